Context: an optimization exercise on an open-source flow, tuned for small area. The choices shown serve that exercise and are no tape-out recipe.
Only simulation tests tie the RTL to the original design; equivalence was not proved.
Order is by start time. A run may have started before the one above it ended, and the first run may already hold edits.
Some runs may be left out. An edit can pass the tests and still lose a function that they never use.
Power and IR drop assume default switching activity.

==> flow/design.v <==
`timescale 1ns / 1ps
module sah(
  input  CLK, BTN_R, BTN_RST, BTN_L, BTN_SR, ROT_BT, reset, SW3,
  output VGA_H, VGA_V, VGA_R, VGA_G, VGA_B
);
  reg [9:0] h_counter, v_counter;
  reg [9:0] vcount_next, hcount_next;
  reg hsync_next, vsync_next, hsync, vsync;
  reg clk25;
  reg zelena, plava, crvena;
  wire ce25 = ~clk25;
  localparam h_display    = 640;
  localparam h_frontporch = 16;
  localparam h_syncwidth  = 96;
  localparam h_backporch  = 48;
  localparam h_total      = 800;
  localparam v_display    = 480;
  localparam v_frontporch = 10;
  localparam v_syncwidth  = 2;
  localparam v_backporch  = 33;
  localparam v_total      = 525;
  reg btnL_q, btnR_q, btnU_q, btnD_q;  
  reg [2:0] pokazivac_x, pokazivac_y;  
  reg [5:0] tmp_id;  
  reg turn_white;  
  reg holding;
  reg [5:0]  sel_id;    
  reg [6:0] pos  [0:31];
  localparam [6:0] NONE = 7'h7F;
  reg [3:0] kind [0:31];
  localparam integer SLOW_TICKS = 500;
  reg [8:0] slow_cnt;
  wire tick = (slow_cnt == SLOW_TICKS-1);
  localparam integer LINE_LEFT_X1  = 60;    
  localparam integer LINE_LEFT_X2  = 100;
  localparam integer LINE_RIGHT_X1 = 540;   
  localparam integer LINE_RIGHT_X2 = 580;
  localparam integer BOOST_PIXELS = 67;
  reg [8:0]  line_y_white;   
  reg [8:0]  line_y_black;
  reg        run_white_line;
  reg        run_black_line;
  reg        first_line_started;   
  reg        turn_white_q;         
reg game_over;
  localparam integer LINE_TICKS = 375;
  reg [8:0] line_div;
  wire line_tick = (line_div == LINE_TICKS-1);
  wire [5:0] cur_idx = pokazivac_y * 6'd8 + pokazivac_x;  
  localparam ACTIVE_LOW_CLICK = 1'b1;           
  wire click_raw = (ACTIVE_LOW_CLICK) ? ~BTN_RST : BTN_RST;  
  localparam X0 = 120, Y0 = 40;
  wire inside_board = (h_counter >= X0 && h_counter < X0 + 10'd400 &&
                       v_counter >= Y0 && v_counter < Y0 + 10'd400);
  wire [9:0] lx = h_counter - X0;    
  wire [9:0] ly = v_counter - Y0;    
localparam integer DEB_TICKS  = 50;
localparam integer RATE_TICKS = 600;
reg        click_m, click_s;         
reg        click_state, click_prev_db;
reg [5:0]  dbC_cnt;                      
reg [9:0]  click_cooldown;               
reg  take_pulse;    
wire TAKE_p     = take_pulse;  
  function [2:0] seg50(input [9:0] val);
    begin
      if      (val < 10'd50)   seg50 = 3'd0;
      else if (val < 10'd100)  seg50 = 3'd1;
      else if (val < 10'd150)  seg50 = 3'd2;
      else if (val < 10'd200)  seg50 = 3'd3;
      else if (val < 10'd250)  seg50 = 3'd4;
      else if (val < 10'd300)  seg50 = 3'd5;
      else if (val < 10'd350)  seg50 = 3'd6;
      else                     seg50 = 3'd7;
    end
  endfunction
  wire [2:0] tile_x   = seg50(lx);
  wire [2:0] tile_y   = seg50(ly);
  wire [5:0] tile_idx = {tile_y,3'b000} + tile_x;    
  wire [9:0] mul50x = {tile_x,5'b0} + {tile_x,4'b0} + {tile_x,1'b0};  
  wire [9:0] mul50y = {tile_y,5'b0} + {tile_y,4'b0} + {tile_y,1'b0};
  wire [9:0] local_x = lx - mul50x;  
  wire [9:0] local_y = ly - mul50y;  
  reg sw3_m, sw3_s, sw3_prev;
always @(posedge CLK) begin
  if (reset) begin
    sw3_m <= 1'b0; sw3_s <= 1'b0; sw3_prev <= 1'b0;
  end else if (ce25) begin
    sw3_m   <= SW3;
    sw3_s   <= sw3_m;
    sw3_prev<= sw3_s;
  end
end
wire sw3_pulse = sw3_s & ~sw3_prev;   
  function pawn_pixel;   input [9:0] x,y; begin
    pawn_pixel = 1'b0;
    if (y>=10 && y<=12 && x>=20 && x<=30) pawn_pixel = 1'b1;
    else if (y>=13 && y<=18 && x>=22 && x<=28) pawn_pixel = 1'b1;
    else if (y>=19 && y<=20 && x>=23 && x<=27) pawn_pixel = 1'b1;
    else if (y>=21 && y<=24 && x>=20 && x<=30) pawn_pixel = 1'b1;
    else if (y>=25 && y<=28 && x>=18 && x<=32) pawn_pixel = 1'b1;
    else if (y>=29 && y<=32 && x>=17 && x<=33) pawn_pixel = 1'b1;
    else if (y>=33 && y<=36 && x>=16 && x<=34) pawn_pixel = 1'b1;
    else if (y>=37 && y<=40 && x>=14 && x<=36) pawn_pixel = 1'b1;
    else if (y>=41 && y<=43 && x>=12 && x<=38) pawn_pixel = 1'b1;
    else if (y>=44 && y<=45 && x>=10 && x<=40) pawn_pixel = 1'b1;
  end endfunction
  function rook_pixel;    input [9:0] x,y; begin
    rook_pixel = 1'b0;
    if (y>=10 && y<=12 && ((x>=12 && x<=16)||(x>=20 && x<=30)||(x>=34 && x<=38))) rook_pixel = 1'b1;
    else if (y>=13 && y<=32 && x>=14 && x<=36) rook_pixel = 1'b1;
    else if (y>=18 && y<=20 && x>=22 && x<=28) rook_pixel = 1'b0;
    else if (y>=33 && y<=36 && x>=12 && x<=38) rook_pixel = 1'b1;
    else if (y>=37 && y<=45 && x>=10 && x<=40) rook_pixel = 1'b1;
  end endfunction
  function bishop_pixel;  input [9:0] x,y; begin
    bishop_pixel = 1'b0;
    if (y>=10 && y<=12 && x>=22 && x<=28) bishop_pixel = 1'b1;
    else if (y>=13 && y<=16 && x>=20 && x<=30) bishop_pixel = 1'b1;
    else if (y>=17 && y<=20 && x>=18 && x<=32) bishop_pixel = 1'b1;
    else if ((x>=y && x<=y+2) && y>=18 && y<=28) bishop_pixel = 1'b1;
    else if (y>=21 && y<=30 && x>=16 && x<=34) bishop_pixel = 1'b1;
    else if (y>=31 && y<=34 && x>=14 && x<=36) bishop_pixel = 1'b1;
    else if (y>=35 && y<=45 && x>=10 && x<=40) bishop_pixel = 1'b1;
  end endfunction
  function knight_pixel;  input [9:0] x,y; begin
    knight_pixel = 1'b0;
    if (y>=12 && y<=16 && x>=24 && x<=32) knight_pixel = 1'b1;
    else if (y>=16 && y<=20 && x>=20 && x<=30) knight_pixel = 1'b1;
    else if (y>=20 && y<=24 && x>=18 && x<=28) knight_pixel = 1'b1;
    else if (y>=24 && y<=28 && x>=16 && x<=26) knight_pixel = 1'b1;
    else if (y>=28 && y<=34 && x>=14 && x<=30) knight_pixel = 1'b1;
    else if (y>=35 && y<=45 && x>=10 && x<=40) knight_pixel = 1'b1;
    if (y>=17 && y<=18 && x>=27 && x<=28) knight_pixel = 1'b0;
  end endfunction
  function queen_pixel;   input [9:0] x,y; begin
    queen_pixel = 1'b0;
    if (y>=10 && y<=12 && ((x>=12 && x<=14)||(x>=20 && x<=22)||(x>=28 && x<=30)||(x>=36 && x<=38))) queen_pixel = 1'b1;
    else if (y>=13 && y<=15 && x>=14 && x<=36) queen_pixel = 1'b1;
    else if (y>=16 && y<=24 && x>=16 && x<=34) queen_pixel = 1'b1;
    else if (y>=25 && y<=28 && x>=18 && x<=32) queen_pixel = 1'b1;
    else if (y>=29 && y<=32 && x>=16 && x<=34) queen_pixel = 1'b1;
    else if (y>=33 && y<=36 && x>=14 && x<=36) queen_pixel = 1'b1;
    else if (y>=37 && y<=45 && x>=10 && x<=40) queen_pixel = 1'b1;
  end endfunction
 function king_pixel;  input [9:0] x,y; begin
  king_pixel = 1'b0;
  if (y >= 4  && y <= 12 && x >= 24 && x <= 26) king_pixel = 1'b1;
  if (y >= 7  && y <= 9  && x >= 20 && x <= 30) king_pixel = 1'b1;
  if (y>=10 && y<=12 && x>=24 && x<=26) king_pixel = 1'b1;
  if (y>=12 && y<=14 && x>=22 && x<=28) king_pixel = 1'b1;
  if (y>=15 && y<=18 && x>=20 && x<=30) king_pixel = 1'b1;
  if (y>=19 && y<=30 && x>=18 && x<=32) king_pixel = 1'b1;
  if (y>=31 && y<=34 && x>=16 && x<=34) king_pixel = 1'b1;
  if (y>=35 && y<=45 && x>=10 && x<=40) king_pixel = 1'b1;
end endfunction
  function piece_on; input [3:0] code; input [9:0] x,y; begin
    case (code)
      4'd1, 4'd7:  piece_on = king_pixel(x,y);
      4'd2, 4'd8:  piece_on = queen_pixel(x,y);
      4'd3, 4'd9:  piece_on = rook_pixel(x,y);
      4'd4, 4'd10: piece_on = bishop_pixel(x,y);
      4'd5, 4'd11: piece_on = knight_pixel(x,y);
      4'd6, 4'd12: piece_on = pawn_pixel(x,y);
      default:     piece_on = 1'b0;
    endcase
  end endfunction
 task reset_board_ids;
  integer p;
  begin
    pos[0]  <= 56; kind[0]  <= 4'd3;    
    pos[1]  <= 57; kind[1]  <= 4'd5;    
    pos[2]  <= 58; kind[2]  <= 4'd4;    
    pos[3]  <= 59; kind[3]  <= 4'd2;    
    pos[4]  <= 60; kind[4]  <= 4'd1;    
    pos[5]  <= 61; kind[5]  <= 4'd4;    
    pos[6]  <= 62; kind[6]  <= 4'd5;    
    pos[7]  <= 63; kind[7]  <= 4'd3;    
    for (p=0; p<8; p=p+1) begin
      pos[8+p]  <= 6'd48 + p[5:0];
      kind[8+p] <= 4'd6;
    end
    for (p=0; p<8; p=p+1) begin
      pos[16+p]  <= 6'd8 + p[5:0];
      kind[16+p] <= 4'd12;
    end
    pos[24] <=  0; kind[24] <= 4'd9;    
    pos[25] <=  1; kind[25] <= 4'd11;   
    pos[26] <=  2; kind[26] <= 4'd10;   
    pos[27] <=  3; kind[27] <= 4'd8;    
    pos[28] <=  4; kind[28] <= 4'd7;    
    pos[29] <=  5; kind[29] <= 4'd10;   
    pos[30] <=  6; kind[30] <= 4'd11;   
    pos[31] <=  7; kind[31] <= 4'd9;    
  end
endtask
  function [5:0] find_piece_at_idx;
  input [5:0] idx;
  integer i;
  begin
    find_piece_at_idx = 6'h3F;
    for (i=0; i<32; i=i+1)
      if (pos[i] != NONE && pos[i][6:0] == idx) begin
        find_piece_at_idx = i[5:0];
      end
  end
endfunction
always @(posedge CLK) begin
 if (reset) begin
  click_m        <= 1'b0;
  click_s        <= 1'b0;
  click_state    <= 1'b0;
  dbC_cnt        <= 0;
  take_pulse     <= 1'b0;
  click_cooldown <= 0;
  click_prev_db  <= 0;
 end else if (ce25) begin
  click_m <= click_raw;
  click_s <= click_m;
  if (click_s == click_state) begin
    dbC_cnt <= 0;          
  end else begin
    if (dbC_cnt == DEB_TICKS-1) begin
      click_state <= click_s;   
      dbC_cnt     <= 0;
    end else begin
      dbC_cnt <= dbC_cnt + 1;
    end
  end
  take_pulse <= 1'b0;
    if (click_cooldown != 0) click_cooldown <= click_cooldown - 1;
    if ( (click_state & ~click_prev_db) && (click_cooldown == 0) ) begin
      take_pulse     <= 1'b1;            
      click_cooldown <= RATE_TICKS;      
    end
    click_prev_db <= click_state;
 end
end
always @(posedge CLK) begin
  if (reset) line_div <= 0;
  else if (ce25) line_div <= line_tick ? 0 : line_div + 1;
end
always @(posedge CLK) begin
  if (reset) begin
    line_y_white       <= 0;
    line_y_black       <= 0;
    run_white_line     <= 1'b0;
    run_black_line     <= 1'b0;
    first_line_started <= 1'b0;
    turn_white_q       <= 1'b1;
    game_over          <= 1'b0;
  end else if (ce25) begin
  if (sw3_pulse) begin
  line_y_white <= 9'd0;
  line_y_black <= 9'd0;
  run_white_line <=1'b0;
  run_black_line <=1'b0;
  first_line_started <= 1'b0;
  turn_white_q <= 1'b1;  
  game_over     <= 1'b0;
  end
  if (!game_over) begin
if (turn_white != turn_white_q) begin
  if (turn_white_q) begin
    if (line_y_white > BOOST_PIXELS) line_y_white <= line_y_white - BOOST_PIXELS;
    else                             line_y_white <= 9'd0;
    run_white_line <= 1'b0;    
    run_black_line <= 1'b1;    
  end else begin
    if (line_y_black > BOOST_PIXELS) line_y_black <= line_y_black - BOOST_PIXELS;
    else                             line_y_black <= 9'd0;
    run_black_line <= 1'b0;    
    run_white_line <= 1'b1;    
  end
  turn_white_q <= turn_white;
end
end
    if (!first_line_started && TAKE_p && turn_white && !holding) begin
      run_white_line     <= 1'b1;
      first_line_started <= 1'b1;  
    end
    if (line_tick) begin
      if (run_white_line && line_y_white < 9'd399) line_y_white <= line_y_white + 1;
      if (run_black_line && line_y_black < 9'd399) line_y_black <= line_y_black + 1;
    end
     if ( (run_white_line && (line_y_white >= 9'd399)) ||
            (run_black_line && (line_y_black >= 9'd399)) ) begin
            run_white_line <= 1'b0;
            run_black_line <= 1'b0;
            game_over       <= 1'b1;
  end
end
end
    always @(posedge CLK) begin
    if (reset) begin
      slow_cnt <= 0;
      pokazivac_x <= 0; pokazivac_y <= 0;
      btnL_q <= 0; btnR_q <= 0; btnU_q <= 0; btnD_q <= 0;
      holding <= 1'b0; sel_id <= 6'h3F;
      reset_board_ids();
        turn_white <= 1'b1;
    end else if (ce25) begin
    if (slow_cnt == SLOW_TICKS-1) slow_cnt <= 0;
    else                          slow_cnt <= slow_cnt + 1;
      if (!game_over && tick) begin
        if (BTN_L && (!btnL_q || BTN_L) && pokazivac_x > 0) pokazivac_x <= pokazivac_x - 1;
        else if (BTN_R && (!btnR_q || BTN_R) && pokazivac_x < 7) pokazivac_x <= pokazivac_x + 1;
        else if (BTN_SR && (!btnD_q || BTN_SR) && pokazivac_y < 7) pokazivac_y <= pokazivac_y + 1;  
        else if (ROT_BT && (!btnU_q || ROT_BT) && pokazivac_y > 0) pokazivac_y <= pokazivac_y - 1;  
        btnL_q <= BTN_L; btnR_q <= BTN_R; btnU_q <= ROT_BT; btnD_q <= BTN_SR;
      end
if (SW3) begin
  reset_board_ids();
  holding   <= 1'b0;
  sel_id    <= 6'h3F;
  turn_white <= 1'b1;
end
if (!game_over && TAKE_p) begin
  if (!holding) begin
    tmp_id = find_piece_at_idx(cur_idx);
    if (tmp_id != 6'h3F) begin
      if ( (turn_white && (kind[tmp_id] <= 4'd6)) ||
           (!turn_white && (kind[tmp_id] >= 4'd7)) ) begin
        sel_id  <= tmp_id;
        holding <= 1'b1;
        pos[tmp_id] <= NONE;            
      end
    end
  end else begin
    tmp_id = find_piece_at_idx(cur_idx);   
    if (tmp_id == 6'h3F) begin
      pos[sel_id] <= {1'b0, cur_idx};
      holding     <= 1'b0;
      sel_id      <= 6'h3F;
      turn_white  <= ~turn_white;         
    end else begin
      if ( (kind[sel_id] <= 4'd6) != (kind[tmp_id] <= 4'd6) ) begin
        pos[tmp_id]   <= NONE;
        pos[sel_id]   <= {1'b0, cur_idx};
        holding       <= 1'b0;
        sel_id        <= 6'h3F;
        turn_white    <= ~turn_white;     
      end
    end
  end
end
end
end
  always @(posedge CLK) begin
    if (reset) clk25 <= 1'b0;
    else       clk25 <= ~clk25;
  end
  always @(posedge CLK) begin
    if (reset) begin
      vsync <= 1'b0; hsync <= 1'b0;
      v_counter <= 0; h_counter <= 0;
    end else begin
      vsync <= vsync_next; hsync <= hsync_next;
      v_counter <= vcount_next; h_counter <= hcount_next;
    end
  end
  always @(posedge CLK) begin
    if (reset)                        hcount_next <= 0;
    else if (ce25) begin
      if (h_counter == h_total - 1) hcount_next <= 0;
      else                          hcount_next <= h_counter + 1;
    end
  end
  always @(posedge CLK) begin
    if (reset)                        vcount_next <= 0;
    else if (ce25) begin
      if (h_counter == h_total - 1) begin
        if (v_counter == v_total - 1) vcount_next <= 0;
        else                          vcount_next <= v_counter + 1;
      end
    end
  end
  always @(posedge CLK) begin
   if (reset) begin
    crvena <= 0; zelena <= 0; plava <= 0;
   end else begin
    if (((h_counter >= 110 && h_counter <= 120) && (v_counter >= 40 && v_counter <= 440)) ||
        ((h_counter >= 520 && h_counter <= 530) && (v_counter >= 40 && v_counter <= 440)) ||
        ((v_counter >= 30 && v_counter <= 40)  && (h_counter >= 110 && h_counter <= 530)) ||
        ((v_counter >= 440 && v_counter <= 450) && (h_counter >= 110 && h_counter <= 530))) begin
      zelena <= 1; plava <= 1; crvena <= 1;
    end
    else if (((h_counter >= 169 && h_counter <= 170) && (v_counter >= 40 && v_counter <= 440)) ||
             ((h_counter >= 219 && h_counter <= 220) && (v_counter >= 40 && v_counter <= 440)) ||
             ((h_counter >= 269 && h_counter <= 270) && (v_counter >= 40 && v_counter <= 440)) ||
             ((h_counter >= 319 && h_counter <= 320) && (v_counter >= 40 && v_counter <= 440)) ||
             ((h_counter >= 369 && h_counter <= 370) && (v_counter >= 40 && v_counter <= 440)) ||
             ((h_counter >= 419 && h_counter <= 420) && (v_counter >= 40 && v_counter <= 440)) ||
             ((h_counter >= 469 && h_counter <= 470) && (v_counter >= 40 && v_counter <= 440))) begin
      zelena <= 1; plava <= 1; crvena <= 1;
    end
    else if (((h_counter >= 120 && h_counter <= 520) && (v_counter >= 89  && v_counter <= 90 )) ||
             ((h_counter >= 120 && h_counter <= 520) && (v_counter >= 139 && v_counter <= 140)) ||
             ((h_counter >= 120 && h_counter <= 520) && (v_counter >= 189 && v_counter <= 190)) ||
             ((h_counter >= 120 && h_counter <= 520) && (v_counter >= 239 && v_counter <= 240)) ||
             ((h_counter >= 120 && h_counter <= 520) && (v_counter >= 289 && v_counter <= 290)) ||
             ((h_counter >= 120 && h_counter <= 520) && (v_counter >= 339 && v_counter <= 340)) ||
             ((h_counter >= 120 && h_counter <= 520) && (v_counter >= 389 && v_counter <= 390))) begin
      zelena <= 1; plava <= 1; crvena <= 1;
    end
    else begin
      crvena <= 0; zelena <= 0; plava <= 0;
    end
    begin : DRAW_PIECE
      integer i;
      reg hit; reg [3:0] ht_kind;
      hit = 1'b0; ht_kind = 4'd0;
      if (inside_board) begin
        for (i=0; i<32; i=i+1)
          if (!hit && pos[i] != NONE && pos[i][6:0] == tile_idx) begin
  hit = 1'b1; ht_kind = kind[i];
end
        if (hit && piece_on(ht_kind, local_x, local_y)) begin
          if (ht_kind <= 4'd6) begin
            crvena<=1; zelena<=1; plava<=1;       
          end else begin
            crvena<=0; zelena<=0; plava<=1;       
          end
        end
      end
    end
if ( (v_counter == (Y0 + line_y_white)) &&
     (h_counter >= LINE_LEFT_X1 && h_counter <= LINE_LEFT_X2) ) begin
  crvena <= 1; zelena <= 1; plava <= 0;    
end
if ( (v_counter == (Y0 + line_y_black)) &&
     (h_counter >= LINE_RIGHT_X1 && h_counter <= LINE_RIGHT_X2) ) begin
  crvena <= 1; zelena <= 0; plava <= 0;    
end
if (inside_board && (tile_idx == cur_idx)) begin
  if (local_x < 2 || local_x > 47 || local_y < 2 || local_y > 47) begin
    if (turn_white) begin
      crvena <= 1; zelena <= 1; plava <= 0;
    end else begin
      crvena <= 1; zelena <= 0; plava <= 0;
    end
  end
end
   end
end
  always @(posedge CLK) begin
    if (reset) begin
      hsync_next <= 1'b0; vsync_next <= 1'b0;
    end else if (ce25) begin
    hsync_next <= (h_counter >= (h_display + h_frontporch) &&
                   h_counter <= (h_display + h_frontporch + h_syncwidth - 1));
    vsync_next <= (v_counter >= (v_display + v_frontporch) &&
                   v_counter <= (v_display + v_frontporch + v_syncwidth - 1));
    end
  end
  assign VGA_H = ~hsync;
  assign VGA_V = ~vsync;
  assign VGA_G = zelena;
  assign VGA_B = plava;
  assign VGA_R = crvena;
endmodule
==> flow/run.sh <==
#!/bin/bash
# synth_recipe.tcl (not shown) runs the flow's synth.tcl, then flattens the netlist and writes it again
# the make line also repeats each setting of config.mk as NAME=value (left out here)
make -C /OpenROAD-flow-scripts/flow DESIGN_CONFIG=/design/flow/config.mk WORK_HOME=/design/flow/orfs CLKGATE_MAP_FILE= SYNTH_SCRIPT=/design/flow/synth_recipe.tcl finish
==> flow/config.mk <==
export PLATFORM = sky130hd
export DESIGN_NAME = sah
export DESIGN_NICKNAME = sah
export VERILOG_FILES = /design/flow/design.v
export SDC_FILE = /design/flow/constraint.sdc
export NUM_CORES = 4
export LEC_CHECK = 0
export CAP_MARGIN = 20
export CORE_MARGIN = 2
export CORE_UTILIZATION = 40
export SLEW_MARGIN = 20
==> flow/constraint.sdc <==
create_clock -name core_clock -period 10.0 [get_ports {CLK}]
set_input_delay 2.0000 -clock core_clock [delete_from_list [all_inputs] [get_ports {CLK}]]
set_output_delay 2.0000 -clock core_clock [all_outputs]
set_load 0.01 [all_outputs]
==> flow_summary.yaml, run 1 <==
routing:
  wire_per_inst_um: 22.1
  firstDrtPassIters: 6
  drcViolationCount: 0
  wl_um: 88000
  vias_per_cell: 6.10
  drtIter0Drc: 2956
  antenna_left: 0
  vias: 24265
finish:
  antenna_cells: 0
  syn_to_final_growth_pct: 8.17
  fill_cells: 6531
  drive_above_1_share_pct: 6.65
  nets: 3175
clocking:
  cts-resized-gates: 0
  cts_tree: "done"
  clock_latency_ps: 570
  cts_root_buffer: "clkbuf_16"
  htree_levels: 2
  clk_pin_slew_ps: 60
  postCtsHoldBufs: 0
  cts_buffers: 41
  cts_buffer_depth: 3
  clock_sinks: 350
  cts_setup_buffers: 0
timing:
  finClkSkew_ps: 28.0
  post-route-period-util_pct: 88.2
  relSlewSlack_pct: 23.8
  min_period_ps: 8820
  setup_viol: 0
  tns_ps: 0
  hold_viol_final: 0
  slew_violations: 0
  worstMarginPinSlew_ps: 1130
  max_freq_mhz: 113
  rsz0062_at_grt: "false"
worst_setup_path:
  startpoint_type: "flip-flop"
  cp_slowest_stage_delay_ps: 860
  critPathKind: "flip-flop to flip-flop"
  cp_slowest_cell: "dfxtp_1"
  critPathRequiredTime_ps: 10420
  path_max_fanout: 26
  reg2reg_setup_slack_ps: 1180
  worstSetupEndpointType: "flip-flop"
  r2r_end: "zelena$_SDFF_PP0_"
  r2r-start: "h_counter[3]$_SDFF_PP0_"
  reg2regPathDepth: 28
  worst_ep_arrival_time_ps: 9240
logic_synthesis:
  synth_cells: 3164
  synth_mux_area_share_pct: 0.457
  synth_edf_count: 192
  avgSynthCellArea_um2: 8.39
  synthSimpleGateAreaFrac_pct: 23.1
  synth_seq_cells: 350
  synth_top_area_share_pct: 21.7
  synth_area_leader_cell: "edfxtp_1"
  synth_adder_area_share_pct: 4.12
  synthDistinctLibCells: 109
  ys.warnings.count: 2
  synthXorXnorAreaFrac_pct: 13.7
  synth_top_family_by_area: "simple AND/OR/NAND/NOR gates"
  async_flop_share_pct: 0
  synth_nets: 3257
  synthTopCellsByArea: "edfxtp_1 (22%), dfxtp_1 (12%), xnor2_1 (8.5%), xor2_1 (5.1%), nand2_1 (4.3%)"
  ys_seq_area_share_pct: 33.6
  ys.flop_type: "edfxtp_1"
  netlist_area_um2: 26500
  synth_compound_area_share_pct: 20.1
min_path:
  hp-class: "flip-flop to flip-flop"
  min_path_cells: 2
  min_from: "vcount_next[8]$_SDFFE_PP0P_"
  hold_path_end: "v_counter[8]$_SDFF_PP0_"
place:
  io_buffer_count: 12
  gp_congestion: 0.959
  dp_hpwl_um: 60600
grt:
  antenna_found_initial: 0
  grt_overflow: 0
  grt_pass1_wl_um: 135000
  grtUsageTotal_pct: 25.4
  grt_pass1_vias: 22354
  grt_max_degree: 66
floorplan:
  core_area_um2: 65700
  initial_core_util_pct: 40.4
  dieWidth_um: 262
  rows: 94
  ioPinCount: 13
  die_area_um2: 68400
  die_h_um: 262
pwr:
  p_total_mw: 3.39
  ir_drop_uv: 198
  power.density_nw_per_um2: 118
  p_leak_nw: 10.5
status:
  outcome: "finished clean"
job:
  maxCapViolations: 0
[how the worst max path moves through the flow]
stage | slack [ps] | depth (start not counted) | from | endpoint
after floorplan | 3180 | 31 | h_counter[3]$_SDFF_PP0_ | zelena$_SDFF_PP0_
after global placement | 1630 | 28 | h_counter[3]$_SDFF_PP0_ | crvena$_SDFF_PP0_
after detailed placement | 1460 | 28 | h_counter[3]$_SDFF_PP0_ | zelena$_SDFF_PP0_
after CTS | 1400 | 28 | h_counter[3]$_SDFF_PP0_ | zelena$_SDFF_PP0_
after global routing | 580 | 28 | h_counter[3]$_SDFF_PP0_ | crvena$_SDFF_PP0_
final | 1180 | 28 | h_counter[3]$_SDFF_PP0_ | zelena$_SDFF_PP0_
[cell type report]
class / count / area, um2 / area share, %
clock buffers: 57 / 1190 / 4.14
clock inverters: 17 / 173 / 0.601
inverters: 122 / 459 / 1.60
multi-input cells: 2499 / 16300 / 56.9
flip-flops and latches: 350 / 8940 / 31.1
well taps: 864 / 1080 / 3.76
repair buffers: 68 / 538 / 1.87
[stage by stage]
stage,instances,instance area [um2],utilization (%),hold slack (ps),setup slack [ps]
after global placement,3903,27400,41.6,424,1630
final,3977,28700,43.7,435,1180
after floorplan,3164,26500,-,416,3180
after CTS,3977,28700,43.7,434,1400
after global routing,3977,28700,43.7,461,580
after detailed placement,3903,27400,41.6,429,1460
[cell families after synthesis]
group                    count (synthesis)
AO/OA/AOI/OAI                          775
XOR/XNOR                               414
adder cells (fa/ha/maj)                 85
buffers and inverters                  315
flip-flops                             350
multiplexers                            12
AND/OR/NAND/NOR                       1213
[power breakdown]
group          switching, mW  leakage, nW  internal, mW
Clock                  0.620        0.677         0.907
Combinational          0.160         6.85         0.102
Sequential            0.0435         3.01          1.56
[metal layers]
| layer | GRT usage, % | share of wire, % | up-vias |
|---|---|---|---|
| li1 | - | - | 11352 |
| met1 | 36.4 | 44 | 11595 |
| met2 | 39.4 | 44 | 1129 |
| met3 | 3.66 | 8.8 | 189 |
| met4 | 8.11 | 3.2 | 0 |
| met5 | 0 | 0 | - |
[critical path, delay by kind of cell, from the launching register on]
| family | cells | cell delay [ps] |
|---|---|---|
| muxes | 1 | 300 |
| and+or+nand+nor | 7 | 1840 |
| adders and majority gates | 4 | 1760 |
| buffers and inverters | 4 | 710 |
| DFF | 1 | 860 |
| xor gates and xnor gates | 1 | 570 |
| AOI/OAI and AO/OA | 11 | 2620 |
[cells in the final DEF, fill, tap and decap left out, types with 12 or more instances in the layout]
| cell | instances |
|---|---|
| a21o_1 | 83 |
| a22o_1 | 15 |
| or3_1 | 38 |
| clkbuf_16 | 42 |
| o32ai_1 | 16 |
| nor2b_1 | 43 |
| o22ai_1 | 21 |
| dfxtp_1 | 151 |
| o211ai_1 | 21 |
| nand3_1 | 130 |
| nand4_1 | 76 |
| o21ai_0 | 169 |
| nor3_1 | 88 |
| a211oi_1 | 23 |
| a21oi_1 | 146 |
| ha_1 | 81 |
| a211o_1 | 13 |
| a22oi_1 | 19 |
| or4_1 | 12 |
| and3_1 | 36 |
| o2111ai_1 | 21 |
| inv_1 | 107 |
| buf_4 | 57 |
| or2_2 | 21 |
| nor2_1 | 264 |
| xnor2_1 | 257 |
| o21a_1 | 28 |
| o31ai_1 | 19 |
| a31oi_1 | 33 |
| nor4_1 | 75 |
| and2_1 | 16 |
| edfxtp_1 | 192 |
| a2111oi_0 | 15 |
| a21boi_0 | 19 |
| xor2_1 | 155 |
| nand2_1 | 301 |
| nand2b_1 | 39 |
[synth_stat cells (12+ instances only)]
cell	instances
o32ai_1	16
or3_1	38
buf_2	16
or2_2	21
a22o_1	15
nand2b_1	40
a2111oi_0	15
nand3_1	130
o21a_1	28
nor2b_1	43
o31ai_1	19
nor3_1	89
o2111ai_1	21
a21oi_1	147
o22ai_1	21
and2_1	16
ha_1	81
or4_1	12
o211ai_1	21
inv_1	107
edfxtp_1	192
nand4_1	76
and3_1	36
xnor2_1	257
nor4_1	75
nand2_1	301
a211oi_1	23
buf_1	20
nor2_1	264
dfxtp_1	158
a21boi_0	19
clkbuf_1	137
a31oi_1	33
xor2_1	155
a211o_1	13
a22oi_1	19
o21ai_0	169
a21o_1	83
[registers in the layout, indices dropped and copies added, names as in the netlist, 3 cells and up]
| register | cells |
|---|---|
| pokazivac_x | 3 |
| v_counter | 10 |
| pos | 224 |
| hcount_next | 10 |
| pokazivac_y | 3 |
| sel_id | 5 |
| dbC_cnt | 6 |
| click_cooldown | 10 |
| vcount_next | 10 |
| line_y_black | 9 |
| h_counter | 10 |
| slow_cnt | 9 |
| line_div | 9 |
| line_y_white | 9 |
==> run 2, diff against run 1 <==
==> flow/design.v (replaced) <==
`timescale 1ns / 1ps
module sah(
  input  CLK, BTN_R, BTN_RST, BTN_L, BTN_SR, ROT_BT, reset, SW3,
  output VGA_H, VGA_V, VGA_R, VGA_G, VGA_B
);
  reg ph;
  wire ce = ~ph;
  always @(posedge CLK) begin
    if (reset) ph <= 1'b0;
    else       ph <= ~ph;
  end
  reg [3:0] hc; reg [5:0] hf;
  reg [3:0] vr; reg [5:0] vg;
  wire hf_last = (hf == 6'd49);
  wire hwrap   = (hc == 4'd13) && (hf == 6'd29);    
  wire vwrap   = (vr == 4'd10) && (vg == 6'd24);    
  always @(posedge CLK) begin
    if (reset) begin
      hc <= 4'd13; hf <= 6'd30;    
      vr <= 4'd9;  vg <= 6'd35;    
    end else if (ph) begin
      if (hf_last) begin hf <= 6'd0; hc <= hc + 4'd1; end
      else hf <= hf + 6'd1;
      if (hwrap) begin
        if (vwrap) begin vr <= 4'd0; vg <= 6'd0; end
        else if (vg == 6'd49) begin vg <= 6'd0; vr <= vr + 4'd1; end
        else vg <= vg + 6'd1;
      end
    end
  end
  wire p25 = (hf == 6'd4) || (hf == 6'd29);         
  reg [3:0] m15;                                    
  always @(posedge CLK) begin
    if (reset) m15 <= 4'd0;
    else if (ph && p25) m15 <= (m15 == 4'd14) ? 4'd0 : m15 + 4'd1;
  end
  wire [1:0] q_s  = (hf < 6'd5) ? 2'd0 : (hf < 6'd30) ? 2'd1 : 2'd2;
  wire [1:0] q4   = {hc[0], 1'b0} + q_s;            
  wire m5is4      = (m15 == 4'd4) || (m15 == 4'd9) || (m15 == 4'd14);
  wire tick       = p25 && (q4 == 2'd3) && m5is4;   
  wire line_tick  = p25 && (m15 == 4'd14);          
  reg click_m, click_s, click_state, click_prev_db, take_pulse;
  reg [5:0] dbC_cnt;
  reg [9:0] click_cooldown;
  always @(posedge CLK) begin
    if (reset) begin
      click_m <= 1'b0; click_s <= 1'b0; click_state <= 1'b0; click_prev_db <= 1'b0;
      take_pulse <= 1'b0; dbC_cnt <= 6'd0; click_cooldown <= 10'd0;
    end else if (ce) begin
      click_m <= ~BTN_RST;
      click_s <= click_m;
      if (click_s == click_state) dbC_cnt <= 6'd0;
      else if (dbC_cnt == 6'd49) begin click_state <= click_s; dbC_cnt <= 6'd0; end
      else dbC_cnt <= dbC_cnt + 6'd1;
      take_pulse <= 1'b0;
      if (click_cooldown != 10'd0) click_cooldown <= click_cooldown - 10'd1;
      if (click_state && !click_prev_db && click_cooldown == 10'd0) begin
        take_pulse <= 1'b1;
        click_cooldown <= 10'd600;
      end
      click_prev_db <= click_state;
    end
  end
  reg sw3_m, sw3_s, sw3_prev;
  always @(posedge CLK) begin
    if (reset) begin
      sw3_m <= 1'b0; sw3_s <= 1'b0; sw3_prev <= 1'b0;
    end else if (ce) begin
      sw3_m <= SW3; sw3_s <= sw3_m; sw3_prev <= sw3_s;
    end
  end
  wire sw3_pulse = sw3_s & ~sw3_prev;
  reg [2:0] cx, cy;
  reg turn_white, holding;
  reg [4:0] sel;
  reg game_over;
  wire [5:0] cur = {cy, cx};
  reg [5:0] pos [0:31];
  reg [31:0] off;
  reg pend;      
  wire [2:0] txn  = hf_last ? hc[2:0] + 3'd1 : hc[2:0];
  wire [5:0] bidx = ph ? {vr[2:0], txn} : cur;
  reg  [31:0] match;
  reg  [4:0]  mn, mx;
  reg         any;
  integer i;
  always @* begin
    for (i = 0; i < 32; i = i + 1) match[i] = ~off[i] && (pos[i] == bidx);
    any = |match;
    mn = 5'd0; mx = 5'd0;
    for (i = 31; i >= 0; i = i - 1) if (match[i]) mn = i[4:0];
    for (i = 0; i < 32; i = i + 1)  if (match[i]) mx = i[4:0];
  end
  wire act     = ce && !game_over && take_pulse;
  wire pick    = act && !holding && any && (mx[4] != turn_white);
  wire place   = act && holding && !any;
  wire capture = act && holding && any && (sel[4] != mx[4]);
  wire pickcap  = pick | capture;
  wire placecap = place | capture;
  wire sw3b    = ce && SW3;
  wire rst_pos = reset | sw3b;
  wire wr_sel  = ~reset & ((placecap & ~SW3) | (ph & pend));
  integer p;
  always @(posedge CLK) begin
    for (p = 0; p < 32; p = p + 1) begin
      if (rst_pos) pos[p] <= {~p[4], ~p[4], ~p[3], p[2:0]};
      else if (wr_sel && sel == p[4:0]) pos[p] <= cur;
    end
  end
  always @(posedge CLK) begin
    for (p = 0; p < 32; p = p + 1) begin
      if (reset) off[p] <= 1'b0;
      else if (ce) begin
        if (pickcap && mx == p[4:0]) off[p] <= 1'b1;
        else if (SW3) off[p] <= 1'b0;
        else if (placecap && sel == p[4:0]) off[p] <= 1'b0;
      end
    end
  end
  always @(posedge CLK) begin
    if (reset) begin
      holding <= 1'b0; turn_white <= 1'b1; pend <= 1'b0;
    end else if (ce) begin
      if (SW3) begin holding <= 1'b0; turn_white <= 1'b1; end
      if (pick) begin holding <= 1'b1; sel <= mx; end
      if (placecap) begin holding <= 1'b0; turn_white <= ~turn_white; end
      pend <= SW3 & placecap;
    end else begin
      pend <= 1'b0;
    end
  end
  always @(posedge CLK) begin
    if (reset) begin
      cx <= 3'd0; cy <= 3'd0;
    end else if (ce && !game_over && tick) begin
      if (BTN_L && cx != 3'd0) cx <= cx - 3'd1;
      else if (BTN_R && cx != 3'd7) cx <= cx + 3'd1;
      else if (BTN_SR && cy != 3'd7) cy <= cy + 3'd1;
      else if (ROT_BT && cy != 3'd0) cy <= cy - 3'd1;
    end
  end
  reg [2:0] ywr, ybr; reg [5:0] ywg, ybg;
  reg run_w, run_b, first_started, turn_q;
  wire yw_gt67 = (ywr > 3'd1) || (ywr == 3'd1 && ywg > 6'd17);
  wire yb_gt67 = (ybr > 3'd1) || (ybr == 3'd1 && ybg > 6'd17);
  wire yw_max  = (ywr == 3'd7) && (ywg == 6'd49);
  wire yb_max  = (ybr == 3'd7) && (ybg == 6'd49);
  always @(posedge CLK) begin
    if (reset) begin
      ywr <= 3'd0; ywg <= 6'd0; ybr <= 3'd0; ybg <= 6'd0;
      run_w <= 1'b0; run_b <= 1'b0; first_started <= 1'b0; turn_q <= 1'b1; game_over <= 1'b0;
    end else if (ce) begin
      if (sw3_pulse) begin
        ywr <= 3'd0; ywg <= 6'd0; ybr <= 3'd0; ybg <= 6'd0;
        run_w <= 1'b0; run_b <= 1'b0; first_started <= 1'b0; turn_q <= 1'b1; game_over <= 1'b0;
      end
      if (!game_over && turn_white != turn_q) begin
        if (turn_q) begin
          if (yw_gt67) begin
            if (ywg >= 6'd17) begin ywr <= ywr - 3'd1; ywg <= ywg - 6'd17; end
            else begin ywr <= ywr - 3'd2; ywg <= ywg + 6'd33; end
          end else begin ywr <= 3'd0; ywg <= 6'd0; end
          run_w <= 1'b0; run_b <= 1'b1;
        end else begin
          if (yb_gt67) begin
            if (ybg >= 6'd17) begin ybr <= ybr - 3'd1; ybg <= ybg - 6'd17; end
            else begin ybr <= ybr - 3'd2; ybg <= ybg + 6'd33; end
          end else begin ybr <= 3'd0; ybg <= 6'd0; end
          run_b <= 1'b0; run_w <= 1'b1;
        end
        turn_q <= turn_white;
      end
      if (!first_started && take_pulse && turn_white && !holding) begin
        run_w <= 1'b1; first_started <= 1'b1;
      end
      if (line_tick) begin
        if (run_w && !yw_max) begin
          if (ywg == 6'd49) begin ywg <= 6'd0; ywr <= ywr + 3'd1; end else ywg <= ywg + 6'd1;
        end
        if (run_b && !yb_max) begin
          if (ybg == 6'd49) begin ybg <= 6'd0; ybr <= ybr + 3'd1; end else ybg <= ybg + 6'd1;
        end
      end
      if ((run_w && yw_max) || (run_b && yb_max)) begin
        run_w <= 1'b0; run_b <= 1'b0; game_over <= 1'b1;
      end
    end
  end
  reg Lv, Lt; reg [4:0] Lm;
  wire [5:0] tile = {vr[2:0], hc[2:0]};
  wire       u_v = (tile[5] == tile[4]);
  wire [4:0] u   = {~tile[5], ~tile[3], tile[2:0]};
  wire       sel_lt_m = (sel < Lm);
  always @(posedge CLK) begin
    if (reset) begin
      Lv <= 1'b0; Lt <= 1'b0; Lm <= 5'd0;
    end else if (ph) begin
      if (pend) begin
        begin : PEND
          reg av, bv;
          av = any && (mn != sel);
          bv = (cur == {vr[2:0], txn});
          Lv <= av | bv;
          Lt <= av & bv;
          Lm <= (av && (!bv || mn < sel)) ? mn : sel;
        end
      end else begin
        Lv <= any;
        Lm <= mn;
        Lt <= any && (mn != mx);
      end
    end else if (SW3) begin
      begin : SW3L
        reg av, bv;
        av = u_v && !(pickcap && u == mx) && !(placecap && u == sel);
        bv = placecap && (cur == tile);
        Lv <= av | bv;
        Lt <= av & bv;
        Lm <= (av && (!bv || u < sel)) ? u : sel;
      end
    end else if (tile == cur) begin
      if (pick) begin
        Lv <= Lt; Lt <= 1'b0;
      end else if (place) begin
        Lv <= 1'b1; Lt <= 1'b0; Lm <= sel;
      end else if (capture) begin
        Lv <= 1'b1;
        if (Lt) begin Lm <= sel_lt_m ? sel : Lm; end
        else Lm <= sel;
      end
    end
  end
  function pawn_pixel;   input [5:0] x,y; begin
    pawn_pixel = 1'b0;
    if (y>=10 && y<=12 && x>=20 && x<=30) pawn_pixel = 1'b1;
    else if (y>=13 && y<=18 && x>=22 && x<=28) pawn_pixel = 1'b1;
    else if (y>=19 && y<=20 && x>=23 && x<=27) pawn_pixel = 1'b1;
    else if (y>=21 && y<=24 && x>=20 && x<=30) pawn_pixel = 1'b1;
    else if (y>=25 && y<=28 && x>=18 && x<=32) pawn_pixel = 1'b1;
    else if (y>=29 && y<=32 && x>=17 && x<=33) pawn_pixel = 1'b1;
    else if (y>=33 && y<=36 && x>=16 && x<=34) pawn_pixel = 1'b1;
    else if (y>=37 && y<=40 && x>=14 && x<=36) pawn_pixel = 1'b1;
    else if (y>=41 && y<=43 && x>=12 && x<=38) pawn_pixel = 1'b1;
    else if (y>=44 && y<=45 && x>=10 && x<=40) pawn_pixel = 1'b1;
  end endfunction
  function rook_pixel;    input [5:0] x,y; begin
    rook_pixel = 1'b0;
    if (y>=10 && y<=12 && ((x>=12 && x<=16)||(x>=20 && x<=30)||(x>=34 && x<=38))) rook_pixel = 1'b1;
    else if (y>=13 && y<=32 && x>=14 && x<=36) rook_pixel = 1'b1;
    else if (y>=33 && y<=36 && x>=12 && x<=38) rook_pixel = 1'b1;
    else if (y>=37 && y<=45 && x>=10 && x<=40) rook_pixel = 1'b1;
  end endfunction
  function bishop_pixel;  input [5:0] x,y; begin
    bishop_pixel = 1'b0;
    if (y>=10 && y<=12 && x>=22 && x<=28) bishop_pixel = 1'b1;
    else if (y>=13 && y<=16 && x>=20 && x<=30) bishop_pixel = 1'b1;
    else if (y>=17 && y<=20 && x>=18 && x<=32) bishop_pixel = 1'b1;
    else if (y>=21 && y<=30 && x>=16 && x<=34) bishop_pixel = 1'b1;
    else if (y>=31 && y<=34 && x>=14 && x<=36) bishop_pixel = 1'b1;
    else if (y>=35 && y<=45 && x>=10 && x<=40) bishop_pixel = 1'b1;
  end endfunction
  function knight_pixel;  input [5:0] x,y; begin
    knight_pixel = 1'b0;
    if (y>=12 && y<=16 && x>=24 && x<=32) knight_pixel = 1'b1;
    else if (y>=16 && y<=20 && x>=20 && x<=30) knight_pixel = 1'b1;
    else if (y>=20 && y<=24 && x>=18 && x<=28) knight_pixel = 1'b1;
    else if (y>=24 && y<=28 && x>=16 && x<=26) knight_pixel = 1'b1;
    else if (y>=28 && y<=34 && x>=14 && x<=30) knight_pixel = 1'b1;
    else if (y>=35 && y<=45 && x>=10 && x<=40) knight_pixel = 1'b1;
    if (y>=17 && y<=18 && x>=27 && x<=28) knight_pixel = 1'b0;
  end endfunction
  function queen_pixel;   input [5:0] x,y; begin
    queen_pixel = 1'b0;
    if (y>=10 && y<=12 && ((x>=12 && x<=14)||(x>=20 && x<=22)||(x>=28 && x<=30)||(x>=36 && x<=38))) queen_pixel = 1'b1;
    else if (y>=13 && y<=15 && x>=14 && x<=36) queen_pixel = 1'b1;
    else if (y>=16 && y<=24 && x>=16 && x<=34) queen_pixel = 1'b1;
    else if (y>=25 && y<=28 && x>=18 && x<=32) queen_pixel = 1'b1;
    else if (y>=29 && y<=32 && x>=16 && x<=34) queen_pixel = 1'b1;
    else if (y>=33 && y<=36 && x>=14 && x<=36) queen_pixel = 1'b1;
    else if (y>=37 && y<=45 && x>=10 && x<=40) queen_pixel = 1'b1;
  end endfunction
  function king_pixel;  input [5:0] x,y; begin
    king_pixel = 1'b0;
    if (y >= 4  && y <= 12 && x >= 24 && x <= 26) king_pixel = 1'b1;
    if (y >= 7  && y <= 9  && x >= 20 && x <= 30) king_pixel = 1'b1;
    if (y>=12 && y<=14 && x>=22 && x<=28) king_pixel = 1'b1;
    if (y>=15 && y<=18 && x>=20 && x<=30) king_pixel = 1'b1;
    if (y>=19 && y<=30 && x>=18 && x<=32) king_pixel = 1'b1;
    if (y>=31 && y<=34 && x>=16 && x<=34) king_pixel = 1'b1;
    if (y>=35 && y<=45 && x>=10 && x<=40) king_pixel = 1'b1;
  end endfunction
  function piece_on; input [4:0] id; input [5:0] x,y; begin
    if (id[4] ^ id[3]) piece_on = pawn_pixel(x,y);
    else case (id[2:0])
      3'd0, 3'd7: piece_on = rook_pixel(x,y);
      3'd1, 3'd6: piece_on = knight_pixel(x,y);
      3'd2, 3'd5: piece_on = bishop_pixel(x,y);
      3'd3:       piece_on = queen_pixel(x,y);
      default:    piece_on = king_pixel(x,y);
    endcase
  end endfunction
  wire inb = ~hc[3] & ~vr[3];
  wire vin  = ~vr[3] || (vr == 4'd8 && vg == 6'd0);                                
  wire hin  = (hc == 4'd15 && hf >= 6'd40) || ~hc[3] || (hc == 4'd8 && hf <= 6'd10);  
  wire fr_b1 = ((hc == 4'd15 && hf >= 6'd40) || (hc == 4'd0 && hf == 6'd0)) && vin;
  wire fr_b2 = (hc == 4'd8 && hf <= 6'd10) && vin;
  wire fr_b3 = ((vr == 4'd10 && vg >= 6'd15) || (vr == 4'd0 && vg == 6'd0)) && hin;
  wire fr_b4 = (vr == 4'd8 && vg <= 6'd10) && hin;
  wire fr_vg = ((hf == 6'd49 && hc < 4'd7) || (hf == 6'd0 && hc >= 4'd1 && hc <= 4'd7)) && vin;
  wire fr_hg = ((vg == 6'd49 && vr < 4'd7) || (vg == 6'd0 && vr >= 4'd1 && vr <= 4'd7)) &&
               (~hc[3] || (hc == 4'd8 && hf == 6'd0));
  wire frame = fr_b1 | fr_b2 | fr_b3 | fr_b4 | fr_vg | fr_hg;
  wire pc_on  = inb && Lv && piece_on(Lm, hf, vg);
  wire pc_wh  = ~Lm[4];
  wire ln_y   = (vr == {1'b0, ywr}) && (vg == ywg) &&
                ((hc == 4'd14 && hf >= 6'd40) || (hc == 4'd15 && hf <= 6'd30));
  wire ln_r   = (vr == {1'b0, ybr}) && (vg == ybg) &&
                ((hc == 4'd8 && hf >= 6'd20) || (hc == 4'd9 && hf <= 6'd10));
  wire hl     = inb && (tile == cur) &&
                (hf < 6'd2 || hf > 6'd47 || vg < 6'd2 || vg > 6'd47);
  reg crvena, zelena, plava;
  always @(posedge CLK) begin
    if (reset) begin
      crvena <= 1'b0; zelena <= 1'b0; plava <= 1'b0;
    end else begin
      if (frame) begin crvena <= 1'b1; zelena <= 1'b1; plava <= 1'b1; end
      else begin crvena <= 1'b0; zelena <= 1'b0; plava <= 1'b0; end
      if (pc_on) begin
        if (pc_wh) begin crvena <= 1'b1; zelena <= 1'b1; plava <= 1'b1; end
        else       begin crvena <= 1'b0; zelena <= 1'b0; plava <= 1'b1; end
      end
      if (ln_y) begin crvena <= 1'b1; zelena <= 1'b1; plava <= 1'b0; end
      if (ln_r) begin crvena <= 1'b1; zelena <= 1'b0; plava <= 1'b0; end
      if (hl) begin crvena <= 1'b1; zelena <= turn_white; plava <= 1'b0; end
    end
  end
  wire h0    = (hc == 4'd13) && (hf == 6'd30);
  wire hsync = (hc == 4'd10 && hf >= 6'd37) || (hc == 4'd11) || (hc == 4'd12 && hf <= 6'd32);
  wire vsync = (vr == 4'd9) && ((vg == 6'd0 && !h0) || (vg == 6'd1) || (vg == 6'd2 && h0));
  assign VGA_H = ~hsync;
  assign VGA_V = ~vsync;
  assign VGA_R = crvena;
  assign VGA_G = zelena;
  assign VGA_B = plava;
endmodule
==> run 2 against run 1 <==
Design area down 24%. Clock skew up 6.8 ps. Clock power about the same. Register-to-register slack better by 1500 ps. Worst setup slack better by 1500 ps. Critical path depth down 6. Largest cell class unchanged. Sequential power down 17%. Global-route usage up 1.0 points.
==> flow_summary.yaml, run 2 <==
place:
  gp_congestion: 0.934
  post_dp_cell_area_um2: 20400
  io_buffer_count: 12
  dp_hpwl_um: 45600
finish:
  final_area_um2: 21700
  drive_above_1_share_pct: 6.06
  syn_to_final_growth_pct: 8.82
  top_regs: "pos (192), off (32), click_cooldown (10)"
  multi_input_area_um2: 12500
  layout_commonest_cell: "dfxtp_1"
  antenna_cells: 0
  largest_register_ffs: 192
  nets: 2524
  regArea_um2: 6460
  fill_cells: 4958
  largest-register: "pos"
  mostFrequentLayoutCells: "dfxtp_1 (312), nand2_1 (253), a21oi_1 (218)"
timing:
  setup_viol: 0
  relSlewSlack_pct: 26.1
  hold_viol_final: 0
  finClkSkew_ps: 34.7
  worstMarginPinSlew_ps: 1100
  slew_violations: 0
  min_period_ps: 7310
  tns_ps: 0
  post-route-period-util_pct: 73.1
  rsz0062_at_grt: "false"
  max_freq_mhz: 137
worst_setup_path:
  startpoint_type: "flip-flop"
  reg2reg_setup_slack_ps: 2690
  critPathKind: "flip-flop to flip-flop"
  worstSetupEndpoint: "Lt$_SDFFE_PP0P_"
  r2r_end: "Lt$_SDFFE_PP0P_"
  critPathRequiredTime_ps: 10450
  worstSetupEndpointType: "flip-flop"
  path_max_fanout: 32
  cp_slowest_cell: "and2_1"
  reg2regPathDepth: 22
  cp_slowest_stage_delay_ps: 800
  r2r-start: "hc[0]$_SDFFE_PP1P_"
  worst_ep_arrival_time_ps: 7760
  cp-startpoint: "hc[0]$_SDFFE_PP1P_"
  crit_chain: "ha_1 -> and3_1 -> buf_4 -> and2_1 -> buf_4 -> o21ai_0 -> a2111oi_0 -> o2111ai_1 -> a211o_1 -> or4b_2 -> o32ai_1 -> inv_1 -> ha_1 -> nand3_1 -> nor2_1 -> or2_2 -> inv_1 -> maj3_1 -> o21ai_0 -> nand2_1 -> o31ai_1 -> nand3_1"
logic_synthesis:
  synthTopCellsByArea: "dfxtp_1 (32%), xnor2_1 (7.3%), a21oi_1 (5.5%), o21ai_0 (5.0%), nand2_1 (4.8%)"
  synthXorXnorAreaFrac_pct: 11.0
  synth_area_leader_cell: "dfxtp_1"
  synthDistinctLibCells: 89
  synth_top_area_share_pct: 31.6
  synthTopCellsByCount: "dfxtp_1 (315), nand2_1 (254), a21oi_1 (218)"
  ys_seq_area_share_pct: 32.3
  synth_mux_area_share_pct: 1.18
  netlist_area_um2: 20000
  ys.warnings.count: 2
  synth_seq_cells: 320
  synth_edf_count: 5
  synth_adder_area_share_pct: 3.44
  synth_top_family_by_area: "compound AO/OA/AOI/OAI gates"
  ys.flop_type: "dfxtp_1"
  synthSimpleGateAreaFrac_pct: 22.8
  async_flop_share_pct: 0
  avgSynthCellArea_um2: 7.76
  synth_compound_area_share_pct: 23.8
  post-synth-top-count-cell: "dfxtp_1"
  synth_cells: 2576
  synth_nets: 2637
clocking:
  postCtsHoldBufs: 0
  htree_levels: 2
  clock_sinks: 320
  clk_pin_slew_ps: 60
  clock_latency_ps: 590
  cts-resized-gates: 0
  cts_root_buffer: "clkbuf_16"
  cts_buffers: 39
  cts_setup_buffers: 0
  cts_buffer_depth: 3
  cts_tree: "done"
min_path:
  hp-class: "flip-flop to flip-flop"
  min_from: "pos[12][3]$_SDFFE_PP0P_"
routing:
  firstDrtPassIters: 6
  antenna_left: 0
  wire_per_inst_um: 22.0
  vias: 19411
  wl_um: 69300
  drtIter0Drc: 1883
  vias_per_cell: 6.15
  drcViolationCount: 0
grt:
  grt_pass1_vias: 17881
  grt_max_degree: 75
  grtUsageTotal_pct: 26.4
  grt_pass1_wl_um: 106000
  grt_overflow: 0
  antenna_found_initial: 0
pwr:
  ir_drop_uv: 143
  power.density_nw_per_um2: 147
  p_total_mw: 3.20
  p_leak_nw: 7.41
floorplan:
  rows: 81
  ioPinCount: 13
  die_area_um2: 51800
  die_h_um: 228
  initial_core_util_pct: 40.7
  dieWidth_um: 228
  core_area_um2: 49200
job:
  maxCapViolations: 0
status:
  outcome: "finished clean"
run 2: cell types whose count changed in the layout (fill, tap and decap cells not counted), moves of 35 or more:
cell      before  now
inv_1        107   57
xnor2_1      257  166
a21oi_1      146  218
nand2_1      301  253
dfxtp_1      151  312
nor4_1        75   16
nor3_1        88  123
nor2_1       264  163
edfxtp_1     192    5
a21o_1        83    6
xor2_1       155   83
run 2: cells by family (layout without fill, tap and decap cells):
logic type / count (synthesis) / count (layout)
compound gates: 744 / 744
mux: 23 / 23
fa+ha+maj: 54 / 54
buf+inv: 261 / 176
xor+xnor: 250 / 250
flops: 320 / 320
simple gates: 924 / 924
run 2: worst min path at each step:
stage | slack [ps] | cells past startpoint | endpoint
detailed placement | 460 | 2 | pos[12][3]$_SDFFE_PP0P_
floorplan | 440 | 2 | pos[11][3]$_SDFFE_PP0P_
finish | 470 | 2 | pos[12][3]$_SDFFE_PP0P_
CTS | 470 | 2 | pos[12][3]$_SDFFE_PP0P_
global route | 490 | 2 | pos[14][0]$_SDFFE_PP0P_
global placement | 450 | 2 | pos[12][3]$_SDFFE_PP0P_
run 2: metal layers:
layer,part of all wire (%),vias up,track usage (%),wire [um]
met1,44,9317,34.8,30300
li1,-,9140,-,-
met4,4.1,0,10.8,2820
met2,46,797,43.3,31600
met5,0,-,0,0
met3,6.5,157,3.91,4530
run 2: worst max-delay path, delay by kind of cell (launching register included):
kind | cells | cell delay [ps]
flip-flops | 1 | 620
AND/OR/NAND/NOR | 8 | 2240
AO/OA/AOI/OAI | 7 | 2270
adder cells (fa/ha/maj) | 3 | 1020
buffers and inverters | 4 | 1000
run 2: per-stage QoR:
step | setup slack (ps) | hold WS (ps) | utilization [%] | cells
6_report | 2690 | 469 | 44.2 | 3155
5_1_grt | 2310 | 491 | 44.2 | 3155
4_1_cts | 2860 | 468 | 44.2 | 3155
3_5_place_dp | 2880 | 458 | 41.5 | 3086
3_3_place_gp | 2990 | 452 | 41.5 | 3086
2_1_floorplan | 4370 | 440 | - | 2576
run 2: area by class of cell:
class / instances / share of cell area (%)
inverters: 59 / 1.02
repair buffers: 48 / 1.78
well taps: 664 / 3.82
multi-input cells: 1995 / 57.4
flip-flops and latches: 320 / 29.7
clock inverters: 18 / 1.32
clock buffers: 51 / 4.92
run 2: report_power, final:
group | switching (mW) | total, mW | internal, mW
Combinational | 0.225 | 0.343 | 0.119
Sequential | 0.0305 | 1.33 | 1.30
Clock | 0.605 | 1.52 | 0.917
==> run 3, diff against run 2 <==
--- a/flow/config.mk
+++ b/flow/config.mk
@@ -5,6 +5,7 @@
 export SDC_FILE = /design/flow/constraint.sdc
 export NUM_CORES = 4
 export LEC_CHECK = 0
+export ABC_AREA = 1
 export CAP_MARGIN = 20
 export CORE_MARGIN = 2
 export CORE_UTILIZATION = 40
==> run 3 against run 2 <==
Still clean. Synthesized cell count is 5.9% higher. Fmax is 17% higher. Power is 2.0% lower. Worst setup slack better by 1000 ps. Sequential power hardly changed. Die area is 3.1% lower. Clock power is 6% lower. Register-to-register slack better by 1000 ps. Clock-buffer cell count is 5 higher.
==> flow_summary.yaml, run 3 <==
floorplan:
  dieWidth_um: 224
  rows: 80
  initial_core_util_pct: 40.5
  ioPinCount: 13
  die_h_um: 224
  core_area_um2: 47700
  die_area_um2: 50100
logic_synthesis:
  synth_cells: 2729
  ys_seq_area_share_pct: 33.4
  post-synth-top-count-cell: "nand2_1"
  synth_nets: 2790
  avgSynthCellArea_um2: 7.09
  ys.flop_type: "dfxtp_1"
  synthTopCellsByArea: "dfxtp_1 (33%), nand2_1 (10%), a21oi_1 (5.5%), inv_1 (5.5%), o21ai_0 (4.7%)"
  synth_seq_cells: 320
  netlist_area_um2: 19300
  synth_top_area_share_pct: 32.6
  synth_edf_count: 5
  synth_area_leader_cell: "dfxtp_1"
  async_flop_share_pct: 0
  synthDistinctLibCells: 72
  ys.warnings.count: 2
  synthTopCellsByCount: "nand2_1 (522), dfxtp_1 (315), inv_1 (282)"
clocking:
  clk_pin_slew_ps: 60
  cts_tree: "done"
  cts_buffers: 39
  cts_buffer_depth: 3
  cts-resized-gates: 0
  clock_sinks: 320
  cts_root_buffer: "clkbuf_16"
  clock_latency_ps: 570
  htree_levels: 2
  postCtsHoldBufs: 0
  cts_setup_buffers: 0
status:
  outcome: "finished clean"
finish:
  multi_input_area_um2: 11100
  utilization_pct: 44.1
  antenna_cells: 0
  drive_above_1_share_pct: 5.99
  largest-register: "pos"
  top_regs: "pos (192), off (32), click_cooldown (10)"
  layout_commonest_cell: "nand2_1"
  nets: 2739
  mostFrequentLayoutCells: "nand2_1 (522), dfxtp_1 (315), inv_1 (282)"
  largest_register_ffs: 192
  final_area_um2: 21100
  syn_to_final_growth_pct: 8.90
  fill_cells: 4885
  regArea_um2: 6460
worst_setup_path:
  r2r-start: "hf[1]$_SDFFE_PP1P_"
  cp_slowest_stage_delay_ps: 740
  startpoint_type: "flip-flop"
  reg2reg_setup_slack_ps: 3730
  critPathRequiredTime_ps: 10450
  reg2regPathDepth: 50
  worst-path-buf-inv: 2
  worst_ep_arrival_time_ps: 6730
  worstSetupEndpointType: "flip-flop"
  critPathKind: "flip-flop to flip-flop"
  r2r_end: "Lm[1]$_SDFFE_PP0P_"
  cp_slowest_cell: "nand2_1"
  path_delay_family: "simple AND/OR/NAND/NOR gates"
  worst_path_most_repeated_cell: "nand2_1"
  path_max_fanout: 15
grt:
  grt_max_degree: 94
  antenna_found_initial: 1
  grt_pass1_vias: 18169
  grt_overflow: 0
  grtUsageTotal_pct: 25.5
  grt_pass1_wl_um: 102000
job:
  maxCapViolations: 0
place:
  post_dp_cell_area_um2: 19800
  io_buffer_count: 12
  dp_hpwl_um: 44300
  gp_congestion: 0.990
timing:
  hold_viol_final: 0
  setup_viol: 0
  worstMarginPinSlew_ps: 1030
  finClkSkew_ps: 17.6
  tns_ps: 0
  relSlewSlack_pct: 31.2
  rsz0062_at_grt: "false"
  post-route-period-util_pct: 62.7
  slew_violations: 0
  min_period_ps: 6270
  max_freq_mhz: 159
routing:
  wire_per_inst_um: 19.5
  wl_um: 64600
  wl_met2_um: 30400
  drtIter0Drc: 1631
  wl_met3_um: 3360
  wirelength_met1_um: 28600
  top_layer: "met5"
  drcViolationCount: 0
  vias: 18819
  antenna_left: 0
  firstDrtPassIters: 5
  vias_per_cell: 5.67
min_path:
  hold_path_end: "pos[13][3]$_SDFFE_PP0P_"
  min_from: "pos[13][3]$_SDFFE_PP0P_"
  hp-class: "flip-flop to flip-flop"
  min_path_cells: 2
pwr:
  power.density_nw_per_um2: 149
  p_leak_nw: 9.14
  ir_drop_uv: 130
==> run 3: changes by cell type in the layout (fill, tap and decap cells not counted), sizes merged, moves of 43 or more <==
cell	previous run	this run
nor2	169	244
nor3	130	53
inv	60	309
xnor2	167	51
o211ai	41	120
nand2	254	547
nand3	159	116
==> run 3: how the worst max path moves through the flow <==
stage / from / endpoint / slack, ps / cells past startpoint
after floorplan: hf[1]$_SDFFE_PP1P_ / Lm[1]$_SDFFE_PP0P_ / 5470 / 50
after global placement: hf[1]$_SDFFE_PP1P_ / Lm[1]$_SDFFE_PP0P_ / 3720 / 48
after detailed placement: ph$_SDFF_PP0_ / pos[30][4]$_SDFFE_PP0P_ / 3800 / 22
after CTS: ph$_SDFF_PP0_ / pos[30][4]$_SDFFE_PP0P_ / 3770 / 22
after global routing: ph$_SDFF_PP0_ / pos[9][3]$_SDFFE_PP0P_ / 3120 / 23
final: hf[1]$_SDFFE_PP1P_ / Lm[1]$_SDFFE_PP0P_ / 3730 / 50
==> run 3: routing by layer <==
metal,track usage [%],vias up
li1,-,9205
met1,33.3,8933
met2,43.2,539
met3,2.92,140
met4,9.91,2
met5,0,-
==> run 3: cell families (layout without fill, tap and decap cells) <==
family	Yosys count	in the layout	synth area share [%]
xor gates and xnor gates	152	152	6.92
adders and majority gates	53	53	3.51
AOI/OAI and AO/OA	744	744	23.9
and+or+nand+nor	1023	1023	23.0
muxes	1	1	0.0517
buffers and inverters	436	411	9.27
DFF	320	320	33.4
==> run 3: final cells by class <==
| class | instances | share of cell area (%) |
|---|---|---|
| Inverter | 310 | 5.55 |
| Multi-Input combinational cell | 1973 | 52.8 |
| Clock buffer | 56 | 5.22 |
| Timing Repair Buffer | 34 | 1.41 |
| Sequential cell | 320 | 30.6 |
| Tap cell | 615 | 3.65 |
| Clock inverter | 11 | 0.760 |
==> run 3: worst register-to-register path: cells and delay by family (launching register included) <==
| family | cells | cell delay (ps) |
|---|---|---|
| AO/OA/AOI/OAI | 5 | 840 |
| adder cells (fa/ha/maj) | 2 | 660 |
| buffers and inverters | 2 | 410 |
| flip-flops | 1 | 580 |
| AND/OR/NAND/NOR | 41 | 3670 |
==> run 3: through the flow <==
stage / power, mW / cells / setup slack, ps / hold slack [ps]
6_report: 3.13 / 3319 / 3730 / 466
5_1_grt: 3.27 / 3319 / 3120 / 485
4_1_cts: 3.15 / 3319 / 3770 / 464
3_5_place_dp: 1.73 / 3252 / 3800 / 455
3_3_place_gp: 1.72 / 3250 / 3720 / 443
2_1_floorplan: 1.63 / 2729 / 5470 / 422
==> run 3: where the power goes <==
part / switching (mW) / leakage, nW / internal (mW) / total [mW]
Sequential: 0.0236 / 2.59 / 1.30 / 1.33
Combinational: 0.267 / 5.94 / 0.114 / 0.380
Clock: 0.582 / 0.606 / 0.846 / 1.43
==> run 4, diff against run 3 <==
--- a/flow/config.mk
+++ b/flow/config.mk
@@ -9,4 +9,7 @@
 export CAP_MARGIN = 20
 export CORE_MARGIN = 2
 export CORE_UTILIZATION = 40
+export CTS_BUF_LIST = sky130_fd_sc_hd__clkbuf_4
+export CTS_CLUSTER_DIAMETER = 40
+export CTS_CLUSTER_SIZE = 10
 export SLEW_MARGIN = 20
==> run 4 against run 3 <==
Global-route usage decreased by 0.093 points. Combinational power hardly changed. Register-to-register slack hardly changed. Via count rose by 0.45%. Flip-flop and latch count unchanged. Core utilization down 0.83 points. Critical endpoint unchanged. Highest routed layer unchanged. Largest cell class unchanged. Clock-buffer cell count is 2 higher. Synthesized cell count unchanged. Critical path type unchanged.
==> flow_summary.yaml, run 4 <==
timing:
  finClkSkew_ps: 66.4
  tns_ps: 0
  fin_ws_ps: 3730
  min_period_ps: 6270
  rsz0062_at_grt: "false"
  setup_viol: 0
  max_freq_mhz: 159
  slew_violations: 0
  relSlewSlack_pct: 26.5
  worstMarginPinSlew_ps: 1090
  holdWs_ps: 471
  hold_viol_final: 0
  post-route-period-util_pct: 62.7
place:
  place_inst: 3252
  io_buffer_count: 12
  dp_hpwl_um: 44300
  post_dp_cell_area_um2: 19800
  gp_congestion: 0.990
  post-place-ws_ps: 3800
clocking:
  clk_pin_slew_ps: 100
  cts_root_buffer: "clkbuf_4"
  cts_buffer_depth: 3
  cts_setup_buffers: 0
  htree_levels: 2
  cts-resized-gates: 0
  cts_buffers: 53
  clock_latency_ps: 830
  clock_sinks: 320
  postCtsHoldBufs: 0
  cts_tree: "done"
finish:
  top_regs: "pos (192), off (32), click_cooldown (10)"
  largest-register: "pos"
  utilization_pct: 43.3
  nets: 2753
  largest_register_ffs: 192
  instances_no_fill: 3350
  final_area_um2: 20700
  drive_above_1_share_pct: 7.02
  layout_commonest_cell: "nand2_1"
  mostFrequentLayoutCells: "nand2_1 (522), dfxtp_1 (315), inv_1 (282)"
  syn_to_final_growth_pct: 6.85
min_path:
  min_path_cells: 2
  min_from: "pos[13][3]$_SDFFE_PP0P_"
  hp-class: "flip-flop to flip-flop"
  hold_path_end: "pos[13][3]$_SDFFE_PP0P_"
logic_synthesis:
  synthDistinctLibCells: 72
  ys.flop_type: "dfxtp_1"
  avgSynthCellArea_um2: 7.09
  synth_area_leader_cell: "dfxtp_1"
  netlist_area_um2: 19300
  synthSimpleGateAreaFrac_pct: 23.0
  ys_seq_area_share_pct: 33.4
  synth_compound_area_share_pct: 23.9
  synth_cells: 2729
  synthTopCellsByCount: "nand2_1 (522), dfxtp_1 (315), inv_1 (282)"
  post-synth-top-count-cell: "nand2_1"
  synth_top_area_share_pct: 32.6
  synth_seq_cells: 320
  async_flop_share_pct: 0
  synthXorXnorAreaFrac_pct: 6.92
  synth_nets: 2790
  synth_mux_area_share_pct: 0.0517
  synthTopCellsByArea: "dfxtp_1 (33%), nand2_1 (10%), a21oi_1 (5.5%), inv_1 (5.5%), o21ai_0 (4.7%)"
  synth_adder_area_share_pct: 3.51
  synth_edf_count: 5
  synth_top_family_by_area: "compound AO/OA/AOI/OAI gates"
  ys.warnings.count: 2
grt:
  antenna_found_initial: 2
  grt_pass1_wl_um: 102000
  grtUsageTotal_pct: 25.5
  grt_overflow: 0
  grt_max_degree: 94
  grt_pass1_vias: 18244
worst_setup_path:
  r2r-start: "hf[1]$_SDFFE_PP1P_"
  worst_ep_arrival_time_ps: 6950
  cp_slowest_cell: "nand2_1"
  worstSetupEndpointType: "flip-flop"
  startpoint_type: "flip-flop"
  worst_path_most_repeated_cell: "nand2_1"
  r2r_end: "Lm[1]$_SDFFE_PP0P_"
  critPathRequiredTime_ps: 10680
  cp_slowest_stage_delay_ps: 730
  path_max_fanout: 15
  reg2reg_setup_slack_ps: 3730
  reg2regPathDepth: 50
  critPathKind: "flip-flop to flip-flop"
pwr:
  internal_power_mw: 1.92
  p_total_mw: 2.76
  switching_share_pct: 30.4
  ir_drop_uv: 61.5
  p_leak_nw: 8.97
  switching_power_mw: 0.840
  pwr-share-comb_pct: 13.7
  clkPwrFrac_pct: 38.3
  power.density_nw_per_um2: 134
  p_seq_share_pct: 48.0
floorplan:
  die_area_um2: 50100
  initial_core_util_pct: 40.5
  ioPinCount: 13
  core_area_um2: 47700
  rows: 80
  dieWidth_um: 224
  die_h_um: 224
routing:
  drcViolationCount: 0
  drtIter0Drc: 1593
  vias: 18903
  antenna_left: 0
  firstDrtPassIters: 6
  wl_um: 64500
  vias_per_cell: 5.64
  wire_per_inst_um: 19.2
status:
  outcome: "finished clean"
job:
  maxCapViolations: 0
run 4: worst max path at each step:
stage                  startpoint                 endpoint  slack (ps)  cells past startpoint
6_report       hf[1]$_SDFFE_PP1P_       Lm[1]$_SDFFE_PP0P_        3730                     50
5_1_grt             ph$_SDFF_PP0_   pos[9][3]$_SDFFE_PP0P_        3110                     23
4_1_cts        hf[1]$_SDFFE_PP1P_       Lm[1]$_SDFFE_PP0P_        3780                     50
3_5_place_dp        ph$_SDFF_PP0_  pos[30][4]$_SDFFE_PP0P_        3800                     22
3_3_place_gp   hf[1]$_SDFFE_PP1P_       Lm[1]$_SDFFE_PP0P_        3720                     48
2_1_floorplan  hf[1]$_SDFFE_PP1P_       Lm[1]$_SDFFE_PP0P_        5470                     50
run 4: area by class of cell:
type / instances / area (um2)
multi-input cells: 1973 / 11100
repair buffers: 34 / 297
well taps: 615 / 769
clock buffers: 58 / 435
clock inverters: 39 / 425
diodes: 1 / 2.50
fillers: 4954 / 27100
flip-flops and latches: 320 / 6460
inverters: 310 / 1170
run 4: critical path: cells and delay by family (launching register included):
family / cells / cell delay (ps)
simple gates: 41 / 3670
compound gates: 5 / 840
fa+ha+maj: 2 / 670
flops: 1 / 600
buf+inv: 2 / 410
run 4: kinds of logic (layout without fill, tap and decap cells):
group | count (synthesis) | after routing
simple gates | 1023 | 1023
xor+xnor | 152 | 152
flops | 320 | 320
buf+inv | 436 | 441
mux | 1 | 1
fa+ha+maj | 53 | 53
compound gates | 744 | 744
other cells | 0 | 1
run 4: per-layer routing:
| metal | track usage [%] | wire [um] |
|---|---|---|
| met1 | 33.1 | 28300 |
| met3 | 3.15 | 3570 |
| met5 | 0 | 13 |
| met2 | 42.9 | 30300 |
| met4 | 10.0 | 2300 |
run 4: power groups by stage:
stage	registers (mW)	logic, mW	clock network (mW)
2_1_floorplan	1.34	0.285	0
3_3_place_gp	1.35	0.367	0
3_5_place_dp	1.35	0.373	0
5_1_grt	1.33	0.426	1.15
4_1_cts	1.33	0.375	1.09
6_report	1.32	0.379	1.06
==> run 5, diff against run 4 <==
--- a/flow/config.mk
+++ b/flow/config.mk
@@ -9,7 +9,7 @@
 export CAP_MARGIN = 20
 export CORE_MARGIN = 2
 export CORE_UTILIZATION = 40
-export CTS_BUF_LIST = sky130_fd_sc_hd__clkbuf_4
-export CTS_CLUSTER_DIAMETER = 40
-export CTS_CLUSTER_SIZE = 10
+export CTS_BUF_LIST = sky130_fd_sc_hd__clkbuf_8
+export CTS_CLUSTER_DIAMETER = 50
+export CTS_CLUSTER_SIZE = 15
 export SLEW_MARGIN = 20
==> run 5 against run 4 <==
Critical endpoint unchanged. Critical path type unchanged. Largest cell class unchanged. Global-route usage decreased by 0.068 points. Clock skew down 18 ps. Highest routed layer unchanged. Final cell count down 0.81%. Critical path depth did not move. Via count shrank 0.50%. Core utilization is 0.081 points higher.
==> flow_summary.yaml, run 5 <==
clocking:
  cts_tree: "done"
  clk_pin_slew_ps: 80
  cts-resized-gates: 0
  cts_root_buffer: "clkbuf_8"
  cts_buffers: 39
  clock_latency_ps: 640
  postCtsHoldBufs: 0
  cts_setup_buffers: 0
  clock_sinks: 320
  cts_buffer_depth: 3
  htree_levels: 2
logic_synthesis:
  ys.warnings.count: 2
  synthDistinctLibCells: 72
  async_flop_share_pct: 0
  ys_seq_area_share_pct: 33.4
  ys.flop_type: "dfxtp_1"
  synth_cells: 2729
  synthTopCellsByArea: "dfxtp_1 (33%), nand2_1 (10%), a21oi_1 (5.5%), inv_1 (5.5%), o21ai_0 (4.7%)"
  synth_area_leader_cell: "dfxtp_1"
  synth_top_area_share_pct: 32.6
  netlist_area_um2: 19300
  post-synth-top-count-cell: "nand2_1"
  synth_nets: 2790
  synth_seq_cells: 320
  avgSynthCellArea_um2: 7.09
  synth_edf_count: 5
  synthTopCellsByCount: "nand2_1 (522), dfxtp_1 (315), inv_1 (282)"
pwr:
  ir_drop_uv: 87.2
  p_leak_nw: 9.01
  power.density_nw_per_um2: 136
finish:
  layout_commonest_cell: "nand2_1"
  top_regs: "pos (192), off (32), click_cooldown (10)"
  nets: 2739
  syn_to_final_growth_pct: 7.05
  instances_no_fill: 3323
  drive_above_1_share_pct: 6.35
  largest-register: "pos"
  mostFrequentLayoutCells: "nand2_1 (522), dfxtp_1 (315), inv_1 (287)"
  antenna_cells: 0
  largest_register_ffs: 192
routing:
  wl_um: 64400
  drtIter0Drc: 1507
  antenna_left: 0
  firstDrtPassIters: 5
  vias: 18809
  drcViolationCount: 0
  wire_per_inst_um: 19.4
  vias_per_cell: 5.66
timing:
  min_period_ps: 6310
  max_freq_mhz: 159
  tns_ps: 0
  slew_violations: 0
  worstMarginPinSlew_ps: 1030
  finClkSkew_ps: 48.5
  holdWs_ps: 466
  fin_ws_ps: 3690
  relSlewSlack_pct: 30.9
  rsz0062_at_grt: "false"
  hold_viol_final: 0
  setup_viol: 0
  post-route-period-util_pct: 63.1
worst_setup_path:
  worst_ep_arrival_time_ps: 6820
  worst-path-buf-inv: 2
  worst_path_most_repeated_cell: "nand2_1"
  cp-startpoint: "hf[1]$_SDFFE_PP1P_"
  worstSetupEndpointType: "flip-flop"
  r2r-start: "hf[1]$_SDFFE_PP1P_"
  cp_slowest_cell: "nand2_1"
  startpoint_type: "flip-flop"
  critPathRequiredTime_ps: 10510
  critPathKind: "flip-flop to flip-flop"
  path_max_fanout: 15
  path_delay_family: "simple AND/OR/NAND/NOR gates"
  reg2reg_setup_slack_ps: 3690
  cp_slowest_stage_delay_ps: 730
floorplan:
  ioPinCount: 13
  core_area_um2: 47700
  die_h_um: 224
  dieWidth_um: 224
  die_area_um2: 50100
  initial_core_util_pct: 40.5
  rows: 80
job:
  maxCapViolations: 0
grt:
  grt_pass1_wl_um: 101000
  grt_overflow: 0
  grtUsageTotal_pct: 25.4
  grt_max_degree: 94
  grt_pass1_vias: 18065
  antenna_found_initial: 1
place:
  io_buffer_count: 12
  dp_hpwl_um: 44300
  post-place-ws_ps: 3800
  gp_congestion: 0.990
  place_inst: 3252
min_path:
  min_from: "pos[6][0]$_SDFFE_PP0P_"
  hp-class: "flip-flop to flip-flop"
status:
  outcome: "finished clean"
## run 5: cell counts after synthesis
No cell type changed its count.
## run 5: worst register-to-register path, delay by kind of cell (launching register included)
kind,cells,cell delay [ps]
AO/OA/AOI/OAI,5,830
AND/OR/NAND/NOR,41,3690
adder cells (fa/ha/maj),2,670
flip-flops,1,590
buffers and inverters,2,410
## run 5: worst paths after layout
kind / to / cells after the start
min reg2reg: pos[6][0]$_SDFFE_PP0P_ / 2
max: Lm[1]$_SDFFE_PP0P_ / 50
max reg2reg: Lm[1]$_SDFFE_PP0P_ / 50
min: pos[6][0]$_SDFFE_PP0P_ / 2
## run 5: layer usage
layer | track usage, % | up-vias | wire (um)
met1 | 33.0 | 8880 | 28300
met3 | 3.11 | 128 | 3570
met2 | 43.1 | 606 | 30300
met5 | 0 | - | 13
met4 | 9.33 | 2 | 2180
li1 | - | 9193 | -
## run 5: final cells by class
cell class | instances | area, um2
fill | 4958 | 27000
multi-input combinational | 1973 | 11100
sequential | 320 | 6460
inverter | 310 | 1170
tap | 615 | 769
clock buffer | 42 | 578
clock inverter | 29 | 324
timing repair buffer | 34 | 297
## run 5: cells by family after synthesis
group	share of synthesized area [%]
xor gates and xnor gates	6.92
adders and majority gates	3.51
AOI/OAI and AO/OA	23.9
and+or+nand+nor	23.0
buffers and inverters	9.27
muxes	0.0517
DFF	33.4
## run 5: through the flow
stage          area (um2)  power (mW)  utilization (%)
3_3_place_gp        19800        1.72             41.4
5_1_grt             20700        2.94             43.4
3_5_place_dp        19800        1.73             41.5
6_report            20700        2.81             43.4
4_1_cts             20700        2.83             43.4
2_1_floorplan       19300        1.63                -
## run 5: power by group
part / internal, mW / leakage [nW] / switching [mW]
clock network: 0.543 / 0.472 / 0.560
logic: 0.114 / 5.94 / 0.266
registers: 1.30 / 2.59 / 0.0238
total: 1.96 / 9.01 / 0.850
==> run 6, diff against run 5 <==
--- a/flow/config.mk
+++ b/flow/config.mk
@@ -6,10 +6,10 @@
 export NUM_CORES = 4
 export LEC_CHECK = 0
 export ABC_AREA = 1
-export CAP_MARGIN = 20
+export CAP_MARGIN = 0
 export CORE_MARGIN = 2
 export CORE_UTILIZATION = 40
 export CTS_BUF_LIST = sky130_fd_sc_hd__clkbuf_8
 export CTS_CLUSTER_DIAMETER = 50
 export CTS_CLUSTER_SIZE = 15
-export SLEW_MARGIN = 20
+export SLEW_MARGIN = 0
==> run 6 against run 5 <==
Worst setup slack worse by 140 ps. Routed wire length is 0.84% lower. Final cell count hardly changed. Register-to-register slack worse by 140 ps. Synthesized cell count stayed put. Clock skew is 2.2 ps higher. Die area stayed put. Design area is 0.25% lower.
==> flow_summary.yaml, run 6 <==
status:
  outcome: "finished clean"
routing:
  vias: 18784
  drcViolationCount: 0
  antenna_left: 0
  drtIter0Drc: 1642
  vias_per_cell: 5.66
  wl_um: 63800
  wire_per_inst_um: 19.2
  firstDrtPassIters: 7
pwr:
  ir_drop_uv: 80.4
  p_total_mw: 2.78
  p_leak_nw: 8.99
  power.density_nw_per_um2: 135
finish:
  nets: 2736
  antenna_cells: 0
  largest-register: "pos"
  drive_above_1_share_pct: 6.21
  syn_to_final_growth_pct: 6.78
  layout_commonest_cell: "nand2_1"
  mostFrequentLayoutCells: "nand2_1 (522), dfxtp_1 (315), inv_1 (287)"
  top_regs: "pos (192), off (32), click_cooldown (10)"
  fill_cells: 4932
  final_area_um2: 20700
  largest_register_ffs: 192
floorplan:
  core_area_um2: 47700
  rows: 80
  initial_core_util_pct: 40.5
  dieWidth_um: 224
  ioPinCount: 13
  die_h_um: 224
  die_area_um2: 50100
logic_synthesis:
  post-synth-top-count-cell: "nand2_1"
  synth_nets: 2790
  synth_compound_area_share_pct: 23.9
  synth_cells: 2729
  synthDistinctLibCells: 72
  synth_area_leader_cell: "dfxtp_1"
  synthTopCellsByCount: "nand2_1 (522), dfxtp_1 (315), inv_1 (282)"
  synth_top_area_share_pct: 32.6
  synth_top_family_by_area: "compound AO/OA/AOI/OAI gates"
  netlist_area_um2: 19300
  ys.warnings.count: 2
  synth_edf_count: 5
  synth_seq_cells: 320
  synthSimpleGateAreaFrac_pct: 23.0
  ys.flop_type: "dfxtp_1"
  async_flop_share_pct: 0
  avgSynthCellArea_um2: 7.09
  ys_seq_area_share_pct: 33.4
  synthTopCellsByArea: "dfxtp_1 (33%), nand2_1 (10%), a21oi_1 (5.5%), inv_1 (5.5%), o21ai_0 (4.7%)"
  synth_mux_area_share_pct: 0.0517
  synth_adder_area_share_pct: 3.51
  synthXorXnorAreaFrac_pct: 6.92
grt:
  antenna_found_initial: 1
  grt_max_degree: 94
  grt_pass1_vias: 18044
  grt_pass1_wl_um: 100000
  grt_overflow: 0
  grtUsageTotal_pct: 25.1
worst_setup_path:
  critPathRequiredTime_ps: 10490
  worst_ep_arrival_time_ps: 6940
  critPathKind: "flip-flop to flip-flop"
  path_delay_family: "simple AND/OR/NAND/NOR gates"
  worst_path_most_repeated_cell: "nand2_1"
  worstSetupEndpointType: "flip-flop"
  reg2regPathDepth: 48
  startpoint_type: "flip-flop"
  cp_slowest_cell: "nand2_2"
  worst-path-stages: 48
  worst-path-buf-inv: 2
  path_max_fanout: 46
  cp_slowest_stage_delay_ps: 660
timing:
  hold_viol_final: 0
  tns_ps: 0
  finClkSkew_ps: 50.7
  slew_violations: 0
  min_period_ps: 6440
  max_freq_mhz: 155
  relSlewSlack_pct: 21.1
  rsz0062_at_grt: "false"
  worstMarginPinSlew_ps: 1180
  post-route-period-util_pct: 64.4
  setup_viol: 0
place:
  gp_congestion: 0.990
  post_dp_cell_area_um2: 19800
  dp_hpwl_um: 43900
  io_buffer_count: 12
clocking:
  clock_latency_ps: 640
  cts_root_buffer: "clkbuf_8"
  clock_sinks: 320
  htree_levels: 2
  cts-resized-gates: 0
  clk_pin_slew_ps: 80
  cts_setup_buffers: 0
  postCtsHoldBufs: 0
  cts_buffer_depth: 3
  cts_buffers: 38
  cts_tree: "done"
min_path:
  min_path_cells: 2
  hp-class: "flip-flop to flip-flop"
job:
  maxCapViolations: 0
==> run 6: per-stage QoR <==
step                util, %  worst slack (ps)  cells  hold WS [ps]
finish                 43.3              3560   3320           463
global route           43.3              2850   3320           486
CTS                    43.3              3650   3320           464
detailed placement     41.4              3700   3250           453
global placement       41.4              3720   3250           443
floorplan                 -              5470   2729           422
==> run 6: cell families after synthesis <==
kind of cell    after synthesis
simple gates               1023
compound gates              744
buf+inv                     436
flops                       320
xor+xnor                    152
fa+ha+maj                    53
mux                           1
==> run 6: area by class of cell <==
| type | count | area [um2] | share of cell area [%] |
|---|---|---|---|
| Clock inverter | 28 | 309 | 1.50 |
| Multi-Input combinational cell | 1973 | 11100 | 53.8 |
| Timing Repair Buffer | 32 | 265 | 1.28 |
| Sequential cell | 320 | 6460 | 31.3 |
| Tap cell | 615 | 769 | 3.72 |
| Clock buffer | 42 | 578 | 2.80 |
| Inverter | 310 | 1170 | 5.66 |
==> run 6: worst paths after layout <==
check / startpoint / endpoint / slack (ps)
setup / recovery: hf[1]$_SDFFE_PP1P_ / Lm[1]$_SDFFE_PP0P_ / 3560
hold reg to reg: pos[6][0]$_SDFFE_PP0P_ / pos[6][0]$_SDFFE_PP0P_ / 460
setup reg to reg: hf[1]$_SDFFE_PP1P_ / Lm[1]$_SDFFE_PP0P_ / 3560
hold / removal: pos[6][0]$_SDFFE_PP0P_ / pos[6][0]$_SDFFE_PP0P_ / 460
==> run 6: tightest hold or removal path: stages, from the launching register on <==
cell and delay, ps:
dfxtp_1 320, inv_1 50, a21oi_1 50
==> run 6: routing by layer <==
layer	track usage [%]	vias up	wire, um
li1	-	9191	-
met1	32.1	8868	28200
met5	0	-	13
met4	10.3	2	2370
met2	42.7	585	30100
met3	3.03	138	3210
==> run 6: power by group <==
group	switching [mW]	total [mW]	internal, mW
registers	0.0235	1.32	1.30
clock network	0.545	1.08	0.537
logic	0.264	0.377	0.113
total	0.832	2.78	1.95
==> run 7, diff against run 6 <==
--- a/flow/design.v
+++ b/flow/design.v
@@ -186,50 +186,21 @@
       end
     end
   end
-  reg Lv, Lt; reg [4:0] Lm;
   wire [5:0] tile = {vr[2:0], hc[2:0]};
-  wire       u_v = (tile[5] == tile[4]);
-  wire [4:0] u   = {~tile[5], ~tile[3], tile[2:0]};
-  wire       sel_lt_m = (sel < Lm);
+  wire       pv_a = any && (mn != sel);
+  wire       pv_b = (cur == {vr[2:0], txn});
+  wire       Dv   = pend ? (pv_a | pv_b) : any;
+  wire [4:0] Dm   = (pend && !(pv_a && (!pv_b || mn < sel))) ? sel : mn;
+  reg Lv; reg [4:0] Lm;
   always @(posedge CLK) begin
     if (reset) begin
-      Lv <= 1'b0; Lt <= 1'b0; Lm <= 5'd0;
+      Lv <= 1'b0; Lm <= 5'd0;
     end else if (ph) begin
-      if (pend) begin
-        begin : PEND
-          reg av, bv;
-          av = any && (mn != sel);
-          bv = (cur == {vr[2:0], txn});
-          Lv <= av | bv;
-          Lt <= av & bv;
-          Lm <= (av && (!bv || mn < sel)) ? mn : sel;
-        end
-      end else begin
-        Lv <= any;
-        Lm <= mn;
-        Lt <= any && (mn != mx);
-      end
-    end else if (SW3) begin
-      begin : SW3L
-        reg av, bv;
-        av = u_v && !(pickcap && u == mx) && !(placecap && u == sel);
-        bv = placecap && (cur == tile);
-        Lv <= av | bv;
-        Lt <= av & bv;
-        Lm <= (av && (!bv || u < sel)) ? u : sel;
-      end
-    end else if (tile == cur) begin
-      if (pick) begin
-        Lv <= Lt; Lt <= 1'b0;
-      end else if (place) begin
-        Lv <= 1'b1; Lt <= 1'b0; Lm <= sel;
-      end else if (capture) begin
-        Lv <= 1'b1;
-        if (Lt) begin Lm <= sel_lt_m ? sel : Lm; end
-        else Lm <= sel;
-      end
+      Lv <= Dv; Lm <= Dm;
     end
   end
+  wire       Cv = ph ? Dv : Lv;
+  wire [4:0] Cm = ph ? Dm : Lm;
   function pawn_pixel;   input [5:0] x,y; begin
     pawn_pixel = 1'b0;
     if (y>=10 && y<=12 && x>=20 && x<=30) pawn_pixel = 1'b1;
@@ -310,8 +281,8 @@
   wire fr_hg = ((vg == 6'd49 && vr < 4'd7) || (vg == 6'd0 && vr >= 4'd1 && vr <= 4'd7)) &&
                (~hc[3] || (hc == 4'd8 && hf == 6'd0));
   wire frame = fr_b1 | fr_b2 | fr_b3 | fr_b4 | fr_vg | fr_hg;
-  wire pc_on  = inb && Lv && piece_on(Lm, hf, vg);
-  wire pc_wh  = ~Lm[4];
+  wire pc_on  = inb && Cv && piece_on(Cm, hf, vg);
+  wire pc_wh  = ~Cm[4];
   wire ln_y   = (vr == {1'b0, ywr}) && (vg == ywg) &&
                 ((hc == 4'd14 && hf >= 6'd40) || (hc == 4'd15 && hf <= 6'd30));
   wire ln_r   = (vr == {1'b0, ybr}) && (vg == ybg) &&
==> run 7 against run 6 <==
Clock-buffer cell count did not move. Register-to-register slack got worse by 570 ps. Largest power group unchanged. Synthesized cell count fell by 4.0%. Final cell count fell by 3.4%. Critical path depth fell by 26. Non-clock buffer count fell by 4.
==> flow_summary.yaml, run 7 <==
clocking:
  clock_sinks: 319
  cts_buffer_depth: 3
  cts_tree: "done"
  cts_buffers: 39
  htree_levels: 2
  postCtsHoldBufs: 0
  cts_root_buffer: "clkbuf_8"
  clock_latency_ps: 640
  cts_setup_buffers: 0
  clk_pin_slew_ps: 90
  cts-resized-gates: 0
logic_synthesis:
  synth_nets: 2669
  synthTopCellsByCount: "nand2_1 (504), dfxtp_1 (314), inv_1 (271)"
  synth_area_leader_cell: "dfxtp_1"
  synth_edf_count: 5
  netlist_area_um2: 18700
  synth_top_area_share_pct: 33.6
  ys.flop_type: "dfxtp_1"
  synthTopCellsByArea: "dfxtp_1 (34%), nand2_1 (10%), inv_1 (5.4%), o211ai_1 (5.4%), xor2_1 (5.2%)"
  ys.warnings.count: 2
  ys_seq_area_share_pct: 34.4
  synth_cells: 2619
  synthDistinctLibCells: 62
  synth_seq_cells: 319
  async_flop_share_pct: 0
  post-synth-top-count-cell: "nand2_1"
  avgSynthCellArea_um2: 7.14
min_path:
  hp-class: "flip-flop to flip-flop"
floorplan:
  die_area_um2: 48500
  dieWidth_um: 220
  core_area_um2: 46400
  initial_core_util_pct: 40.3
  ioPinCount: 13
  rows: 79
  die_h_um: 220
pwr:
  p_seq_share_pct: 47.1
  ir_drop_uv: 132
  p_leak_nw: 8.41
  switching_share_pct: 29.5
  switching_power_mw: 0.822
  pwr-share-comb_pct: 11.6
  clkPwrFrac_pct: 41.2
  power.density_nw_per_um2: 139
  internal_power_mw: 1.96
worst_setup_path:
  worstSetupEndpointType: "flip-flop"
  worst_ep_arrival_time_ps: 7560
  worstSetupEndpoint: "pos[28][5]$_SDFFE_PP0P_"
  reg2regPathDepth: 22
  cp-startpoint: "ph$_SDFF_PP0_"
  path_max_fanout: 38
  startpoint_type: "flip-flop"
  critPathKind: "flip-flop to flip-flop"
  reg2reg_setup_slack_ps: 2990
  r2r_end: "pos[28][5]$_SDFFE_PP0P_"
  critPathRequiredTime_ps: 10550
  r2r-start: "ph$_SDFF_PP0_"
routing:
  drcViolationCount: 0
  firstDrtPassIters: 7
  wl_um: 57700
  vias_per_cell: 5.54
  vias: 17770
  drtIter0Drc: 1530
  wire_per_inst_um: 18.0
  antenna_left: 0
finish:
  drive_above_1_share_pct: 7.46
  nets: 2619
  largest-register: "pos"
  layout_commonest_cell: "nand2_1"
  utilization_pct: 43.2
  top_regs: "pos (192), off (32), click_cooldown (10)"
  syn_to_final_growth_pct: 7.15
  largest_register_ffs: 192
  fill_cells: 4778
  mostFrequentLayoutCells: "nand2_1 (504), dfxtp_1 (314), inv_1 (275)"
timing:
  worstMarginPinSlew_ps: 1170
  slew_violations: 0
  post-route-period-util_pct: 70.1
  hold_viol_final: 0
  setup_viol: 0
  relSlewSlack_pct: 21.8
  finClkSkew_ps: 42.1
  max_freq_mhz: 143
  rsz0062_at_grt: "false"
  tns_ps: 0
  min_period_ps: 7010
grt:
  grtUsageTotal_pct: 23.8
  grt_pass1_vias: 17038
  grt_pass1_wl_um: 92100
  antenna_found_initial: 1
  grt_overflow: 0
  grt_max_degree: 119
job:
  maxCapViolations: 0
place:
  dp_hpwl_um: 39700
  gp_congestion: 0.981
  io_buffer_count: 12
status:
  outcome: "finished clean"
## run 7: cell count changes after synthesis, moves of 12 or more
cell / previous run / this run
nor2_2: 1 / 13
nand2_1: 522 / 504
a21oi_1: 214 / 185
o21ai_1: 49 / 67
xnor2_1: 50 / 36
nor2_1: 238 / 204
o211ai_1: 112 / 134
nor3_1: 52 / 38
nand3_1: 110 / 96
## run 7: stage by stage
stage / instances / hold slack [ps] / setup slack (ps) / cell area (um2) / total power [mW]
after floorplan: 2619 / 423 / 5270 / 18700 / 1.59
after global placement: 3135 / 439 / 3210 / 19100 / 1.66
after detailed placement: 3135 / 449 / 3050 / 19100 / 1.66
after CTS: 3206 / 461 / 3030 / 20000 / 2.81
after global routing: 3207 / 473 / 2240 / 20000 / 2.91
final: 3207 / 456 / 2990 / 20000 / 2.79
## run 7: power by group through the flow
stage                     Combinational, mW  Sequential, mW  Clock [mW]
after floorplan                       0.250            1.34           0
after global placement                0.318            1.34           0
after detailed placement              0.321            1.34           0
after CTS                             0.323            1.31        1.18
after global routing                  0.362            1.32        1.23
final                                 0.324            1.31        1.15
## run 7: worst min path at each step
| stage | startpoint | endpoint | slack [ps] | cells past startpoint |
|---|---|---|---|---|
| after floorplan | click_cooldown[0]$_SDFFE_PP0P_ | click_cooldown[0]$_SDFFE_PP0P_ | 420 | 1 |
| after global placement | click_cooldown[0]$_SDFFE_PP0P_ | click_cooldown[0]$_SDFFE_PP0P_ | 440 | 1 |
| after detailed placement | click_cooldown[0]$_SDFFE_PP0P_ | click_cooldown[0]$_SDFFE_PP0P_ | 450 | 1 |
| after CTS | click_cooldown[0]$_SDFFE_PP0P_ | click_cooldown[0]$_SDFFE_PP0P_ | 460 | 1 |
| after global routing | pos[23][4]$_SDFFE_PP0P_ | pos[23][4]$_SDFFE_PP0P_ | 470 | 2 |
| final | click_cooldown[0]$_SDFFE_PP0P_ | click_cooldown[0]$_SDFFE_PP0P_ | 460 | 1 |
## run 7: cells by family after synthesis
logic type               share of synthesized area, %
AO/OA/AOI/OAI                                    23.5
XOR/XNOR                                         6.89
buffers and inverters                            9.63
adder cells (fa/ha/maj)                          2.89
AND/OR/NAND/NOR                                  22.7
flip-flops                                       34.4
## run 7: layer usage
layer	part of all wire, %	up-vias	track usage, %
met1	45	8385	30.9
met3	4.9	106	3.30
li1	-	8779	-
met4	2.9	0	7.70
met2	47	500	40.7
met5	0	-	0
## run 7: final cells by class
class	instances	area, um2	area share [%]
well taps	607	759	3.79
inverters	316	1190	5.95
flip-flops and latches	319	6440	32.1
multi-input cells	1865	10500	52.2
repair buffers	28	240	1.20
clock buffers	42	578	2.89
clock inverters	29	364	1.82
diodes	1	2.50	0.0125
## run 7: critical path, stage by stage (launching register included)
cell	delay, ps
dfxtp_1	780
inv_2	400
nand2_1	170
nand2_2	360
inv_2	750
o21bai_1	130
a2111oi_0	440
o21ai_0	150
nor4_1	320
nor2_1	130
nand2_1	140
inv_2	60
nand2_4	80
nor2_8	50
xor2_1	210
inv_2	50
nand2_1	50
nand2_1	530
o22ai_4	650
inv_2	460
nor2_1	630
o21ai_0	160
a21oi_1	170
==> run 8, diff against run 7 <==
==> flow/flow/run.sh (new file) <==
#!/bin/bash
set -e
export CTS_ARGS="-sink_clustering_enable -repair_clock_nets -dont_use_dummy_load -buf_list sky130_fd_sc_hd__clkbuf_8 -sink_clustering_size 15 -sink_clustering_max_diameter 50"
bash standard.sh > standard.log 2>&1
==> flow/standard.sh (new file) <==
#!/bin/bash
# synth_recipe.tcl (not shown) runs the flow's synth.tcl, then flattens the netlist and writes it again
# the make line also repeats each setting of config.mk as NAME=value (left out here)
make -C /OpenROAD-flow-scripts/flow DESIGN_CONFIG=/design/flow/config.mk WORK_HOME=/design/flow/orfs CLKGATE_MAP_FILE= SYNTH_SCRIPT=/design/flow/synth_recipe.tcl "${@:-finish}"
removed: flow/run.sh
==> run 8 against run 7 <==
Still clean. Fmax increased by 1.0%. Core utilization shrank 0.87 points. Design area fell by 2.0%. Combinational power about the same. First-iteration DRC count down 5.1%. Largest cell class unchanged.
==> flow_summary.yaml, run 8 <==
routing:
  firstDrtPassIters: 6
  antenna_left: 0
  drcViolationCount: 0
  wire_per_inst_um: 18.1
  vias: 17690
  drtIter0Drc: 1452
  wl_um: 57600
  vias_per_cell: 5.57
floorplan:
  die_h_um: 220
  die_area_um2: 48500
  core_area_um2: 46400
  initial_core_util_pct: 40.3
  ioPinCount: 13
  rows: 79
  dieWidth_um: 220
logic_synthesis:
  synth_top_area_share_pct: 33.6
  ys.warnings.count: 2
  synth_edf_count: 5
  synthXorXnorAreaFrac_pct: 6.89
  synth_area_leader_cell: "dfxtp_1"
  synth_nets: 2669
  synthDistinctLibCells: 62
  synth_top_family_by_area: "compound AO/OA/AOI/OAI gates"
  synth_compound_area_share_pct: 23.5
  avgSynthCellArea_um2: 7.14
  synthTopCellsByArea: "dfxtp_1 (34%), nand2_1 (10%), inv_1 (5.4%), o211ai_1 (5.4%), xor2_1 (5.2%)"
  synthSimpleGateAreaFrac_pct: 22.7
  synth_cells: 2619
  synth_adder_area_share_pct: 2.89
  synthTopCellsByCount: "nand2_1 (504), dfxtp_1 (314), inv_1 (271)"
  async_flop_share_pct: 0
  netlist_area_um2: 18700
  post-synth-top-count-cell: "nand2_1"
  synth_seq_cells: 319
  ys.flop_type: "dfxtp_1"
  ys_seq_area_share_pct: 34.4
  synth_mux_area_share_pct: 0
worst_setup_path:
  startpoint_type: "flip-flop"
  cp_slowest_cell: "dfxtp_1"
  path_delay_family: "simple AND/OR/NAND/NOR gates"
  worst_ep_arrival_time_ps: 7440
  path_max_fanout: 38
  critPathKind: "flip-flop to flip-flop"
  worst_path_most_repeated_cell: "nand2_1"
  worstSetupEndpointType: "flip-flop"
  critPathRequiredTime_ps: 10500
  cp_slowest_stage_delay_ps: 770
  worst-path-buf-inv: 4
clocking:
  cts_buffers: 39
  cts_setup_buffers: 0
  htree_levels: 2
  cts_root_buffer: "clkbuf_8"
  clk_pin_slew_ps: 90
  cts_tree: "done"
  clock_latency_ps: 640
  postCtsHoldBufs: 0
  clock_sinks: 319
  cts-resized-gates: 0
  cts_buffer_depth: 3
timing:
  fin_ws_ps: 3060
  relSlewSlack_pct: 22.4
  tns_ps: 0
  finClkSkew_ps: 80.1
  slew_violations: 0
  max_freq_mhz: 144
  hold_viol_final: 0
  min_period_ps: 6940
  rsz0062_at_grt: "false"
  post-route-period-util_pct: 69.4
  setup_viol: 0
  worstMarginPinSlew_ps: 1160
job:
  maxCapViolations: 0
pwr:
  clkPwrFrac_pct: 33.3
  power.density_nw_per_um2: 125
  internal_power_mw: 1.74
  ir_drop_uv: 87.0
  switching_power_mw: 0.715
  p_leak_nw: 8.20
  pwr-share-comb_pct: 13.2
  p_seq_share_pct: 53.6
  p_total_mw: 2.45
  switching_share_pct: 29.2
grt:
  grt_overflow: 0
  grt_pass1_wl_um: 91900
  grt_pass1_vias: 16985
  grt_max_degree: 119
  grtUsageTotal_pct: 23.8
  antenna_found_initial: 1
place:
  post-place-ws_ps: 3050
  io_buffer_count: 12
  dp_hpwl_um: 39700
  gp_congestion: 0.981
finish:
  top_regs: "pos (192), off (32), click_cooldown (10)"
  mostFrequentLayoutCells: "nand2_1 (504), dfxtp_1 (314), inv_1 (270)"
  nets: 2619
  syn_to_final_growth_pct: 4.98
  layout_commonest_cell: "nand2_1"
  drive_above_1_share_pct: 6.51
  largest-register: "pos"
  fill_cells: 4820
  largest_register_ffs: 192
min_path:
  hp-class: "flip-flop to flip-flop"
status:
  outcome: "finished clean"
==> run 8: final cells by class <==
class / instances / area [um2] / share of cell area, %
diodes: 1 / 2.50 / 0.0128
clock buffers: 39 / 537 / 2.74
inverters: 316 / 1190 / 6.07
multi-input cells: 1865 / 10500 / 53.3
flip-flops and latches: 319 / 6440 / 32.8
well taps: 607 / 759 / 3.87
repair buffers: 28 / 240 / 1.22
==> run 8: worst paths after layout <==
check / from / endpoint / slack (ps) / cells past startpoint
worst min-delay path: click_cooldown[0]$_SDFFE_PP0P_ / click_cooldown[0]$_SDFFE_PP0P_ / 450 / 1
worst min register to register: click_cooldown[0]$_SDFFE_PP0P_ / click_cooldown[0]$_SDFFE_PP0P_ / 450 / 1
worst max register to register: ph$_SDFF_PP0_ / crvena$_SDFF_PP0_ / 3060 / 48
worst max-delay path: ph$_SDFF_PP0_ / crvena$_SDFF_PP0_ / 3060 / 48
==> run 8: kinds of logic (layout without fill, tap and decap cells) <==
| family | after synthesis | after routing |
|---|---|---|
| buffers and inverters | 435 | 383 |
| AOI/OAI and AO/OA | 718 | 718 |
| adders and majority gates | 42 | 42 |
| DFF | 319 | 319 |
| xor gates and xnor gates | 147 | 147 |
| and+or+nand+nor | 958 | 958 |
| other | 0 | 1 |
==> run 8: routing by layer <==
| layer | vias to the layer above | wire length, um | share of wire, % | GRT usage [%] |
|---|---|---|---|---|
| li1 | 8741 | - | - | - |
| met4 | 0 | 1670 | 2.9 | 7.58 |
| met2 | 505 | 27200 | 47 | 40.7 |
| met3 | 100 | 3010 | 5.2 | 3.35 |
| met1 | 8344 | 25700 | 45 | 30.9 |
| met5 | - | 0 | 0 | 0 |
==> run 8: stage by stage <==
step,instance area (um2),instances,utilization (%),hold slack [ps]
2_1_floorplan,18700,2619,-,423
3_3_place_gp,19100,3135,41.2,439
3_5_place_dp,19100,3135,41.2,449
4_1_cts,19600,3174,42.3,458
5_1_grt,19600,3175,42.3,471
6_report,19600,3175,42.3,453
==> run 8: power groups by stage <==
| stage | logic [mW] | registers, mW | clock network, mW |
|---|---|---|---|
| after global placement | 0.318 | 1.34 | 0 |
| final | 0.323 | 1.31 | 0.816 |
| after detailed placement | 0.321 | 1.34 | 0 |
| after floorplan | 0.250 | 1.34 | 0 |
| after CTS | 0.322 | 1.31 | 0.842 |
| after global routing | 0.362 | 1.32 | 0.892 |
==> run 9, diff against run 8 <==
--- a/flow/design.v
+++ b/flow/design.v
@@ -75,68 +75,176 @@
   reg [4:0] sel;
   reg game_over;
   wire [5:0] cur = {cy, cx};
-  reg [5:0] pos [0:31];
-  reg [31:0] off;
-  reg pend;      
-  wire [2:0] txn  = hf_last ? hc[2:0] + 3'd1 : hc[2:0];
-  wire [5:0] bidx = ph ? {vr[2:0], txn} : cur;
-  reg  [31:0] match;
-  reg  [4:0]  mn, mx;
-  reg         any;
-  integer i;
-  always @* begin
-    for (i = 0; i < 32; i = i + 1) match[i] = ~off[i] && (pos[i] == bidx);
-    any = |match;
-    mn = 5'd0; mx = 5'd0;
-    for (i = 31; i >= 0; i = i - 1) if (match[i]) mn = i[4:0];
-    for (i = 0; i < 32; i = i + 1)  if (match[i]) mx = i[4:0];
-  end
-  wire act     = ce && !game_over && take_pulse;
-  wire pick    = act && !holding && any && (mx[4] != turn_white);
-  wire place   = act && holding && !any;
-  wire capture = act && holding && any && (sel[4] != mx[4]);
-  wire pickcap  = pick | capture;
-  wire placecap = place | capture;
-  wire sw3b    = ce && SW3;
-  wire rst_pos = reset | sw3b;
-  wire wr_sel  = ~reset & ((placecap & ~SW3) | (ph & pend));
-  integer p;
-  always @(posedge CLK) begin
-    for (p = 0; p < 32; p = p + 1) begin
-      if (rst_pos) pos[p] <= {~p[4], ~p[4], ~p[3], p[2:0]};
-      else if (wr_sel && sel == p[4:0]) pos[p] <= cur;
-    end
-  end
+  wire mv_en = ce && !reset && !game_over && tick;
+  wire mvL = mv_en && BTN_L && cx != 3'd0;
+  wire mvR = mv_en && !mvL && BTN_R && cx != 3'd7;
+  wire mvD = mv_en && !mvL && !mvR && BTN_SR && cy != 3'd7;
+  wire mvU = mv_en && !mvL && !mvR && !mvD && ROT_BT && cy != 3'd0;
+  wire mv  = mvL | mvR | mvD | mvU;
+  wire [2:0] cx_n = mvL ? cx - 3'd1 : mvR ? cx + 3'd1 : cx;
+  wire [2:0] cy_n = mvD ? cy + 3'd1 : mvU ? cy - 3'd1 : cy;
   always @(posedge CLK) begin
-    for (p = 0; p < 32; p = p + 1) begin
-      if (reset) off[p] <= 1'b0;
-      else if (ce) begin
-        if (pickcap && mx == p[4:0]) off[p] <= 1'b1;
-        else if (SW3) off[p] <= 1'b0;
-        else if (placecap && sel == p[4:0]) off[p] <= 1'b0;
-      end
+    if (reset) begin
+      cx <= 3'd0; cy <= 3'd0;
+    end else begin
+      cx <= cx_n; cy <= cy_n;
     end
   end
+  reg [6:0] slot [0:31];
+  reg [4:0] hid;
+  reg       rl_act;  reg [4:0] rl_cnt;    
+  reg       ms_v;    reg [5:0] ms_pos;    
+  reg       mt_v;    reg [4:0] mt_idx;    
+  reg [4:0] cv, ca;
+  reg [4:0] cm [0:4];
+  reg       gs;          
+  reg       pristine;
+  wire       act      = ce && !reset && !game_over && take_pulse;
+  wire       found    = pristine ? (cur[5] == cur[4]) : ca[0];
+  wire [4:0] tmp      = pristine ? {~cur[5], ~cur[3], cur[2:0]} : cm[0];
+  wire       pick     = act && !holding && found && (tmp[4] != turn_white);
+  wire       place    = act && holding && !found;
+  wire       capture  = act && holding && found && (sel[4] != tmp[4]);
+  wire       pickcap  = pick | capture;
+  wire       placecap = place | capture;
+  wire       sw3b     = ce && !reset && SW3;
+  wire       restart  = reset | sw3b;
+  wire       bchg     = pickcap | placecap;
   always @(posedge CLK) begin
     if (reset) begin
-      holding <= 1'b0; turn_white <= 1'b1; pend <= 1'b0;
+      holding <= 1'b0; turn_white <= 1'b1;
     end else if (ce) begin
       if (SW3) begin holding <= 1'b0; turn_white <= 1'b1; end
-      if (pick) begin holding <= 1'b1; sel <= mx; end
+      if (pick) begin holding <= 1'b1; sel <= tmp; end
       if (placecap) begin holding <= 1'b0; turn_white <= ~turn_white; end
-      pend <= SW3 & placecap;
+    end
+  end
+  wire       ms_v_n   = ~reset & (placecap | (ms_v & ~sw3b));
+  wire [5:0] ms_pos_n = placecap ? cur : ms_pos;
+  wire       mt_v_n   = ~reset & (pickcap | (mt_v & ~sw3b));
+  wire [4:0] mt_idx_n = pickcap ? tmp : mt_idx;
+  wire [4:0] sel_n    = pick ? tmp : sel;
+  wire [4:0] hid_w    = reset ? 5'd31 : hid;      
+  wire       ms_hit   = ms_v_n && (sel_n == hid);
+  wire       mt_hit   = mt_v_n && (mt_idx_n == hid);
+  wire [6:0] wb = ms_hit ? {1'b0, ms_pos_n} :
+                  mt_hit ? 7'h40 :
+                  (restart | rl_act) ? {1'b0, ~hid_w[4], ~hid_w[4], ~hid_w[3], hid_w[2:0]} :
+                  slot[0];
+  integer k;
+  always @(posedge CLK) begin
+    for (k = 0; k < 31; k = k + 1) slot[k] <= slot[k + 1];
+    slot[31] <= wb;
+  end
+  always @(posedge CLK) begin
+    hid    <= reset ? 5'd0 : hid + 5'd1;
+    ms_v   <= ms_v_n & ~ms_hit;
+    mt_v   <= mt_v_n & ~mt_hit;
+    ms_pos <= ms_pos_n;
+    mt_idx <= mt_idx_n;
+    if (restart) begin
+      rl_act <= 1'b1; rl_cnt <= 5'd31;
+    end else if (rl_act) begin
+      rl_cnt <= rl_cnt - 5'd1;
+      if (rl_cnt == 5'd1) rl_act <= 1'b0;
+    end
+  end
+  wire win0 = (hid == 5'd0);
+  wire win1 = (hid == 5'd31);
+  wire [5:0] cq  [0:4];
+  assign cq[0] = cur;
+  assign cq[1] = cur - 6'd1;
+  assign cq[2] = cur + 6'd1;
+  assign cq[3] = cur + 6'd8;
+  assign cq[4] = cur - 6'd8;
+  always @(posedge CLK) begin
+    pristine <= reset | (~bchg & (sw3b | pristine));
+  end
+  integer j;
+  always @(posedge CLK) begin
+    if (reset || bchg || sw3b) begin
+      cv <= 5'd0; gs <= 1'b0;
+    end else if (mv) begin
+      cv <= {4'd0, mvL ? cv[1] : mvR ? cv[2] : mvD ? cv[3] : cv[4]};
+      ca[0] <= mvL ? ca[1] : mvR ? ca[2] : mvD ? ca[3] : ca[4];
+      cm[0] <= mvL ? cm[1] : mvR ? cm[2] : mvD ? cm[3] : cm[4];
+      gs <= 1'b0;
+    end else if (win0 || gs) begin
+      for (j = 0; j < 5; j = j + 1) begin
+        if (!cv[j]) begin
+          if (!wb[6] && wb[5:0] == cq[j]) begin ca[j] <= 1'b1; cm[j] <= hid; end
+          else if (win0) ca[j] <= 1'b0;
+        end
+      end
+      gs <= !win1;
+      if (win1) cv <= 5'b11111;
+    end
+  end
+  wire [5:0] tile  = {vr[2:0], hc[2:0]};
+  wire [5:0] ntile = {vr[2:0], hc[2:0] + 3'd1};
+  function [6:0] patch;
+    input [6:0] old;       
+    input [5:0] X;
+    input tin, sin;
+    reg v, t, uv, a2, b2, rem, add; reg [4:0] m, u;
+    begin
+      v = old[6]; t = old[5]; m = old[4:0];
+      if (sw3b) begin
+        uv = (X[5] == X[4]);
+        u  = {~X[5], ~X[3], X[2:0]};
+        a2 = uv && !(pickcap && u == tmp) && !(placecap && u == sel);
+        b2 = placecap && (cur == X);
+        v = a2 | b2;
+        t = a2 & b2;
+        m = (a2 && (!b2 || u < sel)) ? u : sel;
+      end else begin
+        rem = pickcap && (X == cur) && tin;
+        add = placecap && (X == cur) && sin;
+        if (rem) begin v = t; t = 1'b0; end
+        if (add) begin
+          t = v;
+          m = (v && m < sel) ? m : sel;
+          v = 1'b1;
+        end
+      end
+      patch = {v, t, m};
+    end
+  endfunction
+  reg Lv, Lt; reg [4:0] Lm;
+  reg Nv, Nt; reg [4:0] Nm;
+  reg nval, nscan;
+  wire bnd = ph && hf_last;        
+  wire [6:0] Lp = patch({Lv, Lt, Lm}, tile, 1'b1, 1'b1);
+  wire [6:0] Np = patch({Nv, Nt, Nm}, ntile, nval | (tmp < hid), nval | (sel < hid));
+  wire       n_m = !wb[6] && (wb[5:0] == ntile);
+  always @(posedge CLK) begin
+    if (bnd) begin
+      Lv <= Nv; Lt <= Nt; Lm <= Nm;
     end else begin
-      pend <= 1'b0;
+      Lv <= Lp[6]; Lt <= Lp[5]; Lm <= Lp[4:0];
     end
   end
   always @(posedge CLK) begin
-    if (reset) begin
-      cx <= 3'd0; cy <= 3'd0;
-    end else if (ce && !game_over && tick) begin
-      if (BTN_L && cx != 3'd0) cx <= cx - 3'd1;
-      else if (BTN_R && cx != 3'd7) cx <= cx + 3'd1;
-      else if (BTN_SR && cy != 3'd7) cy <= cy + 3'd1;
-      else if (ROT_BT && cy != 3'd0) cy <= cy - 3'd1;
+    if (reset || bnd) begin
+      nval <= 1'b0; nscan <= 1'b0;
+    end else if (sw3b) begin
+      nval <= 1'b1; nscan <= 1'b0;
+      Nv <= Np[6]; Nt <= Np[5]; Nm <= Np[4:0];
+    end else if (!nval && (nscan || win0)) begin
+      begin : NACC
+        reg v, t; reg [4:0] m;
+        if (win0) begin v = 1'b0; t = 1'b0; m = 5'd0; end
+        else begin v = Np[6]; t = Np[5]; m = Np[4:0]; end
+        if (n_m) begin
+          if (v) t = 1'b1;
+          else begin v = 1'b1; m = hid; end
+        end
+        Nv <= v; Nt <= t; Nm <= m;
+      end
+      nscan <= !win1;
+      nval  <= win1;
+    end else if (nval) begin
+      Nv <= Np[6]; Nt <= Np[5]; Nm <= Np[4:0];
     end
   end
   reg [2:0] ywr, ybr; reg [5:0] ywg, ybg;
@@ -186,21 +294,6 @@
       end
     end
   end
-  wire [5:0] tile = {vr[2:0], hc[2:0]};
-  wire       pv_a = any && (mn != sel);
-  wire       pv_b = (cur == {vr[2:0], txn});
-  wire       Dv   = pend ? (pv_a | pv_b) : any;
-  wire [4:0] Dm   = (pend && !(pv_a && (!pv_b || mn < sel))) ? sel : mn;
-  reg Lv; reg [4:0] Lm;
-  always @(posedge CLK) begin
-    if (reset) begin
-      Lv <= 1'b0; Lm <= 5'd0;
-    end else if (ph) begin
-      Lv <= Dv; Lm <= Dm;
-    end
-  end
-  wire       Cv = ph ? Dv : Lv;
-  wire [4:0] Cm = ph ? Dm : Lm;
   function pawn_pixel;   input [5:0] x,y; begin
     pawn_pixel = 1'b0;
     if (y>=10 && y<=12 && x>=20 && x<=30) pawn_pixel = 1'b1;
@@ -281,8 +374,8 @@
   wire fr_hg = ((vg == 6'd49 && vr < 4'd7) || (vg == 6'd0 && vr >= 4'd1 && vr <= 4'd7)) &&
                (~hc[3] || (hc == 4'd8 && hf == 6'd0));
   wire frame = fr_b1 | fr_b2 | fr_b3 | fr_b4 | fr_vg | fr_hg;
-  wire pc_on  = inb && Cv && piece_on(Cm, hf, vg);
-  wire pc_wh  = ~Cm[4];
+  wire pc_on  = inb && Lv && piece_on(Lm, hf, vg);
+  wire pc_wh  = ~Lm[4];
   wire ln_y   = (vr == {1'b0, ywr}) && (vg == ywg) &&
                 ((hc == 4'd14 && hf >= 6'd40) || (hc == 4'd15 && hf <= 6'd30));
   wire ln_r   = (vr == {1'b0, ybr}) && (vg == ybg) &&
==> run 9 against run 8 <==
Still clean. Final cell count down 21%. Worst hold slack worse by 180 ps. Die area down 11%. Clock-buffer cell count unchanged. Flip-flop and latch count up 67. Critical path type is now primary input to flip-flop.
==> flow_summary.yaml, run 9 <==
clocking:
  cts_buffers: 39
  cts_buffer_depth: 3
  cts-resized-gates: 0
  clock_sinks: 386
  postCtsHoldBufs: 0
  htree_levels: 2
  clock_latency_ps: 620
  cts_tree: "done"
  clk_pin_slew_ps: 80
  cts_setup_buffers: 0
  cts_root_buffer: "clkbuf_8"
finish:
  antenna_cells: 0
  largest_register_ffs: 224
  mostFrequentLayoutCells: "dfxtp_1 (338), nand2_1 (315), inv_1 (230)"
  drive_above_1_share_pct: 6.05
  syn_to_final_growth_pct: 6.83
  nets: 2070
  layout_commonest_cell: "dfxtp_1"
  top_regs: "slot (224), cm (25), click_cooldown (10)"
  largest-register: "slot"
logic_synthesis:
  post-synth-top-count-cell: "dfxtp_1"
  async_flop_share_pct: 0
  ys.flop_type: "dfxtp_1"
  synthDistinctLibCells: 63
  netlist_area_um2: 16700
  synth_area_leader_cell: "dfxtp_1"
  synth_nets: 2058
  synthTopCellsByArea: "dfxtp_1 (41%), edfxtp_1 (8.6%), nand2_1 (7.1%), ha_1 (5.6%), inv_1 (5.2%)"
  synth_cells: 1975
  synthTopCellsByCount: "dfxtp_1 (338), nand2_1 (315), inv_1 (230)"
  ys.warnings.count: 3
  ys_seq_area_share_pct: 49.2
  avgSynthCellArea_um2: 8.45
  synth_edf_count: 48
  synth_seq_cells: 386
  synth_top_area_share_pct: 40.6
worst_setup_path:
  worst_ep_arrival_time_ps: 6090
  worstSetupEndpointType: "flip-flop"
  startpoint_type: "primary input"
  path_delay_family: "simple AND/OR/NAND/NOR gates"
  critPathKind: "primary input to flip-flop"
  path_max_fanout: 29
  cp_slowest_stage_delay_ps: 520
  cp_slowest_cell: "nor3_4"
  crit_chain: "clkdlybuf4s50_1 -> buf_4 -> nor2_4 -> nand2_1 -> nor2_1 -> o21ai_0 -> nor3_4 -> nand2_2 -> nand2_1 -> inv_1 -> nand2_1 -> nor3_2 -> inv_2 -> nand2_2 -> nor2_4 -> nand2_2 -> nor3_4 -> inv_1 -> nor2_1"
  critPathRequiredTime_ps: 10220
  worst-path-buf-inv: 5
floorplan:
  dieWidth_um: 208
  core_area_um2: 41000
  ioPinCount: 13
  rows: 74
  die_area_um2: 43400
  initial_core_util_pct: 40.7
  die_h_um: 208
timing:
  rsz0062_at_grt: "false"
  max_freq_mhz: 170
  min_period_ps: 5870
  holdWs_ps: 278
  setup_viol: 0
  worstMarginPinSlew_ps: 897
  finClkSkew_ps: 71.9
  slew_violations: 0
  tns_ps: 0
  relSlewSlack_pct: 39.6
  post-route-period-util_pct: 58.7
  hold_viol_final: 0
routing:
  wire_per_inst_um: 17.1
  drtIter0Drc: 1093
  drcViolationCount: 0
  antenna_left: 0
  wl_um: 43100
  vias_per_cell: 5.31
  firstDrtPassIters: 5
  vias: 13376
grt:
  antenna_found_initial: 0
  grt_pass1_vias: 12866
  grtUsageTotal_pct: 20.2
  grt_max_degree: 34
  grt_overflow: 0
  grt_pass1_wl_um: 70300
status:
  outcome: "finished clean"
pwr:
  p_leak_nw: 7.58
  ir_drop_uv: 103
  power.density_nw_per_um2: 158
job:
  maxCapViolations: 0
place:
  dp_hpwl_um: 31500
  io_buffer_count: 12
  gp_congestion: 0.911
min_path:
  hp-class: "flip-flop to flip-flop"
-- run 9: cell families after synthesis --
family	synth area share [%]
and+or+nand+nor	21.4
AOI/OAI and AO/OA	13.5
xor gates and xnor gates	3.41
buffers and inverters	6.77
muxes	0.0600
DFF	49.2
adders and majority gates	5.67
-- run 9: area by class of cell --
cell class	instances	area, um2
fill	4038	23200
inverter	242	908
timing repair buffer	17	158
sequential	386	8210
multi-input combinational	1301	7340
clock buffer	39	537
tap	532	666
-- run 9: per-layer routing --
metal	track usage (%)	vias to the layer above	part of all wire [%]
met1	28.1	6300	47
li1	-	6598	-
met2	32.5	407	45
met4	6.50	0	2.4
met3	2.60	71	5.7
met5	0	-	0
-- run 9: final timing paths --
check                  endpoint  slack (ps)                from  cells after the start
max          cm[1][2]$_DFFE_PP_        4130               reset                     19
min          slot[2][6]$_DFF_P_         280  slot[3][6]$_DFF_P_                      0
max reg2reg  cm[1][2]$_DFFE_PP_        5190  hf[5]$_SDFFE_PP0P_                     17
min reg2reg  slot[2][6]$_DFF_P_         280  slot[3][6]$_DFF_P_                      0
-- run 9: through the flow --
step / cells / util, % / total power [mW] / cell area [um2] / setup WS (ps)
after global routing: 2517 / 43.4 / 2.97 / 17800 / 3760
after global placement: 2478 / 42.1 / 2.01 / 17300 / 3770
after CTS: 2517 / 43.4 / 2.86 / 17800 / 4230
after detailed placement: 2478 / 42.1 / 2.02 / 17300 / 3630
after floorplan: 1975 / - / 1.93 / 16700 / 5410
final: 2517 / 43.4 / 2.82 / 17800 / 4130
-- run 9: report_power, final --
part | internal (mW) | leakage [nW] | switching [mW]
Combinational | 0.0901 | 4.05 | 0.193
Clock | 0.347 | 0.280 | 0.482
Sequential | 1.66 | 3.25 | 0.0470
Total | 2.09 | 7.58 | 0.722
-- run 9: worst reg2reg max path: cells and delay by family, from the launching register on --
family,cells,cell delay (ps)
AO/OA/AOI/OAI,1,520
flip-flops,1,490
buffers and inverters,3,390
AND/OR/NAND/NOR,13,3060
==> run 10, diff against run 9 <==
==> flow/flow/run.sh (replaced) <==
#!/bin/bash
set -e
export CTS_ARGS="-sink_clustering_enable -repair_clock_nets -dont_use_dummy_load -buf_list sky130_fd_sc_hd__clkbuf_8 -sink_clustering_size 20 -sink_clustering_max_diameter 60"
bash standard.sh > standard.log 2>&1
==> run 10 against run 9 <==
Worst setup slack better by 72 ps. Power decreased by 3.3%. Fmax is 1.2% higher. First-iteration DRC count down 1.3%. Via count decreased by 0.66%. Register-to-register slack improved by 100 ps. Synthesized cell count unchanged. Non-clock buffer count stayed put. Global-route usage decreased by 0.30 points. Core utilization shrank 0.27 points. Combinational power is essentially flat. Critical path depth is the same. Largest cell class unchanged.
==> flow_summary.yaml, run 10 <==
floorplan:
  core_area_um2: 41000
  rows: 74
  dieWidth_um: 208
  ioPinCount: 13
  die_area_um2: 43400
  die_h_um: 208
  initial_core_util_pct: 40.7
pwr:
  clkPwrFrac_pct: 27.1
  p_leak_nw: 7.53
  ir_drop_uv: 138
  switching_share_pct: 25.8
  p_total_mw: 2.72
  switching_power_mw: 0.702
  power.density_nw_per_um2: 154
  pwr-share-comb_pct: 10.4
  internal_power_mw: 2.02
  p_seq_share_pct: 62.5
clocking:
  cts_buffers: 31
  cts_buffer_depth: 3
  cts_setup_buffers: 0
  clock_sinks: 386
  clk_pin_slew_ps: 110
  cts_root_buffer: "clkbuf_8"
  clock_latency_ps: 660
  cts-resized-gates: 0
  htree_levels: 1
  cts_tree: "done"
  postCtsHoldBufs: 0
finish:
  nets: 2062
  top_regs: "slot (224), cm (25), click_cooldown (10)"
  layout_commonest_cell: "dfxtp_1"
  drive_above_1_share_pct: 5.67
  syn_to_final_growth_pct: 6.17
  largest_register_ffs: 224
  regArea_um2: 8210
  mostFrequentLayoutCells: "dfxtp_1 (338), nand2_1 (315), inv_1 (230)"
  largest-register: "slot"
  antenna_cells: 0
  utilization_pct: 43.2
  multi_input_area_um2: 7340
  fill_cells: 4057
worst_setup_path:
  path_delay_family: "simple AND/OR/NAND/NOR gates"
  r2r-start: "hf[5]$_SDFFE_PP0P_"
  worstSetupEndpoint: "cm[1][2]$_DFFE_PP_"
  worst-path-buf-inv: 5
  worstSetupEndpointType: "flip-flop"
  crit_chain: "clkdlybuf4s50_1 -> buf_4 -> nor2_4 -> nand2_1 -> nor2_1 -> o21ai_0 -> nor3_4 -> nand2_2 -> nand2_1 -> inv_1 -> nand2_1 -> nor3_2 -> inv_2 -> nand2_2 -> nor2_4 -> nand2_2 -> nor3_4 -> inv_1 -> nor2_1"
  critPathRequiredTime_ps: 10320
  worst_ep_arrival_time_ps: 6120
  reg2regPathDepth: 17
  reg2reg_setup_slack_ps: 5290
  cp_slowest_cell: "nor3_4"
  critPathKind: "primary input to flip-flop"
  r2r_end: "cm[1][2]$_DFFE_PP_"
  startpoint_type: "primary input"
  worst-path-stages: 19
  cp_slowest_stage_delay_ps: 520
  cp-startpoint: "reset"
  path_max_fanout: 29
grt:
  grt_pass1_vias: 12810
  antenna_found_initial: 0
  grt_overflow: 0
  grt_max_degree: 34
  grt_pass1_wl_um: 69900
  grtUsageTotal_pct: 19.9
logic_synthesis:
  ys.flop_type: "dfxtp_1"
  synthTopCellsByArea: "dfxtp_1 (41%), edfxtp_1 (8.6%), nand2_1 (7.1%), ha_1 (5.6%), inv_1 (5.2%)"
  avgSynthCellArea_um2: 8.45
  synth_area_leader_cell: "dfxtp_1"
  synth_top_area_share_pct: 40.6
  netlist_area_um2: 16700
  synth_edf_count: 48
  synth_nets: 2058
  synth_cells: 1975
  synthDistinctLibCells: 63
  ys.warnings.count: 3
  post-synth-top-count-cell: "dfxtp_1"
  synth_seq_cells: 386
  synthTopCellsByCount: "dfxtp_1 (338), nand2_1 (315), inv_1 (230)"
  async_flop_share_pct: 0
  ys_seq_area_share_pct: 49.2
place:
  dp_hpwl_um: 31500
  gp_congestion: 0.911
  io_buffer_count: 12
timing:
  worstMarginPinSlew_ps: 874
  relSlewSlack_pct: 41.7
  slew_violations: 0
  rsz0062_at_grt: "false"
  post-route-period-util_pct: 58.0
  setup_viol: 0
  min_period_ps: 5800
  max_freq_mhz: 172
  finClkSkew_ps: 102
  tns_ps: 0
  hold_viol_final: 0
routing:
  wl_um: 42900
  antenna_left: 0
  drtIter0Drc: 1079
  vias: 13288
  firstDrtPassIters: 7
  vias_per_cell: 5.30
  wire_per_inst_um: 17.1
  drcViolationCount: 0
min_path:
  hp-class: "flip-flop to flip-flop"
status:
  outcome: "finished clean"
job:
  maxCapViolations: 0
run 10: cell counts after synthesis:
Identical to the previous run, type by type.
run 10: per-stage QoR:
| stage | worst slack (ps) | hold slack [ps] | instance area, um2 | instances |
|---|---|---|---|---|
| 2_1_floorplan | 5410 | 310 | 16700 | 1975 |
| 3_3_place_gp | 3770 | 310 | 17300 | 2478 |
| 3_5_place_dp | 3630 | 312 | 17300 | 2478 |
| 4_1_cts | 4340 | 240 | 17700 | 2509 |
| 5_1_grt | 3880 | 245 | 17700 | 2509 |
| 6_report | 4200 | 251 | 17700 | 2509 |
run 10: layer usage:
layer | routed length [um] | vias up | GRT usage, %
met4 | 912 | 0 | 4.54
met5 | 0 | - | 0
li1 | - | 6589 | -
met1 | 20400 | 6265 | 28.1
met3 | 2260 | 62 | 2.26
met2 | 19300 | 372 | 32.6
run 10: cells by family (layout without fill, tap and decap cells):
| family | count (synthesis) | after routing | synth area share (%) |
|---|---|---|---|
| simple gates | 783 | 783 | 21.4 |
| flops | 386 | 386 | 49.2 |
| compound gates | 377 | 377 | 13.5 |
| buf+inv | 288 | 290 | 6.77 |
| fa+ha+maj | 75 | 75 | 5.67 |
| xor+xnor | 65 | 65 | 3.41 |
| mux | 1 | 1 | 0.0600 |
run 10: how the worst min path moves through the flow:
stage	start	endpoint	slack [ps]	cells past startpoint
2_1_floorplan	slot[1][0]$_DFF_P_	slot[0][0]$_DFF_P_	310	0
5_1_grt	slot[1][6]$_DFF_P_	slot[0][6]$_DFF_P_	250	0
3_5_place_dp	slot[18][3]$_DFF_P_	slot[17][3]$_DFF_P_	310	0
3_3_place_gp	slot[16][0]$_DFF_P_	slot[15][0]$_DFF_P_	310	0
4_1_cts	slot[4][0]$_DFF_P_	slot[3][0]$_DFF_P_	240	0
6_report	slot[4][0]$_DFF_P_	slot[3][0]$_DFF_P_	250	0
run 10: cell type report:
class                   instances  area share, %
flip-flops and latches        386           46.3
multi-input cells            1301           41.5
inverters                     242           5.13
well taps                     532           3.76
clock buffers                  31           2.41
repair buffers                 17          0.890
run 10: power by group through the flow:
stage / registers, mW / clock network (mW) / logic, mW
2_1_floorplan: 1.72 / 0 / 0.213
3_5_place_dp: 1.74 / 0 / 0.281
6_report: 1.70 / 0.737 / 0.283
4_1_cts: 1.70 / 0.771 / 0.281
5_1_grt: 1.71 / 0.823 / 0.327
3_3_place_gp: 1.74 / 0 / 0.272
run 10: worst reg2reg max path, cell delays in order (launching register included):
cell and delay (ps):
dfxtp_1 490, nor2_2 400, nand2_1 200, o31ai_1 500, nand2_1 180, nor3_4 480
nand2_2 150, nand2_1 340, inv_1 140, nand2_1 100, nor3_2 70, inv_2 170
nand2_2 120, nor2_4 320, nand2_2 140, nor3_4 210, inv_1 90, nor2_1 370
==> run 11, diff against run 10 <==
==> flow/flow/run.sh (replaced) <==
#!/bin/bash
# The standard layout (standard.sh) with two changes:
#  1. the synthesis maps the logic with a stronger ABC area script (flow/abc_area.script:
#     deepsyn, then repeated dch / map -a). ABC runs without -dff, as in the standard
#     synthesis, so the registers are those of the standard synthesis.
#  2. clock tree synthesis without dummy load cells, with clkbuf_8 buffers.
# Each tool's output is in standard.log and orfs/logs/.
set -euo pipefail
here=$(pwd)
rm -rf "$here/scripts_mod"
cp -r "$FLOW_HOME/scripts" "$here/scripts_mod"
cp "$here/flow/abc_area.script" "$here/scripts_mod/abc_area.script"
export SCRIPTS_DIR="$here/scripts_mod"
export CTS_ARGS="-sink_clustering_enable -repair_clock_nets -dont_use_dummy_load -buf_list sky130_fd_sc_hd__clkbuf_8 -sink_clustering_size 20 -sink_clustering_max_diameter 60"
bash standard.sh > standard.log 2>&1
==> flow/flow/abc_area.script (new file) <==
strash
&get -n
&deepsyn -T 240
&put
dch -f
map -a
strash
dc2
dch -f
map -a
strash
dc2
dch -f
map -a
topo
stime -c
buffer -c
upsize -c
dnsize -c
--- a/flow/config.mk
+++ b/flow/config.mk
@@ -10,6 +10,6 @@
 export CORE_MARGIN = 2
 export CORE_UTILIZATION = 40
 export CTS_BUF_LIST = sky130_fd_sc_hd__clkbuf_8
-export CTS_CLUSTER_DIAMETER = 50
-export CTS_CLUSTER_SIZE = 15
+export CTS_CLUSTER_DIAMETER = 60
+export CTS_CLUSTER_SIZE = 20
 export SLEW_MARGIN = 0
==> run 11 against run 10 <==
Still clean on timing, DRC and antenna. Synthesized area decreased by 9.9%. First-iteration DRC count is 4.2% lower. Fmax decreased by 9.3%. Critical path type unchanged.
==> flow_summary.yaml, run 11 <==
timing:
  finClkSkew_ps: 84.9
  rsz0062_at_grt: "false"
  relSlewSlack_pct: 17.9
  max_freq_mhz: 156
  min_period_ps: 6400
  post-route-period-util_pct: 64.0
  setup_viol: 0
  hold_viol_final: 0
  worstMarginPinSlew_ps: 1230
  tns_ps: 0
  slew_violations: 0
logic_synthesis:
  synthTopCellsByArea: "dfxtp_1 (45%), edfxtp_1 (9.6%), ha_1 (6.2%), inv_1 (5.1%), nor2_1 (4.7%)"
  synth_edf_count: 48
  synthDistinctLibCells: 63
  ys.warnings.count: 3
  async_flop_share_pct: 0
  synth_area_leader_cell: "dfxtp_1"
  ys.flop_type: "dfxtp_1"
  synth_cells: 1619
  synth_seq_cells: 386
  post-synth-top-count-cell: "dfxtp_1"
  avgSynthCellArea_um2: 9.28
  synth_nets: 1702
  ys_seq_area_share_pct: 54.6
  netlist_area_um2: 15000
  synthTopCellsByCount: "dfxtp_1 (338), inv_1 (204), nor2_1 (188)"
  synth_top_area_share_pct: 45.0
worst_setup_path:
  startpoint_type: "primary input"
  critPathRequiredTime_ps: 10340
  worst_ep_arrival_time_ps: 6730
  critPathKind: "primary input to flip-flop"
  cp_slowest_stage_delay_ps: 540
  cp_slowest_cell: "clkdlybuf4s50_1"
  worstSetupEndpointType: "flip-flop"
  worst_path_most_repeated_cell: "nor2_8"
  path_max_fanout: 16
grt:
  grtUsageTotal_pct: 18.2
  met2_usage_pct: 29.3
  antenna_found_initial: 0
  grt_max_degree: 29
  grt_pass1_wl_um: 56500
  grtUsageMet1_pct: 24.7
  globalRoute.busiestLayer: "met2"
  grt_pass1_vias: 10558
  grtUsageMet3_pct: 2.78
  grt_overflow: 0
floorplan:
  core_area_um2: 37300
  die_h_um: 198
  die_area_um2: 39100
  dieWidth_um: 198
  initial_core_util_pct: 40.3
  rows: 71
  ioPinCount: 13
min_path:
  hp-class: "flip-flop to flip-flop"
pwr:
  p_leak_nw: 6.61
  power.density_nw_per_um2: 174
  ir_drop_uv: 169
  p_total_mw: 2.80
routing:
  vias_per_cell: 5.28
  drtIter0Drc: 1034
  drcViolationCount: 0
  wire_per_inst_um: 16.8
  wl_um: 35500
  vias: 11172
  antenna_left: 0
  firstDrtPassIters: 6
clocking:
  cts-resized-gates: 0
  clock_latency_ps: 660
  htree_levels: 1
  cts_tree: "done"
  clk_pin_slew_ps: 100
  cts_buffer_depth: 3
  cts_setup_buffers: 0
  cts_root_buffer: "clkbuf_8"
  cts_buffers: 31
  postCtsHoldBufs: 0
  clock_sinks: 386
finish:
  top_regs: "slot (224), cm (25), click_cooldown (10)"
  mostFrequentLayoutCells: "dfxtp_1 (338), inv_1 (204), nor2_1 (188)"
  layout_commonest_cell: "dfxtp_1"
  drive_above_1_share_pct: 4.56
  nets: 1728
  largest_register_ffs: 224
  antenna_cells: 0
  syn_to_final_growth_pct: 7.12
  largest-register: "slot"
  fill_cells: 3682
job:
  maxCapViolations: 0
place:
  io_buffer_count: 12
  dp_hpwl_um: 26300
  gp_congestion: 0.931
status:
  outcome: "finished clean"
-- run 11: power by group --
part,leakage [nW],total (mW),switching [mW],internal [mW]
Clock,0.223,0.734,0.459,0.275
Combinational,3.13,0.337,0.217,0.120
Sequential,3.26,1.73,0.0548,1.67
Total,6.61,2.80,0.731,2.07
-- run 11: cell type report --
type | instances | area [um2] | share of cell area, %
sequential | 386 | 8210 | 51.0
inverter | 221 | 837 | 5.20
clock buffer | 31 | 427 | 2.65
timing repair buffer | 16 | 150 | 0.933
tap | 474 | 593 | 3.68
multi-input combinational | 989 | 5880 | 36.6
-- run 11: per-layer routing --
metal / wire length (um) / part of all wire [%] / vias up
met4: 1220 / 3.4 / 0
met3: 2030 / 5.7 / 85
met2: 15900 / 45 / 338
met5: 0 / 0 / -
met1: 16400 / 46 / 5227
li1: - / - / 5522
-- run 11: per-stage QoR --
| step | cells | instance area (um2) | hold WS [ps] | setup slack [ps] | util [%] |
|---|---|---|---|---|---|
| floorplan | 1619 | 15000 | 310 | 4430 | - |
| global route | 2117 | 16100 | 284 | 3210 | 43.1 |
| global placement | 2086 | 15700 | 310 | 3120 | 42.0 |
| finish | 2117 | 16100 | 284 | 3600 | 43.1 |
| CTS | 2117 | 16100 | 282 | 3640 | 43.1 |
| detailed placement | 2086 | 15700 | 312 | 2930 | 42.0 |
-- run 11: kinds of logic after synthesis --
group           count (synthesis)  share of synthesized area [%]
buf+inv                       244                           6.24
compound gates                375                           15.4
fa+ha+maj                      75                           6.29
mux                             1                         0.0749
simple gates                  490                           14.5
xor+xnor                       48                           2.80
flops                         386                           54.6
-- run 11: path summary, 6_finish.rpt --
path	from	slack, ps	cells past startpoint	end
min	slot[18][3]$_DFF_P_	280	0	slot[17][3]$_DFF_P_
max	reset	3600	28	cm[1][2]$_DFFE_PP_
max reg2reg	pristine$_DFF_P_	4920	27	cm[1][2]$_DFFE_PP_
min reg2reg	slot[18][3]$_DFF_P_	280	0	slot[17][3]$_DFF_P_
-- run 11: worst max-delay path: cells and delay by family --
kind	cells	cell delay [ps]
AOI/OAI and AO/OA	7	1280
buffers and inverters	5	1060
and+or+nand+nor	14	1960
xor gates and xnor gates	2	440
==> run 12, diff against run 11 <==
==> flow/flow/run.sh (replaced) <==
#!/bin/bash
set -e
export CTS_ARGS='-sink_clustering_enable -repair_clock_nets -dont_use_dummy_load -buf_list {sky130_fd_sc_hd__clkbuf_8 sky130_fd_sc_hd__clkbuf_16} -sink_clustering_size 30 -sink_clustering_max_diameter 80'
bash standard.sh > standard.log 2>&1
--- a/flow/config.mk
+++ b/flow/config.mk
@@ -10,6 +10,6 @@
 export CORE_MARGIN = 2
 export CORE_UTILIZATION = 40
 export CTS_BUF_LIST = sky130_fd_sc_hd__clkbuf_8
-export CTS_CLUSTER_DIAMETER = 60
-export CTS_CLUSTER_SIZE = 20
+export CTS_CLUSTER_DIAMETER = 50
+export CTS_CLUSTER_SIZE = 15
 export SLEW_MARGIN = 0
removed: flow/flow/abc_area.script
==> run 12 against run 11 <==
Still clean. Sequential power hardly changed. Design area increased by 11%. Flip-flop and latch count unchanged. Critical path depth shrank 9. Synthesized cell count increased by 22%. Sequential share of layout area decreased by 5.0 points. Non-clock buffer count is 1 higher. Global-route usage increased by 1.7 points. Critical endpoint is now cm[1][4]$_DFFE_PP_. Largest cell class unchanged. Largest power group unchanged. Highest routed layer unchanged.
==> flow_summary.yaml, run 12 <==
status:
  outcome: "finished clean"
worst_setup_path:
  cp_slowest_cell: "nor3_4"
  crit_chain: "clkdlybuf4s50_1 -> buf_4 -> nor2_4 -> nand2_1 -> nor2_1 -> o21ai_0 -> nor3_4 -> nand2_2 -> nand2_1 -> inv_1 -> nand2_1 -> nor3_2 -> inv_2 -> nand2_2 -> nor2_4 -> nand2_2 -> nor3_4 -> inv_1 -> nor2_1"
  worst_ep_arrival_time_ps: 6090
  reg2reg_setup_slack_ps: 5250
  startpoint_type: "primary input"
  cp-startpoint: "reset"
  r2r_end: "cm[1][4]$_DFFE_PP_"
  critPathKind: "primary input to flip-flop"
  critPathRequiredTime_ps: 10230
  worstSetupEndpointType: "flip-flop"
  path_max_fanout: 29
  cp_slowest_stage_delay_ps: 520
  reg2regPathDepth: 17
  r2r-start: "hf[5]$_SDFFE_PP0P_"
routing:
  wire_per_inst_um: 17.1
  antenna_left: 0
  drtIter0Drc: 1101
  firstDrtPassIters: 6
  vias: 13335
  drcViolationCount: 0
  wl_um: 42800
  vias_per_cell: 5.33
grt:
  grt_max_degree: 34
  grtUsageTotal_pct: 19.9
  grt_pass1_vias: 12781
  grt_overflow: 0
  antenna_found_initial: 0
  grt_pass1_wl_um: 69900
logic_synthesis:
  synth_edf_count: 48
  netlist_area_um2: 16700
  synthTopCellsByCount: "dfxtp_1 (338), nand2_1 (315), inv_1 (230)"
  synth_area_leader_cell: "dfxtp_1"
  ys.flop_type: "dfxtp_1"
  post-synth-top-count-cell: "dfxtp_1"
  synth_cells: 1975
  async_flop_share_pct: 0
  ys_seq_area_share_pct: 49.2
  synth_seq_cells: 386
  avgSynthCellArea_um2: 8.45
  synthTopCellsByArea: "dfxtp_1 (41%), edfxtp_1 (8.6%), nand2_1 (7.1%), ha_1 (5.6%), inv_1 (5.2%)"
  synth_nets: 2058
  synth_top_area_share_pct: 40.6
  ys.warnings.count: 3
  synthDistinctLibCells: 63
timing:
  rsz0062_at_grt: "false"
  relSlewSlack_pct: 39.9
  holdWs_ps: 276
  slew_violations: 0
  setup_viol: 0
  finClkSkew_ps: 107
  post-route-period-util_pct: 58.6
  worstMarginPinSlew_ps: 892
  hold_viol_final: 0
  tns_ps: 0
  max_freq_mhz: 171
  min_period_ps: 5860
place:
  dp_hpwl_um: 31500
  gp_congestion: 0.911
  io_buffer_count: 12
floorplan:
  core_area_um2: 41000
  die_h_um: 208
  ioPinCount: 13
  die_area_um2: 43400
  initial_core_util_pct: 40.7
  rows: 74
  dieWidth_um: 208
clocking:
  clk_pin_slew_ps: 100
  cts_buffers: 22
  clock_sinks: 386
  htree_levels: 1
  clock_latency_ps: 580
  cts_setup_buffers: 0
  postCtsHoldBufs: 0
  cts-resized-gates: 0
  cts_buffer_depth: 3
  cts_tree: "done"
  cts_root_buffer: "clkbuf_16"
pwr:
  power.density_nw_per_um2: 160
  p_leak_nw: 7.57
  ir_drop_uv: 134
finish:
  nets: 2053
  mostFrequentLayoutCells: "dfxtp_1 (338), nand2_1 (315), inv_1 (230)"
  top_regs: "slot (224), cm (25), click_cooldown (10)"
  drive_above_1_share_pct: 5.23
  largest_register_ffs: 224
  antenna_cells: 0
  utilization_pct: 43.5
  largest-register: "slot"
  layout_commonest_cell: "dfxtp_1"
  syn_to_final_growth_pct: 6.92
min_path:
  min_path_cells: 0
  min_from: "slot[18][5]$_DFF_P_"
  hold_path_end: "slot[17][5]$_DFF_P_"
  hp-class: "flip-flop to flip-flop"
job:
  maxCapViolations: 0
-- run 12: cell count changes in the layout (fill, tap and decap cells not counted), sizes merged, moves of 8 or more --
cell / delta
o21ai: +37
xnor2: +10
nand2: +180
inv: +28
o22ai: -28
nor2: +18
nand4: +17
o211ai: +14
o221ai: +8
nand3: +88
a22oi: -8
clkbuf: -9
-- run 12: final cells by class --
cell class / instances / area, um2
Clock buffer: 22 / 551
Fill cell: 4027 / 23200
Inverter: 242 / 908
Multi-Input combinational cell: 1301 / 7340
Sequential cell: 386 / 8210
Tap cell: 532 / 666
Timing Repair Buffer: 17 / 158
-- run 12: cells by family after synthesis --
kind of cell               synth area share (%)
and+or+nand+nor                            21.4
AOI/OAI and AO/OA                          13.5
muxes                                    0.0600
xor gates and xnor gates                   3.41
DFF                                        49.2
buffers and inverters                      6.77
adders and majority gates                  5.67
-- run 12: worst max-delay path by stage --
stage                     depth (start not counted)                 end
after floorplan                                  20  cm[1][0]$_DFFE_PP_
after global placement                           19  cm[1][0]$_DFFE_PP_
after detailed placement                         19  cm[1][2]$_DFFE_PP_
after CTS                                        19  cm[1][1]$_DFFE_PP_
after global routing                             19  cm[1][3]$_DFFE_PP_
final                                            19  cm[1][4]$_DFFE_PP_
-- run 12: through the flow --
step	std cells	total power [mW]	cell area, um2	worst slack [ps]
after floorplan	1975	1.93	16700	5410
after global placement	2478	2.01	17300	3770
after detailed placement	2478	2.02	17300	3630
after CTS	2500	2.88	17800	4230
after global routing	2500	2.98	17800	3770
final	2500	2.85	17800	4140
-- run 12: layer usage --
layer  up-vias  global-route usage, %  part of all wire, %  wire, um
li1       6569                      -                    -         -
met1      6290                   28.1                   47     20100
met2       407                   32.6                   45     19400
met3        69                   1.92                  5.6      2390
met4         0                   5.21                  2.2       927
met5         -                      0                    0         0
-- run 12: where the power goes --
part / total (mW) / internal (mW) / switching, mW
combinational: 0.284 / 0.0902 / 0.193
clock: 0.862 / 0.391 / 0.471
sequential: 1.70 / 1.66 / 0.0471
-- run 12: critical path: cells and delay by family --
kind,cells,cell delay (ps)
AOI/OAI and AO/OA,1,150
buffers and inverters,5,1060
and+or+nand+nor,13,2860
==> run 13, diff against run 12 <==
==> flow/flow/run.sh (replaced) <==
#!/bin/bash
set -e
export CTS_ARGS="-sink_clustering_enable -repair_clock_nets -dont_use_dummy_load -buf_list sky130_fd_sc_hd__clkbuf_16 -sink_clustering_size 30 -sink_clustering_max_diameter 60"
bash standard.sh > standard.log 2>&1
==> run 13 against run 12 <==
Register-to-register slack worse by 30 ps. Die area unchanged. Clock skew shrank 24 ps. Critical endpoint is now cm[1][2]$_DFFE_PP_.
==> flow_summary.yaml, run 13 <==
routing:
  wire_per_inst_um: 17.2
  drcViolationCount: 0
  wl_um: 43000
  antenna_left: 0
  firstDrtPassIters: 5
  drtIter0Drc: 1093
  vias_per_cell: 5.32
  vias: 13336
logic_synthesis:
  synth_top_area_share_pct: 40.6
  avgSynthCellArea_um2: 8.45
  ys.warnings.count: 3
  ys_seq_area_share_pct: 49.2
  netlist_area_um2: 16700
  synth_seq_cells: 386
  synthTopCellsByCount: "dfxtp_1 (338), nand2_1 (315), inv_1 (230)"
  synth_edf_count: 48
  synthDistinctLibCells: 63
  synth_cells: 1975
  async_flop_share_pct: 0
  synthTopCellsByArea: "dfxtp_1 (41%), edfxtp_1 (8.6%), nand2_1 (7.1%), ha_1 (5.6%), inv_1 (5.2%)"
  post-synth-top-count-cell: "dfxtp_1"
  synth_area_leader_cell: "dfxtp_1"
  ys.flop_type: "dfxtp_1"
  synth_nets: 2058
pwr:
  power.density_nw_per_um2: 166
  p_total_mw: 2.99
  clkPwrFrac_pct: 33.5
  switching_power_mw: 0.739
  pwr-share-comb_pct: 9.5
  p_leak_nw: 7.66
  p_seq_share_pct: 56.9
  switching_share_pct: 24.7
  ir_drop_uv: 162
  internal_power_mw: 2.25
grt:
  grt_max_degree: 34
  grt_pass1_wl_um: 70000
  grt_pass1_vias: 12804
  grtUsageTotal_pct: 19.9
  grt_overflow: 0
  antenna_found_initial: 0
finish:
  utilization_pct: 43.9
  layout_commonest_cell: "dfxtp_1"
  final_area_um2: 18000
  top_regs: "slot (224), cm (25), click_cooldown (10)"
  mostFrequentLayoutCells: "dfxtp_1 (338), nand2_1 (315), inv_1 (230)"
  nets: 2060
  largest_register_ffs: 224
  instances_no_fill: 2507
  drive_above_1_share_pct: 5.57
  antenna_cells: 0
  largest-register: "slot"
  syn_to_final_growth_pct: 7.97
worst_setup_path:
  worst-path-buf-inv: 5
  path_max_fanout: 29
  worst_ep_arrival_time_ps: 6110
  startpoint_type: "primary input"
  critPathKind: "primary input to flip-flop"
  worstSetupEndpointType: "flip-flop"
  critPathRequiredTime_ps: 10210
  path_delay_family: "simple AND/OR/NAND/NOR gates"
  cp_slowest_stage_delay_ps: 520
  crit_chain: "clkdlybuf4s50_1 -> buf_4 -> nor2_4 -> nand2_1 -> nor2_1 -> o21ai_0 -> nor3_4 -> nand2_2 -> nand2_1 -> inv_1 -> nand2_1 -> nor3_2 -> inv_2 -> nand2_2 -> nor2_4 -> nand2_2 -> nor3_4 -> inv_1 -> nor2_1"
  cp_slowest_cell: "nor3_4"
job:
  maxCapViolations: 0
timing:
  holdWs_ps: 264
  min_period_ps: 5900
  fin_ws_ps: 4100
  post-route-period-util_pct: 59.0
  worstMarginPinSlew_ps: 886
  hold_viol_final: 0
  tns_ps: 0
  relSlewSlack_pct: 40.9
  finClkSkew_ps: 82.5
  setup_viol: 0
  slew_violations: 0
  max_freq_mhz: 169
  rsz0062_at_grt: "false"
floorplan:
  core_area_um2: 41000
  initial_core_util_pct: 40.7
  die_area_um2: 43400
  die_h_um: 208
  dieWidth_um: 208
  ioPinCount: 13
  rows: 74
clocking:
  htree_levels: 1
  clock_sinks: 386
  cts_tree: "done"
  postCtsHoldBufs: 0
  cts_buffers: 29
  cts_buffer_depth: 3
  clk_pin_slew_ps: 90
  cts-resized-gates: 0
  cts_root_buffer: "clkbuf_16"
  clock_latency_ps: 600
  cts_setup_buffers: 0
place:
  place_inst: 2478
  io_buffer_count: 12
  gp_congestion: 0.911
  dp_hpwl_um: 31500
  post-place-ws_ps: 3630
  post_dp_cell_area_um2: 17300
min_path:
  hp-class: "flip-flop to flip-flop"
status:
  outcome: "finished clean"
## run 13: cell families after synthesis
logic type | after synthesis | share of synthesized area (%)
buf+inv | 288 | 6.77
fa+ha+maj | 75 | 5.67
flops | 386 | 49.2
xor+xnor | 65 | 3.41
mux | 1 | 0.0600
compound gates | 377 | 13.5
simple gates | 783 | 21.4
## run 13: layout make-up
type,instances,area (um2)
clock buffer,29,726
fill,4015,23000
inverter,242,908
multi-input combinational,1301,7340
sequential,386,8210
tap,532,666
timing repair buffer,17,158
## run 13: path summary, 6_finish.rpt
check	cells after the start	to	start	slack [ps]
max	19	cm[1][2]$_DFFE_PP_	reset	4100
min	0	slot[3][0]$_DFF_P_	slot[4][0]$_DFF_P_	260
max reg2reg	17	cm[1][2]$_DFFE_PP_	hf[5]$_SDFFE_PP0P_	5220
min reg2reg	0	slot[3][0]$_DFF_P_	slot[4][0]$_DFF_P_	260
## run 13: per-layer routing
layer	GRT usage (%)	up-vias	part of all wire (%)	routed length (um)
li1	-	6583	-	-
met1	28.3	6276	48	20500
met2	32.5	404	45	19300
met3	2.31	73	5.0	2170
met4	4.74	0	2.5	1060
met5	0	-	0	0
## run 13: power groups by stage
stage | Clock [mW] | Combinational [mW] | Sequential [mW]
floorplan | 0 | 0.213 | 1.72
global placement | 0 | 0.272 | 1.74
detailed placement | 0 | 0.281 | 1.74
CTS | 1.04 | 0.283 | 1.71
global route | 1.09 | 0.328 | 1.72
finish | 1.00 | 0.285 | 1.70
==> run 14, diff against run 13 <==
--- a/flow/design.v
+++ b/flow/design.v
@@ -12,6 +12,8 @@
   reg [3:0] hc; reg [5:0] hf;
   reg [3:0] vr; reg [5:0] vg;
   wire hf_last = (hf == 6'd49);
+  wire [3:0] hmod = hf[3:0] + {hc[2:0], 1'b0} + 4'd8;
+  wire [4:0] hid  = {hmod, ph};
   wire hwrap   = (hc == 4'd13) && (hf == 6'd29);    
   wire vwrap   = (vr == 4'd10) && (vg == 6'd24);    
   always @(posedge CLK) begin
@@ -91,8 +93,7 @@
     end
   end
   reg [6:0] slot [0:31];
-  reg [4:0] hid;
-  reg       rl_act;  reg [4:0] rl_cnt;    
+  reg [1:0] rls;       
   reg       ms_v;    reg [5:0] ms_pos;    
   reg       mt_v;    reg [4:0] mt_idx;    
   reg [4:0] cv, ca;
@@ -127,9 +128,12 @@
   wire [4:0] hid_w    = reset ? 5'd31 : hid;      
   wire       ms_hit   = ms_v_n && (sel_n == hid);
   wire       mt_hit   = mt_v_n && (mt_idx_n == hid);
+  wire       rl_here  = restart | (rls != 2'd0);
+  wire [1:0] rls_n    = restart ? ((hid_w == 5'd31) ? 2'd1 : 2'd2) :
+                        (rls != 2'd0 && hid == 5'd31) ? rls - 2'd1 : rls;
   wire [6:0] wb = ms_hit ? {1'b0, ms_pos_n} :
                   mt_hit ? 7'h40 :
-                  (restart | rl_act) ? {1'b0, ~hid_w[4], ~hid_w[4], ~hid_w[3], hid_w[2:0]} :
+                  rl_here ? {1'b0, ~hid_w[4], ~hid_w[4], ~hid_w[3], hid_w[2:0]} :
                   slot[0];
   integer k;
   always @(posedge CLK) begin
@@ -137,17 +141,11 @@
     slot[31] <= wb;
   end
   always @(posedge CLK) begin
-    hid    <= reset ? 5'd0 : hid + 5'd1;
-    ms_v   <= ms_v_n & ~ms_hit;
-    mt_v   <= mt_v_n & ~mt_hit;
+    ms_v   <= ms_v_n & ~(ms_hit & (rls_n == 2'd0));
+    mt_v   <= mt_v_n & ~(mt_hit & (rls_n == 2'd0));
     ms_pos <= ms_pos_n;
     mt_idx <= mt_idx_n;
-    if (restart) begin
-      rl_act <= 1'b1; rl_cnt <= 5'd31;
-    end else if (rl_act) begin
-      rl_cnt <= rl_cnt - 5'd1;
-      if (rl_cnt == 5'd1) rl_act <= 1'b0;
-    end
+    rls    <= rls_n;
   end
   wire win0 = (hid == 5'd0);
   wire win1 = (hid == 5'd31);
==> flow/flow/run.sh (replaced) <==
#!/bin/bash
# The standard layout (standard.sh) with two changes:
#  1. the synthesis maps the logic with a stronger ABC area script (flow/abc_area.script:
#     deepsyn, then repeated dch / map -a). ABC runs without -dff, as in the standard
#     synthesis, so the registers are those of the standard synthesis.
#  2. clock tree synthesis without dummy load cells, with clkbuf_8 buffers.
# Each tool's output is in standard.log and orfs/logs/.
set -euo pipefail
here=$(pwd)
rm -rf "$here/scripts_mod"
cp -r "$FLOW_HOME/scripts" "$here/scripts_mod"
cp "$here/flow/abc_area.script" "$here/scripts_mod/abc_area.script"
export SCRIPTS_DIR="$here/scripts_mod"
export CTS_ARGS="-sink_clustering_enable -repair_clock_nets -dont_use_dummy_load -buf_list sky130_fd_sc_hd__clkbuf_8 -sink_clustering_size 20 -sink_clustering_max_diameter 60"
bash standard.sh > standard.log 2>&1
==> flow/flow/abc_area.script (new file) <==
strash
&get -n
&deepsyn -T 240
&put
dch -f
map -a
strash
dc2
dch -f
map -a
strash
dc2
dch -f
map -a
topo
stime -c
buffer -c
upsize -c
dnsize -c
--- a/flow/config.mk
+++ b/flow/config.mk
@@ -10,6 +10,6 @@
 export CORE_MARGIN = 2
 export CORE_UTILIZATION = 40
 export CTS_BUF_LIST = sky130_fd_sc_hd__clkbuf_8
-export CTS_CLUSTER_DIAMETER = 50
-export CTS_CLUSTER_SIZE = 15
+export CTS_CLUSTER_DIAMETER = 60
+export CTS_CLUSTER_SIZE = 20
 export SLEW_MARGIN = 0
==> run 14 against run 13 <==
Still clean. Worst setup slack got worse by 460 ps. First-iteration DRC count decreased by 9.3%. Via count fell by 15%. Routed wire length fell by 12%. Non-clock buffer count down 1. Register-to-register slack got worse by 660 ps. Core utilization shrank 0.20 points. Final cell count decreased by 15%. Combinational power up 18%. Critical path type unchanged. Largest cell class unchanged.
==> flow_summary.yaml, run 14 <==
pwr:
  p_total_mw: 2.85
  pwr-share-comb_pct: 11.8
  p_leak_nw: 6.86
  switching_share_pct: 26.0
  switching_power_mw: 0.740
  internal_power_mw: 2.11
  ir_drop_uv: 120
  power.density_nw_per_um2: 177
  clkPwrFrac_pct: 26.8
  p_seq_share_pct: 61.4
finish:
  fill_cells: 3622
  utilization_pct: 43.7
  largest-register: "slot"
  antenna_cells: 0
  drive_above_1_share_pct: 5.52
  mostFrequentLayoutCells: "dfxtp_1 (329), inv_1 (218), nand2_1 (187)"
  final_area_um2: 16100
  regArea_um2: 8030
  nets: 1752
  layout_commonest_cell: "dfxtp_1"
  instances_no_fill: 2136
  multi_input_area_um2: 5960
  syn_to_final_growth_pct: 7.22
  largest_register_ffs: 224
  top_regs: "slot (224), cm (25), click_cooldown (10)"
clocking:
  clock_sinks: 377
  cts_buffer_depth: 3
  cts_buffers: 34
  htree_levels: 2
  clk_pin_slew_ps: 110
  cts_root_buffer: "clkbuf_8"
  cts-resized-gates: 0
  postCtsHoldBufs: 0
  clock_latency_ps: 570
  cts_setup_buffers: 0
  cts_tree: "done"
place:
  post_dp_cell_area_um2: 15600
  io_buffer_count: 12
  place_inst: 2102
  dp_hpwl_um: 27900
  gp_congestion: 0.918
logic_synthesis:
  synthTopCellsByCount: "dfxtp_1 (329), inv_1 (218), nand2_1 (187)"
  synth_top_area_share_pct: 43.9
  synthTopCellsByArea: "dfxtp_1 (44%), edfxtp_1 (9.6%), ha_1 (6.1%), inv_1 (5.5%), nand2_1 (4.7%)"
  async_flop_share_pct: 0
  synth_seq_cells: 377
  synth_cells: 1646
  netlist_area_um2: 15000
  synth_area_leader_cell: "dfxtp_1"
  ys_seq_area_share_pct: 53.5
  synthDistinctLibCells: 76
  avgSynthCellArea_um2: 9.11
  synth_nets: 1728
  post-synth-top-count-cell: "dfxtp_1"
  ys.warnings.count: 3
  synth_edf_count: 48
  ys.flop_type: "dfxtp_1"
routing:
  wl_um: 37700
  antenna_left: 0
  firstDrtPassIters: 5
  vias_per_cell: 5.32
  vias: 11372
  drtIter0Drc: 991
  wire_per_inst_um: 17.7
  drcViolationCount: 0
grt:
  grt_max_degree: 33
  grtUsageTotal_pct: 19.5
  antenna_found_initial: 0
  grt_overflow: 0
  grt_pass1_wl_um: 59300
  grt_pass1_vias: 10872
worst_setup_path:
  reg2regPathDepth: 9
  critPathRequiredTime_ps: 10260
  path_max_fanout: 32
  startpoint_type: "primary input"
  critPathKind: "primary input to flip-flop"
  worstSetupEndpointType: "flip-flop"
  worst_ep_arrival_time_ps: 6630
  r2r-start: "hf[0]$_SDFFE_PP0P_"
  r2r_end: "cm[0][1]$_DFFE_PP_"
  reg2reg_setup_slack_ps: 4560
timing:
  slew_violations: 0
  relSlewSlack_pct: 37.0
  min_period_ps: 6360
  max_freq_mhz: 157
  worstMarginPinSlew_ps: 921
  tns_ps: 0
  rsz0062_at_grt: "false"
  hold_viol_final: 0
  post-route-period-util_pct: 63.6
  finClkSkew_ps: 79.2
  setup_viol: 0
status:
  outcome: "finished clean"
min_path:
  min_from: "slot[31][1]$_DFF_P_"
  hp-class: "flip-flop to flip-flop"
  hold_path_end: "slot[30][1]$_DFF_P_"
  min_path_cells: 0
floorplan:
  die_h_um: 198
  ioPinCount: 13
  dieWidth_um: 198
  core_area_um2: 36800
  die_area_um2: 39000
  rows: 70
  initial_core_util_pct: 40.8
job:
  maxCapViolations: 0
[run 14: changes by cell type after synthesis, sizes merged, moves of 11 or more]
cell,delta
o22ai,+15
nand2,-157
o21ai,-39
nor2,-21
nand3,-78
o211ai,-12
nand4,-11
buf,-12
[run 14: worst max path at each step]
stage	startpoint	to	slack, ps	depth (start not counted)
floorplan	reset	cm[1][0]$_DFFE_PP_	4600	26
finish	reset	cm[4][1]$_DFFE_PP_	3640	28
global placement	reset	cm[1][3]$_DFFE_PP_	3110	31
detailed placement	reset	cm[1][4]$_DFFE_PP_	3080	29
global route	reset	cm[4][4]$_DFFE_PP_	3280	27
CTS	reset	Nm[4]$_DFFE_PP_	3700	30
[run 14: cell type report]
cell class	instances	share of cell area, %
multi-input combinational	1006	37.1
inverter	235	5.50
sequential	377	49.9
timing repair buffer	16	0.934
tap	468	3.64
clock buffer	34	2.91
[run 14: power groups by stage]
| stage | combinational (mW) | clock, mW | sequential, mW |
|---|---|---|---|
| floorplan | 0.256 | 0 | 1.75 |
| global placement | 0.326 | 0 | 1.78 |
| detailed placement | 0.332 | 0 | 1.78 |
| CTS | 0.334 | 0.800 | 1.75 |
| global route | 0.385 | 0.858 | 1.76 |
| finish | 0.337 | 0.762 | 1.75 |
[run 14: logic make-up (layout without fill, tap and decap cells)]
group	count (synthesis)	count (layout)	synth area share (%)
xor gates and xnor gates	50	50	3.02
DFF	377	377	53.5
buffers and inverters	263	285	6.71
and+or+nand+nor	528	528	15.9
AOI/OAI and AO/OA	354	354	14.6
adders and majority gates	74	74	6.22
[run 14: worst max-delay path, cell delays in order]
cell and delay, ps:
clkdlybuf4s50_1 400, buf_4 260, nor2_8 280, inv_4 130, nor2_8 110, inv_2 50
nor3_2 100, inv_1 90, nor2_4 390, nor2_4 90, nor2_8 160, inv_2 80
or2_1 220, o21ai_2 60, inv_2 60, o22ai_1 140, a211oi_2 60, nand4_2 110
nand2_2 100, nor3_4 260, nand2_1 110, nand3_2 150, xor2_1 130, nor3_1 350
nand2_1 140, nor3_1 240, nand2_1 130, inv_1 190
[run 14: per-layer routing]
layer / track usage [%] / routed length (um) / vias to the layer above
met5: 0 / 0 / -
li1: - / - / 5551
met2: 30.0 / 16100 / 396
met3: 3.64 / 2530 / 97
met1: 27.2 / 17700 / 5328
met4: 7.66 / 1350 / 0
[run 14: stage by stage]
| stage | setup slack, ps | hold WS (ps) |
|---|---|---|
| 2_1_floorplan | 4600 | 310 |
| 3_3_place_gp | 3110 | 310 |
| 3_5_place_dp | 3080 | 312 |
| 4_1_cts | 3700 | 276 |
| 5_1_grt | 3280 | 274 |
| 6_report | 3640 | 275 |
==> run 15, diff against run 14 <==
--- a/flow/flow/run.sh
+++ b/flow/flow/run.sh
@@ -1,7 +1,8 @@
 #!/bin/bash
 # The standard layout (standard.sh) with two changes:
 #  1. the synthesis maps the logic with a stronger ABC area script (flow/abc_area.script:
-#     deepsyn, then repeated dch / map -a). ABC runs without -dff, as in the standard
+#     deepsyn, then repeated dch / map -a, no buffering or upsizing). ABC runs without
+#     -dff, as in the standard
 #     synthesis, so the registers are those of the standard synthesis.
 #  2. clock tree synthesis without dummy load cells, with clkbuf_8 buffers.
 # Each tool's output is in standard.log and orfs/logs/.
==> flow/flow/abc_area.script (replaced) <==
strash
&get -n
&deepsyn -T 300
&put
dch -f
map -a
strash
dc2
dch -f
map -a
strash
dc2
dch -f
map -a
topo
dnsize -c
==> run 15 against run 14 <==
Clock skew grew 63 ps. Core utilization shrank 0.20 points. Via count grew 0.36%. Sequential share of layout area grew 0.84 points. Synthesized area shrank 2.4%. Design area shrank 1.7%. Sequential power is essentially flat. Worst setup slack lost 1800 ps. Register-to-register slack lost 1100 ps. Flip-flop and latch count is the same. Worst hold slack lost 9.8 ps. Power shrank 2.0%. Largest power group unchanged. Highest routed layer unchanged.
==> flow_summary.yaml, run 15 <==
floorplan:
  ioPinCount: 13
  rows: 70
  die_h_um: 195
  initial_core_util_pct: 40.3
  core_area_um2: 36300
  dieWidth_um: 195
  die_area_um2: 38100
logic_synthesis:
  async_flop_share_pct: 0
  ys_seq_area_share_pct: 54.8
  avgSynthCellArea_um2: 9.04
  synthTopCellsByArea: "dfxtp_1 (45%), edfxtp_1 (9.8%), ha_1 (6.2%), clkinv_1 (6.0%), nand2_1 (5.0%)"
  synthTopCellsByCount: "dfxtp_1 (329), clkinv_1 (235), nand2_1 (194)"
  synth_nets: 1701
  netlist_area_um2: 14600
  synthDistinctLibCells: 50
  synth_cells: 1619
  ys.flop_type: "dfxtp_1"
  synth_edf_count: 48
  synth_seq_cells: 377
  ys.warnings.count: 3
  post-synth-top-count-cell: "dfxtp_1"
  synth_area_leader_cell: "dfxtp_1"
  synth_top_area_share_pct: 45.0
place:
  dp_hpwl_um: 27500
  io_buffer_count: 12
  place_inst: 2106
  gp_congestion: 0.935
  post_dp_cell_area_um2: 15400
finish:
  antenna_cells: 0
  mostFrequentLayoutCells: "dfxtp_1 (329), clkinv_1 (235), nand2_1 (194)"
  largest_register_ffs: 224
  instances_no_fill: 2136
  layout_commonest_cell: "dfxtp_1"
  fill_cells: 3525
  largest-register: "slot"
  top_regs: "slot (224), cm (25), click_cooldown (10)"
  syn_to_final_growth_pct: 8.03
  nets: 1752
  drive_above_1_share_pct: 3.00
  final_area_um2: 15800
pwr:
  pwr-share-comb_pct: 11.8
  switching_share_pct: 26.0
  power.density_nw_per_um2: 176
  p_total_mw: 2.79
  p_leak_nw: 6.07
  internal_power_mw: 2.06
  ir_drop_uv: 125
  switching_power_mw: 0.726
  clkPwrFrac_pct: 25.5
  p_seq_share_pct: 62.7
job:
  maxCapViolations: 0
worst_setup_path:
  reg2regPathDepth: 25
  critPathKind: "primary input to flip-flop"
  worst-path-buf-inv: 6
  worst_ep_arrival_time_ps: 8490
  worst_path_most_repeated_cell: "nor2_1"
  critPathRequiredTime_ps: 10370
  cp_slowest_cell: "a2111oi_0"
  path_max_fanout: 10
  startpoint_type: "primary input"
  worst-path-stages: 26
  cp_slowest_stage_delay_ps: 670
  worstSetupEndpointType: "flip-flop"
  path_delay_family: "simple AND/OR/NAND/NOR gates"
clocking:
  cts-resized-gates: 0
  cts_buffer_depth: 3
  clock_sinks: 377
  cts_buffers: 30
  cts_tree: "done"
  cts_root_buffer: "clkbuf_8"
  clock_latency_ps: 670
  clk_pin_slew_ps: 110
  htree_levels: 1
  postCtsHoldBufs: 0
  cts_setup_buffers: 0
timing:
  finClkSkew_ps: 142
  rsz0062_at_grt: "false"
  slew_violations: 0
  hold_viol_final: 0
  relSlewSlack_pct: 47.0
  min_period_ps: 8120
  setup_viol: 0
  tns_ps: 0
  worstMarginPinSlew_ps: 794
  max_freq_mhz: 123
  post-route-period-util_pct: 81.2
grt:
  antenna_found_initial: 0
  grt_pass1_vias: 10791
  grt_pass1_wl_um: 59100
  grt_overflow: 0
  grt_max_degree: 32
  grtUsageTotal_pct: 19.5
routing:
  drcViolationCount: 0
  firstDrtPassIters: 6
  antenna_left: 0
  vias: 11413
  wl_um: 37200
  drtIter0Drc: 881
  vias_per_cell: 5.34
  wire_per_inst_um: 17.4
min_path:
  min_path_cells: 0
  hp-class: "flip-flop to flip-flop"
status:
  outcome: "finished clean"
run 15: cell types whose count changed after synthesis, sizes merged:
cell / change
clkinv: +230
clkbuf: -24
buf: -3
inv: -230
run 15: area by class of cell:
cell class | instances | area [um2] | share of cell area [%]
sequential | 377 | 8030 | 50.8
multi-input combinational | 1006 | 5720 | 36.2
inverter | 235 | 882 | 5.58
tap | 468 | 586 | 3.70
clock buffer | 30 | 413 | 2.61
timing repair buffer | 20 | 180 | 1.14
run 15: worst reg2reg max path: stages (launching register included):
cell and delay [ps]:
dfxtp_1 370, nor2_1 170, clkinv_1 480, nor2_1 380, nand4_1 240, nand2_1 300
nor2_1 120, nor2_1 440, clkinv_1 250, or2_2 320, o21ai_0 80, clkinv_1 140
o22ai_1 150, a211oi_1 80, nand4_1 140, nand2_1 90, nor3_1 490, nand2_1 100
nand3_1 330, xor2_1 370, clkinv_1 140, nor2_1 160, nor2_1 60, a2111oi_0 670
nand2_1 160, clkinv_1 170
run 15: power groups by stage:
stage,Clock (mW),Combinational [mW],Sequential [mW]
after floorplan,0,0.242,1.76
after global placement,0,0.315,1.78
after detailed placement,0,0.324,1.78
after CTS,0.744,0.325,1.75
after global routing,0.794,0.374,1.77
final,0.712,0.330,1.75
run 15: logic make-up (layout without fill, tap and decap cells):
logic type                 count (synthesis)  count (layout)  synth area share (%)
xor gates and xnor gates                  50              50                  2.99
and+or+nand+nor                          528             528                  15.1
AOI/OAI and AO/OA                        354             354                  14.6
buffers and inverters                    236             285                  6.05
DFF                                      377             377                  54.8
adders and majority gates                 74              74                  6.38
run 15: metrics by stage:
stage	util, %	hold WS [ps]	setup WS [ps]
after floorplan	-	310	2380
after global placement	42.4	310	1720
after detailed placement	42.4	312	1380
after CTS	43.5	257	2090
after global routing	43.5	273	1330
final	43.5	266	1880
run 15: final timing paths:
kind | start | endpoint | slack, ps
setup / recovery | reset | cm[1][4]$_DFFE_PP_ | 1880
hold reg to reg | slot[3][4]$_DFF_P_ | slot[2][4]$_DFF_P_ | 270
hold / removal | slot[3][4]$_DFF_P_ | slot[2][4]$_DFF_P_ | 270
setup reg to reg | ph$_SDFF_PP0_ | cm[1][4]$_DFFE_PP_ | 3420
run 15: per-layer routing:
metal / global-route usage [%] / vias to the layer above / wire length, um
li1: - / 5593 / -
met1: 26.9 / 5355 / 17400
met2: 31.2 / 374 / 16500
met3: 2.95 / 91 / 2070
met4: 6.73 / 0 / 1260
met5: 0 / - / 0
==> run 16, diff against run 15 <==
--- a/flow/flow/run.sh
+++ b/flow/flow/run.sh
@@ -1,7 +1,7 @@
 #!/bin/bash
 # The standard layout (standard.sh) with two changes:
 #  1. the synthesis maps the logic with a stronger ABC area script (flow/abc_area.script:
-#     deepsyn, then repeated dch / map -a, no buffering or upsizing). ABC runs without
+#     deepsyn, then repeated dch / amap, no buffering or upsizing). ABC runs without
 #     -dff, as in the standard
 #     synthesis, so the registers are those of the standard synthesis.
 #  2. clock tree synthesis without dummy load cells, with clkbuf_8 buffers.
==> flow/flow/abc_area.script (replaced) <==
strash
&get -n
&deepsyn -T 300
&put
dch -f
amap
strash
dc2
dch -f
amap
strash
dc2
dch -f
amap
topo
dnsize -c
==> run 16 against run 15 <==
Still clean on timing, DRC and antenna. Clock-buffer cell count up 1. Clock skew down 37 ps. Fmax decreased by 5.8%. Synthesized cell count fell by 7.0%. Worst setup slack lost 500 ps. Routed wire length shrank 2.4%. Flip-flop and latch count is the same. Die area is 1.9% lower. Sequential share of layout area increased by 0.85 points. Sequential power hardly changed. Critical path depth increased by 1. Clock power is 2% higher.
==> flow_summary.yaml, run 16 <==
grt:
  grt_pass1_vias: 10465
  grt_overflow: 0
  antenna_found_initial: 0
  grt_pass1_wl_um: 57600
  grtUsageTotal_pct: 19.1
  grt_max_degree: 27
finish:
  drive_above_1_share_pct: 2.63
  mostFrequentLayoutCells: "dfxtp_1 (329), nor2_1 (225), clkinv_1 (197)"
  nets: 1640
  syn_to_final_growth_pct: 8.31
  antenna_cells: 0
  largest-register: "slot"
  utilization_pct: 43.8
  fill_cells: 3456
  layout_commonest_cell: "dfxtp_1"
  instances_no_fill: 2017
  top_regs: "slot (224), cm (25), click_cooldown (10)"
  largest_register_ffs: 224
timing:
  worstMarginPinSlew_ps: 865
  max_freq_mhz: 116
  tns_ps: 0
  rsz0062_at_grt: "false"
  slew_violations: 0
  setup_viol: 0
  min_period_ps: 8620
  post-route-period-util_pct: 86.2
  hold_viol_final: 0
  holdWs_ps: 292
  relSlewSlack_pct: 42.1
  finClkSkew_ps: 105
routing:
  drtIter0Drc: 934
  vias_per_cell: 5.55
  wl_um: 36400
  vias: 11185
  firstDrtPassIters: 6
  antenna_left: 0
  wire_per_inst_um: 18.0
  drcViolationCount: 0
floorplan:
  dieWidth_um: 193
  initial_core_util_pct: 40.5
  die_h_um: 193
  ioPinCount: 13
  die_area_um2: 37400
  core_area_um2: 35500
  rows: 69
pwr:
  p_leak_nw: 5.66
  power.density_nw_per_um2: 176
  ir_drop_uv: 142
logic_synthesis:
  synthTopCellsByArea: "dfxtp_1 (46%), edfxtp_1 (10%), ha_1 (6.4%), nor2_1 (5.9%), clkinv_1 (5.2%)"
  synth_nets: 1587
  avgSynthCellArea_um2: 9.54
  synthTopCellsByCount: "dfxtp_1 (329), nor2_1 (225), clkinv_1 (197)"
  synth_edf_count: 48
  async_flop_share_pct: 0
  synth_seq_cells: 377
  synth_area_leader_cell: "dfxtp_1"
  ys_seq_area_share_pct: 55.9
  netlist_area_um2: 14400
  post-synth-top-count-cell: "dfxtp_1"
  synth_top_area_share_pct: 45.9
  ys.flop_type: "dfxtp_1"
  synth_cells: 1505
  synthDistinctLibCells: 50
  ys.warnings.count: 3
min_path:
  min_from: "slot[30][4]$_DFF_P_"
  hold_path_end: "slot[29][4]$_DFF_P_"
  min_path_cells: 0
  hp-class: "flip-flop to flip-flop"
worst_setup_path:
  critPathKind: "primary input to flip-flop"
  r2r_end: "ca[2]$_SDFFCE_PP1P_"
  critPathRequiredTime_ps: 10380
  startpoint_type: "primary input"
  path_max_fanout: 13
  worst_ep_arrival_time_ps: 9000
  reg2regPathDepth: 26
  worstSetupEndpointType: "flip-flop"
  reg2reg_setup_slack_ps: 2550
  worst_path_most_repeated_cell: "nor2_1"
  cp_slowest_stage_delay_ps: 590
  path_delay_family: "simple AND/OR/NAND/NOR gates"
  cp_slowest_cell: "a221oi_1"
  r2r-start: "cy[2]$_SDFFE_PP0P_"
  worst-path-buf-inv: 6
clocking:
  cts_setup_buffers: 0
  postCtsHoldBufs: 0
  clk_pin_slew_ps: 110
  clock_latency_ps: 650
  cts-resized-gates: 0
  htree_levels: 1
  cts_root_buffer: "clkbuf_8"
  cts_buffer_depth: 3
  cts_tree: "done"
  cts_buffers: 31
  clock_sinks: 377
status:
  outcome: "finished clean"
place:
  gp_congestion: 0.915
  dp_hpwl_um: 26600
  place_inst: 1986
  io_buffer_count: 12
job:
  maxCapViolations: 0
==> run 16: changes by cell type in the layout (fill, tap and decap cells not counted), moves of 33 or more <==
cell,change
nand2_1,-104
xor2_1,-37
a21oi_1,-38
nor2_1,+33
o22ai_1,+42
o21ai_0,-39
clkinv_1,-38
nand3_1,-35
==> run 16: cells by family after synthesis <==
group | after synthesis | synth area share (%)
fa+ha+maj | 74 | 6.50
simple gates | 468 | 14.4
buf+inv | 198 | 5.18
compound gates | 388 | 18.0
flops | 377 | 55.9
==> run 16: worst max path at each step <==
stage / startpoint / endpoint / slack (ps) / cells after the start
after floorplan: reset / ca[2]$_SDFFCE_PP1P_ / 1610 / 22
after global placement: reset / ca[1]$_SDFFCE_PP1P_ / 1120 / 26
after detailed placement: reset / ca[2]$_SDFFCE_PP1P_ / 850 / 27
after CTS: reset / ca[2]$_SDFFCE_PP1P_ / 1520 / 27
after global routing: reset / ca[1]$_SDFFCE_PP1P_ / 760 / 26
final: reset / ca[2]$_SDFFCE_PP1P_ / 1380 / 27
==> run 16: layer usage <==
| layer | vias up | GRT usage (%) | routed length, um |
|---|---|---|---|
| met5 | - | 0 | 0 |
| met1 | 5228 | 27.4 | 17100 |
| li1 | 5468 | - | - |
| met2 | 386 | 29.0 | 15500 |
| met3 | 103 | 2.77 | 2200 |
| met4 | 0 | 7.80 | 1540 |
==> run 16: final cells by class <==
| type | instances | area (um2) | area share (%) |
|---|---|---|---|
| Sequential cell | 377 | 8030 | 51.6 |
| Multi-Input combinational cell | 930 | 5590 | 36.0 |
| Inverter | 197 | 739 | 4.75 |
| Tap cell | 461 | 577 | 3.71 |
| Clock buffer | 31 | 427 | 2.74 |
| Timing Repair Buffer | 21 | 188 | 1.21 |
==> run 16: worst register-to-register path, cell delays in order, from the launching register on <==
cell,delay (ps)
dfxtp_1,440
clkinv_1,280
o22ai_1,190
o22ai_1,240
or3_1,410
nor3_1,220
nor2_1,170
clkinv_1,160
nor2_1,110
nor2_1,460
clkinv_1,290
o22ai_1,260
clkinv_1,110
a222oi_1,320
nand4_1,210
nand2_1,130
a31oi_1,100
and3_1,260
a221oi_1,590
clkinv_1,320
o22ai_1,340
nor2b_1,290
nor2_1,80
a2111oi_0,410
o21ai_0,240
nor2_1,410
or2_0,190
==> run 16: per-stage QoR <==
stage | worst slack, ps | total power [mW] | instance area, um2
2_1_floorplan | 1610 | 1.95 | 14400
3_3_place_gp | 1120 | 2.05 | 15100
3_5_place_dp | 847 | 2.05 | 15100
4_1_cts | 1520 | 2.78 | 15600
5_1_grt | 765 | 2.88 | 15600
6_report | 1380 | 2.74 | 15600
==> run 16: report_power, final <==
| group | total [mW] | internal [mW] | leakage (nW) | switching [mW] |
|---|---|---|---|---|
| clock | 0.723 | 0.275 | 0.223 | 0.448 |
| combinational | 0.286 | 0.102 | 2.26 | 0.184 |
| sequential | 1.74 | 1.68 | 3.17 | 0.0566 |
==> run 17, diff against run 16 <==
--- a/flow/design.v
+++ b/flow/design.v
@@ -12,8 +12,6 @@
   reg [3:0] hc; reg [5:0] hf;
   reg [3:0] vr; reg [5:0] vg;
   wire hf_last = (hf == 6'd49);
-  wire [3:0] hmod = hf[3:0] + {hc[2:0], 1'b0} + 4'd8;
-  wire [4:0] hid  = {hmod, ph};
   wire hwrap   = (hc == 4'd13) && (hf == 6'd29);    
   wire vwrap   = (vr == 4'd10) && (vg == 6'd24);    
   always @(posedge CLK) begin
@@ -93,7 +91,8 @@
     end
   end
   reg [6:0] slot [0:31];
-  reg [1:0] rls;       
+  reg [4:0] hid;
+  reg       rl_act;  reg [4:0] rl_cnt;    
   reg       ms_v;    reg [5:0] ms_pos;    
   reg       mt_v;    reg [4:0] mt_idx;    
   reg [4:0] cv, ca;
@@ -128,12 +127,9 @@
   wire [4:0] hid_w    = reset ? 5'd31 : hid;      
   wire       ms_hit   = ms_v_n && (sel_n == hid);
   wire       mt_hit   = mt_v_n && (mt_idx_n == hid);
-  wire       rl_here  = restart | (rls != 2'd0);
-  wire [1:0] rls_n    = restart ? ((hid_w == 5'd31) ? 2'd1 : 2'd2) :
-                        (rls != 2'd0 && hid == 5'd31) ? rls - 2'd1 : rls;
   wire [6:0] wb = ms_hit ? {1'b0, ms_pos_n} :
                   mt_hit ? 7'h40 :
-                  rl_here ? {1'b0, ~hid_w[4], ~hid_w[4], ~hid_w[3], hid_w[2:0]} :
+                  (restart | rl_act) ? {1'b0, ~hid_w[4], ~hid_w[4], ~hid_w[3], hid_w[2:0]} :
                   slot[0];
   integer k;
   always @(posedge CLK) begin
@@ -141,11 +137,17 @@
     slot[31] <= wb;
   end
   always @(posedge CLK) begin
-    ms_v   <= ms_v_n & ~(ms_hit & (rls_n == 2'd0));
-    mt_v   <= mt_v_n & ~(mt_hit & (rls_n == 2'd0));
+    hid    <= reset ? 5'd0 : hid + 5'd1;
+    ms_v   <= ms_v_n & ~ms_hit;
+    mt_v   <= mt_v_n & ~mt_hit;
     ms_pos <= ms_pos_n;
     mt_idx <= mt_idx_n;
-    rls    <= rls_n;
+    if (restart) begin
+      rl_act <= 1'b1; rl_cnt <= 5'd31;
+    end else if (rl_act) begin
+      rl_cnt <= rl_cnt - 5'd1;
+      if (rl_cnt == 5'd1) rl_act <= 1'b0;
+    end
   end
   wire win0 = (hid == 5'd0);
   wire win1 = (hid == 5'd31);
==> flow/flow/run.sh (replaced) <==
#!/bin/bash
set -e
export CTS_ARGS='-sink_clustering_enable -repair_clock_nets -dont_use_dummy_load -buf_list {sky130_fd_sc_hd__clkbuf_4 sky130_fd_sc_hd__clkbuf_8} -sink_clustering_size 20 -sink_clustering_max_diameter 60'
bash standard.sh > standard.log 2>&1
--- a/flow/config.mk
+++ b/flow/config.mk
@@ -10,6 +10,6 @@
 export CORE_MARGIN = 2
 export CORE_UTILIZATION = 40
 export CTS_BUF_LIST = sky130_fd_sc_hd__clkbuf_8
-export CTS_CLUSTER_DIAMETER = 60
-export CTS_CLUSTER_SIZE = 20
+export CTS_CLUSTER_DIAMETER = 50
+export CTS_CLUSTER_SIZE = 15
 export SLEW_MARGIN = 0
removed: flow/flow/abc_area.script
==> run 17 against run 16 <==
Sequential power shrank 2%. Synthesized area grew 16%. Final cell count grew 24%. Global-route usage grew 0.76 points. Power shrank 0.76%. Sequential share of layout area shrank 5.3 points. Fmax grew 49%. Clock skew shrank 3.8 ps. Register-to-register slack gained 2700 ps. Routed wire length grew 18%. Critical path type unchanged.
==> flow_summary.yaml, run 17 <==
place:
  post-place-ws_ps: 3630
  dp_hpwl_um: 31500
  gp_congestion: 0.911
  io_buffer_count: 12
floorplan:
  ioPinCount: 13
  die_h_um: 208
  initial_core_util_pct: 40.7
  dieWidth_um: 208
  rows: 74
  core_area_um2: 41000
  die_area_um2: 43400
clocking:
  clock_latency_ps: 660
  cts-resized-gates: 0
  postCtsHoldBufs: 0
  cts_setup_buffers: 0
  clk_pin_slew_ps: 110
  cts_root_buffer: "clkbuf_8"
  cts_buffers: 31
  htree_levels: 1
  clock_sinks: 386
  cts_buffer_depth: 3
  cts_tree: "done"
finish:
  nets: 2062
  largest_register_ffs: 224
  largest-register: "slot"
  layout_commonest_cell: "dfxtp_1"
  drive_above_1_share_pct: 5.67
  top_regs: "slot (224), cm (25), click_cooldown (10)"
  utilization_pct: 43.2
  antenna_cells: 0
  fill_cells: 4057
  mostFrequentLayoutCells: "dfxtp_1 (338), nand2_1 (315), inv_1 (230)"
  syn_to_final_growth_pct: 6.17
status:
  outcome: "finished clean"
timing:
  fin_ws_ps: 4200
  post-route-period-util_pct: 58.0
  worstMarginPinSlew_ps: 874
  relSlewSlack_pct: 41.7
  hold_viol_final: 0
  max_freq_mhz: 172
  rsz0062_at_grt: "false"
  slew_violations: 0
  setup_viol: 0
  min_period_ps: 5800
  tns_ps: 0
  finClkSkew_ps: 102
logic_synthesis:
  ys.flop_type: "dfxtp_1"
  avgSynthCellArea_um2: 8.45
  synthTopCellsByArea: "dfxtp_1 (41%), edfxtp_1 (8.6%), nand2_1 (7.1%), ha_1 (5.6%), inv_1 (5.2%)"
  netlist_area_um2: 16700
  ys.warnings.count: 3
  ys_seq_area_share_pct: 49.2
  synthTopCellsByCount: "dfxtp_1 (338), nand2_1 (315), inv_1 (230)"
  post-synth-top-count-cell: "dfxtp_1"
  synth_edf_count: 48
  synth_top_area_share_pct: 40.6
  synth_area_leader_cell: "dfxtp_1"
  synth_nets: 2058
  synthDistinctLibCells: 63
  async_flop_share_pct: 0
  synth_cells: 1975
  synth_seq_cells: 386
pwr:
  ir_drop_uv: 138
  power.density_nw_per_um2: 154
  p_leak_nw: 7.53
routing:
  vias_per_cell: 5.30
  wire_per_inst_um: 17.1
  vias: 13288
  wl_um: 42900
  drcViolationCount: 0
  antenna_left: 0
  firstDrtPassIters: 7
  drtIter0Drc: 1079
grt:
  grt_pass1_vias: 12810
  grt_overflow: 0
  grt_pass1_wl_um: 69900
  grt_max_degree: 34
  grtUsageTotal_pct: 19.9
  antenna_found_initial: 0
job:
  maxCapViolations: 0
worst_setup_path:
  worst-path-buf-inv: 5
  critPathKind: "primary input to flip-flop"
  startpoint_type: "primary input"
  path_delay_family: "simple AND/OR/NAND/NOR gates"
  path_max_fanout: 29
  worst_ep_arrival_time_ps: 6120
  critPathRequiredTime_ps: 10320
  worstSetupEndpointType: "flip-flop"
  cp_slowest_cell: "nor3_4"
  crit_chain: "clkdlybuf4s50_1 -> buf_4 -> nor2_4 -> nand2_1 -> nor2_1 -> o21ai_0 -> nor3_4 -> nand2_2 -> nand2_1 -> inv_1 -> nand2_1 -> nor3_2 -> inv_2 -> nand2_2 -> nor2_4 -> nand2_2 -> nor3_4 -> inv_1 -> nor2_1"
  cp_slowest_stage_delay_ps: 520
min_path:
  hp-class: "flip-flop to flip-flop"
## run 17: changes by cell type after synthesis, moves of 19 or more
| cell | previous run | this run |
|---|---|---|
| nor2_1 | 225 | 200 |
| o21a_1 | 29 | 5 |
| xor2_1 | 0 | 46 |
| o22ai_1 | 79 | 22 |
| nand3_1 | 17 | 124 |
| clkinv_1 | 197 | 3 |
| nand2_1 | 90 | 315 |
| a21oi_1 | 62 | 97 |
| inv_1 | 0 | 230 |
| clkbuf_1 | 0 | 30 |
| o21ai_0 | 72 | 144 |
| nand2_2 | 0 | 29 |
| xnor2_1 | 0 | 19 |
## run 17: path summary, 6_finish.rpt
kind | startpoint | end | slack [ps] | cells past startpoint
max | reset | cm[1][2]$_DFFE_PP_ | 4200 | 19
min | slot[4][0]$_DFF_P_ | slot[3][0]$_DFF_P_ | 250 | 0
max reg2reg | hf[5]$_SDFFE_PP0P_ | cm[1][2]$_DFFE_PP_ | 5290 | 17
min reg2reg | slot[4][0]$_DFF_P_ | slot[3][0]$_DFF_P_ | 250 | 0
## run 17: stage by stage
stage	hold WS [ps]	area, um2	instances	total power, mW
floorplan	310	16700	1975	1.93
global placement	310	17300	2478	2.01
detailed placement	312	17300	2478	2.02
CTS	240	17700	2509	2.76
global route	245	17700	2509	2.86
finish	251	17700	2509	2.72
## run 17: cell type report
type	count	area (um2)	share of cell area [%]
Clock buffer	31	427	2.41
Sequential cell	386	8210	46.3
Multi-Input combinational cell	1301	7340	41.5
Timing Repair Buffer	17	158	0.890
Tap cell	532	666	3.76
Inverter	242	908	5.13
## run 17: cells by family after synthesis
family                   share of synthesized area [%]
XOR/XNOR                                          3.41
buffers and inverters                             6.77
multiplexers                                    0.0600
AND/OR/NAND/NOR                                   21.4
flip-flops                                        49.2
adder cells (fa/ha/maj)                           5.67
AO/OA/AOI/OAI                                     13.5
## run 17: per-layer routing
| metal | share of wire [%] | global-route usage, % |
|---|---|---|
| met5 | 0 | 0 |
| met4 | 2.1 | 4.54 |
| met3 | 5.3 | 2.26 |
| met2 | 45 | 32.6 |
| met1 | 48 | 28.1 |
## run 17: power breakdown
| part | total, mW | internal [mW] | switching [mW] |
|---|---|---|---|
| Sequential | 1.70 | 1.66 | 0.0469 |
| Clock | 0.737 | 0.275 | 0.462 |
| Combinational | 0.283 | 0.0902 | 0.193 |
| Total | 2.72 | 2.02 | 0.702 |
## run 17: worst reg2reg max path: stages, from the launching register on
cell and delay (ps):
dfxtp_1 490, nor2_2 400, nand2_1 200, o31ai_1 500
nand2_1 180, nor3_4 480, nand2_2 150, nand2_1 340
inv_1 140, nand2_1 100, nor3_2 70, inv_2 170
nand2_2 120, nor2_4 320, nand2_2 140, nor3_4 210
inv_1 90, nor2_1 370
==> run 18, diff against run 17 <==
--- a/flow/design.v
+++ b/flow/design.v
@@ -12,6 +12,8 @@
   reg [3:0] hc; reg [5:0] hf;
   reg [3:0] vr; reg [5:0] vg;
   wire hf_last = (hf == 6'd49);
+  wire [3:0] hmod = hf[3:0] + {hc[2:0], 1'b0} + 4'd8;
+  wire [4:0] hid  = {hmod, ph};
   wire hwrap   = (hc == 4'd13) && (hf == 6'd29);    
   wire vwrap   = (vr == 4'd10) && (vg == 6'd24);    
   always @(posedge CLK) begin
@@ -91,8 +93,7 @@
     end
   end
   reg [6:0] slot [0:31];
-  reg [4:0] hid;
-  reg       rl_act;  reg [4:0] rl_cnt;    
+  reg [1:0] rls;       
   reg       ms_v;    reg [5:0] ms_pos;    
   reg       mt_v;    reg [4:0] mt_idx;    
   reg [4:0] cv, ca;
@@ -127,9 +128,12 @@
   wire [4:0] hid_w    = reset ? 5'd31 : hid;      
   wire       ms_hit   = ms_v_n && (sel_n == hid);
   wire       mt_hit   = mt_v_n && (mt_idx_n == hid);
+  wire       rl_here  = restart | (rls != 2'd0);
+  wire [1:0] rls_n    = restart ? ((hid_w == 5'd31) ? 2'd1 : 2'd2) :
+                        (rls != 2'd0 && hid == 5'd31) ? rls - 2'd1 : rls;
   wire [6:0] wb = ms_hit ? {1'b0, ms_pos_n} :
                   mt_hit ? 7'h40 :
-                  (restart | rl_act) ? {1'b0, ~hid_w[4], ~hid_w[4], ~hid_w[3], hid_w[2:0]} :
+                  rl_here ? {1'b0, ~hid_w[4], ~hid_w[4], ~hid_w[3], hid_w[2:0]} :
                   slot[0];
   integer k;
   always @(posedge CLK) begin
@@ -137,17 +141,11 @@
     slot[31] <= wb;
   end
   always @(posedge CLK) begin
-    hid    <= reset ? 5'd0 : hid + 5'd1;
-    ms_v   <= ms_v_n & ~ms_hit;
-    mt_v   <= mt_v_n & ~mt_hit;
+    ms_v   <= ms_v_n & ~(ms_hit & (rls_n == 2'd0));
+    mt_v   <= mt_v_n & ~(mt_hit & (rls_n == 2'd0));
     ms_pos <= ms_pos_n;
     mt_idx <= mt_idx_n;
-    if (restart) begin
-      rl_act <= 1'b1; rl_cnt <= 5'd31;
-    end else if (rl_act) begin
-      rl_cnt <= rl_cnt - 5'd1;
-      if (rl_cnt == 5'd1) rl_act <= 1'b0;
-    end
+    rls    <= rls_n;
   end
   wire win0 = (hid == 5'd0);
   wire win1 = (hid == 5'd31);
==> flow/flow/run.sh (replaced) <==
#!/bin/bash
# The standard layout (standard.sh) with three changes:
#  1. the synthesis maps the logic with a stronger ABC area script (flow/abc_area.script:
#     deepsyn, then repeated dch / amap, no buffering or upsizing);
#  2. adders are left to ABC instead of being mapped to half / full adder cells first
#     (ADDER_MAP_FILE empty). Neither change touches the registers: ABC runs without
#     -dff, as in the standard synthesis, so the registers are the standard synthesis's;
#  3. clock tree synthesis without dummy load cells, with clkbuf_8 buffers.
# Each tool's output is in standard.log and orfs/logs/.
set -euo pipefail
here=$(pwd)
rm -rf "$here/scripts_mod"
cp -r "$FLOW_HOME/scripts" "$here/scripts_mod"
cp "$here/flow/abc_area.script" "$here/scripts_mod/abc_area.script"
export SCRIPTS_DIR="$here/scripts_mod"
export ADDER_MAP_FILE=
export CTS_ARGS="-sink_clustering_enable -repair_clock_nets -dont_use_dummy_load -buf_list sky130_fd_sc_hd__clkbuf_8 -sink_clustering_size 20 -sink_clustering_max_diameter 60"
bash standard.sh > standard.log 2>&1
==> flow/flow/abc_area.script (new file) <==
strash
&get -n
&deepsyn -T 300
&put
dch -f
amap
strash
dc2
dch -f
amap
strash
dc2
dch -f
amap
topo
dnsize -c
--- a/flow/config.mk
+++ b/flow/config.mk
@@ -10,6 +10,6 @@
 export CORE_MARGIN = 2
 export CORE_UTILIZATION = 40
 export CTS_BUF_LIST = sky130_fd_sc_hd__clkbuf_8
-export CTS_CLUSTER_DIAMETER = 50
-export CTS_CLUSTER_SIZE = 15
+export CTS_CLUSTER_DIAMETER = 60
+export CTS_CLUSTER_SIZE = 20
 export SLEW_MARGIN = 0
==> run 18 against run 17 <==
Via count shrank 21%. Design area shrank 19%. Register-to-register slack lost 3000 ps. Routed wire length shrank 20%. Critical endpoint is now Nm[2]$_DFFE_PP_. Largest power group unchanged.
==> flow_summary.yaml, run 18 <==
pwr:
  p_seq_share_pct: 65.1
  p_leak_nw: 5.02
  switching_power_mw: 0.631
  power.density_nw_per_um2: 182
  ir_drop_uv: 116
  pwr-share-comb_pct: 8.6
  p_total_mw: 2.61
  internal_power_mw: 1.97
  clkPwrFrac_pct: 26.3
  switching_share_pct: 24.2
floorplan:
  initial_core_util_pct: 40.6
  die_h_um: 185
  rows: 66
  die_area_um2: 34400
  dieWidth_um: 185
  ioPinCount: 13
  core_area_um2: 32500
timing:
  hold_viol_final: 0
  max_freq_mhz: 112
  tns_ps: 0
  relSlewSlack_pct: 28.7
  post-route-period-util_pct: 89.0
  holdWs_ps: 297
  setup_viol: 0
  worstMarginPinSlew_ps: 1040
  min_period_ps: 8900
  slew_violations: 0
  finClkSkew_ps: 42.4
  rsz0062_at_grt: "false"
worst_setup_path:
  startpoint_type: "primary input"
  cp_slowest_stage_delay_ps: 690
  worst_path_most_repeated_cell: "clkinv_1"
  reg2reg_setup_slack_ps: 2280
  reg2regPathDepth: 26
  critPathRequiredTime_ps: 10430
  r2r-start: "cy[2]$_SDFFE_PP0P_"
  worst_ep_arrival_time_ps: 9330
  cp-startpoint: "reset"
  critPathKind: "primary input to flip-flop"
  cp_slowest_cell: "nor4b_1"
  worstSetupEndpointType: "flip-flop"
  worst-path-buf-inv: 9
  path_delay_family: "simple AND/OR/NAND/NOR gates"
  path_max_fanout: 8
  r2r_end: "Nm[2]$_DFFE_PP_"
logic_synthesis:
  synth_area_leader_cell: "dfxtp_1"
  synth_mux_area_share_pct: 0
  synthXorXnorAreaFrac_pct: 0.0666
  synthTopCellsByCount: "dfxtp_1 (329), nor2_1 (248), clkinv_1 (189)"
  synth_cells: 1397
  synthTopCellsByArea: "dfxtp_1 (50%), edfxtp_1 (11%), nor2_1 (7.1%), clkinv_1 (5.4%), o21ai_0 (3.4%)"
  synth_adder_area_share_pct: 0
  netlist_area_um2: 13200
  ys_seq_area_share_pct: 61.0
  synth_top_area_share_pct: 50.0
  ys.flop_type: "dfxtp_1"
  post-synth-top-count-cell: "dfxtp_1"
  synth_edf_count: 48
  synth_seq_cells: 377
  synth_top_family_by_area: "compound AO/OA/AOI/OAI gates"
  ys.warnings.count: 3
  synthSimpleGateAreaFrac_pct: 15.0
  synth_nets: 1405
  avgSynthCellArea_um2: 9.42
  async_flop_share_pct: 0
  synthDistinctLibCells: 47
  synth_compound_area_share_pct: 18.5
finish:
  mostFrequentLayoutCells: "dfxtp_1 (329), nor2_1 (248), clkinv_1 (189)"
  nets: 1464
  fill_cells: 3112
  syn_to_final_growth_pct: 9.04
  antenna_cells: 0
  top_regs: "slot (224), cm (25), click_cooldown (10)"
  final_area_um2: 14400
  layout_commonest_cell: "dfxtp_1"
  largest_register_ffs: 224
  multi_input_area_um2: 4420
  largest-register: "slot"
  drive_above_1_share_pct: 3.16
  regArea_um2: 8030
clocking:
  cts_setup_buffers: 0
  cts_root_buffer: "clkbuf_8"
  postCtsHoldBufs: 0
  clock_sinks: 377
  clock_latency_ps: 600
  cts-resized-gates: 0
  htree_levels: 1
  cts_buffer_depth: 3
  cts_tree: "done"
  clk_pin_slew_ps: 110
  cts_buffers: 28
grt:
  grt_pass1_wl_um: 54000
  grt_max_degree: 27
  antenna_found_initial: 0
  grt_pass1_vias: 9719
  grtUsageTotal_pct: 20.1
  grt_overflow: 0
place:
  dp_hpwl_um: 24700
  io_buffer_count: 12
  gp_congestion: 0.941
  post_dp_cell_area_um2: 14000
min_path:
  hp-class: "flip-flop to flip-flop"
  min_path_cells: 0
  min_from: "slot[31][3]$_DFF_P_"
  hold_path_end: "slot[30][3]$_DFF_P_"
routing:
  antenna_left: 0
  vias_per_cell: 5.54
  drtIter0Drc: 970
  vias: 10498
  wl_um: 34300
  firstDrtPassIters: 6
  drcViolationCount: 0
  wire_per_inst_um: 18.1
status:
  outcome: "finished clean"
job:
  maxCapViolations: 0
## run 18: power groups by stage
| stage | clock network, mW | registers, mW | logic (mW) |
|---|---|---|---|
| 6_report | 0.686 | 1.70 | 0.223 |
| 5_1_grt | 0.769 | 1.71 | 0.249 |
| 4_1_cts | 0.714 | 1.70 | 0.219 |
| 3_5_place_dp | 0 | 1.73 | 0.219 |
| 3_3_place_gp | 0 | 1.73 | 0.216 |
| 2_1_floorplan | 0 | 1.71 | 0.154 |
## run 18: layout make-up
class / count / share of cell area [%]
flip-flops and latches: 377 / 55.9
inverters: 189 / 4.94
repair buffers: 30 / 1.78
well taps: 442 / 3.85
clock buffers: 28 / 2.69
multi-input cells: 830 / 30.8
## run 18: worst max-delay path by stage
stage | end | slack, ps | cells past startpoint
after detailed placement | Nm[2]$_DFFE_PP_ | 750 | 27
after CTS | Nm[2]$_DFFE_PP_ | 1390 | 27
final | Nm[2]$_DFFE_PP_ | 1100 | 27
after floorplan | ca[4]$_SDFFCE_PP1P_ | 2240 | 22
after global routing | Nm[2]$_DFFE_PP_ | 350 | 27
after global placement | Nm[3]$_DFFE_PP_ | 940 | 27
## run 18: metal layers
layer | vias to the layer above | track usage [%] | share of wire, %
met1 | 4925 | 29.2 | 46
met4 | 0 | 5.62 | 2.3
met2 | 459 | 31.2 | 44
met3 | 73 | 2.69 | 8.0
met5 | - | 0 | 0
li1 | 5041 | - | -
## run 18: kinds of logic after synthesis
group	after synthesis
AOI/OAI and AO/OA	369
xor gates and xnor gates	1
buffers and inverters	190
DFF	377
and+or+nand+nor	460
## run 18: stage by stage
step	utilization [%]	cells	setup slack, ps
after floorplan	-	1397	2240
after global placement	43.0	1868	938
after detailed placement	43.0	1868	753
after CTS	44.2	1896	1390
after global routing	44.2	1896	346
final	44.2	1896	1100

## static timing again, ports no longer ideal
The results above use ideal ports. As a check the final layouts listed here were re-extracted and re-timed, cells and wires unchanged. Step 1 (the two cells are an assumption about what drives the block):
set clk [get_ports {CLK}]
set_driving_cell -lib_cell sky130_fd_sc_hd__clkbuf_16 $clk
set_driving_cell -lib_cell sky130_fd_sc_hd__buf_2 [delete_from_list [all_inputs] $clk]
Step 2 moves the port delays by t, midway between the first and last clock arrival at a register: inputs arrive t later, outputs are due t later. That takes back most of the time a late clock gives input paths. Three values: ideal ports, drivers, drivers and shift; two values: the first two.
run | t, ns | slack for setup (ns) | worst setup path after step 2 | slew at the worst register clock pin (ns) | cell pins on the clock port's net
run 1 | 0.611 | 1.181 / 1.181 / 1.181 | register to register | 0.06 / 0.06 | 1
run 2 | 0.631 | 2.691 / 2.691 / 2.691 | register to register | 0.07 / 0.07 | 1
run 3 | 0.616 | 3.728 / 3.728 / 3.728 | register to register | 0.06 / 0.06 | 1
run 4 | 0.844 | 3.730 / 3.730 / 3.730 | register to register | 0.11 / 0.11 | 1
run 5 | 0.662 | 3.694 / 3.694 / 3.694 | register to register | 0.10 / 0.10 | 1
run 6 | 0.657 | 3.555 / 3.555 / 3.555 | register to register | 0.10 / 0.10 | 1
run 7 | 0.676 | 2.989 / 2.989 / 2.989 | register to register | 0.10 / 0.10 | 1
run 8 | 0.654 | 3.059 / 3.059 / 3.059 | register to register | 0.10 / 0.10 | 1
run 9 | 0.623 | 4.129 / 4.158 / 3.536 | input to register | 0.09 / 0.09 | 1
run 10 | 0.662 | 4.201 / 4.228 / 3.566 | input to register | 0.11 / 0.11 | 1
run 11 | 0.659 | 3.604 / 3.619 / 2.960 | input to register | 0.11 / 0.11 | 1
run 12 | 0.577 | 4.136 / 4.166 / 3.589 | input to register | 0.10 / 0.10 | 1
run 13 | 0.617 | 4.097 / 4.129 / 3.513 | input to register | 0.10 / 0.10 | 1
run 14 | 0.579 | 3.637 / 3.660 / 3.081 | input to register | 0.11 / 0.11 | 1
run 15 | 0.645 | 1.882 / 1.898 / 1.253 | input to register | 0.11 / 0.11 | 1
run 16 | 0.643 | 1.380 / 1.400 / 0.757 | input to register | 0.11 / 0.11 | 1
run 17 | 0.662 | 4.201 / 4.228 / 3.566 | input to register | 0.11 / 0.11 | 1
run 18 | 0.619 | 1.101 / 1.122 / 0.503 | input to register | 0.11 / 0.11 | 1
After both steps every run listed still meets setup and hold. For run 11, which loses most, drivers alone change the setup slack by +0.015 ns; drivers and shift together by -0.644 ns.
